What follows belongs to an exercise in optimizing a design on an open flow for a short achievable clock period and low power; a production flow would make more cautious choices. RTL that was checked went through simulation tests only; none was proved equivalent to the original. Runs are listed by start time; runs that overlapped did not see each other's results, and the first one shown may already differ from the original design. Some runs may be left out. An edit can pass the tests and still lose a function that they never use. Function not checked in runs 4, 6, 12 to 14 and 16: the RTL went through the layout flow alone. No activity file was given, so power comes from the tool's default toggle rates.

[config.mk]
export PLATFORM = sky130hd
export DESIGN_NAME = bn_mac_unit
export DESIGN_NICKNAME = bn_mac_unit
export VERILOG_FILES = /design/flow/design.v
export SDC_FILE = /design/flow/constraint.sdc
export NUM_CORES = 4
export LEC_CHECK = 0
export CAP_MARGIN = 20
export CORE_MARGIN = 2
export CORE_UTILIZATION = 40
export SLEW_MARGIN = 20
[constraint.sdc]
create_clock -name core_clock -period 9.0 [get_ports {aclk}]
set_input_delay 1.8000 -clock core_clock [delete_from_list [all_inputs] [get_ports {aclk}]]
set_output_delay 1.8000 -clock core_clock [all_outputs]
set_load 0.01 [all_outputs]
[design.v]
`timescale 1ns / 1ps
module signed_mul #(
	parameter integer op_a_width = 16,  
	parameter integer op_b_width = 16,  
	parameter integer output_width = 32,  
	parameter en_in_reg = "false",  
	parameter en_out_reg = "false",  
	parameter real simulation_delay = 1  
)(
	input wire clk,
	input wire ce_in_reg,
	input wire ce_mul,
	input wire ce_out_reg,
	input wire signed[op_a_width-1:0] op_a,
	input wire signed[op_b_width-1:0] op_b,
	output wire signed[output_width-1:0] res
);
	reg signed[op_a_width-1:0] op_a_r;
	reg signed[op_b_width-1:0] op_b_r;
	always @(posedge clk)
	begin
		if(ce_in_reg)
		begin
			op_a_r <= op_a;
			op_b_r <= op_b;
		end
	end
	wire signed[op_a_width-1:0] mul_in1;
	wire signed[op_b_width-1:0] mul_in2;
	reg signed[(op_a_width+op_b_width)-1:0] mul_res;
	assign mul_in1 = (en_in_reg == "false") ? op_a:op_a_r;
	assign mul_in2 = (en_in_reg == "false") ? op_b:op_b_r;
	always @(posedge clk)
	begin
		if(ce_mul)
			mul_res <= mul_in1 * mul_in2;
	end
	reg signed[(op_a_width+op_b_width)-1:0] res_r;
	assign res = (en_out_reg == "false") ? mul_res:res_r;
	always @(posedge clk)
	begin
		if(ce_out_reg)
			res_r <= mul_res;
	end
endmodule
`timescale 1ns / 1ps
module batch_nml_mac_cell #(
	parameter INT16_SUPPORTED = 1'b0,  
	parameter INT32_SUPPORTED = 1'b1,  
	parameter FP32_SUPPORTED = 1'b1,  
	parameter integer INFO_ALONG_WIDTH = 1,  
	parameter real SIM_DELAY = 1  
)(
	input wire aclk,
	input wire aresetn,
	input wire aclken,
	input wire bypass,  
	input wire[1:0] bn_calfmt,  
	input wire[4:0] fixed_point_quat_accrc,  
	input wire[31:0] mac_cell_i_op_a,  
	input wire[31:0] mac_cell_i_op_x,  
	input wire[31:0] mac_cell_i_op_b,  
	input wire mac_cell_i_is_a_eq_1,  
	input wire mac_cell_i_is_b_eq_0,  
	input wire[INFO_ALONG_WIDTH-1:0] mac_cell_i_info_along,  
	input wire mac_cell_i_vld,
	output wire[31:0] mac_cell_o_res,  
	output wire[INFO_ALONG_WIDTH-1:0] mac_cell_o_info_along,  
	output wire mac_cell_o_vld,
	output wire mul_clk,
	output wire[(INT16_SUPPORTED ? 4*18:(INT32_SUPPORTED ? 32:25))-1:0] mul_op_a,  
	output wire[(INT16_SUPPORTED ? 4*18:(INT32_SUPPORTED ? 32:25))-1:0] mul_op_b,  
	output wire[(INT16_SUPPORTED ? 4:3)-1:0] mul_ce,  
	input wire[(INT16_SUPPORTED ? 4*36:(INT32_SUPPORTED ? 64:50))-1:0] mul_res  
);
	localparam BN_CAL_FMT_INT16 = 2'b00;
	localparam BN_CAL_FMT_INT32 = 2'b01;
	localparam BN_CAL_FMT_FP32 = 2'b10;
	localparam BN_CAL_FMT_NONE = 2'b11;
	wire[1:0] bn_calfmt_inner;
	assign bn_calfmt_inner = 
		(INT16_SUPPORTED & (bn_calfmt == BN_CAL_FMT_INT16)) ? BN_CAL_FMT_INT16:
		(INT32_SUPPORTED & (bn_calfmt == BN_CAL_FMT_INT32)) ? BN_CAL_FMT_INT32:
		(FP32_SUPPORTED & (bn_calfmt == BN_CAL_FMT_FP32))   ? BN_CAL_FMT_FP32:
		                                                      BN_CAL_FMT_NONE;
	wire[17:0] int_mac_mul_op_a[3:0];
	wire[17:0] int_mac_mul_op_b[3:0];
	wire[3:0] int_mac_mul_ce;
	wire[17:0] fp_mac_mul_op_a[3:0];
	wire[17:0] fp_mac_mul_op_b[3:0];
	wire[3:0] fp_mac_mul_ce;
	reg[17:0] mul_op_a_r[3:0];
	reg[17:0] mul_op_b_r[3:0];
	reg[3:0] mul_in_vld_r;
	assign mul_clk = aclk;
	assign mul_op_a = 
		INT16_SUPPORTED ? 
			{mul_op_a_r[3], mul_op_a_r[2], mul_op_a_r[1], mul_op_a_r[0]}:
			{mul_op_a_r[2][(INT32_SUPPORTED ? 16:9)-1:0], mul_op_a_r[0][15:0]};
	assign mul_op_b = 
		INT16_SUPPORTED ? 
			{mul_op_b_r[3], mul_op_b_r[2], mul_op_b_r[1], mul_op_b_r[0]}:
			{mul_op_b_r[1][(INT32_SUPPORTED ? 16:9)-1:0], mul_op_b_r[0][15:0]};
	genvar mul_in_i;
	generate
		for(mul_in_i = 0;mul_in_i < 4;mul_in_i = mul_in_i + 1)
		begin:mul_in_blk
			always @(posedge aclk)
			begin
				if(
					aclken & 
					(
						(bn_calfmt_inner == BN_CAL_FMT_FP32) ? 
							fp_mac_mul_ce[mul_in_i]:
							int_mac_mul_ce[mul_in_i]
					)
				)
				begin
					mul_op_a_r[mul_in_i] <= 
						(bn_calfmt_inner == BN_CAL_FMT_FP32) ? 
							fp_mac_mul_op_a[mul_in_i]:
							int_mac_mul_op_a[mul_in_i];
					mul_op_b_r[mul_in_i] <= 
						(bn_calfmt_inner == BN_CAL_FMT_FP32) ? 
							fp_mac_mul_op_b[mul_in_i]:
							int_mac_mul_op_b[mul_in_i];
				end
			end
			always @(posedge aclk or negedge aresetn)
			begin
				if(~aresetn)
					mul_in_vld_r[mul_in_i] <= 1'b0;
				else if(aclken)
					mul_in_vld_r[mul_in_i] <= 
						(bn_calfmt_inner == BN_CAL_FMT_FP32) ? 
							fp_mac_mul_ce[mul_in_i]:
							int_mac_mul_ce[mul_in_i];
			end
		end
	endgenerate
	wire signed[31:0] int_mac_add_op_a;
	wire signed[31:0] int_mac_add_op_b;
	wire signed[31:0] fp_mac_add_op_a;
	wire signed[31:0] fp_mac_add_op_b;
	wire signed[31:0] shared_adder0_op_a;
	wire signed[31:0] shared_adder0_op_b;
	wire signed[32:0] shared_adder0_res;
	assign shared_adder0_op_a = 
		(bn_calfmt_inner == BN_CAL_FMT_FP32) ? 
			fp_mac_add_op_a:
			int_mac_add_op_a;
	assign shared_adder0_op_b = 
		(bn_calfmt_inner == BN_CAL_FMT_FP32) ? 
			fp_mac_add_op_b:
			int_mac_add_op_b;
	assign shared_adder0_res = 
		{shared_adder0_op_a[31], shared_adder0_op_a} + 
		{shared_adder0_op_b[31], shared_adder0_op_b};
	wire signed[31:0] shared_sh0_op_a;
	wire[4:0] shared_sh0_op_b;
	wire signed[31:0] shared_sh0_res;
	assign shared_sh0_res = $signed(shared_sh0_op_a) >>> shared_sh0_op_b;
	reg[8:1] mac_cell_i_vld_delayed;  
	always @(posedge aclk or negedge aresetn)
	begin
		if(~aresetn)
			mac_cell_i_vld_delayed <= 8'b00000000;
		else if(aclken)
			mac_cell_i_vld_delayed <= {mac_cell_i_vld_delayed[7:1], mac_cell_i_vld};
	end
	reg[6:1] mac_cell_i_is_a_eq_1_delayed;  
	reg[6:1] mac_cell_i_is_b_eq_0_delayed;  
	always @(posedge aclk)
	begin
		if(aclken & mac_cell_i_vld)
			mac_cell_i_is_a_eq_1_delayed[1] <= mac_cell_i_is_a_eq_1;
	end
	always @(posedge aclk)
	begin
		if(aclken & mac_cell_i_vld_delayed[1])
			mac_cell_i_is_a_eq_1_delayed[2] <= mac_cell_i_is_a_eq_1_delayed[1];
	end
	always @(posedge aclk)
	begin
		if(aclken & mac_cell_i_vld_delayed[2])
			mac_cell_i_is_a_eq_1_delayed[3] <= mac_cell_i_is_a_eq_1_delayed[2];
	end
	always @(posedge aclk)
	begin
		if(aclken & mac_cell_i_vld_delayed[3])
			mac_cell_i_is_a_eq_1_delayed[4] <= mac_cell_i_is_a_eq_1_delayed[3];
	end
	always @(posedge aclk)
	begin
		if(aclken & mac_cell_i_vld_delayed[4])
			mac_cell_i_is_a_eq_1_delayed[5] <= mac_cell_i_is_a_eq_1_delayed[4];
	end
	always @(posedge aclk)
	begin
		if(aclken & mac_cell_i_vld_delayed[5])
			mac_cell_i_is_a_eq_1_delayed[6] <= mac_cell_i_is_a_eq_1_delayed[5];
	end
	always @(posedge aclk)
	begin
		if(aclken & mac_cell_i_vld)
			mac_cell_i_is_b_eq_0_delayed[1] <= mac_cell_i_is_b_eq_0;
	end
	always @(posedge aclk)
	begin
		if(aclken & mac_cell_i_vld_delayed[1])
			mac_cell_i_is_b_eq_0_delayed[2] <= mac_cell_i_is_b_eq_0_delayed[1];
	end
	always @(posedge aclk)
	begin
		if(aclken & mac_cell_i_vld_delayed[2])
			mac_cell_i_is_b_eq_0_delayed[3] <= mac_cell_i_is_b_eq_0_delayed[2];
	end
	always @(posedge aclk)
	begin
		if(aclken & mac_cell_i_vld_delayed[3])
			mac_cell_i_is_b_eq_0_delayed[4] <= mac_cell_i_is_b_eq_0_delayed[3];
	end
	always @(posedge aclk)
	begin
		if(aclken & mac_cell_i_vld_delayed[4])
			mac_cell_i_is_b_eq_0_delayed[5] <= mac_cell_i_is_b_eq_0_delayed[4];
	end
	always @(posedge aclk)
	begin
		if(aclken & mac_cell_i_vld_delayed[5])
			mac_cell_i_is_b_eq_0_delayed[6] <= mac_cell_i_is_b_eq_0_delayed[5];
	end
	reg signed[31:0] mac_cell_i_op_x_delayed[1:4];  
	reg signed[31:0] mac_cell_i_op_b_delayed[1:6];  
	always @(posedge aclk)
	begin
		if(aclken & mac_cell_i_vld)
			mac_cell_i_op_x_delayed[1] <= mac_cell_i_op_x;
	end
	always @(posedge aclk)
	begin
		if(aclken & mac_cell_i_vld_delayed[1])
			mac_cell_i_op_x_delayed[2] <= mac_cell_i_op_x_delayed[1];
	end
	always @(posedge aclk)
	begin
		if(aclken & mac_cell_i_vld_delayed[2])
			mac_cell_i_op_x_delayed[3] <= mac_cell_i_op_x_delayed[2];
	end
	always @(posedge aclk)
	begin
		if(aclken & mac_cell_i_vld_delayed[3])
			mac_cell_i_op_x_delayed[4] <= mac_cell_i_op_x_delayed[3];
	end
	always @(posedge aclk)
	begin
		if(aclken & mac_cell_i_vld & (~mac_cell_i_is_b_eq_0))
			mac_cell_i_op_b_delayed[1] <= mac_cell_i_op_b;
	end
	always @(posedge aclk)
	begin
		if(aclken & mac_cell_i_vld_delayed[1] & (~mac_cell_i_is_b_eq_0_delayed[1]))
			mac_cell_i_op_b_delayed[2] <= mac_cell_i_op_b_delayed[1];
	end
	always @(posedge aclk)
	begin
		if(aclken & mac_cell_i_vld_delayed[2] & (~mac_cell_i_is_b_eq_0_delayed[2]))
			mac_cell_i_op_b_delayed[3] <= mac_cell_i_op_b_delayed[2];
	end
	always @(posedge aclk)
	begin
		if(aclken & mac_cell_i_vld_delayed[3] & (~mac_cell_i_is_b_eq_0_delayed[3]))
			mac_cell_i_op_b_delayed[4] <= mac_cell_i_op_b_delayed[3];
	end
	always @(posedge aclk)
	begin
		if(aclken & mac_cell_i_vld_delayed[4] & (~mac_cell_i_is_b_eq_0_delayed[4]))
			mac_cell_i_op_b_delayed[5] <= mac_cell_i_op_b_delayed[4];
	end
	always @(posedge aclk)
	begin
		if(aclken & mac_cell_i_vld_delayed[5] & (~mac_cell_i_is_b_eq_0_delayed[5]))
			mac_cell_i_op_b_delayed[6] <= mac_cell_i_op_b_delayed[5];
	end
	reg[INFO_ALONG_WIDTH-1:0] mac_cell_i_info_along_delayed[1:8];
	always @(posedge aclk)
	begin
		if(aclken & mac_cell_i_vld)
			mac_cell_i_info_along_delayed[1] <= mac_cell_i_info_along;
	end
	always @(posedge aclk)
	begin
		if(aclken & mac_cell_i_vld_delayed[1])
			mac_cell_i_info_along_delayed[2] <= mac_cell_i_info_along_delayed[1];
	end
	always @(posedge aclk)
	begin
		if(aclken & mac_cell_i_vld_delayed[2])
			mac_cell_i_info_along_delayed[3] <= mac_cell_i_info_along_delayed[2];
	end
	always @(posedge aclk)
	begin
		if(aclken & mac_cell_i_vld_delayed[3])
			mac_cell_i_info_along_delayed[4] <= mac_cell_i_info_along_delayed[3];
	end
	always @(posedge aclk)
	begin
		if(aclken & mac_cell_i_vld_delayed[4])
			mac_cell_i_info_along_delayed[5] <= mac_cell_i_info_along_delayed[4];
	end
	always @(posedge aclk)
	begin
		if(aclken & mac_cell_i_vld_delayed[5])
			mac_cell_i_info_along_delayed[6] <= mac_cell_i_info_along_delayed[5];
	end
	always @(posedge aclk)
	begin
		if(aclken & mac_cell_i_vld_delayed[6])
			mac_cell_i_info_along_delayed[7] <= mac_cell_i_info_along_delayed[6];
	end
	always @(posedge aclk)
	begin
		if(aclken & mac_cell_i_vld_delayed[7])
			mac_cell_i_info_along_delayed[8] <= mac_cell_i_info_along_delayed[7];
	end
	wire partial_product_adder_in_vld;
	wire partial_product_adder_in_vld_d1;
	wire partial_product_adder_out_vld;
	wire partial_product_adder_in_mask;
	wire partial_product_adder_in_mask_d1;
	wire[31:0] partial_product_arr[3:0];  
	reg[31:0] partial_product_d1[3:0];  
	reg[31:0] partial_product_d2[3:0];  
	reg[47:0] partial_product_add_0;  
	reg[47:0] partial_product_add_1;  
	wire signed[63:0] partial_product_add_res;  
	assign mul_ce = 
		INT16_SUPPORTED ? 
			({4{aclken}} & mul_in_vld_r):
			(
				{3{aclken}} & 
				{
					partial_product_adder_in_vld_d1 & (~partial_product_adder_in_mask_d1),
					partial_product_adder_in_vld & (~partial_product_adder_in_mask),
					mul_in_vld_r[0]
				}
			);
	assign partial_product_adder_in_vld = mac_cell_i_vld_delayed[2];
	assign partial_product_adder_in_vld_d1 = mac_cell_i_vld_delayed[3];
	assign partial_product_adder_out_vld = mac_cell_i_vld_delayed[4];
	assign partial_product_adder_in_mask = (bn_calfmt_inner == BN_CAL_FMT_INT16) | mac_cell_i_is_a_eq_1_delayed[2];
	assign partial_product_adder_in_mask_d1 = (bn_calfmt_inner == BN_CAL_FMT_INT16) | mac_cell_i_is_a_eq_1_delayed[3];
	assign partial_product_arr[0] = INT16_SUPPORTED ? mul_res[0*36+31:0*36]:32'dx;
	assign partial_product_arr[1] = INT16_SUPPORTED ? mul_res[1*36+31:1*36]:32'dx;
	assign partial_product_arr[2] = INT16_SUPPORTED ? mul_res[2*36+31:2*36]:32'dx;
	assign partial_product_arr[3] = INT16_SUPPORTED ? mul_res[3*36+31:3*36]:32'dx;
	assign partial_product_add_res = 
		INT16_SUPPORTED ? 
			(
				(bn_calfmt_inner == BN_CAL_FMT_INT16) ? 
					{{32{partial_product_d2[0][31]}}, partial_product_d2[0][31:0]}:
					{partial_product_add_1[47:0], partial_product_d2[0][15:0]}
			):
			{
				INT32_SUPPORTED ? 
					mul_res[63:50]:
					{14{mul_res[49]}},
				mul_res[49:0]
			};
	always @(posedge aclk)
	begin
		if(aclken & partial_product_adder_in_vld & (~partial_product_adder_in_mask))
		begin
			partial_product_d1[0] <= partial_product_arr[0];
			partial_product_d1[1] <= partial_product_arr[1];
			partial_product_d1[2] <= partial_product_arr[2];
			partial_product_d1[3] <= partial_product_arr[3];
		end
	end
	always @(posedge aclk)
	begin
		if(aclken & partial_product_adder_in_vld_d1 & (~partial_product_adder_in_mask_d1))
		begin
			partial_product_d2[0] <= partial_product_d1[0];
			partial_product_d2[1] <= partial_product_d1[1];
			partial_product_d2[2] <= partial_product_d1[2];
			partial_product_d2[3] <= partial_product_d1[3];
		end
	end
	always @(posedge aclk)
	begin
		if(aclken & partial_product_adder_in_vld & (~partial_product_adder_in_mask))
			partial_product_add_0 <= 
				{partial_product_arr[3][31:0], partial_product_arr[0][31:16]} + 
				{{16{partial_product_arr[1][31]}}, partial_product_arr[1][31:0]};
	end
	always @(posedge aclk)
	begin
		if(aclken & partial_product_adder_in_vld_d1 & (~partial_product_adder_in_mask_d1))
			partial_product_add_1 <= 
				partial_product_add_0[47:0] + 
				{{16{partial_product_d1[2][31]}}, partial_product_d1[2][31:0]};
	end
	wire int_mac_dec_pt_align_in_vld;
	wire int_mac_dec_pt_align_in_is_a_eq_1;
	wire signed[31:0] int_mac_dec_pt_align_in_op_x;
	wire signed[63:0] int_mac_dec_pt_align_in_mul_res;
	wire signed[63:0] int_mac_dec_pt_align_in_mul_res_shifted;
	reg signed[63:0] int_mac_amx;
	wire int_mac_amx_lmt_in_vld;
	wire signed[63:0] int_mac_amx_lmt_in_amx;
	wire int_mac_amx_lmt_amx_up_ovf;
	wire int_mac_amx_lmt_amx_down_ovf;
	reg signed[31:0] int_mac_amx_lmt_res;
	wire int_mac_final_in_vld;
	wire int_mac_final_in_is_b_eq_0;
	wire int_mac_final_out_vld;
	wire[INFO_ALONG_WIDTH-1:0] int_mac_final_out_info_along;
	wire int_mac_final_add_res_up_ovf;
	wire int_mac_final_add_res_down_ovf;
	reg signed[31:0] int_mac_final_res;
	assign int_mac_mul_op_a[0] = {{2{(bn_calfmt_inner == BN_CAL_FMT_INT16) & mac_cell_i_op_a[15]}}, mac_cell_i_op_a[15:0]};
	assign int_mac_mul_op_b[0] = {{2{(bn_calfmt_inner == BN_CAL_FMT_INT16) & mac_cell_i_op_x[15]}}, mac_cell_i_op_x[15:0]};
	assign int_mac_mul_op_a[1] = {2'b00, mac_cell_i_op_a[15:0]};
	assign int_mac_mul_op_b[1] = {{2{mac_cell_i_op_x[31]}}, mac_cell_i_op_x[31:16]};
	assign int_mac_mul_op_a[2] = {{2{mac_cell_i_op_a[31]}}, mac_cell_i_op_a[31:16]};
	assign int_mac_mul_op_b[2] = {2'b00, mac_cell_i_op_x[15:0]};
	assign int_mac_mul_op_a[3] = {{2{mac_cell_i_op_a[31]}}, mac_cell_i_op_a[31:16]};
	assign int_mac_mul_op_b[3] = {{2{mac_cell_i_op_x[31]}}, mac_cell_i_op_x[31:16]};
	assign int_mac_mul_ce = {4{mac_cell_i_vld & (~mac_cell_i_is_a_eq_1)}} & {{3{bn_calfmt_inner != BN_CAL_FMT_INT16}}, 1'b1};
	assign int_mac_add_op_a = 
		int_mac_final_in_vld ? 
			int_mac_amx_lmt_res:
			32'h0000_0000;
	assign int_mac_add_op_b = 
		(int_mac_final_in_vld & (~int_mac_final_in_is_b_eq_0)) ? 
			mac_cell_i_op_b_delayed[6]:
			32'h0000_0000;
	assign int_mac_dec_pt_align_in_vld = mac_cell_i_vld_delayed[4];
	assign int_mac_dec_pt_align_in_is_a_eq_1 = mac_cell_i_is_a_eq_1_delayed[4];
	assign int_mac_dec_pt_align_in_op_x = mac_cell_i_op_x_delayed[4];
	assign int_mac_dec_pt_align_in_mul_res = partial_product_add_res;
	assign int_mac_dec_pt_align_in_mul_res_shifted = $signed(int_mac_dec_pt_align_in_mul_res) >>> fixed_point_quat_accrc;
	assign int_mac_amx_lmt_in_vld = mac_cell_i_vld_delayed[5];
	assign int_mac_amx_lmt_in_amx = int_mac_amx;
	assign int_mac_amx_lmt_amx_up_ovf = (~int_mac_amx_lmt_in_amx[63]) & (|int_mac_amx_lmt_in_amx[63:31]);
	assign int_mac_amx_lmt_amx_down_ovf = int_mac_amx_lmt_in_amx[63] & (~(&int_mac_amx_lmt_in_amx[63:31]));
	assign int_mac_final_in_vld = mac_cell_i_vld_delayed[6];
	assign int_mac_final_in_is_b_eq_0 = mac_cell_i_is_b_eq_0_delayed[6];
	assign int_mac_final_out_vld = mac_cell_i_vld_delayed[7];
	assign int_mac_final_out_info_along = mac_cell_i_info_along_delayed[7];
	assign int_mac_final_add_res_up_ovf = 
		(bn_calfmt_inner == BN_CAL_FMT_INT16) ? 
			((~shared_adder0_res[32]) & (|shared_adder0_res[32:15])):
			((~shared_adder0_res[32]) & shared_adder0_res[31]);
	assign int_mac_final_add_res_down_ovf = 
		(bn_calfmt_inner == BN_CAL_FMT_INT16) ? 
			(shared_adder0_res[32] & (~(&shared_adder0_res[32:15]))):
			(shared_adder0_res[32] & (~shared_adder0_res[31]));
	always @(posedge aclk)
	begin
		if(aclken & int_mac_dec_pt_align_in_vld)
			int_mac_amx <= 
				int_mac_dec_pt_align_in_is_a_eq_1 ? 
					{{32{int_mac_dec_pt_align_in_op_x[31]}}, int_mac_dec_pt_align_in_op_x}:
					int_mac_dec_pt_align_in_mul_res_shifted;
	end
	always @(posedge aclk)
	begin
		if(aclken & int_mac_amx_lmt_in_vld)
			int_mac_amx_lmt_res <= 
				{
					int_mac_amx_lmt_in_amx[63],
					{31{~int_mac_amx_lmt_amx_down_ovf}} & ({31{int_mac_amx_lmt_amx_up_ovf}} | int_mac_amx_lmt_in_amx[30:0])
				};
	end
	always @(posedge aclk)
	begin
		if(aclken & int_mac_final_in_vld)
			int_mac_final_res <= 
				{
					shared_adder0_res[32],
					{31{~int_mac_final_add_res_down_ovf}} & ({31{int_mac_final_add_res_up_ovf}} | shared_adder0_res[30:0])
				};
	end
	wire fp_mac_i_op_a_s;  
	wire[7:0] fp_mac_i_op_a_ec;  
	wire signed[7:0] fp_mac_i_op_a_exp;  
	wire[22:0] fp_mac_i_op_a_m;  
	wire signed[24:0] fp_mac_i_op_a_f;  
	wire fp_mac_i_op_x_s;  
	wire[7:0] fp_mac_i_op_x_ec;  
	wire signed[7:0] fp_mac_i_op_x_exp;  
	wire[22:0] fp_mac_i_op_x_m;  
	wire signed[24:0] fp_mac_i_op_x_f;  
	reg signed[24:0] fp_mac_i_op_x_f_delayed[1:4];  
	wire fp_mac_i_op_b_s;  
	wire[4:1] fp_mac_i_op_b_s_delayed;  
	wire[7:0] fp_mac_i_op_b_ec;  
	wire[7:0] fp_mac_i_op_b_ec_delayed[1:4];  
	wire signed[7:0] fp_mac_i_op_b_exp;  
	wire signed[7:0] fp_mac_i_op_b_exp_delayed[1:4];  
	wire[22:0] fp_mac_i_op_b_m;  
	wire[22:0] fp_mac_i_op_b_m_delayed[1:4];  
	wire signed[24:0] fp_mac_i_op_b_f;  
	wire signed[24:0] fp_mac_i_op_b_f_delayed[1:4];  
	wire fp_mac_exp_alignment_in_vld;
	wire fp_mac_exp_alignment_in_is_b_eq_0;
	wire[5:1] fp_mac_exp_alignment_in_vld_delayed;
	wire fp_mac_is_exp_of_ax_gth_b;  
	reg[4:2] fp_mac_is_exp_of_ax_gth_b_delayed;  
	wire signed[8:0] fp_mac_exp_aligned;  
	reg signed[8:0] fp_mac_exp_aligned_delayed[2:7];  
	wire[8:0] fp_mac_exp_abs_diff;  
	reg[8:0] fp_mac_exp_abs_diff_delayed[2:4];  
	wire fp_mac_exp_algm_rsh_in_vld;
	wire fp_mac_exp_algm_rsh_in_is_b_eq_0;
	reg signed[31:0] fp_mac_ax_f_after_exp_algm;  
	reg signed[31:0] fp_mac_b_f_after_exp_algm;  
	wire fp_mac_ax_exp_in_vld;
	wire[3:1] fp_mac_ax_exp_in_vld_delayed;
	wire fp_mac_ax_exp_in_is_a_eq_1;
	wire[4:1] fp_mac_ax_exp_in_is_a_eq_1_delayed;
	reg signed[8:0] fp_mac_ax_exp_res;  
	wire signed[48:0] fp_mac_ax_f;  
	wire fp_mac_f_add_in_vld;
	wire fp_mac_f_add_in_is_b_eq_0;
	reg signed[32:0] fp_mac_f_added;  
	wire signed[32:0] fp_mac_f_added_rvs;
	wire fp_mac_nml_in_vld;
	wire fp_mac_nml_in_is_a_eq_1;
	wire fp_mac_nml_in_is_b_eq_0;
	wire[31:0] fp_mac_nml_shift_n_onehot;
	reg signed[32:0] fp_mac_nml_res;  
	reg signed[5:0] fp_mac_nml_exp_var;  
	wire fp_mac_pack_in_vld;
	wire fp_mac_pack_out_vld;
	wire[INFO_ALONG_WIDTH-1:0] fp_mac_pack_out_info_along;
	wire signed[9:0] fp_mac_pack_exp;  
	wire fp_mac_pack_underflow;  
	reg[31:0] fp_mac_fp32_packed;  
	assign fp_mac_mul_op_a[0] = {2'b00, fp_mac_i_op_a_f[15:0]};
	assign fp_mac_mul_op_b[0] = {2'b00, fp_mac_i_op_x_f[15:0]};
	assign fp_mac_mul_op_a[1] = {2'b00, fp_mac_i_op_a_f[15:0]};
	assign fp_mac_mul_op_b[1] = {{9{fp_mac_i_op_x_f[24]}}, fp_mac_i_op_x_f[24:16]};
	assign fp_mac_mul_op_a[2] = {{9{fp_mac_i_op_a_f[24]}}, fp_mac_i_op_a_f[24:16]};
	assign fp_mac_mul_op_b[2] = {2'b00, fp_mac_i_op_x_f[15:0]};
	assign fp_mac_mul_op_a[3] = {{9{fp_mac_i_op_a_f[24]}}, fp_mac_i_op_a_f[24:16]};
	assign fp_mac_mul_op_b[3] = {{9{fp_mac_i_op_x_f[24]}}, fp_mac_i_op_x_f[24:16]};
	assign fp_mac_mul_ce = {4{mac_cell_i_vld & (~mac_cell_i_is_a_eq_1)}};
	assign fp_mac_add_op_a = 
		fp_mac_f_add_in_vld ? 
			fp_mac_ax_f_after_exp_algm:
			32'h0000_0000;
	assign fp_mac_add_op_b = 
		(fp_mac_f_add_in_vld & (~fp_mac_f_add_in_is_b_eq_0)) ? 
			fp_mac_b_f_after_exp_algm:
			32'h0000_0000;
	assign shared_sh0_op_a = 
		fp_mac_exp_algm_rsh_in_vld ? 
			(
				fp_mac_is_exp_of_ax_gth_b_delayed[4] ? 
					{fp_mac_i_op_b_f_delayed[4][24], fp_mac_i_op_b_f_delayed[4][24:0], 6'd0}:
					fp_mac_ax_f[48:17]
			):
			32'h0000_0000;
	assign shared_sh0_op_b = 
		fp_mac_exp_algm_rsh_in_vld ? 
			fp_mac_exp_abs_diff_delayed[4][4:0]:
			5'd0;
	assign {fp_mac_i_op_a_s, fp_mac_i_op_a_ec, fp_mac_i_op_a_m} = mac_cell_i_op_a;
	assign {fp_mac_i_op_x_s, fp_mac_i_op_x_ec, fp_mac_i_op_x_m} = mac_cell_i_op_x;
	assign {fp_mac_i_op_b_s, fp_mac_i_op_b_ec, fp_mac_i_op_b_m} = mac_cell_i_op_b;
	assign fp_mac_i_op_a_exp = fp_mac_i_op_a_ec + {6'b100000, fp_mac_i_op_a_ec == 8'd0, fp_mac_i_op_a_ec != 8'd0};
	assign fp_mac_i_op_x_exp = fp_mac_i_op_x_ec + {6'b100000, fp_mac_i_op_x_ec == 8'd0, fp_mac_i_op_x_ec != 8'd0};
	assign fp_mac_i_op_b_exp = fp_mac_i_op_b_ec + {6'b100000, fp_mac_i_op_b_ec == 8'd0, fp_mac_i_op_b_ec != 8'd0};
	assign fp_mac_i_op_a_f = 
		({25{fp_mac_i_op_a_s}} ^ {1'b0, fp_mac_i_op_a_ec != 8'd0, fp_mac_i_op_a_m}) + fp_mac_i_op_a_s;
	assign fp_mac_i_op_x_f = 
		({25{fp_mac_i_op_x_s}} ^ {1'b0, fp_mac_i_op_x_ec != 8'd0, fp_mac_i_op_x_m}) + fp_mac_i_op_x_s;
	assign fp_mac_i_op_b_f = 
		({25{fp_mac_i_op_b_s}} ^ {1'b0, fp_mac_i_op_b_ec != 8'd0, fp_mac_i_op_b_m}) + fp_mac_i_op_b_s;
	genvar fp_mac_i_op_b_delay_i;
	generate
		for(fp_mac_i_op_b_delay_i = 1;fp_mac_i_op_b_delay_i <= 4;fp_mac_i_op_b_delay_i = fp_mac_i_op_b_delay_i + 1)
		begin:fp_mac_i_op_b_delay_blk
			assign {
				fp_mac_i_op_b_s_delayed[fp_mac_i_op_b_delay_i],
				fp_mac_i_op_b_ec_delayed[fp_mac_i_op_b_delay_i],
				fp_mac_i_op_b_m_delayed[fp_mac_i_op_b_delay_i]
			} = mac_cell_i_op_b_delayed[fp_mac_i_op_b_delay_i];
			assign fp_mac_i_op_b_exp_delayed[fp_mac_i_op_b_delay_i] = 
				fp_mac_i_op_b_ec_delayed[fp_mac_i_op_b_delay_i] + 
				{
					6'b100000,
					fp_mac_i_op_b_ec_delayed[fp_mac_i_op_b_delay_i] == 8'd0,
					fp_mac_i_op_b_ec_delayed[fp_mac_i_op_b_delay_i] != 8'd0
				};
			assign fp_mac_i_op_b_f_delayed[fp_mac_i_op_b_delay_i] = 
				(
					{25{fp_mac_i_op_b_s_delayed[fp_mac_i_op_b_delay_i]}} ^ 
					{1'b0, fp_mac_i_op_b_ec_delayed[fp_mac_i_op_b_delay_i] != 8'd0, fp_mac_i_op_b_m_delayed[fp_mac_i_op_b_delay_i]}
				) + fp_mac_i_op_b_s_delayed[fp_mac_i_op_b_delay_i];
		end
	endgenerate
	assign fp_mac_exp_alignment_in_vld = mac_cell_i_vld_delayed[1];
	assign fp_mac_exp_alignment_in_is_b_eq_0 = mac_cell_i_is_b_eq_0_delayed[1];
	assign fp_mac_exp_alignment_in_vld_delayed = 
		{
			mac_cell_i_vld_delayed[6],
			mac_cell_i_vld_delayed[5],
			mac_cell_i_vld_delayed[4],
			mac_cell_i_vld_delayed[3],
			mac_cell_i_vld_delayed[2]
		};
	assign fp_mac_is_exp_of_ax_gth_b = 
		fp_mac_exp_alignment_in_is_b_eq_0 | (fp_mac_ax_exp_res > fp_mac_i_op_b_exp_delayed[1]);
	assign fp_mac_exp_aligned = 
		fp_mac_is_exp_of_ax_gth_b ? 
			fp_mac_ax_exp_res:
			{fp_mac_i_op_b_exp_delayed[1][7], fp_mac_i_op_b_exp_delayed[1][7:0]};
	assign fp_mac_exp_abs_diff = 
		fp_mac_is_exp_of_ax_gth_b ? 
			(fp_mac_ax_exp_res - {fp_mac_i_op_b_exp_delayed[1][7], fp_mac_i_op_b_exp_delayed[1][7:0]}):
			({fp_mac_i_op_b_exp_delayed[1][7], fp_mac_i_op_b_exp_delayed[1][7:0]} - fp_mac_ax_exp_res);
	assign fp_mac_exp_algm_rsh_in_vld = mac_cell_i_vld_delayed[4];
	assign fp_mac_exp_algm_rsh_in_is_b_eq_0 = mac_cell_i_is_b_eq_0_delayed[4];
	assign fp_mac_ax_exp_in_vld = mac_cell_i_vld;
	assign fp_mac_ax_exp_in_vld_delayed = 
		{
			mac_cell_i_vld_delayed[3],
			mac_cell_i_vld_delayed[2],
			mac_cell_i_vld_delayed[1]
		};
	assign fp_mac_ax_exp_in_is_a_eq_1 = mac_cell_i_is_a_eq_1;
	assign fp_mac_ax_exp_in_is_a_eq_1_delayed = 
		{
			mac_cell_i_is_a_eq_1_delayed[4],
			mac_cell_i_is_a_eq_1_delayed[3],
			mac_cell_i_is_a_eq_1_delayed[2],
			mac_cell_i_is_a_eq_1_delayed[1]
		};
	assign fp_mac_ax_f = 
		fp_mac_ax_exp_in_is_a_eq_1_delayed[4] ? 
			{fp_mac_i_op_x_f_delayed[4][24], fp_mac_i_op_x_f_delayed[4][24:0], 23'd0}:
			partial_product_add_res[48:0];
	assign fp_mac_f_add_in_vld = mac_cell_i_vld_delayed[5];
	assign fp_mac_f_add_in_is_b_eq_0 = mac_cell_i_is_b_eq_0_delayed[5];
	assign fp_mac_f_added_rvs = 
		{
			fp_mac_f_added[0], fp_mac_f_added[1], fp_mac_f_added[2], fp_mac_f_added[3],
			fp_mac_f_added[4], fp_mac_f_added[5], fp_mac_f_added[6], fp_mac_f_added[7],
			fp_mac_f_added[8], fp_mac_f_added[9], fp_mac_f_added[10], fp_mac_f_added[11],
			fp_mac_f_added[12], fp_mac_f_added[13], fp_mac_f_added[14], fp_mac_f_added[15],
			fp_mac_f_added[16], fp_mac_f_added[17], fp_mac_f_added[18], fp_mac_f_added[19],
			fp_mac_f_added[20], fp_mac_f_added[21], fp_mac_f_added[22], fp_mac_f_added[23],
			fp_mac_f_added[24], fp_mac_f_added[25], fp_mac_f_added[26], fp_mac_f_added[27],
			fp_mac_f_added[28], fp_mac_f_added[29], fp_mac_f_added[30], fp_mac_f_added[31],
			fp_mac_f_added[32]
		};
	assign fp_mac_nml_in_vld = mac_cell_i_vld_delayed[6];
	assign fp_mac_nml_in_is_a_eq_1 = mac_cell_i_is_a_eq_1_delayed[6];
	assign fp_mac_nml_in_is_b_eq_0 = mac_cell_i_is_b_eq_0_delayed[6];
	assign fp_mac_nml_shift_n_onehot = 
		({32{fp_mac_f_added_rvs[0]}} ^ fp_mac_f_added_rvs[32:1]) & 
		((~({32{fp_mac_f_added_rvs[0]}} ^ fp_mac_f_added_rvs[32:1])) + 1'b1);
	assign fp_mac_pack_in_vld = mac_cell_i_vld_delayed[7];
	assign fp_mac_pack_out_vld = mac_cell_i_vld_delayed[8];
	assign fp_mac_pack_out_info_along = mac_cell_i_info_along_delayed[8];
	assign fp_mac_pack_exp = 
		{fp_mac_exp_aligned_delayed[7][8], fp_mac_exp_aligned_delayed[7][8:0]} + {{4{fp_mac_nml_exp_var[5]}}, fp_mac_nml_exp_var[5:0]};
	assign fp_mac_pack_underflow = 
		(fp_mac_pack_exp < -10'sd126) | 
		(fp_mac_nml_res[30:29] == 2'b00) | ((fp_mac_nml_res[30:29] == 2'b11) & (|fp_mac_nml_res[28:6]));  
	always @(posedge aclk)
	begin
		if(aclken & mac_cell_i_vld)
			fp_mac_i_op_x_f_delayed[1] <= fp_mac_i_op_x_f;
	end
	always @(posedge aclk)
	begin
		if(aclken & mac_cell_i_vld_delayed[1])
			fp_mac_i_op_x_f_delayed[2] <= fp_mac_i_op_x_f_delayed[1];
	end
	always @(posedge aclk)
	begin
		if(aclken & mac_cell_i_vld_delayed[2])
			fp_mac_i_op_x_f_delayed[3] <= fp_mac_i_op_x_f_delayed[2];
	end
	always @(posedge aclk)
	begin
		if(aclken & mac_cell_i_vld_delayed[3])
			fp_mac_i_op_x_f_delayed[4] <= fp_mac_i_op_x_f_delayed[3];
	end
	always @(posedge aclk)
	begin
		if(aclken & fp_mac_exp_alignment_in_vld)
		begin
			fp_mac_is_exp_of_ax_gth_b_delayed[2] <= fp_mac_is_exp_of_ax_gth_b;
			fp_mac_exp_aligned_delayed[2] <= fp_mac_exp_aligned;
			fp_mac_exp_abs_diff_delayed[2] <= fp_mac_exp_abs_diff;
		end
	end
	always @(posedge aclk)
	begin
		if(aclken & fp_mac_exp_alignment_in_vld_delayed[1])
		begin
			fp_mac_is_exp_of_ax_gth_b_delayed[3] <= fp_mac_is_exp_of_ax_gth_b_delayed[2];
			fp_mac_exp_aligned_delayed[3] <= fp_mac_exp_aligned_delayed[2];
			fp_mac_exp_abs_diff_delayed[3] <= fp_mac_exp_abs_diff_delayed[2];
		end
	end
	always @(posedge aclk)
	begin
		if(aclken & fp_mac_exp_alignment_in_vld_delayed[2])
		begin
			fp_mac_is_exp_of_ax_gth_b_delayed[4] <= fp_mac_is_exp_of_ax_gth_b_delayed[3];
			fp_mac_exp_aligned_delayed[4] <= fp_mac_exp_aligned_delayed[3];
			fp_mac_exp_abs_diff_delayed[4] <= fp_mac_exp_abs_diff_delayed[3];
		end
	end
	always @(posedge aclk)
	begin
		if(aclken & fp_mac_exp_alignment_in_vld_delayed[3])
		begin
			fp_mac_exp_aligned_delayed[5] <= fp_mac_exp_aligned_delayed[4];
		end
	end
	always @(posedge aclk)
	begin
		if(aclken & fp_mac_exp_alignment_in_vld_delayed[4])
		begin
			fp_mac_exp_aligned_delayed[6] <= fp_mac_exp_aligned_delayed[5];
		end
	end
	always @(posedge aclk)
	begin
		if(aclken & fp_mac_exp_alignment_in_vld_delayed[5])
		begin
			fp_mac_exp_aligned_delayed[7] <= fp_mac_exp_aligned_delayed[6];
		end
	end
	always @(posedge aclk)
	begin
		if(aclken & fp_mac_exp_algm_rsh_in_vld)
			fp_mac_ax_f_after_exp_algm <= 
				fp_mac_is_exp_of_ax_gth_b_delayed[4] ? 
					fp_mac_ax_f[48:17]:
					(
						(fp_mac_exp_abs_diff_delayed[4] >= 9'd32) ? 
							32'd0:
							shared_sh0_res[31:0]
					);
	end
	always @(posedge aclk)
	begin
		if(aclken & fp_mac_exp_algm_rsh_in_vld & (~fp_mac_exp_algm_rsh_in_is_b_eq_0))
			fp_mac_b_f_after_exp_algm <= 
				fp_mac_is_exp_of_ax_gth_b_delayed[4] ? 
					(
						(fp_mac_exp_abs_diff_delayed[4] >= 9'd32) ? 
							32'd0:
							shared_sh0_res[31:0]
					):
					{fp_mac_i_op_b_f_delayed[4][24], fp_mac_i_op_b_f_delayed[4][24:0], 6'd0};
	end
	always @(posedge aclk)
	begin
		if(aclken & fp_mac_ax_exp_in_vld)
			fp_mac_ax_exp_res <= 
				fp_mac_ax_exp_in_is_a_eq_1 ? 
					{fp_mac_i_op_x_exp[7], fp_mac_i_op_x_exp[7:0]}:
					(
						({9{~fp_mac_ax_exp_in_is_a_eq_1}} & {fp_mac_i_op_a_exp[7], fp_mac_i_op_a_exp[7:0]}) + 
						({9{~fp_mac_ax_exp_in_is_a_eq_1}} & {fp_mac_i_op_x_exp[7], fp_mac_i_op_x_exp[7:0]})
					);
	end
	always @(posedge aclk)
	begin
		if(aclken & fp_mac_f_add_in_vld)
			fp_mac_f_added <= shared_adder0_res;
	end
	always @(posedge aclk)
	begin
		if(aclken & fp_mac_nml_in_vld)
		begin
			fp_mac_nml_res <= 
				(fp_mac_nml_in_is_a_eq_1 & fp_mac_nml_in_is_b_eq_0) ? 
					fp_mac_f_added:
					(
						({33{fp_mac_nml_shift_n_onehot[0]}} & {{2{fp_mac_f_added[32]}}, fp_mac_f_added[32:2]}) |  
						({33{fp_mac_nml_shift_n_onehot[1]}} & {fp_mac_f_added[32], fp_mac_f_added[32:1]}) |  
						({33{fp_mac_nml_shift_n_onehot[2]}} & fp_mac_f_added) | 
						({33{fp_mac_nml_shift_n_onehot[3]}} & (fp_mac_f_added << 1)) | 
						({33{fp_mac_nml_shift_n_onehot[4]}} & (fp_mac_f_added << 2)) | 
						({33{fp_mac_nml_shift_n_onehot[5]}} & (fp_mac_f_added << 3)) | 
						({33{fp_mac_nml_shift_n_onehot[6]}} & (fp_mac_f_added << 4)) | 
						({33{fp_mac_nml_shift_n_onehot[7]}} & (fp_mac_f_added << 5)) | 
						({33{fp_mac_nml_shift_n_onehot[8]}} & (fp_mac_f_added << 6)) | 
						({33{fp_mac_nml_shift_n_onehot[9]}} & (fp_mac_f_added << 7)) | 
						({33{fp_mac_nml_shift_n_onehot[10]}} & (fp_mac_f_added << 8)) | 
						({33{fp_mac_nml_shift_n_onehot[11]}} & (fp_mac_f_added << 9)) | 
						({33{fp_mac_nml_shift_n_onehot[12]}} & (fp_mac_f_added << 10)) | 
						({33{fp_mac_nml_shift_n_onehot[13]}} & (fp_mac_f_added << 11)) | 
						({33{fp_mac_nml_shift_n_onehot[14]}} & (fp_mac_f_added << 12)) | 
						({33{fp_mac_nml_shift_n_onehot[15]}} & (fp_mac_f_added << 13)) | 
						({33{fp_mac_nml_shift_n_onehot[16]}} & (fp_mac_f_added << 14)) | 
						({33{fp_mac_nml_shift_n_onehot[17]}} & (fp_mac_f_added << 15)) | 
						({33{fp_mac_nml_shift_n_onehot[18]}} & (fp_mac_f_added << 16)) | 
						({33{fp_mac_nml_shift_n_onehot[19]}} & (fp_mac_f_added << 17)) | 
						({33{fp_mac_nml_shift_n_onehot[20]}} & (fp_mac_f_added << 18)) | 
						({33{fp_mac_nml_shift_n_onehot[21]}} & (fp_mac_f_added << 19)) | 
						({33{fp_mac_nml_shift_n_onehot[22]}} & (fp_mac_f_added << 20)) | 
						({33{fp_mac_nml_shift_n_onehot[23]}} & (fp_mac_f_added << 21)) | 
						({33{fp_mac_nml_shift_n_onehot[24]}} & (fp_mac_f_added << 22)) | 
						({33{fp_mac_nml_shift_n_onehot[25]}} & (fp_mac_f_added << 23)) | 
						({33{fp_mac_nml_shift_n_onehot[26]}} & (fp_mac_f_added << 24)) | 
						({33{fp_mac_nml_shift_n_onehot[27]}} & (fp_mac_f_added << 25)) | 
						({33{fp_mac_nml_shift_n_onehot[28]}} & (fp_mac_f_added << 26)) | 
						({33{fp_mac_nml_shift_n_onehot[29]}} & (fp_mac_f_added << 27)) | 
						({33{fp_mac_nml_shift_n_onehot[30]}} & (fp_mac_f_added << 28)) | 
						({33{fp_mac_nml_shift_n_onehot[31] | (~(|fp_mac_nml_shift_n_onehot))}} & (fp_mac_f_added << 29))
					);
			fp_mac_nml_exp_var <= 
				(fp_mac_nml_in_is_a_eq_1 & fp_mac_nml_in_is_b_eq_0) ? 
					6'b000000:
					(
						({6{fp_mac_nml_shift_n_onehot[0]}} & 6'b000010) |  
						({6{fp_mac_nml_shift_n_onehot[1]}} & 6'b000001) |  
						({6{fp_mac_nml_shift_n_onehot[2]}} & 6'b000000) |  
						({6{fp_mac_nml_shift_n_onehot[3]}} & 6'b111111) |  
						({6{fp_mac_nml_shift_n_onehot[4]}} & 6'b111110) |  
						({6{fp_mac_nml_shift_n_onehot[5]}} & 6'b111101) |  
						({6{fp_mac_nml_shift_n_onehot[6]}} & 6'b111100) |  
						({6{fp_mac_nml_shift_n_onehot[7]}} & 6'b111011) |  
						({6{fp_mac_nml_shift_n_onehot[8]}} & 6'b111010) |  
						({6{fp_mac_nml_shift_n_onehot[9]}} & 6'b111001) |  
						({6{fp_mac_nml_shift_n_onehot[10]}} & 6'b111000) |  
						({6{fp_mac_nml_shift_n_onehot[11]}} & 6'b110111) |  
						({6{fp_mac_nml_shift_n_onehot[12]}} & 6'b110110) |  
						({6{fp_mac_nml_shift_n_onehot[13]}} & 6'b110101) |  
						({6{fp_mac_nml_shift_n_onehot[14]}} & 6'b110100) |  
						({6{fp_mac_nml_shift_n_onehot[15]}} & 6'b110011) |  
						({6{fp_mac_nml_shift_n_onehot[16]}} & 6'b110010) |  
						({6{fp_mac_nml_shift_n_onehot[17]}} & 6'b110001) |  
						({6{fp_mac_nml_shift_n_onehot[18]}} & 6'b110000) |  
						({6{fp_mac_nml_shift_n_onehot[19]}} & 6'b101111) |  
						({6{fp_mac_nml_shift_n_onehot[20]}} & 6'b101110) |  
						({6{fp_mac_nml_shift_n_onehot[21]}} & 6'b101101) |  
						({6{fp_mac_nml_shift_n_onehot[22]}} & 6'b101100) |  
						({6{fp_mac_nml_shift_n_onehot[23]}} & 6'b101011) |  
						({6{fp_mac_nml_shift_n_onehot[24]}} & 6'b101010) |  
						({6{fp_mac_nml_shift_n_onehot[25]}} & 6'b101001) |  
						({6{fp_mac_nml_shift_n_onehot[26]}} & 6'b101000) |  
						({6{fp_mac_nml_shift_n_onehot[27]}} & 6'b100111) |  
						({6{fp_mac_nml_shift_n_onehot[28]}} & 6'b100110) |  
						({6{fp_mac_nml_shift_n_onehot[29]}} & 6'b100101) |  
						({6{fp_mac_nml_shift_n_onehot[30]}} & 6'b100100) |  
						({6{fp_mac_nml_shift_n_onehot[31] | (~(|fp_mac_nml_shift_n_onehot))}} & 6'b100011)  
					);
		end
	end
	always @(posedge aclk)
	begin
		if(aclken & fp_mac_pack_in_vld)
		begin
			fp_mac_fp32_packed[31] <= 
				fp_mac_nml_res[32];
			fp_mac_fp32_packed[30:23] <= 
				fp_mac_pack_underflow ? 
					8'h00:
					(
						fp_mac_pack_exp[7:0] + 
						(
							(fp_mac_nml_res[30:6] == {2'b10, 23'd0}) ?  
								8'd128:
								8'd127
						)
					);
			fp_mac_fp32_packed[22:0] <= 
				(
					{23{fp_mac_nml_res[32]}} ^ 
					(
						(fp_mac_pack_underflow | (fp_mac_nml_res[30:6] == {2'b10, 23'd0})) ? 
							23'd0:
							fp_mac_nml_res[28:6]
					)
				) + fp_mac_nml_res[32];
		end
	end
	reg[31:0] mac_cell_o_res_r;  
	reg[INFO_ALONG_WIDTH-1:0] mac_cell_o_info_along_r;  
	reg mac_cell_o_vld_r;
	assign mac_cell_o_res = mac_cell_o_res_r;
	assign mac_cell_o_info_along = mac_cell_o_info_along_r;
	assign mac_cell_o_vld = mac_cell_o_vld_r;
	always @(posedge aclk or negedge aresetn)
	begin
		if(~aresetn)
			mac_cell_o_vld_r <= 1'b0;
		else if(aclken)
			mac_cell_o_vld_r <= 
				bypass ? 
					mac_cell_i_vld:
					(
						(bn_calfmt_inner == BN_CAL_FMT_FP32) ? 
							fp_mac_pack_out_vld:
							int_mac_final_out_vld
					);
	end
	always @(posedge aclk)
	begin
		if(
			aclken & 
			(
				bypass ? 
					mac_cell_i_vld:
					(
						(bn_calfmt_inner == BN_CAL_FMT_FP32) ? 
							fp_mac_pack_out_vld:
							int_mac_final_out_vld
					)
			)
		)
		begin
			mac_cell_o_res_r <= 
				bypass ? 
					mac_cell_i_op_x:
					(
						(bn_calfmt_inner == BN_CAL_FMT_FP32) ? 
							fp_mac_fp32_packed:
							int_mac_final_res
					);
			mac_cell_o_info_along_r <= 
				bypass ? 
					mac_cell_i_info_along:
					(
						(bn_calfmt_inner == BN_CAL_FMT_FP32) ? 
							fp_mac_pack_out_info_along:
							int_mac_final_out_info_along
					);
		end
	end
endmodule
`timescale 1ns / 1ps
module bn_mac_unit (
	input wire aclk,
	input wire aresetn,
	input wire aclken,
	input wire bypass,
	input wire[1:0] bn_calfmt,
	input wire[4:0] fixed_point_quat_accrc,
	input wire[31:0] mac_cell_i_op_a,
	input wire[31:0] mac_cell_i_op_x,
	input wire[31:0] mac_cell_i_op_b,
	input wire mac_cell_i_is_a_eq_1,
	input wire mac_cell_i_is_b_eq_0,
	input wire[1:0] mac_cell_i_info_along,
	input wire mac_cell_i_vld,
	output wire[31:0] mac_cell_o_res,
	output wire[1:0] mac_cell_o_info_along,
	output wire mac_cell_o_vld
);
	wire mul_clk;
	wire[31:0] mul_op_a;
	wire[31:0] mul_op_b;
	wire[2:0] mul_ce;
	wire[63:0] mul_res;
	batch_nml_mac_cell #(
		.INT16_SUPPORTED(1'b0),
		.INT32_SUPPORTED(1'b1),
		.FP32_SUPPORTED(1'b1),
		.INFO_ALONG_WIDTH(2),
		.SIM_DELAY(0)
	)mac_cell_u(
		.aclk(aclk),
		.aresetn(aresetn),
		.aclken(aclken),
		.bypass(bypass),
		.bn_calfmt(bn_calfmt),
		.fixed_point_quat_accrc(fixed_point_quat_accrc),
		.mac_cell_i_op_a(mac_cell_i_op_a),
		.mac_cell_i_op_x(mac_cell_i_op_x),
		.mac_cell_i_op_b(mac_cell_i_op_b),
		.mac_cell_i_is_a_eq_1(mac_cell_i_is_a_eq_1),
		.mac_cell_i_is_b_eq_0(mac_cell_i_is_b_eq_0),
		.mac_cell_i_info_along(mac_cell_i_info_along),
		.mac_cell_i_vld(mac_cell_i_vld),
		.mac_cell_o_res(mac_cell_o_res),
		.mac_cell_o_info_along(mac_cell_o_info_along),
		.mac_cell_o_vld(mac_cell_o_vld),
		.mul_clk(mul_clk),
		.mul_op_a(mul_op_a),
		.mul_op_b(mul_op_b),
		.mul_ce(mul_ce),
		.mul_res(mul_res)
	);
	signed_mul #(
		.op_a_width(32),
		.op_b_width(32),
		.output_width(64),
		.en_in_reg("true"),
		.en_out_reg("true"),
		.simulation_delay(0)
	)mul_u(
		.clk(aclk),
		.ce_in_reg(mul_ce[0]),
		.ce_mul(mul_ce[1]),
		.ce_out_reg(mul_ce[2]),
		.op_a(mul_op_a),
		.op_b(mul_op_b),
		.res(mul_res)
	);
endmodule
[run.sh]
#!/bin/bash
# synth_recipe.tcl (not shown) runs the flow's synth.tcl, then flattens the netlist and writes it again
# the make line also repeats each setting of config.mk as NAME=value (left out here)
make -C /OpenROAD-flow-scripts/flow DESIGN_CONFIG=/design/flow/config.mk WORK_HOME=/design/flow/orfs CLKGATE_MAP_FILE= SYNTH_SCRIPT=/design/flow/synth_recipe.tcl finish
==> results of run 1 <==
==> flip-flops by register name (all words and copies together) (netlist names), 26 cells and up <==
signal	cells
mac_cell_u.mac_cell_i_op_b_delayed	192
mac_cell_u.mac_cell_i_op_x_delayed	128
mac_cell_u.fp_mac_i_op_x_f_delayed	100
mac_cell_u.int_mac_amx	64
mul_u.mul_res	64
mul_u.res_r	64
mac_cell_u.fp_mac_exp_aligned_delayed	54
mac_cell_u.fp_mac_f_added	33
mac_cell_u.fp_mac_ax_f_after_exp_algm	32
mac_cell_u.fp_mac_b_f_after_exp_algm	32
mac_cell_u.fp_mac_fp32_packed	32
mac_cell_u.int_mac_amx_lmt_res	32
mac_cell_u.int_mac_final_res	32
mac_cell_u.mac_cell_o_res_r	32
mac_cell_u.mul_op_a_r	32
mac_cell_u.mul_op_b_r	32
mul_u.op_a_r	32
mul_u.op_b_r	32
mac_cell_u.fp_mac_exp_abs_diff_delayed	27
mac_cell_u.fp_mac_nml_res	26
==> synthesized netlist by cell type, drive strengths merged (89+ instances only) <==
master / instances
a21o: 94
a21oi: 289
a22oi: 89
and2: 542
clkbuf: 503
edfxtp: 1120
fa: 1088
ha: 273
inv: 1035
mux2i: 124
nand2: 1114
nand3: 102
nor2: 407
o21ai: 265
xnor2: 180
xor2: 112
==> path summary, 6_finish.rpt <==
kind | endpoint | from | depth (start not counted) | slack [ps]
worst max register to register | mul_u.mul_res[57]$_DFFE_PP_ | mul_u.op_b_r[3]$_DFFE_PP_ | 21 | 400
worst min-delay path | mac_cell_u.fp_mac_i_op_x_f_delayed[2][4]$_DFFE_PP_ | mac_cell_u.fp_mac_i_op_x_f_delayed[1][4]$_DFFE_PP_ | 0 | 380
worst max-delay path | mul_u.mul_res[57]$_DFFE_PP_ | mul_u.op_b_r[3]$_DFFE_PP_ | 21 | 400
max in group asynchronous | mac_cell_u.mac_cell_i_vld_delayed[1]$_DFFE_PN0P_ | aresetn | 1 | 7090
worst min register to register | mac_cell_u.fp_mac_i_op_x_f_delayed[2][4]$_DFFE_PP_ | mac_cell_u.fp_mac_i_op_x_f_delayed[1][4]$_DFFE_PP_ | 0 | 380
min in group asynchronous | mac_cell_u.mac_cell_o_vld_r$_DFFE_PN0P_ | aresetn | 1 | 1420
==> cells in the final DEF (no fill, tap or decap), types with 112 or more instances in the layout <==
cell / count
sky130_fd_sc_hd__buf_4: 262
sky130_fd_sc_hd__xor2_1: 112
sky130_fd_sc_hd__ha_1: 273
sky130_fd_sc_hd__nand2_1: 1113
sky130_fd_sc_hd__fa_1: 1088
sky130_fd_sc_hd__xnor2_1: 179
sky130_fd_sc_hd__clkbuf_16: 119
sky130_fd_sc_hd__o21ai_0: 253
sky130_fd_sc_hd__nor2_1: 390
sky130_fd_sc_hd__mux2i_1: 124
sky130_fd_sc_hd__clkdlybuf4s50_1: 139
sky130_fd_sc_hd__inv_1: 1026
sky130_fd_sc_hd__edfxtp_1: 1120
sky130_fd_sc_hd__a21oi_1: 289
sky130_fd_sc_hd__and2_1: 539
==> metrics by stage <==
step | area [µm²] | hold WS [ps] | cells | worst slack (ps)
final | 102000 | 377 | 11700 | 396
after global routing | 102000 | 392 | 11700 | 144
after CTS | 102000 | 382 | 11700 | 393
after detailed placement | 98100 | 405 | 11500 | 405
after global placement | 98100 | 401 | 11500 | 487
after floorplan | 92900 | 400 | 8600 | 1010
==> layer usage <==
metal  track usage  vias to the layer above
met5             0                        -
met4        0.0856                        0
met3        0.0368                      485
met2         0.410                     2833
met1         0.332                    34000
li1              -                    29100
==> cell type report <==
class	instances	share of cell area
Clock inverter	69	0.00854
Tap cell	3026	0.0370
Antenna cell	9	0.000220
Inverter	1040	0.0382
Sequential cell	1130	0.331
Timing Repair Buffer	415	0.0349
Clock buffer	152	0.0307
Multi-Input combinational cell	5863	0.519
==> critical path: stages (launching register included) <==
cell and delay [ps]:
sky130_fd_sc_hd__edfxtp_1 810, sky130_fd_sc_hd__buf_4 270, sky130_fd_sc_hd__nand2_1 80, sky130_fd_sc_hd__fa_1 550, sky130_fd_sc_hd__fa_1 430, sky130_fd_sc_hd__fa_1 530, sky130_fd_sc_hd__fa_1 560, sky130_fd_sc_hd__inv_1 60
sky130_fd_sc_hd__fa_1 500, sky130_fd_sc_hd__fa_1 590, sky130_fd_sc_hd__fa_1 440, sky130_fd_sc_hd__fa_1 440, sky130_fd_sc_hd__ha_1 390, sky130_fd_sc_hd__and3_1 230, sky130_fd_sc_hd__a221o_1 330, sky130_fd_sc_hd__a311o_1 350
sky130_fd_sc_hd__a21oi_1 510, sky130_fd_sc_hd__o31a_1 370, sky130_fd_sc_hd__o211ai_1 210, sky130_fd_sc_hd__a31oi_1 350, sky130_fd_sc_hd__o21ai_0 170, sky130_fd_sc_hd__xor2_1 170
==> what timing repair did <==
| item | 4_1_cts | 5_1_grt |
|---|---|---|
| setup buffers | 0 | 1 |
| endpoints found under the hold margin | 0 | 0 |
| endpoints found under the setup margin | 0 | 1 |
==> cell families after synthesis <==
group	Yosys count
adder cells (fa/ha/maj)	1392
XOR/XNOR	292
buffers and inverters	1607
multiplexers	222
AO/OA/AOI/OAI	1377
flip-flops	1130
AND/OR/NAND/NOR	2580
==> flow_metrics.py, run 1 <==
metrics = {
    "yosys": {
        "largest_family_of_logic_cells_by_synthesized_area": "adder cells",
        "post_synth_mux_area_share": 0.0322,
        "synth_compound_area_frac": 0.102,
        "synth_largest_type_area_fraction": 0.362,
        "postSynthAreaPerCell_um2": 10.8,
        "library_cell_with_the_largest_summed_area_after_synthesis": "sky130_fd_sc_hd__edfxtp_1",
        "net_count_of_the_mapped_netlist": 10100,
        "post_synth_xor_area_fraction": 0.0275,
        "syn-cell-area_um2": 92900,
        "netlist-cell-type-count": 103,
        "post_synth_and_or_nand_nor_area_fraction": 0.133,
        "synth_warnings": 12,
        "synth-seq-cells": 1130,
        "synth-edff-count": 1120,
        "synth-main-ff-cell": "sky130_fd_sc_hd__edfxtp_1",
        "synthTopCellsByArea": "sky130_fd_sc_hd__edfxtp_1 (36%), sky130_fd_sc_hd__fa_1 (23%), sky130_fd_sc_hd__nand2_1 (4.5%), sky130_fd_sc_hd__inv_1 (4.2%), sky130_fd_sc_hd__ha_1 (3.7%)",
        "asyncSetResetFlopFracSynth": 0.00885,
        "postSynthCellCount": 8600,
        "seq_area_frac_synth": 0.365,
        "post_synth_fa_ha_maj_area_fraction": 0.275,
    },
    "drt": {
        "highest-signal-layer": "met4",
        "met3RoutedLength_um": 20800,
        "drt-met1-wl_um": 122000,
        "drt_pre_antenna_iters": 8,
        "route.vias.total": 66400,
        "met2RoutedLength_um": 141000,
        "drcViolationCount": 0,
        "drt-wirelength-per-cell_um": 25.1,
        "viasPerCell": 5.67,
        "drt-total-wl_um": 294000,
        "detail_route.iter0.violations": 7046,
        "route.antenna.remaining_nets": 0,
    },
    "timing": {
        "drv_slew": 0,
        "hold_viol_final": 0,
        "setup-violations-final": 0,
        "final.min_clock_period_ps": 8600,
        "timing.final.crit_share": 0.956,
        "tightest_slew_ps": 1130,
        "max_fclk_mhz": 116,
        "rsz_0062_raised_after_global_routing": "false",
        "setup-tns-final_ps": 0,
        "worst_clock_skew_ps": 53.2,
        "max_slew_margin": 0.242,
    },
    "status": {
        "run_status": "no timing/DRC/antenna violations",
    },
    "floorplan": {
        "std_cell_rows": 176,
        "start_util": 0.403,
        "core_area_um2": 230000,
        "dieHeight_um": 486,
        "design.die.area_um2": 236000,
        "dieWidth_um": 486,
        "num_io_pins": 147,
    },
    "global_routing": {
        "antenna_found_initial": 13,
        "first_global_vias": 67700,
        "largest_net_degree_at_the_start_of_global_routing": 77,
        "grt_first_pass_wirelength_um": 442000,
        "global_route.overflow_total": 0,
        "grt_util_all_layers": 0.248,
    },
    "cells_and_area": {
        "final-seq-area_um2": 33900,
        "final_core_utilization": 0.444,
        "fillCellCount": 21400,
        "area_growth_pct": 10.1,
        "num-nets-final": 10000,
        "multiInputGateArea_um2": 53100,
        "drive_above_1_share": 0.0738,
    },
    "setup_path": {
        "crit_arrival_ps": 9100,
        "cp-start-kind": "flip-flop",
        "critical_path_required_ps": 9490,
        "crit_path_max_fanout": 13,
        "crit_path_end_kind": "flip-flop",
        "critical_setup_path_kind": "flip-flop to flip-flop",
    },
    "cts": {
        "cts_hold_buffers": 0,
        "clk-insertion-delay-late_ps": 800,
        "tritoncts": "yes",
        "cts-buffers-inserted": 119,
        "htreeDepth": 3,
        "numClockSinks": 1130,
        "cts_max_path_buffers": 3,
        "post_cts_resize_count": 0,
        "clk_transition_reported_paths_ps": 60,
        "clk_root_buf": "sky130_fd_sc_hd__clkbuf_16",
    },
    "worst_hold_path": {
        "hold_path_class": "flip-flop to flip-flop",
    },
    "job": {
        "cap_violations": 0,
    },
    "place": {
        "dp_hpwl_um": 227000,
        "buffer_ports.inserted": 146,
        "place_congestion": 0.944,
    },
}
Power of run 1 is not shown: default switching activity piles up to over one toggle a cycle in this logic, so the estimate is an artifact.
--- run 2: outline of the changes from run 1 ---
design.v: 1014 -> 4086 lines; modules unchanged: 0
  bn_mul_tree: new, 3836 lines, shown in part
  bn_mac_unit: edited, 69 -> 248 lines
  removed: signed_mul, batch_nml_mac_cell
  code outside the modules changed too, not shown
==> module bn_mul_tree as of run 2, first 142 of 3836 lines <==
module bn_mul_tree (
	input wire clk,
	input wire en,
	input wire[31:0] a,
	input wire[31:0] b,
	input wire flip,
	output wire[63:0] s,
	output wire[63:0] c
);
	wire one1;
	wire two2;
	wire neg3;
	wire pp4;
	wire pp5;
	wire pp6;
	wire pp7;
	wire pp8;
	wire pp9;
	wire pp10;
	wire pp11;
	wire pp12;
	wire pp13;
	wire pp14;
	wire pp15;
	wire pp16;
	wire pp17;
	wire pp18;
	wire pp19;
	wire pp20;
	wire pp21;
	wire pp22;
	wire pp23;
	wire pp24;
	wire pp25;
	wire pp26;
	wire pp27;
	wire pp28;
	wire pp29;
	wire pp30;
	wire pp31;
	wire pp32;
	wire pp33;
	wire pp34;
	wire pp35;
	wire pp36;
	wire pp37;
	wire one38;
	wire two39;
	wire neg40;
	wire pp41;
	wire pp42;
	wire pp43;
	wire pp44;
	wire pp45;
	wire pp46;
	wire pp47;
	wire pp48;
	wire pp49;
	wire pp50;
	wire pp51;
	wire pp52;
	wire pp53;
	wire pp54;
	wire pp55;
	wire pp56;
	wire pp57;
	wire pp58;
	wire pp59;
	wire pp60;
	wire pp61;
	wire pp62;
	wire pp63;
	wire pp64;
	wire pp65;
	wire pp66;
	wire pp67;
	wire pp68;
	wire pp69;
	wire pp70;
	wire pp71;
	wire pp72;
	wire pp73;
	wire pp74;
	wire one75;
	wire two76;
	wire neg77;
	wire pp78;
	wire pp79;
	wire pp80;
	wire pp81;
	wire pp82;
	wire pp83;
	wire pp84;
	wire pp85;
	wire pp86;
	wire pp87;
	wire pp88;
	wire pp89;
	wire pp90;
	wire pp91;
	wire pp92;
	wire pp93;
	wire pp94;
	wire pp95;
	wire pp96;
	wire pp97;
	wire pp98;
	wire pp99;
	wire pp100;
	wire pp101;
	wire pp102;
	wire pp103;
	wire pp104;
	wire pp105;
	wire pp106;
	wire pp107;
	wire pp108;
	wire pp109;
	wire pp110;
	wire pp111;
	wire one112;
	wire two113;
	wire neg114;
	wire pp115;
	wire pp116;
	wire pp117;
	wire pp118;
	wire pp119;
	wire pp120;
	wire pp121;
	wire pp122;
	wire pp123;
	wire pp124;
	wire pp125;
	wire pp126;
	wire pp127;
	wire pp128;
	wire pp129;
	wire pp130;
	wire pp131;
	wire pp132;
	wire pp133;
==> module bn_mac_unit as of run 2 <==
module bn_mac_unit (
	input wire aclk,
	input wire aresetn,
	input wire aclken,
	input wire bypass,
	input wire[1:0] bn_calfmt,
	input wire[4:0] fixed_point_quat_accrc,
	input wire[31:0] mac_cell_i_op_a,
	input wire[31:0] mac_cell_i_op_x,
	input wire[31:0] mac_cell_i_op_b,
	input wire mac_cell_i_is_a_eq_1,
	input wire mac_cell_i_is_b_eq_0,
	input wire[1:0] mac_cell_i_info_along,
	input wire mac_cell_i_vld,
	output wire[31:0] mac_cell_o_res,
	output wire[1:0] mac_cell_o_info_along,
	output wire mac_cell_o_vld
);
	reg fp_m;
	reg[4:0] q_m;
	always @(posedge aclk)
	begin
		fp_m <= (bn_calfmt == 2'b10) & (~bypass);
		q_m <= fixed_point_quat_accrc;
	end
	reg[6:0] v;
	always @(posedge aclk or negedge aresetn)
	begin
		if(~aresetn)
			v <= 7'd0;
		else if(aclken)
			v <= {v[5:0], mac_cell_i_vld};
	end
	wire[6:0] en = {7{aclken}} & v;
	wire en_in = aclken & mac_cell_i_vld;
	wire fp_in = (bn_calfmt == 2'b10) & (~bypass);
	wire a1_in = mac_cell_i_is_a_eq_1 | bypass;
	wire b0_in = mac_cell_i_is_b_eq_0 | bypass;
	wire[31:0] ia = mac_cell_i_op_a;
	wire[31:0] ix = mac_cell_i_op_x;
	reg[31:0] A0;  
	reg[31:0] X0;
	reg[31:0] B0;
	reg F0;  
	reg a1_0, b0_0;
	reg[1:0] I0;
	always @(posedge aclk)
	begin
		if(en_in)
		begin
			A0 <=
				fp_in ?
					(a1_in ? {8'd127, 1'b1, 23'd0}:{ia[30:23], |ia[30:23], ia[22:0]}):
					(a1_in ? 32'd1:ia);
			X0 <= fp_in ? {ix[30:23], |ix[30:23], ix[22:0]}:ix;
			B0 <= b0_in ? 32'd0:mac_cell_i_op_b;
			F0 <= fp_in & (a1_in ? ix[31]:(ia[31] ^ ix[31]));
			a1_0 <= a1_in;
			b0_0 <= b0_in;
			I0 <= mac_cell_i_info_along;
		end
	end
	wire[31:0] mA = {A0[31:24] & {8{~fp_m}}, A0[23:0]};
	wire[31:0] mX = {X0[31:24] & {8{~fp_m}}, X0[23:0]};
	wire[63:0] tree_s;
	wire[63:0] tree_c;
	bn_mul_tree tree_u(
		.clk(aclk),
		.en(en[0]),
		.a(mA),
		.b(mX),
		.flip(F0),
		.s(tree_s),
		.c(tree_c)
	);
	wire[7:0] a_exp0 = A0[31:24] + {6'b100000, A0[31:24] == 8'd0, A0[31:24] != 8'd0};
	wire[7:0] x_exp0 = X0[31:24] + {6'b100000, X0[31:24] == 8'd0, X0[31:24] != 8'd0};
	wire[7:0] b_exp0 = B0[30:23] + {6'b100000, B0[30:23] == 8'd0, B0[30:23] != 8'd0};
	wire[24:0] b_f0 = ({25{B0[31]}} ^ {1'b0, B0[30:23] != 8'd0, B0[22:0]}) + B0[31];
	reg[8:0] AXE1;  
	reg[32:0] B1;  
	reg a1_1, b0_1;
	reg[1:0] I1;
	always @(posedge aclk)
	begin
		if(en[0])
		begin
			AXE1 <= {a_exp0[7], a_exp0} + {x_exp0[7], x_exp0};
			B1 <= fp_m ? {b_exp0, b_f0}:{1'b0, B0};
			a1_1 <= a1_0;
			b0_1 <= b0_0;
			I1 <= I0;
		end
	end
	reg[63:0] RS2;
	reg[63:0] RC2;
	reg[31:0] B2;  
	reg gth2;  
	reg[4:0] diff2;
	reg big2;  
	reg[8:0] E2;  
	reg a1_2, nn2;  
	reg[1:0] I2;
	wire signed[9:0] ed1 = {AXE1[8], AXE1} - {{2{B1[32]}}, B1[32:25]};
	wire gth1 = b0_1 | (~ed1[9] & (|ed1[8:0]));
	wire[9:0] adiff1 = gth1 ? ed1:(-ed1);
	always @(posedge aclk)
	begin
		if(en[1])
		begin
			RS2 <= tree_s;
			RC2 <= tree_c;
			B2 <= fp_m ? {{7{B1[24]}}, B1[24:0]}:B1[31:0];
			gth2 <= gth1;
			diff2 <= adiff1[4:0];
			big2 <= |adiff1[8:5];
			E2 <= gth1 ? AXE1:{B1[32], B1[32:25]};
			a1_2 <= a1_1;
			nn2 <= a1_1 & b0_1;
			I2 <= I1;
		end
	end
	reg[63:0] P3;
	reg[31:0] B3;  
	reg[5:0] sh3;  
	reg z3;  
	reg[8:0] E3;
	reg nn3;
	reg[1:0] I3;
	wire[31:0] b_q29 = {B2[24], B2[24:0], 6'd0};
	wire[31:0] b_sh2 = $signed(b_q29) >>> diff2;
	wire[31:0] b_al2 =
		gth2 ?
			(big2 ? 32'd0:b_sh2):
			b_q29;
	always @(posedge aclk)
	begin
		if(en[2])
		begin
			P3 <= RS2 + RC2;
			B3 <= fp_m ? b_al2:B2;
			sh3 <=
				fp_m ?
					(gth2 ? 6'd17:(6'd17 + {1'b0, diff2})):
					(a1_2 ? 6'd0:{1'b0, q_m});
			z3 <= fp_m & (~gth2) & big2;
			E3 <= E2;
			nn3 <= nn2;
			I3 <= I2;
		end
	end
	reg[31:0] AX4;
	reg[31:0] B4;
	reg[8:0] E4;
	reg nn4;
	reg[1:0] I4;
	wire[63:0] p_sh3 = $signed(P3) >>> sh3;
	wire[31:0] p_ne3 = P3[62:31] ^ {32{P3[63]}};
	wire[31:0] p_keep3 = {32{1'b1}} << sh3[4:0];
	wire ovf3 = |(p_ne3 & p_keep3);
	wire[31:0] amx3 = ovf3 ? {P3[63], {31{~P3[63]}}}:p_sh3[31:0];
	always @(posedge aclk)
	begin
		if(en[3])
		begin
			AX4 <= fp_m ? (z3 ? 32'd0:p_sh3[31:0]):amx3;
			B4 <= B3;
			E4 <= E3;
			nn4 <= nn3;
			I4 <= I3;
		end
	end
	reg[32:0] SUM5;
	reg[8:0] E5;
	reg nn5;
	reg[1:0] I5;
	always @(posedge aclk)
	begin
		if(en[4])
		begin
			SUM5 <= {AX4[31], AX4} + {B4[31], B4};
			E5 <= E4;
			nn5 <= nn4;
			I5 <= I4;
		end
	end
	wire[31:0] int_res5 =
		{
			SUM5[32],
			{31{~(SUM5[32] & (~SUM5[31]))}} & ({31{(~SUM5[32]) & SUM5[31]}} | SUM5[30:0])
		};
	wire[31:0] lsd5 = SUM5[31:0] ^ {32{SUM5[32]}};
	reg[4:0] j5;
	integer k;
	always @(*)
	begin
		j5 = 5'd31;
		for(k = 31;k >= 0;k = k - 1)
			if(lsd5[31 - k])
				j5 = k;
		if(nn5)
			j5 = 5'd2;
	end
	wire[34:0] nml_ext5 = {SUM5[32], SUM5[32], SUM5} << j5;
	wire[32:0] nml5 = nml_ext5[34:2];
	reg NS6;  
	reg[24:0] NM6;  
	reg[9:0] PE6;  
	reg[1:0] I6;
	always @(posedge aclk)
	begin
		if(en[5] & fp_m)
		begin
			NS6 <= nml5[32];
			NM6 <= nml5[30:6];
			PE6 <= {E5[8], E5} + 10'd2 - {5'd0, j5};
			I6 <= I5;
		end
	end
	wire uf6 =
		($signed(PE6) < -10'sd126) |
		(NM6[24:23] == 2'b00) | ((NM6[24:23] == 2'b11) & (|NM6[22:0]));
	wire neg2_6 = NM6 == {2'b10, 23'd0};
	wire[7:0] fe6 = uf6 ? 8'h00:(PE6[7:0] + (neg2_6 ? 8'd128:8'd127));
	wire[22:0] fm6 = ({23{NS6}} ^ ((uf6 | neg2_6) ? 23'd0:NM6[22:0])) + NS6;
	reg[31:0] res_r;
	reg[1:0] info_r;
	reg vld_r;
	wire out_vld = fp_m ? v[6]:v[5];
	assign mac_cell_o_res = res_r;
	assign mac_cell_o_info_along = info_r;
	assign mac_cell_o_vld = vld_r;
	always @(posedge aclk or negedge aresetn)
	begin
		if(~aresetn)
			vld_r <= 1'b0;
		else if(aclken)
			vld_r <= out_vld;
	end
	always @(posedge aclk)
	begin
		if(aclken & out_vld)
		begin
			res_r <= fp_m ? {NS6, fe6, fm6}:int_res5;
			info_r <= fp_m ? I6:I5;
		end
	end
endmodule
==> flow_metrics.py, run 2 <==
metrics = {
    "floorplan": {
        "core_area_um2": 176000,
        "dieWidth_um": 424,
        "num_io_pins": 147,
        "dieHeight_um": 424,
        "std_cell_rows": 154,
        "design.die.area_um2": 180000,
        "start_util": 0.402,
    },
    "cts": {
        "cts_hold_buffers": 0,
        "clk_transition_reported_paths_ps": 60,
        "post_cts_resize_count": 0,
        "numClockSinks": 977,
        "cts_setup_buffers": 0,
        "htreeDepth": 3,
        "clk_root_buf": "sky130_fd_sc_hd__clkbuf_16",
        "clk-insertion-delay-late_ps": 800,
        "cts-buffers-inserted": 111,
        "cts_max_path_buffers": 3,
        "tritoncts": "yes",
    },
    "cells_and_area": {
        "final_core_utilization": 0.446,
        "num-nets-final": 7152,
        "final-seq-area_um2": 29200,
        "multiInputGateArea_um2": 37200,
        "area_growth_pct": 11.1,
        "drive_above_1_share": 0.0808,
        "most_used_cells_in_the_layout_excluding_fill_and_tap_cells": "sky130_fd_sc_hd__edfxtp_1 (963), sky130_fd_sc_hd__inv_1 (703), sky130_fd_sc_hd__xnor2_1 (510), sky130_fd_sc_hd__fa_1 (435)",
        "fillCellCount": 16300,
        "top_regs": "P3 x64, RS2 x64, RC2 x63",
        "design_area_um2": 78400,
        "final_common_cell": "sky130_fd_sc_hd__edfxtp_1",
    },
    "setup_path": {
        "reg2reg_to": "res_r[22]$_DFFE_PP_",
        "cp-start-kind": "flip-flop",
        "critical_path_required_ps": 9520,
        "crit_arrival_ps": 5620,
        "r2r_cells": 16,
        "timing.critical_path.mode_cell": "sky130_fd_sc_hd__nand2_1",
        "crit_path_end_kind": "flip-flop",
        "critical_setup_path_kind": "flip-flop to flip-flop",
        "critical_path.max_stage_delay_ps": 660,
        "regToRegStartpoint": "NM6[17]$_DFFE_PP_",
        "crit_path_max_fanout": 19,
        "slowest_stage": "sky130_fd_sc_hd__nor2_1",
        "ff2ff_setup_slack_ps": 3900,
        "crit_path_cell_trace": "nor3_1, nand4_1, o31a_1, xnor2_4, nor2_1, buf_4, nand2_1, xnor2_1, ha_1, nand2_1, o2bb2ai_2, nand2b_4, or2_1, a22o_1, a21oi_1, o21ai_1",
    },
    "drt": {
        "drt-total-wl_um": 210000,
        "drcViolationCount": 0,
        "route.antenna.remaining_nets": 0,
        "route.vias.total": 50300,
        "viasPerCell": 5.69,
        "drt_pre_antenna_iters": 6,
        "drt-wirelength-per-cell_um": 23.7,
        "detail_route.iter0.violations": 5096,
    },
    "timing": {
        "rsz_0062_raised_after_global_routing": "false",
        "setup-violations-final": 0,
        "drv_slew": 0,
        "max_fclk_mhz": 196,
        "max_slew_margin": 0.195,
        "timing.final.crit_share": 0.567,
        "setup-tns-final_ps": 0,
        "worst_clock_skew_ps": 85.3,
        "hold_viol_final": 0,
        "tightest_slew_ps": 1200,
        "final.min_clock_period_ps": 5100,
    },
    "job": {
        "cap_violations": 0,
    },
    "place": {
        "place_congestion": 0.924,
        "placed_area_um2": 74500,
        "dp_hpwl_um": 147000,
        "buffer_ports.inserted": 146,
    },
    "yosys": {
        "asyncSetResetFlopFracSynth": 0.00819,
        "net_count_of_the_mapped_netlist": 7248,
        "synth-seq-cells": 977,
        "yosysMostFrequentCell": "sky130_fd_sc_hd__edfxtp_1",
        "syn-cell-area_um2": 70600,
        "synth_warnings": 2,
        "synthTopCellsByArea": "sky130_fd_sc_hd__edfxtp_1 (41%), sky130_fd_sc_hd__fa_1 (12%), sky130_fd_sc_hd__xnor2_1 (6.5%), sky130_fd_sc_hd__a22oi_1 (4.5%), sky130_fd_sc_hd__inv_1 (3.7%)",
        "netlist-cell-type-count": 103,
        "seq_area_frac_synth": 0.414,
        "library_cell_with_the_largest_summed_area_after_synthesis": "sky130_fd_sc_hd__edfxtp_1",
        "synth-main-ff-cell": "sky130_fd_sc_hd__edfxtp_1",
        "synth-edff-count": 963,
        "synth_largest_type_area_fraction": 0.409,
        "ys_top_cells_by_count": "sky130_fd_sc_hd__edfxtp_1 (963), sky130_fd_sc_hd__inv_1 (705), sky130_fd_sc_hd__xnor2_1 (522)",
        "postSynthCellCount": 6499,
        "postSynthAreaPerCell_um2": 10.9,
    },
    "worst_hold_path": {
        "hold_path_class": "flip-flop to flip-flop",
        "hold_start": "B1[22]$_DFFE_PP_",
        "whs_path_depth": 0,
        "worst_hold_path.endpoint": "B2[22]$_DFFE_PP_",
    },
    "global_routing": {
        "first_global_vias": 50300,
        "grt_util_all_layers": 0.231,
        "grt_first_pass_wirelength_um": 316000,
        "antenna_found_initial": 2,
        "global_route.overflow_total": 0,
        "largest_net_degree_at_the_start_of_global_routing": 182,
    },
    "power_and_ir_drop": {
        "cellLeakagePower_uw": 0.0298,
        "pwr_density_cell_nw_per_um2": 299,
        "max-vdd-ir-drop_mv": 0.182,
    },
    "status": {
        "run_status": "no timing/DRC/antenna violations",
    },
}
-- run 2: stage by stage --
step                      worst slack, ps  hold slack (ps)  std cells  power [µW]
after floorplan                      1610              400       6499       14800
after global placement               3980              401       8626       18400
after detailed placement             3930              405       8626       18600
after CTS                            3960              403       8836       23500
after global routing                 3570              412       8842       25100
final                                3900              394       8843       23500
-- run 2: worst max-delay path by stage --
stage	start	to	slack (ps)	cells after the start
global placement	NM6[20]$_DFFE_PP_	res_r[22]$_DFFE_PP_	3980	16
detailed placement	NM6[20]$_DFFE_PP_	res_r[14]$_DFFE_PP_	3930	16
floorplan	aclken	AXE1[0]$_DFFE_PP_	1610	3
finish	NM6[17]$_DFFE_PP_	res_r[22]$_DFFE_PP_	3900	16
CTS	NM6[20]$_DFFE_PP_	res_r[22]$_DFFE_PP_	3960	16
global route	NM6[3]$_SDFFCE_PP0P_	res_r[22]$_DFFE_PP_	3570	16
-- run 2: cells by family after synthesis --
group | after synthesis | share of synthesized area
flip-flops | 977 | 0.414
buffers and inverters | 1196 | 0.0644
multiplexers | 240 | 0.0457
AND/OR/NAND/NOR | 1146 | 0.0766
AO/OA/AOI/OAI | 1527 | 0.143
adder cells (fa/ha/maj) | 639 | 0.159
XOR/XNOR | 774 | 0.0965
-- run 2: layout make-up --
type,count,area share
Clock buffer,124,0.0360
Multi-Input combinational cell,4326,0.475
Antenna cell,3,0.0000957
Inverter,719,0.0344
Timing Repair Buffer,268,0.0315
Sequential cell,977,0.373
Clock inverter,86,0.0132
Tap cell,2340,0.0373
-- run 2: where the power goes --
group | leakage, µW | internal (µW) | switching, µW | total [µW]
clock | 0.00187 | 2750 | 2020 | 4780
sequential | 0.00909 | 7030 | 665 | 7690
combinational | 0.0189 | 4380 | 6630 | 11000
-- run 2: critical path: cells and delay by family, from the launching register on --
family                   cells  cell delay [ps]
buffers and inverters        1              360
AO/OA/AOI/OAI                5             1270
flip-flops                   1              500
XOR/XNOR                     2              400
AND/OR/NAND/NOR              7             1990
adder cells (fa/ha/maj)      1              310
-- run 2: per-layer routing --
| layer | part of all wire | wire (µm) | global-route usage | vias up |
|---|---|---|---|---|
| met2 | 0.48 | 101000 | 0.384 | 2186 |
| met1 | 0.40 | 83900 | 0.295 | 24900 |
| met3 | 0.073 | 15200 | 0.0371 | 518 |
| met5 | 0.000062 | 13 | 0 | - |
| met4 | 0.048 | 10100 | 0.107 | 2 |
| li1 | - | - | - | 22700 |
==> inputs of run 3 (changes only) <==
--- a/config.mk
+++ b/config.mk
@@ -5,7 +5,9 @@
 export SDC_FILE = /design/flow/constraint.sdc
 export NUM_CORES = 4
 export LEC_CHECK = 0
+export ABC_CLOCK_PERIOD_IN_PS = 2500
 export CAP_MARGIN = 20
 export CORE_MARGIN = 2
 export CORE_UTILIZATION = 40
+export SETUP_SLACK_MARGIN = 5
 export SLEW_MARGIN = 20
==> flow_metrics.py, run 3 <==
metrics = {
    "global_routing": {
        "grt_first_pass_wirelength_um": 323000,
        "antenna_found_initial": 4,
        "largest_net_degree_at_the_start_of_global_routing": 171,
        "global_route.overflow_total": 0,
        "grt_util_all_layers": 0.236,
        "first_global_vias": 51200,
    },
    "cts": {
        "htreeDepth": 3,
        "clk_transition_reported_paths_ps": 60,
        "cts_hold_buffers": 0,
        "cts_max_path_buffers": 3,
        "numClockSinks": 977,
        "tritoncts": "yes",
        "cts-buffers-inserted": 110,
        "clk-insertion-delay-late_ps": 800,
        "clk_root_buf": "sky130_fd_sc_hd__clkbuf_16",
    },
    "cells_and_area": {
        "multiInputGateArea_um2": 37700,
        "fillCellCount": 16100,
        "final_common_cell": "sky130_fd_sc_hd__edfxtp_1",
        "drive_above_1_share": 0.101,
        "final_core_utilization": 0.453,
        "num-nets-final": 7233,
        "final-seq-area_um2": 29200,
        "area_growth_pct": 12.8,
        "top_regs": "P3 x64, RS2 x64, RC2 x63",
        "final-instance-count-excl-fill": 8920,
        "most_used_cells_in_the_layout_excluding_fill_and_tap_cells": "sky130_fd_sc_hd__edfxtp_1 (963), sky130_fd_sc_hd__inv_1 (702), sky130_fd_sc_hd__xnor2_1 (508), sky130_fd_sc_hd__fa_1 (435), sky130_fd_sc_hd__a22oi_1 (428)",
    },
    "worst_hold_path": {
        "hold_start": "B3[0]$_DFFE_PP_",
        "whs_path_depth": 0,
        "hold_path_class": "flip-flop to flip-flop",
        "worst_hold_path.endpoint": "B4[0]$_DFFE_PP_",
    },
    "timing": {
        "max_fclk_mhz": 256,
        "setup-violations-final": 0,
        "rsz_0062_raised_after_global_routing": "true",
        "max_slew_margin": 0.194,
        "drv_slew": 0,
        "whs_ps": 378,
        "final.min_clock_period_ps": 3910,
        "tightest_slew_ps": 1210,
        "timing.final.crit_share": 0.435,
        "hold_viol_final": 0,
        "worst_clock_skew_ps": 78.5,
        "setup-tns-final_ps": 0,
    },
    "yosys": {
        "post_synth_xor_area_fraction": 0.0965,
        "post_synth_and_or_nand_nor_area_fraction": 0.0766,
        "synth_largest_type_area_fraction": 0.409,
        "ys_top_cells_by_count": "sky130_fd_sc_hd__edfxtp_1 (963), sky130_fd_sc_hd__inv_1 (705), sky130_fd_sc_hd__xnor2_1 (522)",
        "post_synth_fa_ha_maj_area_fraction": 0.159,
        "seq_area_frac_synth": 0.414,
        "asyncSetResetFlopFracSynth": 0.00819,
        "synth-main-ff-cell": "sky130_fd_sc_hd__edfxtp_1",
        "netlist-cell-type-count": 103,
        "postSynthCellCount": 6499,
        "yosysMostFrequentCell": "sky130_fd_sc_hd__edfxtp_1",
        "synth-seq-cells": 977,
        "syn-cell-area_um2": 70600,
        "largest_family_of_logic_cells_by_synthesized_area": "adder cells",
        "net_count_of_the_mapped_netlist": 7248,
        "post_synth_mux_area_share": 0.0457,
        "library_cell_with_the_largest_summed_area_after_synthesis": "sky130_fd_sc_hd__edfxtp_1",
        "postSynthAreaPerCell_um2": 10.9,
        "synth-edff-count": 963,
        "synth_compound_area_frac": 0.143,
        "synthTopCellsByArea": "sky130_fd_sc_hd__edfxtp_1 (41%), sky130_fd_sc_hd__fa_1 (12%), sky130_fd_sc_hd__xnor2_1 (6.5%), sky130_fd_sc_hd__a22oi_1 (4.5%), sky130_fd_sc_hd__inv_1 (3.7%)",
        "synth_warnings": 2,
    },
    "setup_path": {
        "crit_path_end_kind": "flip-flop",
        "reg2reg_to": "tree_u.r3_s1033$_DFFE_PP_",
        "r2r_cells": 9,
        "critical_path_required_ps": 9470,
        "crit_arrival_ps": 4380,
        "cp-start-kind": "flip-flop",
        "regToRegStartpoint": "F0$_DFFE_PP_",
        "ff2ff_setup_slack_ps": 5090,
        "crit_path_max_fanout": 20,
        "critical_setup_path_kind": "flip-flop to flip-flop",
    },
    "drt": {
        "route.antenna.remaining_nets": 0,
        "route.vias.total": 51000,
        "drt-total-wl_um": 218000,
        "detail_route.iter0.violations": 5124,
        "drt_pre_antenna_iters": 6,
        "drt-wirelength-per-cell_um": 24.4,
        "drcViolationCount": 0,
        "viasPerCell": 5.71,
    },
    "place": {
        "post-place-cells": 8635,
        "dp_hpwl_um": 151000,
        "place_congestion": 0.912,
        "buffer_ports.inserted": 146,
    },
    "power_and_ir_drop": {
        "switching_share": 0.399,
        "p_int_uw": 14300,
        "sequential_share_of_power": 0.321,
        "pwr_density_cell_nw_per_um2": 300,
        "power_dissipated_by_switching_net_loads_uw": 9520,
        "combPwrFrac": 0.476,
        "cellLeakagePower_uw": 0.0304,
        "max-vdd-ir-drop_mv": 0.189,
        "clock_power_share": 0.203,
        "totalPowerFinal_uw": 23900,
    },
    "floorplan": {
        "std_cell_rows": 154,
        "start_util": 0.402,
        "core_area_um2": 176000,
        "dieHeight_um": 424,
        "design.die.area_um2": 180000,
        "dieWidth_um": 424,
        "num_io_pins": 147,
    },
    "job": {
        "cap_violations": 0,
    },
    "status": {
        "run_status": "no timing/DRC/antenna violations",
    },
}
## run 3: cell counts after synthesis
No cell type changed its count.
## run 3: routing by layer
| layer | routed length (µm) | up-vias | global-route usage |
|---|---|---|---|
| met3 | 16800 | 561 | 0.0423 |
| met1 | 86600 | 25200 | 0.301 |
| met5 | 12 | - | 0 |
| met2 | 105000 | 2358 | 0.398 |
| li1 | - | 22800 | - |
| met4 | 9250 | 2 | 0.0929 |
## run 3: worst max-delay path, cell delays in order (launching register included)
cell	delay [ps]
sky130_fd_sc_hd__edfxtp_1	400
sky130_fd_sc_hd__buf_8	250
sky130_fd_sc_hd__xnor2_4	650
sky130_fd_sc_hd__buf_4	550
sky130_fd_sc_hd__xor2_1	180
sky130_fd_sc_hd__fa_1	460
sky130_fd_sc_hd__inv_1	110
sky130_fd_sc_hd__fa_1	430
sky130_fd_sc_hd__inv_1	100
sky130_fd_sc_hd__fa_1	420
## run 3: layout make-up
class,instances,area share
Antenna cell,1,0.0000314
Clock buffer,120,0.0350
Clock inverter,87,0.0141
Inverter,719,0.0343
Multi-Input combinational cell,4330,0.473
Sequential cell,977,0.367
Tap cell,2340,0.0368
Timing Repair Buffer,346,0.0396
## run 3: worst max-delay path by stage
stage                        from                        end  slack [ps]  depth (start not counted)
4_1_cts              F0$_DFFE_PP_  tree_u.r3_s1033$_DFFE_PP_        4990                          9
3_5_place_dp   SUM5[32]$_DFFE_PP_           PE6[9]$_DFFE_PP_        4140                         18
6_report             F0$_DFFE_PP_  tree_u.r3_s1033$_DFFE_PP_        5090                          9
3_3_place_gp   SUM5[32]$_DFFE_PP_           PE6[8]$_DFFE_PP_        4100                         17
2_1_floorplan              aclken          AXE1[0]$_DFFE_PP_        3890                          3
5_1_grt        SUM5[32]$_DFFE_PP_           PE6[9]$_DFFE_PP_        4930                         18
## run 3: what timing repair did
action                     4_1_cts  5_1_grt
cloned                           2        4
buffers inserted                18       52
setup endpoints to repair      119      459
pin swaps                        6       20
gates resized for setup         47       64
## run 3: logic make-up (layout without fill, tap and decap cells)
kind of cell | Yosys count | in the layout
flip-flops | 977 | 977
AND/OR/NAND/NOR | 1146 | 1148
other | 0 | 1
adder cells (fa/ha/maj) | 639 | 639
AO/OA/AOI/OAI | 1527 | 1529
XOR/XNOR | 774 | 774
buffers and inverters | 1196 | 1272
multiplexers | 240 | 240
## run 3: power groups by stage
| stage | Combinational, µW | Clock, µW | Sequential (µW) |
|---|---|---|---|
| 2_1_floorplan | 7380 | 0 | 7450 |
| 3_3_place_gp | 10800 | 0 | 7750 |
| 3_5_place_dp | 11100 | 0 | 7770 |
| 4_1_cts | 11200 | 4930 | 7680 |
| 5_1_grt | 12700 | 5110 | 7770 |
| 6_report | 11400 | 4840 | 7670 |
## run 3: metrics by stage
step | cell area (µm²) | worst slack [ps]
after floorplan | 70800 | 3890
after global placement | 74600 | 4100
after detailed placement | 74600 | 4140
after CTS | 78900 | 4990
after global routing | 79600 | 4930
final | 79600 | 5090
==> run 4: too many edits to list; what changed since run 3 <==
design.v: 4086 -> 3320 lines; modules unchanged: 0
  bn_mul_tree: edited, 3836 -> 3079 lines, shown in part
  bn_mac_unit: edited, 248 -> 239 lines
==> module bn_mul_tree, changes in run 4, first 120 of 4140 lines <==
@@ -1,15 +1,14 @@
 module bn_mul_tree (
-	input wire clk,
-	input wire en,
 	input wire[31:0] a,
-	input wire[31:0] b,
-	input wire flip,
+	input wire[15:0] one,
+	input wire[15:0] two,
+	input wire[15:0] neg,
 	output wire[63:0] s,
 	output wire[63:0] c
 );
-	wire one1;
-	wire two2;
-	wire neg3;
+	wire pp1;
+	wire pp2;
+	wire pp3;
 	wire pp4;
 	wire pp5;
 	wire pp6;
@@ -44,9 +43,9 @@
 	wire pp35;
 	wire pp36;
 	wire pp37;
-	wire one38;
-	wire two39;
-	wire neg40;
+	wire pp38;
+	wire pp39;
+	wire pp40;
 	wire pp41;
 	wire pp42;
 	wire pp43;
@@ -81,9 +80,9 @@
 	wire pp72;
 	wire pp73;
 	wire pp74;
-	wire one75;
-	wire two76;
-	wire neg77;
+	wire pp75;
+	wire pp76;
+	wire pp77;
 	wire pp78;
 	wire pp79;
 	wire pp80;
@@ -118,9 +117,9 @@
 	wire pp109;
 	wire pp110;
 	wire pp111;
-	wire one112;
-	wire two113;
-	wire neg114;
+	wire pp112;
+	wire pp113;
+	wire pp114;
 	wire pp115;
 	wire pp116;
 	wire pp117;
@@ -155,9 +154,9 @@
 	wire pp146;
 	wire pp147;
 	wire pp148;
-	wire one149;
-	wire two150;
-	wire neg151;
+	wire pp149;
+	wire pp150;
+	wire pp151;
 	wire pp152;
 	wire pp153;
 	wire pp154;
@@ -192,9 +191,9 @@
 	wire pp183;
 	wire pp184;
 	wire pp185;
-	wire one186;
-	wire two187;
-	wire neg188;
+	wire pp186;
+	wire pp187;
+	wire pp188;
 	wire pp189;
 	wire pp190;
 	wire pp191;
@@ -229,9 +228,9 @@
 	wire pp220;
 	wire pp221;
 	wire pp222;
-	wire one223;
-	wire two224;
-	wire neg225;
+	wire pp223;
+	wire pp224;
+	wire pp225;
 	wire pp226;
 	wire pp227;
 	wire pp228;
@@ -266,9 +265,9 @@
 	wire pp257;
 	wire pp258;
 	wire pp259;
-	wire one260;
-	wire two261;
-	wire neg262;
+	wire pp260;
+	wire pp261;
+	wire pp262;
 	wire pp263;
 	wire pp264;
 	wire pp265;
@@ -303,9 +302,9 @@
 	wire pp294;
 	wire pp295;
 	wire pp296;
-	wire one297;
-	wire two298;
-	wire neg299;
==> module bn_mac_unit as of run 4 <==
module bn_mac_unit (
	input wire aclk,
	input wire aresetn,
	input wire aclken,
	input wire bypass,
	input wire[1:0] bn_calfmt,
	input wire[4:0] fixed_point_quat_accrc,
	input wire[31:0] mac_cell_i_op_a,
	input wire[31:0] mac_cell_i_op_x,
	input wire[31:0] mac_cell_i_op_b,
	input wire mac_cell_i_is_a_eq_1,
	input wire mac_cell_i_is_b_eq_0,
	input wire[1:0] mac_cell_i_info_along,
	input wire mac_cell_i_vld,
	output wire[31:0] mac_cell_o_res,
	output wire[1:0] mac_cell_o_info_along,
	output wire mac_cell_o_vld
);
	reg fp_m;
	reg[4:0] q_m;
	always @(posedge aclk)
	begin
		fp_m <= (bn_calfmt == 2'b10) & (~bypass);
		q_m <= fixed_point_quat_accrc;
	end
	reg[4:0] v;
	always @(posedge aclk or negedge aresetn)
	begin
		if(~aresetn)
			v <= 5'd0;
		else if(aclken)
			v <= {v[3:0], mac_cell_i_vld};
	end
	wire[4:0] en = {5{aclken}} & v;
	wire en_in = aclken & mac_cell_i_vld;
	wire fp_in = (bn_calfmt == 2'b10) & (~bypass);
	wire a1_in = mac_cell_i_is_a_eq_1 | bypass;
	wire b0_in = mac_cell_i_is_b_eq_0 | bypass;
	wire[31:0] ia = mac_cell_i_op_a;
	wire[31:0] ix = mac_cell_i_op_x;
	wire[31:0] op_a =
		fp_in ?
			(a1_in ? {8'd0, 1'b1, 23'd0}:{8'd0, |ia[30:23], ia[22:0]}):
			(a1_in ? 32'd1:ia);
	wire[31:0] op_x = fp_in ? {8'd0, |ix[30:23], ix[22:0]}:ix;
	wire flip = fp_in & (a1_in ? ix[31]:(ia[31] ^ ix[31]));
	wire[32:0] op_x_ext = {op_x, 1'b0};
	reg[15:0] bd_one, bd_two, bd_neg;
	integer d;
	always @(*)
	begin
		for(d = 0;d < 16;d = d + 1)
		begin
			bd_one[d] = op_x_ext[2 * d + 1] ^ op_x_ext[2 * d];
			bd_two[d] =
				(op_x_ext[2 * d + 2] & (~op_x_ext[2 * d + 1]) & (~op_x_ext[2 * d])) |
				((~op_x_ext[2 * d + 2]) & op_x_ext[2 * d + 1] & op_x_ext[2 * d]);
			bd_neg[d] = op_x_ext[2 * d + 2] ^ flip;
		end
	end
	wire[7:0] a_exp_in = a1_in ? 8'd0:(ia[30:23] + {6'b100000, ia[30:23] == 8'd0, ia[30:23] != 8'd0});
	wire[7:0] x_exp_in = ix[30:23] + {6'b100000, ix[30:23] == 8'd0, ix[30:23] != 8'd0};
	reg[31:0] A0;
	reg[15:0] ONE0, TWO0, NEG0;
	reg[8:0] AXE0;  
	reg[31:0] B0;
	reg a1_0, b0_0;
	reg[1:0] I0;
	always @(posedge aclk)
	begin
		if(en_in)
		begin
			A0 <= op_a;
			ONE0 <= bd_one;
			TWO0 <= bd_two;
			NEG0 <= bd_neg;
			AXE0 <= {a_exp_in[7], a_exp_in} + {x_exp_in[7], x_exp_in};
			B0 <= b0_in ? 32'd0:mac_cell_i_op_b;
			a1_0 <= a1_in;
			b0_0 <= b0_in;
			I0 <= mac_cell_i_info_along;
		end
	end
	wire[63:0] tree_s;
	wire[63:0] tree_c;
	bn_mul_tree tree_u(
		.a(A0),
		.one(ONE0),
		.two(TWO0),
		.neg(NEG0),
		.s(tree_s),
		.c(tree_c)
	);
	wire[7:0] b_exp0 = B0[30:23] + {6'b100000, B0[30:23] == 8'd0, B0[30:23] != 8'd0};
	wire[24:0] b_f0 = ({25{B0[31]}} ^ {1'b0, B0[30:23] != 8'd0, B0[22:0]}) + B0[31];
	wire[9:0] ed0 = {AXE0[8], AXE0} - {{2{b_exp0[7]}}, b_exp0};
	wire gth0 = b0_0 | ((~ed0[9]) & (|ed0[8:0]));
	wire[9:0] adiff0 = gth0 ? ed0:(-ed0);
	reg[63:0] RS1;
	reg[63:0] RC1;
	reg[31:0] B1;  
	reg gth1;  
	reg[4:0] diff1;
	reg big1;  
	reg[8:0] E1;  
	reg a1_1, nn1;  
	reg[1:0] I1;
	always @(posedge aclk)
	begin
		if(en[0])
		begin
			RS1 <= tree_s;
			RC1 <= tree_c;
			B1 <= fp_m ? {{7{b_f0[24]}}, b_f0}:B0;
			gth1 <= gth0;
			diff1 <= adiff0[4:0];
			big1 <= |adiff0[8:5];
			E1 <= gth0 ? AXE0:{b_exp0[7], b_exp0};
			a1_1 <= a1_0;
			nn1 <= a1_0 & b0_0;
			I1 <= I0;
		end
	end
	wire[5:0] sh1 =
		fp_m ?
			(gth1 ? 6'd17:(6'd17 + {1'b0, diff1})):
			(a1_1 ? 6'd0:{1'b0, q_m});
	wire[63:0] p1 = RS1 + RC1;
	wire[63:0] p_hi1 = $signed(p1) >>> {sh1[5:3], 3'b000};
	wire[31:0] b_q29 = {B1[24], B1[24:0], 6'd0};
	wire[31:0] b_sh1 = $signed(b_q29) >>> diff1;
	wire[31:0] b_al1 =
		gth1 ?
			(big1 ? 32'd0:b_sh1):
			b_q29;
	reg[63:0] P2;
	reg[2:0] sh2;
	reg z2;  
	reg[31:0] B2;  
	reg[8:0] E2;
	reg nn2;
	reg[1:0] I2;
	always @(posedge aclk)
	begin
		if(en[1])
		begin
			P2 <= p_hi1;
			sh2 <= sh1[2:0];
			z2 <= fp_m & (~gth1) & big1;
			B2 <= fp_m ? b_al1:B1;
			E2 <= E1;
			nn2 <= nn1;
			I2 <= I1;
		end
	end
	wire[63:0] p_sh2 = $signed(P2) >>> sh2;
	wire[31:0] p_ne2 = P2[62:31] ^ {32{P2[63]}};
	wire[31:0] p_keep2 = {32{1'b1}} << sh2;
	wire ovf2 = |(p_ne2 & p_keep2);
	wire[31:0] ax2 =
		fp_m ?
			(z2 ? 32'd0:p_sh2[31:0]):
			(ovf2 ? {P2[63], {31{~P2[63]}}}:p_sh2[31:0]);
	reg[32:0] SUM3;
	reg[8:0] E3;
	reg nn3;
	reg[1:0] I3;
	always @(posedge aclk)
	begin
		if(en[2])
		begin
			SUM3 <= {ax2[31], ax2} + {B2[31], B2};
			E3 <= E2;
			nn3 <= nn2;
			I3 <= I2;
		end
	end
	wire[31:0] int_res3 =
		{
			SUM3[32],
			{31{~(SUM3[32] & (~SUM3[31]))}} & ({31{(~SUM3[32]) & SUM3[31]}} | SUM3[30:0])
		};
	wire[31:0] lsd3 = SUM3[31:0] ^ {32{SUM3[32]}};
	reg[4:0] j3;
	integer k;
	always @(*)
	begin
		j3 = 5'd31;
		for(k = 31;k >= 0;k = k - 1)
			if(lsd3[31 - k])
				j3 = k;
		if(nn3)
			j3 = 5'd2;
	end
	wire[34:0] nml_ext3 = {SUM3[32], SUM3[32], SUM3} << j3;
	wire[32:0] nml3 = nml_ext3[34:2];
	reg NS4;  
	reg[24:0] NM4;  
	reg[9:0] PE4;  
	reg[1:0] I4;
	always @(posedge aclk)
	begin
		if(en[3] & fp_m)
		begin
			NS4 <= nml3[32];
			NM4 <= nml3[30:6];
			PE4 <= {E3[8], E3} + 10'd2 - {5'd0, j3};
			I4 <= I3;
		end
	end
	wire uf4 =
		($signed(PE4) < -10'sd126) |
		(NM4[24:23] == 2'b00) | ((NM4[24:23] == 2'b11) & (|NM4[22:0]));
	wire neg2_4 = NM4 == {2'b10, 23'd0};
	wire[7:0] fe4 = uf4 ? 8'h00:(PE4[7:0] + (neg2_4 ? 8'd128:8'd127));
	wire[22:0] fm4 = ({23{NS4}} ^ ((uf4 | neg2_4) ? 23'd0:NM4[22:0])) + NS4;
	reg[31:0] res_r;
	reg[1:0] info_r;
	reg vld_r;
	wire out_vld = fp_m ? v[4]:v[3];
	assign mac_cell_o_res = res_r;
	assign mac_cell_o_info_along = info_r;
	assign mac_cell_o_vld = vld_r;
	always @(posedge aclk or negedge aresetn)
	begin
		if(~aresetn)
			vld_r <= 1'b0;
		else if(aclken)
			vld_r <= out_vld;
	end
	always @(posedge aclk)
	begin
		if(aclken & out_vld)
		begin
			res_r <= fp_m ? {NS4, fe4, fm4}:int_res3;
			info_r <= fp_m ? I4:I3;
		end
	end
endmodule
==> flow_metrics.py, run 4 <==
metrics = {
    "yosys": {
        "synth-main-ff-cell": "sky130_fd_sc_hd__edfxtp_1",
        "seq_area_frac_synth": 0.285,
        "asyncSetResetFlopFracSynth": 0.0110,
        "synth-seq-cells": 544,
        "net_count_of_the_mapped_netlist": 6712,
        "syn-cell-area_um2": 57000,
        "postSynthAreaPerCell_um2": 9.56,
        "postSynthCellCount": 5966,
        "yosysMostFrequentCell": "sky130_fd_sc_hd__inv_1",
        "synth_warnings": 1,
        "ys_top_cells_by_count": "sky130_fd_sc_hd__inv_1 (548), sky130_fd_sc_hd__edfxtp_1 (532), sky130_fd_sc_hd__a22oi_1 (508)",
        "netlist-cell-type-count": 106,
        "synth_largest_type_area_fraction": 0.280,
        "synthTopCellsByArea": "sky130_fd_sc_hd__edfxtp_1 (28%), sky130_fd_sc_hd__fa_1 (15%), sky130_fd_sc_hd__a22oi_1 (6.7%), sky130_fd_sc_hd__xnor2_1 (6.4%), sky130_fd_sc_hd__xor2_1 (5.1%)",
        "library_cell_with_the_largest_summed_area_after_synthesis": "sky130_fd_sc_hd__edfxtp_1",
        "synth-edff-count": 532,
    },
    "power_and_ir_drop": {
        "cellLeakagePower_uw": 0.0265,
        "max-vdd-ir-drop_mv": 0.343,
        "totalPowerFinal_uw": 24600,
        "pwr_density_cell_nw_per_um2": 361,
    },
    "cts": {
        "cts-buffers-inserted": 67,
        "cts_max_path_buffers": 3,
        "tritoncts": "yes",
        "clk-insertion-delay-late_ps": 700,
        "clk_root_buf": "sky130_fd_sc_hd__clkbuf_16",
        "htreeDepth": 3,
        "cts_hold_buffers": 0,
        "numClockSinks": 544,
        "clk_transition_reported_paths_ps": 60,
    },
    "drt": {
        "route.antenna.remaining_nets": 0,
        "drt-met1-wl_um": 78200,
        "viasPerCell": 6.07,
        "met3RoutedLength_um": 17100,
        "met2RoutedLength_um": 93600,
        "drcViolationCount": 0,
        "drt-wirelength-per-cell_um": 25.2,
        "drt_pre_antenna_iters": 7,
        "drt-total-wl_um": 202000,
        "detail_route.iter0.violations": 5260,
        "highest-signal-layer": "met5",
        "route.vias.total": 48600,
    },
    "setup_path": {
        "crit_arrival_ps": 4960,
        "cp-start-kind": "flip-flop",
        "slowest_stage": "sky130_fd_sc_hd__a2111oi_4",
        "timing.critical_path.buf_inv": 4,
        "path_delay_family": "compound AO/OA/AOI/OAI gates",
        "critical_path.max_stage_delay_ps": 420,
        "critical_path_required_ps": 9430,
        "crit_path_end_kind": "flip-flop",
        "ff2ff_setup_slack_ps": 4470,
        "critical_setup_path_kind": "flip-flop to flip-flop",
        "crit_path_max_fanout": 7,
        "timing.critical_path.mode_cell": "sky130_fd_sc_hd__o21ai_2",
    },
    "timing": {
        "setup-violations-final": 0,
        "final.min_clock_period_ps": 4530,
        "max_slew_margin": 0.306,
        "timing.final.crit_share": 0.503,
        "worst_clock_skew_ps": 48.4,
        "hold_viol_final": 0,
        "drv_slew": 0,
        "tightest_slew_ps": 1040,
        "rsz_0062_raised_after_global_routing": "true",
        "max_fclk_mhz": 221,
        "setup-tns-final_ps": 0,
    },
    "floorplan": {
        "dieWidth_um": 382,
        "std_cell_rows": 138,
        "design.die.area_um2": 146000,
        "start_util": 0.403,
        "dieHeight_um": 382,
        "core_area_um2": 142000,
        "num_io_pins": 147,
    },
    "global_routing": {
        "antenna_found_initial": 4,
        "first_global_vias": 48100,
        "grt_first_pass_wirelength_um": 299000,
        "global_route.overflow_total": 0,
        "grt_util_all_layers": 0.267,
        "largest_net_degree_at_the_start_of_global_routing": 134,
    },
    "cells_and_area": {
        "top_regs": "P2 x64, RC1 x63, RS1 x63",
        "fillCellCount": 13000,
        "most_used_cells_in_the_layout_excluding_fill_and_tap_cells": "sky130_fd_sc_hd__edfxtp_1 (532), sky130_fd_sc_hd__inv_1 (468), sky130_fd_sc_hd__a22oi_1 (397), sky130_fd_sc_hd__nand2_1 (392), sky130_fd_sc_hd__xnor2_1 (380)",
        "drive_above_1_share": 0.198,
        "final_antenna_diode_count": 0,
        "top_register": "P2",
        "num-nets-final": 6806,
        "multiInputGateArea_um2": 39300,
        "final-seq-area_um2": 16200,
        "largest_register_ff_count": 64,
        "final_common_cell": "sky130_fd_sc_hd__edfxtp_1",
        "area_growth_pct": 19.5,
    },
    "place": {
        "buffer_ports.inserted": 146,
        "dp_hpwl_um": 132000,
        "place_congestion": 0.959,
    },
    "job": {
        "cap_violations": 0,
    },
    "status": {
        "run_status": "no timing/DRC/antenna violations",
    },
    "worst_hold_path": {
        "hold_path_class": "flip-flop to flip-flop",
    },
}
-- run 4: logic make-up (layout without fill, tap and decap cells) --
logic type | Yosys count | after routing | share of synthesized area
mux | 219 | 219 | 0.0475
fa+ha+maj | 634 | 634 | 0.196
flops | 544 | 544 | 0.285
xor+xnor | 746 | 746 | 0.115
buf+inv | 1063 | 1207 | 0.0710
simple gates | 1168 | 1170 | 0.0976
compound gates | 1592 | 1595 | 0.189
-- run 4: final timing paths --
path,start,endpoint,cells after the start
setup reg to reg,sh2[1]$_DFFE_PP_,SUM3[30]$_DFFE_PP_,25
setup / recovery,sh2[1]$_DFFE_PP_,SUM3[30]$_DFFE_PP_,25
hold / removal,E2[5]$_DFFE_PP_,E3[5]$_DFFE_PP_,0
max in group asynchronous,aresetn,vld_r$_DFFE_PN0P_,1
min in group asynchronous,aresetn,v[2]$_DFFE_PN0P_,1
hold reg to reg,E2[5]$_DFFE_PP_,E3[5]$_DFFE_PP_,0
-- run 4: metal layers --
layer / track usage / up-vias
met5: 0 / -
met4: 0.138 / 4
met3: 0.0505 / 732
met2: 0.436 / 2684
met1: 0.336 / 23900
li1: - / 21300
-- run 4: final cells by class --
| cell class | instances | area share |
|---|---|---|
| Inverter | 557 | 0.0319 |
| Multi-Input combinational cell | 4364 | 0.577 |
| Timing Repair Buffer | 526 | 0.0833 |
| Clock buffer | 80 | 0.0259 |
| Sequential cell | 544 | 0.238 |
| Tap cell | 1890 | 0.0347 |
| Clock inverter | 44 | 0.00885 |
-- run 4: worst register-to-register path: stages, from the launching register on --
cell and delay [ps]:
sky130_fd_sc_hd__edfxtp_1 400, sky130_fd_sc_hd__buf_12 150, sky130_fd_sc_hd__clkinv_8 70, sky130_fd_sc_hd__a21oi_4 120
sky130_fd_sc_hd__nor2_2 60, sky130_fd_sc_hd__nor2_2 120, sky130_fd_sc_hd__o21ai_2 100, sky130_fd_sc_hd__nor4_2 210
sky130_fd_sc_hd__a21oi_2 80, sky130_fd_sc_hd__a2111oi_4 420, sky130_fd_sc_hd__or3_4 280, sky130_fd_sc_hd__buf_6 110
sky130_fd_sc_hd__o21ai_2 40, sky130_fd_sc_hd__ha_2 200, sky130_fd_sc_hd__fa_2 340, sky130_fd_sc_hd__a21o_1 200
sky130_fd_sc_hd__a21oi_4 170, sky130_fd_sc_hd__o21ai_2 90, sky130_fd_sc_hd__nand3_2 140, sky130_fd_sc_hd__a31oi_4 130
sky130_fd_sc_hd__o22ai_4 140, sky130_fd_sc_hd__o211ai_1 170, sky130_fd_sc_hd__buf_4 190, sky130_fd_sc_hd__a21oi_4 180
sky130_fd_sc_hd__o21ai_2 70, sky130_fd_sc_hd__xnor2_1 120
-- run 4: power by group --
group          internal, µW  total, µW  leakage [µW]  switching, µW
Sequential             4380       4770       0.00502            385
Combinational          6860      16900        0.0204          10000
Clock                  1700       2900       0.00113           1200
-- run 4: metrics by stage --
step / utilization / cell area, µm² / instances / hold WS (ps) / worst slack, ps
after floorplan: - / 58100 / 5966 / 400 / 4330
after global placement: 0.426 / 60300 / 7619 / 402 / 3390
after detailed placement: 0.426 / 60300 / 7619 / 406 / 3260
after CTS: 0.465 / 65800 / 7881 / 417 / 4510
after global routing: 0.481 / 68100 / 8005 / 422 / 4290
final: 0.481 / 68100 / 8005 / 416 / 4470
-- run 4: what timing repair did --
item / in CTS / in global routing
buffers inserted: 112 / 116
endpoints found under the setup margin: 197 / 178
cloned: 26 / 8
resized for setup: 455 / 375
pin swaps: 159 / 249
==> inputs of run 5 (changes only) <==
==> design.v: back to that of run 2 <==
--- a/config.mk
+++ b/config.mk
@@ -8,6 +8,7 @@
 export ABC_CLOCK_PERIOD_IN_PS = 2500
 export CAP_MARGIN = 20
 export CORE_MARGIN = 2
-export CORE_UTILIZATION = 40
+export CORE_UTILIZATION = 65
+export PLACE_DENSITY = 0.75
 export SETUP_SLACK_MARGIN = 5
 export SLEW_MARGIN = 20
==> flow_metrics.py, run 5 <==
metrics = {
    "global_routing": {
        "antenna_found_initial": 17,
        "global_route.overflow_total": 0,
        "first_global_vias": 51900,
        "largest_net_degree_at_the_start_of_global_routing": 165,
        "grt_first_pass_wirelength_um": 319000,
        "grt_util_all_layers": 0.382,
    },
    "setup_path": {
        "r2r_cells": 11,
        "path_delay_family": "adder cells",
        "timing.critical_path.buf_inv": 6,
        "reg2reg_to": "tree_u.r3_s1015$_DFFE_PP_",
        "crit_path_cell_trace": "buf_4, buf_6, xnor2_1, buf_4, inv_4, xnor2_1, fa_1, inv_1, fa_1, inv_1, fa_1",
        "crit_arrival_ps": 4450,
        "crit_path_end_kind": "flip-flop",
        "ff2ff_setup_slack_ps": 5000,
        "slowest_stage": "sky130_fd_sc_hd__fa_1",
        "critical_path_required_ps": 9450,
        "worst_setup_path_startpoint": "F0$_DFFE_PP_",
        "cp-start-kind": "flip-flop",
        "crit_path_max_fanout": 28,
        "timing.critical_path.mode_cell": "sky130_fd_sc_hd__fa_1",
        "critical_setup_path_kind": "flip-flop to flip-flop",
        "critical_path.max_stage_delay_ps": 550,
        "regToRegStartpoint": "F0$_DFFE_PP_",
    },
    "yosys": {
        "synth-main-ff-cell": "sky130_fd_sc_hd__edfxtp_1",
        "synth-edff-count": 963,
        "postSynthCellCount": 6499,
        "net_count_of_the_mapped_netlist": 7248,
        "synth_warnings": 2,
        "synthTopCellsByArea": "sky130_fd_sc_hd__edfxtp_1 (41%), sky130_fd_sc_hd__fa_1 (12%), sky130_fd_sc_hd__xnor2_1 (6.5%), sky130_fd_sc_hd__a22oi_1 (4.5%), sky130_fd_sc_hd__inv_1 (3.7%)",
        "asyncSetResetFlopFracSynth": 0.00819,
        "yosysMostFrequentCell": "sky130_fd_sc_hd__edfxtp_1",
        "library_cell_with_the_largest_summed_area_after_synthesis": "sky130_fd_sc_hd__edfxtp_1",
        "netlist-cell-type-count": 103,
        "postSynthAreaPerCell_um2": 10.9,
        "seq_area_frac_synth": 0.414,
        "synth-seq-cells": 977,
        "synth_largest_type_area_fraction": 0.409,
        "ys_top_cells_by_count": "sky130_fd_sc_hd__edfxtp_1 (963), sky130_fd_sc_hd__inv_1 (705), sky130_fd_sc_hd__xnor2_1 (522)",
        "syn-cell-area_um2": 70600,
    },
    "timing": {
        "whs_ps": 390,
        "rsz_0062_raised_after_global_routing": "true",
        "final.min_clock_period_ps": 4000,
        "timing.final.crit_share": 0.445,
        "max_slew_margin": 0.190,
        "max_fclk_mhz": 250,
        "drv_slew": 0,
        "worst_clock_skew_ps": 45.2,
        "setup-violations-final": 0,
        "setup-tns-final_ps": 0,
        "tightest_slew_ps": 1210,
        "hold_viol_final": 0,
    },
    "floorplan": {
        "dieHeight_um": 334,
        "dieWidth_um": 334,
        "core_area_um2": 107000,
        "num_io_pins": 147,
        "start_util": 0.658,
        "design.die.area_um2": 111000,
        "std_cell_rows": 120,
    },
    "power_and_ir_drop": {
        "pwr_density_cell_nw_per_um2": 314,
        "max-vdd-ir-drop_mv": 0.311,
        "cellLeakagePower_uw": 0.0304,
    },
    "cts": {
        "cts-buffers-inserted": 105,
        "cts_max_path_buffers": 3,
        "clk_root_buf": "sky130_fd_sc_hd__clkbuf_16",
        "tritoncts": "yes",
        "cts_hold_buffers": 0,
        "clk_transition_reported_paths_ps": 70,
        "clk-insertion-delay-late_ps": 730,
        "numClockSinks": 977,
        "htreeDepth": 3,
    },
    "job": {
        "cap_violations": 0,
    },
    "status": {
        "run_status": "no timing/DRC/antenna violations",
    },
    "drt": {
        "detail_route.iter0.violations": 7694,
        "viasPerCell": 6.69,
        "route.antenna.remaining_nets": 0,
        "drt-total-wl_um": 217000,
        "route.vias.total": 53400,
        "drcViolationCount": 0,
        "drt_pre_antenna_iters": 9,
        "drt-wirelength-per-cell_um": 27.2,
    },
    "cells_and_area": {
        "most_used_cells_in_the_layout_excluding_fill_and_tap_cells": "sky130_fd_sc_hd__edfxtp_1 (963), sky130_fd_sc_hd__inv_1 (703), sky130_fd_sc_hd__xnor2_1 (510), sky130_fd_sc_hd__fa_1 (435), sky130_fd_sc_hd__a22oi_1 (428)",
        "top_regs": "P3 x64, RS2 x64, RC2 x63",
        "drive_above_1_share": 0.0995,
        "num-nets-final": 7235,
        "final_core_utilization": 0.730,
        "area_growth_pct": 10.9,
        "final_common_cell": "sky130_fd_sc_hd__edfxtp_1",
    },
    "worst_hold_path": {
        "hold_start": "tree_u.r3_neg3$_DFFE_PP_",
        "whs_path_depth": 0,
        "worst_hold_path.endpoint": "RC2[0]$_DFFE_PP_",
        "hold_path_class": "flip-flop to flip-flop",
    },
    "place": {
        "buffer_ports.inserted": 146,
        "dp_hpwl_um": 146000,
        "place_congestion": 0.977,
    },
}
## run 5: worst max path at each step
| stage | end | slack, ps | depth (start not counted) |
|---|---|---|---|
| floorplan | AXE1[0]$_DFFE_PP_ | 3890 | 3 |
| global placement | PE6[9]$_DFFE_PP_ | 4310 | 18 |
| detailed placement | PE6[9]$_DFFE_PP_ | 4200 | 18 |
| CTS | PE6[9]$_DFFE_PP_ | 4980 | 17 |
| global route | PE6[9]$_DFFE_PP_ | 4870 | 17 |
| finish | tree_u.r3_s1015$_DFFE_PP_ | 5000 | 11 |
## run 5: report_power, final
part           total, µW  switching [µW]  internal (µW)
logic              12300            7530           4720
clock network       4700            1960           2730
registers           7690             661           7030
total              24600           10200          14500
## run 5: per-layer routing
layer | track usage | share of wire | up-vias | wire length, µm
met5 | 0 | 0.00045 | - | 97
met4 | 0.160 | 0.048 | 14 | 10500
met3 | 0.119 | 0.14 | 821 | 30500
met2 | 0.557 | 0.43 | 3848 | 93000
met1 | 0.532 | 0.38 | 25800 | 82700
li1 | - | - | 22900 | -
## run 5: kinds of logic (layout without fill, tap and decap cells)
family,after synthesis,in the layout,share of synthesized area
buffers and inverters,1196,1267,0.0644
flip-flops,977,977,0.414
XOR/XNOR,774,776,0.0965
adder cells (fa/ha/maj),639,639,0.159
AO/OA/AOI/OAI,1527,1529,0.143
AND/OR/NAND/NOR,1146,1148,0.0766
other,0,3,0
multiplexers,240,240,0.0457
## run 5: layout make-up
type / count / area (µm²)
clock buffers: 112 / 2700
inverters: 719 / 2720
well taps: 1403 / 1760
flip-flops and latches: 977 / 29200
multi-input cells: 4332 / 37700
fillers: 7414 / 29000
repair buffers: 351 / 3230
diodes: 3 / 7.51
clock inverters: 85 / 1030
## run 5: repair_timing
action	CTS	global route
gates resized for setup	44	44
pin swaps	5	26
endpoints found under the setup margin	121	429
cloned	4	5
setup buffers	22	56
## run 5: metrics by stage
stage          area (µm²)  instances  setup WS, ps  power [µW]
3_5_place_dp        73500       7695          4200       19300
3_3_place_gp        73500       7695          4310       18900
2_1_floorplan       70800       6499          3890       14800
6_report            78400       7982          5000       24600
4_1_cts             77600       7918          4980       24100
5_1_grt             78300       7979          4870       25900
--- run 6: outline of the changes from run 5 ---
design.v: 4086 -> 4015 lines; modules unchanged: 0
  bn_mul_tree: edited, 3836 -> 3741 lines, shown in part
  bn_mac_unit: edited, 248 -> 272 lines
==> module bn_mul_tree, changes in run 6, first 121 of 4071 lines <==
@@ -2,14 +2,15 @@
 	input wire clk,
 	input wire en,
 	input wire[31:0] a,
-	input wire[31:0] b,
-	input wire flip,
+	input wire[15:0] one,
+	input wire[15:0] two,
+	input wire[15:0] neg,
 	output wire[63:0] s,
 	output wire[63:0] c
 );
-	wire one1;
-	wire two2;
-	wire neg3;
+	wire pp1;
+	wire pp2;
+	wire pp3;
 	wire pp4;
 	wire pp5;
 	wire pp6;
@@ -44,9 +45,9 @@
 	wire pp35;
 	wire pp36;
 	wire pp37;
-	wire one38;
-	wire two39;
-	wire neg40;
+	wire pp38;
+	wire pp39;
+	wire pp40;
 	wire pp41;
 	wire pp42;
 	wire pp43;
@@ -81,9 +82,9 @@
 	wire pp72;
 	wire pp73;
 	wire pp74;
-	wire one75;
-	wire two76;
-	wire neg77;
+	wire pp75;
+	wire pp76;
+	wire pp77;
 	wire pp78;
 	wire pp79;
 	wire pp80;
@@ -118,9 +119,9 @@
 	wire pp109;
 	wire pp110;
 	wire pp111;
-	wire one112;
-	wire two113;
-	wire neg114;
+	wire pp112;
+	wire pp113;
+	wire pp114;
 	wire pp115;
 	wire pp116;
 	wire pp117;
@@ -155,9 +156,9 @@
 	wire pp146;
 	wire pp147;
 	wire pp148;
-	wire one149;
-	wire two150;
-	wire neg151;
+	wire pp149;
+	wire pp150;
+	wire pp151;
 	wire pp152;
 	wire pp153;
 	wire pp154;
@@ -192,9 +193,9 @@
 	wire pp183;
 	wire pp184;
 	wire pp185;
-	wire one186;
-	wire two187;
-	wire neg188;
+	wire pp186;
+	wire pp187;
+	wire pp188;
 	wire pp189;
 	wire pp190;
 	wire pp191;
@@ -229,9 +230,9 @@
 	wire pp220;
 	wire pp221;
 	wire pp222;
-	wire one223;
-	wire two224;
-	wire neg225;
+	wire pp223;
+	wire pp224;
+	wire pp225;
 	wire pp226;
 	wire pp227;
 	wire pp228;
@@ -266,9 +267,9 @@
 	wire pp257;
 	wire pp258;
 	wire pp259;
-	wire one260;
-	wire two261;
-	wire neg262;
+	wire pp260;
+	wire pp261;
+	wire pp262;
 	wire pp263;
 	wire pp264;
 	wire pp265;
@@ -303,9 +304,9 @@
 	wire pp294;
 	wire pp295;
 	wire pp296;
-	wire one297;
-	wire two298;
-	wire neg299;
+	wire pp297;
+	wire pp298;
==> module bn_mac_unit as of run 6 <==
module bn_mac_unit (
	input wire aclk,
	input wire aresetn,
	input wire aclken,
	input wire bypass,
	input wire[1:0] bn_calfmt,
	input wire[4:0] fixed_point_quat_accrc,
	input wire[31:0] mac_cell_i_op_a,
	input wire[31:0] mac_cell_i_op_x,
	input wire[31:0] mac_cell_i_op_b,
	input wire mac_cell_i_is_a_eq_1,
	input wire mac_cell_i_is_b_eq_0,
	input wire[1:0] mac_cell_i_info_along,
	input wire mac_cell_i_vld,
	output wire[31:0] mac_cell_o_res,
	output wire[1:0] mac_cell_o_info_along,
	output wire mac_cell_o_vld
);
	reg fp_m;
	reg[4:0] q_m;
	always @(posedge aclk)
	begin
		fp_m <= (bn_calfmt == 2'b10) & (~bypass);
		q_m <= fixed_point_quat_accrc;
	end
	reg[5:0] v;
	always @(posedge aclk or negedge aresetn)
	begin
		if(~aresetn)
			v <= 6'd0;
		else if(aclken)
			v <= {v[4:0], mac_cell_i_vld};
	end
	wire[5:0] en = {6{aclken}} & v;
	wire en_in = aclken & mac_cell_i_vld;
	wire fp_in = (bn_calfmt == 2'b10) & (~bypass);
	wire a1_in = mac_cell_i_is_a_eq_1 | bypass;
	wire b0_in = mac_cell_i_is_b_eq_0 | bypass;
	wire[31:0] ia = mac_cell_i_op_a;
	wire[31:0] ix = mac_cell_i_op_x;
	wire[31:0] op_a =
		fp_in ?
			(a1_in ? {8'd0, 1'b1, 23'd0}:{8'd0, |ia[30:23], ia[22:0]}):
			(a1_in ? 32'd1:ia);
	wire[31:0] op_x = fp_in ? {8'd0, |ix[30:23], ix[22:0]}:ix;
	wire flip = fp_in & (a1_in ? ix[31]:(ia[31] ^ ix[31]));
	wire[32:0] op_x_ext = {op_x, 1'b0};
	reg[15:0] bd_one, bd_two, bd_neg;
	integer d;
	always @(*)
	begin
		for(d = 0;d < 16;d = d + 1)
		begin
			bd_one[d] = op_x_ext[2 * d + 1] ^ op_x_ext[2 * d];
			bd_two[d] =
				(op_x_ext[2 * d + 2] & (~op_x_ext[2 * d + 1]) & (~op_x_ext[2 * d])) |
				((~op_x_ext[2 * d + 2]) & op_x_ext[2 * d + 1] & op_x_ext[2 * d]);
			bd_neg[d] = op_x_ext[2 * d + 2] ^ flip;
		end
	end
	wire[7:0] a_exp_in = a1_in ? 8'd0:(ia[30:23] + {6'b100000, ia[30:23] == 8'd0, ia[30:23] != 8'd0});
	wire[7:0] x_exp_in = ix[30:23] + {6'b100000, ix[30:23] == 8'd0, ix[30:23] != 8'd0};
	reg[31:0] A0;
	reg[15:0] ONE0, TWO0, NEG0;
	reg[8:0] AXE0;  
	reg[31:0] B0;
	reg a1_0, b0_0;
	reg[1:0] I0;
	always @(posedge aclk)
	begin
		if(en_in)
		begin
			A0 <= op_a;
			ONE0 <= bd_one;
			TWO0 <= bd_two;
			NEG0 <= bd_neg;
			AXE0 <= {a_exp_in[7], a_exp_in} + {x_exp_in[7], x_exp_in};
			B0 <= b0_in ? 32'd0:mac_cell_i_op_b;
			a1_0 <= a1_in;
			b0_0 <= b0_in;
			I0 <= mac_cell_i_info_along;
		end
	end
	wire[63:0] tree_s;
	wire[63:0] tree_c;
	bn_mul_tree tree_u(
		.clk(aclk),
		.en(en[0]),
		.a(A0),
		.one(ONE0),
		.two(TWO0),
		.neg(NEG0),
		.s(tree_s),
		.c(tree_c)
	);
	wire[7:0] b_exp0 = B0[30:23] + {6'b100000, B0[30:23] == 8'd0, B0[30:23] != 8'd0};
	wire[24:0] b_f0 = ({25{B0[31]}} ^ {1'b0, B0[30:23] != 8'd0, B0[22:0]}) + B0[31];
	wire bz0 = B0[30:23] == 8'd0;
	wire b255 = &B0[30:23];
	wire[9:0] ed0 =
		b255 ?
			({AXE0[8], AXE0} + 10'd128):
			({AXE0[8], AXE0} - {2'b00, B0[30:23]} + 10'd127 - {9'd0, bz0});
	wire[9:0] edn0 =
		b255 ?
			(-10'd128 - {AXE0[8], AXE0}):
			({2'b00, B0[30:23]} - {AXE0[8], AXE0} - 10'd127 + {9'd0, bz0});
	wire gth0 = b0_0 | ((~ed0[9]) & (|ed0[8:0]));
	wire[9:0] adiff0 = gth0 ? ed0:edn0;
	reg[31:0] B1;  
	reg gth1;  
	reg[4:0] diff1;
	reg big1;  
	reg[8:0] E1;  
	reg a1_1, nn1;  
	reg[1:0] I1;
	always @(posedge aclk)
	begin
		if(en[0])
		begin
			B1 <= fp_m ? {{7{b_f0[24]}}, b_f0}:B0;
			gth1 <= gth0;
			diff1 <= adiff0[4:0];
			big1 <= |adiff0[8:5];
			E1 <= gth0 ? AXE0:{b_exp0[7], b_exp0};
			a1_1 <= a1_0;
			nn1 <= a1_0 & b0_0;
			I1 <= I0;
		end
	end
	wire[31:0] b_q29 = {B1[24], B1[24:0], 6'd0};
	wire[31:0] b_sh1 = $signed(b_q29) >>> diff1;
	wire[31:0] b_al1 =
		gth1 ?
			(big1 ? 32'd0:b_sh1):
			b_q29;
	wire[32:0] p_lo1 = {1'b0, tree_s[31:0]} + {1'b0, tree_c[31:0]};
	reg[31:0] RS2;
	reg[31:0] RC2;
	reg[32:0] PL2;  
	reg[31:0] B2;  
	reg[5:0] sh2;  
	reg z2;  
	reg[8:0] E2;
	reg nn2;
	reg[1:0] I2;
	always @(posedge aclk)
	begin
		if(en[1])
		begin
			RS2 <= tree_s[63:32];
			RC2 <= tree_c[63:32];
			PL2 <= p_lo1;
			B2 <= fp_m ? b_al1:B1;
			sh2 <=
				fp_m ?
					(gth1 ? 6'd17:(6'd17 + {1'b0, diff1})):
					(a1_1 ? 6'd0:{1'b0, q_m});
			z2 <= fp_m & (~gth1) & big1;
			E2 <= E1;
			nn2 <= nn1;
			I2 <= I1;
		end
	end
	wire[31:0] p_hi2 = RS2 + RC2 + {31'd0, PL2[32]};
	wire[63:0] p2 = {p_hi2, PL2[31:0]};
	wire[63:0] p_sh2 = $signed(p2) >>> sh2;
	wire[31:0] p_ne2 = p2[62:31] ^ {32{p2[63]}};
	wire[31:0] p_keep2 = {32{1'b1}} << sh2[4:0];
	wire ovf2 = (~fp_m) & (|(p_ne2 & p_keep2));
	reg[31:0] AX3;
	reg ovf3;
	reg ps3;  
	reg[31:0] B3;
	reg[8:0] E3;
	reg nn3;
	reg[1:0] I3;
	always @(posedge aclk)
	begin
		if(en[2])
		begin
			AX3 <= z2 ? 32'd0:p_sh2[31:0];
			ovf3 <= ovf2;
			ps3 <= p2[63];
			B3 <= B2;
			E3 <= E2;
			nn3 <= nn2;
			I3 <= I2;
		end
	end
	wire[32:0] sum3 = {AX3[31], AX3} + {B3[31], B3};
	wire[32:0] bx3 = {1'b0, ~B3[31], B3[30:0]};
	wire[32:0] sat_lo3 = {1'b1, ~B3[31], B3[30:0]};
	wire[32:0] sat_hi3 = bx3 - 33'd1;
	reg[32:0] SUM4;
	reg[8:0] E4;
	reg nn4;
	reg[1:0] I4;
	always @(posedge aclk)
	begin
		if(en[3])
		begin
			SUM4 <= ovf3 ? (ps3 ? sat_lo3:sat_hi3):sum3;
			E4 <= E3;
			nn4 <= nn3;
			I4 <= I3;
		end
	end
	wire[31:0] int_res4 =
		{
			SUM4[32],
			{31{~(SUM4[32] & (~SUM4[31]))}} & ({31{(~SUM4[32]) & SUM4[31]}} | SUM4[30:0])
		};
	wire[31:0] lsd4 = SUM4[31:0] ^ {32{SUM4[32]}};
	reg[4:0] j4;
	integer k;
	always @(*)
	begin
		j4 = 5'd31;
		for(k = 31;k >= 0;k = k - 1)
			if(lsd4[31 - k])
				j4 = k;
		if(nn4)
			j4 = 5'd2;
	end
	wire[34:0] nml_ext4 = {SUM4[32], SUM4[32], SUM4} << j4;
	wire[32:0] nml4 = nml_ext4[34:2];
	reg NS5;  
	reg[24:0] NM5;  
	reg[9:0] PE5;  
	reg[1:0] I5;
	always @(posedge aclk)
	begin
		if(en[4] & fp_m)
		begin
			NS5 <= nml4[32];
			NM5 <= nml4[30:6];
			PE5 <= {E4[8], E4} + 10'd2 - {5'd0, j4};
			I5 <= I4;
		end
	end
	wire uf5 =
		($signed(PE5) < -10'sd126) |
		(NM5[24:23] == 2'b00) | ((NM5[24:23] == 2'b11) & (|NM5[22:0]));
	wire neg2_5 = NM5 == {2'b10, 23'd0};
	wire[7:0] fe_raw5 = PE5[7:0] + (neg2_5 ? 8'd128:8'd127);
	wire[22:0] fm_raw5 = ({23{NS5}} ^ NM5[22:0]) + NS5;
	wire[7:0] fe5 = uf5 ? 8'h00:fe_raw5;
	wire[22:0] fm5 = (uf5 | neg2_5) ? 23'd0:fm_raw5;
	reg[31:0] res_r;
	reg[1:0] info_r;
	reg vld_r;
	wire out_vld = fp_m ? v[5]:v[4];
	assign mac_cell_o_res = res_r;
	assign mac_cell_o_info_along = info_r;
	assign mac_cell_o_vld = vld_r;
	always @(posedge aclk or negedge aresetn)
	begin
		if(~aresetn)
			vld_r <= 1'b0;
		else if(aclken)
			vld_r <= out_vld;
	end
	always @(posedge aclk)
	begin
		if(aclken & out_vld)
		begin
			res_r <= fp_m ? {NS5, fe5, fm5}:int_res4;
			info_r <= fp_m ? I5:I4;
		end
	end
endmodule
removed: run.sh
==> flow/run.sh (new file) <==
#!/bin/bash
set -euo pipefail
bash standard.sh SETUP_SLACK_MARGIN=5.6 finish > standard_flow.log 2>&1
==> standard.sh (new file) <==
#!/bin/bash
# synth_recipe.tcl (not shown) runs the flow's synth.tcl, then flattens the netlist and writes it again
# the make line also repeats each setting of config.mk as NAME=value (left out here)
make -C /OpenROAD-flow-scripts/flow DESIGN_CONFIG=/design/flow/config.mk WORK_HOME=/design/flow/orfs CLKGATE_MAP_FILE= SYNTH_SCRIPT=/design/flow/synth_recipe.tcl "${@:-finish}"
--- a/config.mk
+++ b/config.mk
@@ -8,7 +8,5 @@
 export ABC_CLOCK_PERIOD_IN_PS = 2500
 export CAP_MARGIN = 20
 export CORE_MARGIN = 2
-export CORE_UTILIZATION = 65
-export PLACE_DENSITY = 0.75
-export SETUP_SLACK_MARGIN = 5
+export CORE_UTILIZATION = 40
 export SLEW_MARGIN = 20
==> flow_metrics.py, run 6 <==
metrics = {
    "yosys": {
        "yosysMostFrequentCell": "sky130_fd_sc_hd__edfxtp_1",
        "ys_top_cells_by_count": "sky130_fd_sc_hd__edfxtp_1 (849), sky130_fd_sc_hd__inv_1 (758), sky130_fd_sc_hd__a22oi_1 (506), sky130_fd_sc_hd__xnor2_1 (506), sky130_fd_sc_hd__fa_1 (440)",
        "postSynthAreaPerCell_um2": 10.4,
        "netlist-cell-type-count": 102,
        "net_count_of_the_mapped_netlist": 7323,
        "synth-main-ff-cell": "sky130_fd_sc_hd__edfxtp_1",
        "synth_warnings": 2,
        "synth_largest_type_area_fraction": 0.373,
        "syn-cell-area_um2": 68400,
        "synthTopCellsByArea": "sky130_fd_sc_hd__edfxtp_1 (37%), sky130_fd_sc_hd__fa_1 (13%), sky130_fd_sc_hd__xnor2_1 (6.5%), sky130_fd_sc_hd__a22oi_1 (5.6%), sky130_fd_sc_hd__inv_1 (4.2%)",
        "synth-seq-cells": 862,
        "library_cell_with_the_largest_summed_area_after_synthesis": "sky130_fd_sc_hd__edfxtp_1",
        "synth-edff-count": 849,
        "seq_area_frac_synth": 0.377,
        "postSynthCellCount": 6546,
        "asyncSetResetFlopFracSynth": 0.00812,
    },
    "global_routing": {
        "grt_util_all_layers": 0.255,
        "largest_net_degree_at_the_start_of_global_routing": 126,
        "global_route.overflow_total": 0,
        "antenna_found_initial": 9,
        "first_global_vias": 54000,
        "grt_first_pass_wirelength_um": 340000,
    },
    "power_and_ir_drop": {
        "max-vdd-ir-drop_mv": 0.399,
        "p_int_uw": 15500,
        "clock_power_share": 0.162,
        "cellLeakagePower_uw": 0.0319,
        "switching_share": 0.423,
        "sequential_share_of_power": 0.231,
        "combPwrFrac": 0.607,
        "pwr_density_cell_nw_per_um2": 329,
        "power_dissipated_by_switching_net_loads_uw": 11400,
    },
    "setup_path": {
        "crit_path_cell_trace": "inv_2, fa_1, inv_1, fa_1, inv_1, fa_1, inv_1, ha_2, or3_4, a211oi_4, nand2_2, nor3_4, a31oi_4, o2111ai_2, a21boi_2, o41ai_2, o21ai_1, nor2_2, a21oi_2",
        "slowest_stage": "sky130_fd_sc_hd__fa_1",
        "critical_path_required_ps": 9520,
        "ff2ff_setup_slack_ps": 4380,
        "critical_path.max_stage_delay_ps": 520,
        "cp-start-kind": "flip-flop",
        "crit_path_end_kind": "flip-flop",
        "regToRegStartpoint": "tree_u.r3_c884$_DFFE_PP_",
        "critical_setup_path_kind": "flip-flop to flip-flop",
        "reg2reg_to": "PL2[32]$_DFFE_PP_",
        "r2r_cells": 19,
        "crit_path_max_fanout": 3,
        "crit_arrival_ps": 5140,
    },
    "cells_and_area": {
        "num-nets-final": 7517,
        "most_used_cells_in_the_layout_excluding_fill_and_tap_cells": "sky130_fd_sc_hd__edfxtp_1 (849), sky130_fd_sc_hd__inv_1 (730), sky130_fd_sc_hd__a22oi_1 (501), sky130_fd_sc_hd__xnor2_1 (495), sky130_fd_sc_hd__fa_1 (429)",
        "final-instance-count-excl-fill": 9043,
        "drive_above_1_share": 0.188,
        "top_regs": "PL2 x33, SUM4 x33",
        "design_area_um2": 81600,
        "area_growth_pct": 19.4,
        "final_common_cell": "sky130_fd_sc_hd__edfxtp_1",
    },
    "cts": {
        "clk_root_buf": "sky130_fd_sc_hd__clkbuf_16",
        "tritoncts": "yes",
        "clk-insertion-delay-late_ps": 770,
        "cts_hold_buffers": 0,
        "clk_transition_reported_paths_ps": 70,
        "htreeDepth": 3,
        "cts-buffers-inserted": 100,
        "cts_max_path_buffers": 3,
        "numClockSinks": 862,
    },
    "timing": {
        "max_fclk_mhz": 216,
        "hold_viol_final": 0,
        "drv_slew": 0,
        "worst_clock_skew_ps": 41.8,
        "rsz_0062_raised_after_global_routing": "true",
        "tightest_slew_ps": 1070,
        "timing.final.crit_share": 0.513,
        "max_slew_margin": 0.289,
        "setup-violations-final": 0,
        "setup-tns-final_ps": 0,
        "final.min_clock_period_ps": 4620,
    },
    "place": {
        "buffer_ports.inserted": 146,
        "place_congestion": 0.902,
        "placed_area_um2": 72000,
        "post-place-cells": 8554,
        "dp_hpwl_um": 144000,
    },
    "worst_hold_path": {
        "hold_path_class": "flip-flop to flip-flop",
        "hold_start": "B2[21]$_DFFE_PP_",
        "whs_path_depth": 0,
        "worst_hold_path.endpoint": "B3[21]$_DFFE_PP_",
    },
    "drt": {
        "detail_route.iter0.violations": 5577,
        "drt_pre_antenna_iters": 9,
        "drt-wirelength-per-cell_um": 25.0,
        "viasPerCell": 5.88,
        "route.vias.total": 53200,
        "drt-total-wl_um": 226000,
        "drcViolationCount": 0,
        "route.antenna.remaining_nets": 0,
    },
    "floorplan": {
        "start_util": 0.403,
        "num_io_pins": 147,
        "dieWidth_um": 417,
        "design.die.area_um2": 174000,
        "core_area_um2": 170000,
        "std_cell_rows": 151,
        "dieHeight_um": 417,
    },
    "job": {
        "cap_violations": 0,
    },
    "status": {
        "run_status": "no timing/DRC/antenna violations",
    },
}
==> run 6: cell types whose count changed after synthesis, sizes merged, moves of 30 or more <==
cell,change
a22oi,+78
nand2,-66
edfxtp,-114
o21ai,-58
nor3,+30
inv,+50
nor2,+57
a21oi,-47
mux2i,+32
==> run 6: how the worst max path moves through the flow <==
stage                             start           endpoint  slack (ps)
6_report       tree_u.r3_c884$_DFFE_PP_  PL2[32]$_DFFE_PP_        4380
5_1_grt        tree_u.r3_c878$_DFFE_PP_  PL2[30]$_DFFE_PP_        4230
4_1_cts        tree_u.r3_c866$_DFFE_PP_  PL2[30]$_DFFE_PP_        4510
3_5_place_dp         SUM4[32]$_DFFE_PP_   PE5[8]$_DFFE_PP_        3900
3_3_place_gp        mac_cell_i_op_a[24]  AXE0[8]$_DFFE_PP_        3950
2_1_floorplan                    aclken    B1[0]$_DFFE_PP_        3840
==> run 6: cells by family (layout without fill, tap and decap cells) <==
family,Yosys count,after routing,share of synthesized area
XOR/XNOR,771,771,0.0991
buffers and inverters,1255,1529,0.0695
adder cells (fa/ha/maj),667,667,0.170
AO/OA/AOI/OAI,1540,1540,0.155
AND/OR/NAND/NOR,1198,1202,0.0828
other,0,1,0
multiplexers,253,253,0.0459
flip-flops,862,862,0.377
==> run 6: power by group through the flow <==
stage	logic, µW	registers (µW)	clock network, µW
floorplan	8680	6160	0
global placement	12200	6290	0
detailed placement	12400	6310	0
CTS	14700	6220	4420
global route	17700	6280	4550
finish	16300	6220	4340
==> run 6: repair_timing <==
action	4_1_cts	5_1_grt
gates cloned	11	0
buffers inserted	203	88
setup endpoints to repair	676	197
pin swaps	208	177
gates resized for setup	675	248
==> run 6: layer usage <==
layer  share of wire  up-vias  track usage  wire, µm
li1                -    23400            -         -
met1            0.39    26400        0.323     89400
met2            0.48     2626        0.423    108000
met3           0.077      736       0.0464     17400
met4           0.052        8        0.119     11800
met5         0.00027        -            0        62
==> run 6: critical path, delay by kind of cell, from the launching register on <==
| kind | cells | cell delay, ps |
|---|---|---|
| simple gates | 4 | 880 |
| compound gates | 7 | 1250 |
| buf+inv | 4 | 200 |
| fa+ha+maj | 4 | 1700 |
| flops | 1 | 340 |
==> run 6: final cells by class <==
| class | count | area (µm²) |
|---|---|---|
| tap | 2218 | 2780 |
| clock inverter | 75 | 926 |
| sequential | 862 | 25800 |
| clock buffer | 111 | 2550 |
| inverter | 770 | 2960 |
| antenna | 1 | 2.50 |
| timing repair buffer | 573 | 5220 |
| fill | 15300 | 88000 |
| multi-input combinational | 4433 | 41400 |
==> run 6: metrics by stage <==
step	utilization	total power, µW	setup WS (ps)	hold WS (ps)
after floorplan	-	14800	3840	400
after global placement	0.424	18500	3950	401
after detailed placement	0.424	18700	3900	405
after CTS	0.470	25300	4510	414
after global routing	0.481	28500	4230	423
final	0.481	26900	4380	413
==> inputs of run 7 (changes only) <==
==> design.v: back to that of run 2 <==
==> run.sh (new file) <==
#!/bin/bash
# synth_recipe.tcl (not shown) runs the flow's synth.tcl, then flattens the netlist and writes it again
# the make line also repeats each setting of config.mk as NAME=value (left out here)
make -C /OpenROAD-flow-scripts/flow DESIGN_CONFIG=/design/flow/config.mk WORK_HOME=/design/flow/orfs CLKGATE_MAP_FILE= SYNTH_SCRIPT=/design/flow/synth_recipe.tcl finish
--- a/config.mk
+++ b/config.mk
@@ -9,4 +9,7 @@
 export CAP_MARGIN = 20
 export CORE_MARGIN = 2
 export CORE_UTILIZATION = 40
+export CTS_BUF_LIST = sky130_fd_sc_hd__clkbuf_4 sky130_fd_sc_hd__clkbuf_8
+export CTS_CLUSTER_SIZE = 20
+export SETUP_SLACK_MARGIN = 5
 export SLEW_MARGIN = 20
removed: flow/run.sh
removed: standard.sh
==> flow_metrics.py, run 7 <==
metrics = {
    "status": {
        "run_status": "no timing/DRC/antenna violations",
    },
    "cells_and_area": {
        "drive_above_1_share": 0.116,
        "final-seq-area_um2": 29200,
        "num-nets-final": 7307,
        "area_growth_pct": 12.7,
        "fillCellCount": 16200,
        "most_used_cells_in_the_layout_excluding_fill_and_tap_cells": "sky130_fd_sc_hd__edfxtp_1 (963), sky130_fd_sc_hd__inv_1 (702), sky130_fd_sc_hd__xnor2_1 (508), sky130_fd_sc_hd__fa_1 (435), sky130_fd_sc_hd__a22oi_1 (428)",
        "top_regs": "P3 x64, RS2 x64, RC2 x63",
        "multiInputGateArea_um2": 37700,
        "final-instance-count-excl-fill": 9031,
        "final_common_cell": "sky130_fd_sc_hd__edfxtp_1",
    },
    "setup_path": {
        "crit_arrival_ps": 4570,
        "critical_path_required_ps": 9660,
        "slowest_stage": "sky130_fd_sc_hd__edfxtp_1",
        "critical_path.max_stage_delay_ps": 750,
        "cp-start-kind": "flip-flop",
        "crit_path_end_kind": "flip-flop",
        "timing.critical_path.mode_cell": "sky130_fd_sc_hd__fa_1",
        "critical_setup_path_kind": "flip-flop to flip-flop",
        "crit_path_cell_trace": "nand2_1, o22ai_1, xnor2_1, fa_1, inv_1, fa_1, inv_1, fa_1",
        "crit_path_max_fanout": 9,
    },
    "cts": {
        "htreeDepth": 4,
        "clk_root_buf": "sky130_fd_sc_hd__clkbuf_8",
        "cts_max_path_buffers": 3,
        "cts_hold_buffers": 0,
        "tritoncts": "yes",
        "clk-insertion-delay-late_ps": 970,
        "clk_transition_reported_paths_ps": 60,
        "numClockSinks": 977,
        "cts-buffers-inserted": 170,
    },
    "floorplan": {
        "design.die.area_um2": 180000,
        "std_cell_rows": 154,
        "core_area_um2": 176000,
        "num_io_pins": 147,
        "dieWidth_um": 424,
        "dieHeight_um": 424,
        "start_util": 0.402,
    },
    "timing": {
        "max_slew_margin": 0.174,
        "hold_viol_final": 0,
        "rsz_0062_raised_after_global_routing": "false",
        "worst_clock_skew_ps": 66.3,
        "setup-violations-final": 0,
        "setup-tns-final_ps": 0,
        "max_fclk_mhz": 256,
        "timing.final.crit_share": 0.434,
        "tightest_slew_ps": 1240,
        "drv_slew": 0,
        "final.min_clock_period_ps": 3910,
        "whs_ps": 405,
        "setup_slack_ps": 5090,
    },
    "place": {
        "buffer_ports.inserted": 146,
        "place_congestion": 0.912,
        "dp_slack_ps": 4140,
        "post-place-cells": 8635,
        "dp_hpwl_um": 151000,
    },
    "power_and_ir_drop": {
        "pwr_density_cell_nw_per_um2": 297,
        "cellLeakagePower_uw": 0.0305,
        "max-vdd-ir-drop_mv": 0.168,
        "totalPowerFinal_uw": 23600,
    },
    "yosys": {
        "postSynthAreaPerCell_um2": 10.9,
        "largest_family_of_logic_cells_by_synthesized_area": "adder cells",
        "syn-cell-area_um2": 70600,
        "post_synth_fa_ha_maj_area_fraction": 0.159,
        "seq_area_frac_synth": 0.414,
        "ys_top_cells_by_count": "sky130_fd_sc_hd__edfxtp_1 (963), sky130_fd_sc_hd__inv_1 (705), sky130_fd_sc_hd__xnor2_1 (522)",
        "netlist-cell-type-count": 103,
        "post_synth_mux_area_share": 0.0457,
        "post_synth_and_or_nand_nor_area_fraction": 0.0766,
        "synth_warnings": 2,
        "synth-main-ff-cell": "sky130_fd_sc_hd__edfxtp_1",
        "postSynthCellCount": 6499,
        "library_cell_with_the_largest_summed_area_after_synthesis": "sky130_fd_sc_hd__edfxtp_1",
        "synth_largest_type_area_fraction": 0.409,
        "synth-seq-cells": 977,
        "synth_compound_area_frac": 0.143,
        "net_count_of_the_mapped_netlist": 7248,
        "asyncSetResetFlopFracSynth": 0.00819,
        "synth-edff-count": 963,
        "post_synth_xor_area_fraction": 0.0965,
        "synthTopCellsByArea": "sky130_fd_sc_hd__edfxtp_1 (41%), sky130_fd_sc_hd__fa_1 (12%), sky130_fd_sc_hd__xnor2_1 (6.5%), sky130_fd_sc_hd__a22oi_1 (4.5%), sky130_fd_sc_hd__inv_1 (3.7%)",
        "yosysMostFrequentCell": "sky130_fd_sc_hd__edfxtp_1",
    },
    "global_routing": {
        "grt_util_all_layers": 0.238,
        "grt_first_pass_wirelength_um": 325000,
        "largest_net_degree_at_the_start_of_global_routing": 171,
        "global_route.overflow_total": 0,
        "first_global_vias": 51700,
        "antenna_found_initial": 4,
    },
    "drt": {
        "viasPerCell": 5.68,
        "drt-wirelength-per-cell_um": 24.3,
        "drcViolationCount": 0,
        "route.vias.total": 51300,
        "route.antenna.remaining_nets": 0,
        "drt-total-wl_um": 219000,
        "drt_pre_antenna_iters": 6,
        "detail_route.iter0.violations": 5225,
    },
    "worst_hold_path": {
        "hold_path_class": "flip-flop to flip-flop",
    },
    "job": {
        "cap_violations": 0,
    },
}
## run 7: final timing paths
check	startpoint	end	slack, ps	cells after the start
min reg2reg	E4[1]$_DFFE_PP_	E5[1]$_DFFE_PP_	410	0
min in group asynchronous	aresetn	v[0]$_DFFE_PN0P_	1140	1
min	E4[1]$_DFFE_PP_	E5[1]$_DFFE_PP_	410	0
max reg2reg	A0[25]$_DFFE_PP_	tree_u.r3_s1021$_DFFE_PP_	5090	8
max	A0[25]$_DFFE_PP_	tree_u.r3_s1021$_DFFE_PP_	5090	8
max in group asynchronous	aresetn	v[1]$_DFFE_PN0P_	7570	1
## run 7: cell families (layout without fill, tap and decap cells)
logic type	after synthesis	count (layout)
xor+xnor	774	774
compound gates	1527	1530
other cells	0	1
flops	977	977
mux	240	240
buf+inv	1196	1383
fa+ha+maj	639	639
simple gates	1146	1147
## run 7: layout make-up
class                   instances  area share
flip-flops and latches        977       0.368
clock buffers                 213      0.0337
multi-input cells            4330       0.473
clock inverters                91      0.0134
repair buffers                359      0.0407
inverters                     719      0.0344
diodes                          1   0.0000314
well taps                    2340      0.0368
repair inverters                1   0.0000629
## run 7: what timing repair did
item                                    in CTS  in global routing
endpoints found under the setup margin     123                107
buffers inserted                            16                 67
gates resized for setup                     49                 59
cloned                                       3                  4
pin swaps                                    6                 20
## run 7: worst max-delay path: cells and delay by family, from the launching register on
kind	cells	cell delay (ps)
AO/OA/AOI/OAI	1	400
flip-flops	1	750
XOR/XNOR	1	140
adder cells (fa/ha/maj)	3	1470
AND/OR/NAND/NOR	1	750
buffers and inverters	2	100
## run 7: metrics by stage
stage | instance area (µm²) | util
2_1_floorplan | 70800 | -
3_3_place_gp | 74600 | 0.424
3_5_place_dp | 74600 | 0.424
4_1_cts | 78700 | 0.448
5_1_grt | 79600 | 0.453
6_report | 79600 | 0.453
## run 7: per-layer routing
| layer | global-route usage | vias up | part of all wire |
|---|---|---|---|
| met2 | 0.400 | 2351 | 0.48 |
| li1 | - | 23000 | - |
| met4 | 0.0949 | 2 | 0.044 |
| met3 | 0.0473 | 562 | 0.078 |
| met1 | 0.302 | 25400 | 0.40 |
| met5 | 0 | - | 0.000055 |
## run 7: where the power goes
group / leakage (µW) / total (µW) / internal [µW] / switching [µW]
clock network: 0.00194 / 4560 / 2500 / 2050
logic: 0.0195 / 11400 / 4510 / 6870
registers: 0.00909 / 7670 / 7030 / 641
==> inputs of run 8 (changes only) <==
--- a/config.mk
+++ b/config.mk
@@ -5,7 +5,7 @@
 export SDC_FILE = /design/flow/constraint.sdc
 export NUM_CORES = 4
 export LEC_CHECK = 0
-export ABC_CLOCK_PERIOD_IN_PS = 2500
+export ABC_AREA = 1
 export CAP_MARGIN = 20
 export CORE_MARGIN = 2
 export CORE_UTILIZATION = 40
==> flow_metrics.py, run 8 <==
metrics = {
    "setup_path": {
        "critical_setup_path_kind": "flip-flop to flip-flop",
        "critical_path.max_stage_delay_ps": 430,
        "critical_path_required_ps": 9810,
        "timing.critical_path.mode_cell": "sky130_fd_sc_hd__nor2_1",
        "slowest_stage": "sky130_fd_sc_hd__edfxtp_1",
        "cp-start-kind": "flip-flop",
        "path_delay_family": "compound AO/OA/AOI/OAI gates",
        "crit_arrival_ps": 5060,
        "crit_path_max_fanout": 19,
        "timing.critical_path.buf_inv": 7,
        "crit_path_end_kind": "flip-flop",
    },
    "yosys": {
        "yosysMostFrequentCell": "sky130_fd_sc_hd__inv_1",
        "postSynthCellCount": 7041,
        "ys_top_cells_by_count": "sky130_fd_sc_hd__inv_1 (1050), sky130_fd_sc_hd__edfxtp_1 (963), sky130_fd_sc_hd__nand2_1 (962)",
        "postSynthAreaPerCell_um2": 9.76,
        "synth_warnings": 2,
        "seq_area_frac_synth": 0.426,
        "netlist-cell-type-count": 65,
        "synth-main-ff-cell": "sky130_fd_sc_hd__edfxtp_1",
        "synth-seq-cells": 977,
        "synthTopCellsByArea": "sky130_fd_sc_hd__edfxtp_1 (42%), sky130_fd_sc_hd__fa_1 (13%), sky130_fd_sc_hd__xor2_1 (8.7%), sky130_fd_sc_hd__inv_1 (5.7%), sky130_fd_sc_hd__nand2_1 (5.3%)",
        "syn-cell-area_um2": 68700,
        "asyncSetResetFlopFracSynth": 0.00819,
        "synth_largest_type_area_fraction": 0.421,
        "synth-edff-count": 963,
        "library_cell_with_the_largest_summed_area_after_synthesis": "sky130_fd_sc_hd__edfxtp_1",
        "net_count_of_the_mapped_netlist": 7790,
    },
    "place": {
        "place_congestion": 0.935,
        "dp_hpwl_um": 145000,
        "buffer_ports.inserted": 146,
    },
    "drt": {
        "route.antenna.remaining_nets": 0,
        "drt_pre_antenna_iters": 6,
        "drt-wirelength-per-cell_um": 22.3,
        "drcViolationCount": 0,
        "route.vias.total": 52600,
        "drt-total-wl_um": 212000,
        "detail_route.iter0.violations": 5022,
        "viasPerCell": 5.53,
    },
    "cells_and_area": {
        "final-seq-area_um2": 29200,
        "multiInputGateArea_um2": 35000,
        "final_common_cell": "sky130_fd_sc_hd__inv_1",
        "drive_above_1_share": 0.104,
        "most_used_cells_in_the_layout_excluding_fill_and_tap_cells": "sky130_fd_sc_hd__inv_1 (1020), sky130_fd_sc_hd__edfxtp_1 (963), sky130_fd_sc_hd__nand2_1 (900), sky130_fd_sc_hd__xor2_1 (679), sky130_fd_sc_hd__o22ai_1 (524)",
        "top_regs": "P3 x64, RS2 x64, RC2 x63",
        "num-nets-final": 7877,
        "area_growth_pct": 13.3,
        "final_core_utilization": 0.455,
        "fillCellCount": 16100,
    },
    "floorplan": {
        "dieHeight_um": 418,
        "dieWidth_um": 418,
        "num_io_pins": 147,
        "start_util": 0.401,
        "std_cell_rows": 152,
        "design.die.area_um2": 175000,
        "core_area_um2": 171000,
    },
    "timing": {
        "tightest_slew_ps": 1310,
        "setup-violations-final": 0,
        "hold_viol_final": 0,
        "max_fclk_mhz": 235,
        "worst_clock_skew_ps": 76.8,
        "rsz_0062_raised_after_global_routing": "true",
        "drv_slew": 0,
        "setup-tns-final_ps": 0,
        "timing.final.crit_share": 0.472,
        "max_slew_margin": 0.124,
        "final.min_clock_period_ps": 4250,
    },
    "power_and_ir_drop": {
        "max-vdd-ir-drop_mv": 0.234,
        "pwr_density_cell_nw_per_um2": 263,
        "cellLeakagePower_uw": 0.0323,
    },
    "cts": {
        "numClockSinks": 977,
        "cts_hold_buffers": 0,
        "clk_root_buf": "sky130_fd_sc_hd__clkbuf_8",
        "clk_transition_reported_paths_ps": 60,
        "cts_max_path_buffers": 3,
        "clk-insertion-delay-late_ps": 980,
        "htreeDepth": 4,
        "cts-buffers-inserted": 172,
        "tritoncts": "yes",
    },
    "job": {
        "cap_violations": 0,
    },
    "status": {
        "run_status": "no timing/DRC/antenna violations",
    },
    "global_routing": {
        "grt_first_pass_wirelength_um": 321000,
        "antenna_found_initial": 5,
        "first_global_vias": 53500,
        "global_route.overflow_total": 0,
        "grt_util_all_layers": 0.240,
        "largest_net_degree_at_the_start_of_global_routing": 186,
    },
    "worst_hold_path": {
        "hold_path_class": "flip-flop to flip-flop",
    },
}
[run 8: changes by cell type in the layout (fill, tap and decap cells not counted), moves of 318 or more]
cell	before	now
sky130_fd_sc_hd__nand2_1	417	900
sky130_fd_sc_hd__o22ai_1	78	524
sky130_fd_sc_hd__xor2_1	237	679
sky130_fd_sc_hd__xnor2_1	508	79
sky130_fd_sc_hd__a22oi_1	428	6
sky130_fd_sc_hd__inv_1	702	1020
[run 8: final timing paths]
| kind | slack (ps) | cells past startpoint | from | end |
|---|---|---|---|---|
| worst max-delay path | 4750 | 28 | SUM5[32]$_DFFE_PP_ | PE6[9]$_DFFE_PP_ |
| worst min-delay path | 400 | 0 | E4[0]$_DFFE_PP_ | E5[0]$_DFFE_PP_ |
| worst max register to register | 4750 | 28 | SUM5[32]$_DFFE_PP_ | PE6[9]$_DFFE_PP_ |
| worst min register to register | 400 | 0 | E4[0]$_DFFE_PP_ | E5[0]$_DFFE_PP_ |
| max in group asynchronous | 7480 | 1 | aresetn | v[6]$_DFFE_PN0P_ |
| min in group asynchronous | 1180 | 1 | aresetn | v[1]$_DFFE_PN0P_ |
[run 8: area by class of cell]
| cell class | count | share of cell area |
|---|---|---|
| multi-input combinational | 4577 | 0.450 |
| sequential | 977 | 0.376 |
| inverter | 1073 | 0.0522 |
| timing repair buffer | 326 | 0.0403 |
| tap | 2233 | 0.0359 |
| clock buffer | 215 | 0.0346 |
| clock inverter | 105 | 0.0111 |
| antenna | 5 | 0.000161 |
| timing repair inverter | 1 | 0.0000643 |
[run 8: where the power goes]
| part | total (µW) | switching [µW] | leakage (µW) | internal, µW |
|---|---|---|---|---|
| sequential | 6970 | 353 | 0.00902 | 6620 |
| combinational | 9230 | 5810 | 0.0214 | 3420 |
| clock | 4290 | 2040 | 0.00184 | 2250 |
[run 8: kinds of logic (layout without fill, tap and decap cells)]
logic type	Yosys count	after routing	share of synthesized area
AOI/OAI and AO/OA	1347	1348	0.114
and+or+nand+nor	1753	1754	0.107
other	0	5	0
buffers and inverters	1489	1720	0.0819
muxes	63	63	0.00918
adders and majority gates	637	637	0.164
xor gates and xnor gates	775	775	0.0989
DFF	977	977	0.426
[run 8: through the flow]
step / setup WS [ps] / cell area (µm²) / hold WS, ps / power [µW] / std cells
after floorplan: 1140 / 68800 / 400 / 12700 / 7041
after global placement: 3070 / 72500 / 401 / 15700 / 9116
after detailed placement: 3050 / 72500 / 405 / 15900 / 9116
after CTS: 4770 / 76600 / 405 / 20300 / 9466
after global routing: 4430 / 77800 / 403 / 21900 / 9509
final: 4750 / 77800 / 404 / 20500 / 9512
[run 8: timing repair]
action	4_1_cts	5_1_grt
pin swaps	13	63
buffers inserted	23	36
endpoints found under the setup margin	80	184
resized for setup	58	204
gates cloned	7	4
[run 8: metal layers]
layer,up-vias,routed length (µm),GRT usage
li1,23900,-,-
met2,2526,99500,0.391
met5,-,0,0
met1,25500,84800,0.298
met3,687,17200,0.0559
met4,0,10800,0.120
==> run 9: too many edits to list; what changed since run 8 <==
design.v: 4086 -> 4009 lines; modules unchanged: 0
  bn_mul_tree: edited, 3836 -> 3741 lines, shown in part
  bn_mac_unit: edited, 248 -> 266 lines
==> module bn_mul_tree, changes in run 9, first 121 of 4071 lines <==
@@ -2,14 +2,15 @@
 	input wire clk,
 	input wire en,
 	input wire[31:0] a,
-	input wire[31:0] b,
-	input wire flip,
+	input wire[15:0] one,
+	input wire[15:0] two,
+	input wire[15:0] neg,
 	output wire[63:0] s,
 	output wire[63:0] c
 );
-	wire one1;
-	wire two2;
-	wire neg3;
+	wire pp1;
+	wire pp2;
+	wire pp3;
 	wire pp4;
 	wire pp5;
 	wire pp6;
@@ -44,9 +45,9 @@
 	wire pp35;
 	wire pp36;
 	wire pp37;
-	wire one38;
-	wire two39;
-	wire neg40;
+	wire pp38;
+	wire pp39;
+	wire pp40;
 	wire pp41;
 	wire pp42;
 	wire pp43;
@@ -81,9 +82,9 @@
 	wire pp72;
 	wire pp73;
 	wire pp74;
-	wire one75;
-	wire two76;
-	wire neg77;
+	wire pp75;
+	wire pp76;
+	wire pp77;
 	wire pp78;
 	wire pp79;
 	wire pp80;
@@ -118,9 +119,9 @@
 	wire pp109;
 	wire pp110;
 	wire pp111;
-	wire one112;
-	wire two113;
-	wire neg114;
+	wire pp112;
+	wire pp113;
+	wire pp114;
 	wire pp115;
 	wire pp116;
 	wire pp117;
@@ -155,9 +156,9 @@
 	wire pp146;
 	wire pp147;
 	wire pp148;
-	wire one149;
-	wire two150;
-	wire neg151;
+	wire pp149;
+	wire pp150;
+	wire pp151;
 	wire pp152;
 	wire pp153;
 	wire pp154;
@@ -192,9 +193,9 @@
 	wire pp183;
 	wire pp184;
 	wire pp185;
-	wire one186;
-	wire two187;
-	wire neg188;
+	wire pp186;
+	wire pp187;
+	wire pp188;
 	wire pp189;
 	wire pp190;
 	wire pp191;
@@ -229,9 +230,9 @@
 	wire pp220;
 	wire pp221;
 	wire pp222;
-	wire one223;
-	wire two224;
-	wire neg225;
+	wire pp223;
+	wire pp224;
+	wire pp225;
 	wire pp226;
 	wire pp227;
 	wire pp228;
@@ -266,9 +267,9 @@
 	wire pp257;
 	wire pp258;
 	wire pp259;
-	wire one260;
-	wire two261;
-	wire neg262;
+	wire pp260;
+	wire pp261;
+	wire pp262;
 	wire pp263;
 	wire pp264;
 	wire pp265;
@@ -303,9 +304,9 @@
 	wire pp294;
 	wire pp295;
 	wire pp296;
-	wire one297;
-	wire two298;
-	wire neg299;
+	wire pp297;
+	wire pp298;
==> module bn_mac_unit, changes in run 9 <==
@@ -38,43 +38,61 @@
 	wire b0_in = mac_cell_i_is_b_eq_0 | bypass;
 	wire[31:0] ia = mac_cell_i_op_a;
 	wire[31:0] ix = mac_cell_i_op_x;
-	reg[31:0] A0;  
-	reg[31:0] X0;
+	wire[31:0] op_a =
+		fp_in ?
+			(a1_in ? {8'd0, 1'b1, 23'd0}:{8'd0, |ia[30:23], ia[22:0]}):
+			(a1_in ? 32'd1:ia);
+	wire[31:0] op_x = fp_in ? {8'd0, |ix[30:23], ix[22:0]}:ix;
+	wire flip = fp_in & (a1_in ? ix[31]:(ia[31] ^ ix[31]));
+	wire[32:0] op_x_ext = {op_x, 1'b0};
+	reg[15:0] bd_one, bd_two, bd_neg;
+	integer d;
+	always @(*)
+	begin
+		for(d = 0;d < 16;d = d + 1)
+		begin
+			bd_one[d] = op_x_ext[2 * d + 1] ^ op_x_ext[2 * d];
+			bd_two[d] =
+				(op_x_ext[2 * d + 2] & (~op_x_ext[2 * d + 1]) & (~op_x_ext[2 * d])) |
+				((~op_x_ext[2 * d + 2]) & op_x_ext[2 * d + 1] & op_x_ext[2 * d]);
+			bd_neg[d] = op_x_ext[2 * d + 2] ^ flip;
+		end
+	end
+	wire[7:0] a_exp_in = a1_in ? 8'd0:(ia[30:23] + {6'b100000, ia[30:23] == 8'd0, ia[30:23] != 8'd0});
+	wire[7:0] x_exp_in = ix[30:23] + {6'b100000, ix[30:23] == 8'd0, ix[30:23] != 8'd0};
+	reg[31:0] A0;
+	reg[15:0] ONE0, TWO0, NEG0;
+	reg[8:0] AXE0;  
 	reg[31:0] B0;
-	reg F0;  
 	reg a1_0, b0_0;
 	reg[1:0] I0;
 	always @(posedge aclk)
 	begin
 		if(en_in)
 		begin
-			A0 <=
-				fp_in ?
-					(a1_in ? {8'd127, 1'b1, 23'd0}:{ia[30:23], |ia[30:23], ia[22:0]}):
-					(a1_in ? 32'd1:ia);
-			X0 <= fp_in ? {ix[30:23], |ix[30:23], ix[22:0]}:ix;
+			A0 <= op_a;
+			ONE0 <= bd_one;
+			TWO0 <= bd_two;
+			NEG0 <= bd_neg;
+			AXE0 <= {a_exp_in[7], a_exp_in} + {x_exp_in[7], x_exp_in};
 			B0 <= b0_in ? 32'd0:mac_cell_i_op_b;
-			F0 <= fp_in & (a1_in ? ix[31]:(ia[31] ^ ix[31]));
 			a1_0 <= a1_in;
 			b0_0 <= b0_in;
 			I0 <= mac_cell_i_info_along;
 		end
 	end
-	wire[31:0] mA = {A0[31:24] & {8{~fp_m}}, A0[23:0]};
-	wire[31:0] mX = {X0[31:24] & {8{~fp_m}}, X0[23:0]};
 	wire[63:0] tree_s;
 	wire[63:0] tree_c;
 	bn_mul_tree tree_u(
 		.clk(aclk),
 		.en(en[0]),
-		.a(mA),
-		.b(mX),
-		.flip(F0),
+		.a(A0),
+		.one(ONE0),
+		.two(TWO0),
+		.neg(NEG0),
 		.s(tree_s),
 		.c(tree_c)
 	);
-	wire[7:0] a_exp0 = A0[31:24] + {6'b100000, A0[31:24] == 8'd0, A0[31:24] != 8'd0};
-	wire[7:0] x_exp0 = X0[31:24] + {6'b100000, X0[31:24] == 8'd0, X0[31:24] != 8'd0};
 	wire[7:0] b_exp0 = B0[30:23] + {6'b100000, B0[30:23] == 8'd0, B0[30:23] != 8'd0};
 	wire[24:0] b_f0 = ({25{B0[31]}} ^ {1'b0, B0[30:23] != 8'd0, B0[22:0]}) + B0[31];
 	reg[8:0] AXE1;  
@@ -85,7 +103,7 @@
 	begin
 		if(en[0])
 		begin
-			AXE1 <= {a_exp0[7], a_exp0} + {x_exp0[7], x_exp0};
+			AXE1 <= AXE0;
 			B1 <= fp_m ? {b_exp0, b_f0}:{1'b0, B0};
 			a1_1 <= a1_0;
 			b0_1 <= b0_0;
--- a/config.mk
+++ b/config.mk
@@ -5,7 +5,7 @@
 export SDC_FILE = /design/flow/constraint.sdc
 export NUM_CORES = 4
 export LEC_CHECK = 0
-export ABC_AREA = 1
+export ABC_CLOCK_PERIOD_IN_PS = 2500
 export CAP_MARGIN = 20
 export CORE_MARGIN = 2
 export CORE_UTILIZATION = 40
==> flow_metrics.py, run 9 <==
metrics = {
    "status": {
        "run_status": "no timing/DRC/antenna violations",
    },
    "place": {
        "dp_hpwl_um": 143000,
        "place_congestion": 0.889,
        "placed_area_um2": 74700,
        "buffer_ports.inserted": 146,
        "post-place-cells": 8670,
    },
    "cells_and_area": {
        "most_used_cells_in_the_layout_excluding_fill_and_tap_cells": "sky130_fd_sc_hd__edfxtp_1 (987), sky130_fd_sc_hd__inv_1 (680), sky130_fd_sc_hd__a22oi_1 (508), sky130_fd_sc_hd__xnor2_1 (496), sky130_fd_sc_hd__fa_1 (433)",
        "design_area_um2": 80300,
        "fillCellCount": 16500,
        "final_common_cell": "sky130_fd_sc_hd__edfxtp_1",
        "area_growth_pct": 12.9,
        "final-instance-count-excl-fill": 9105,
        "drive_above_1_share": 0.117,
        "num-nets-final": 7371,
        "top_regs": "P3 x64, RS2 x64, RC2 x63",
    },
    "power_and_ir_drop": {
        "cellLeakagePower_uw": 0.0311,
        "sequential_share_of_power": 0.353,
        "max-vdd-ir-drop_mv": 0.158,
        "totalPowerFinal_uw": 20700,
        "pwr_density_cell_nw_per_um2": 257,
        "combPwrFrac": 0.435,
        "power_dissipated_by_switching_net_loads_uw": 7970,
        "clock_power_share": 0.213,
        "p_int_uw": 12700,
        "switching_share": 0.386,
    },
    "worst_hold_path": {
        "whs_path_depth": 0,
        "hold_path_class": "flip-flop to flip-flop",
        "hold_start": "E4[1]$_DFFE_PP_",
    },
    "global_routing": {
        "largest_net_degree_at_the_start_of_global_routing": 183,
        "grt_first_pass_wirelength_um": 329000,
        "global_route.overflow_total": 0,
        "grt_util_all_layers": 0.238,
        "first_global_vias": 52300,
        "antenna_found_initial": 3,
    },
    "yosys": {
        "yosysMostFrequentCell": "sky130_fd_sc_hd__edfxtp_1",
        "synthTopCellsByArea": "sky130_fd_sc_hd__edfxtp_1 (42%), sky130_fd_sc_hd__fa_1 (12%), sky130_fd_sc_hd__xnor2_1 (6.2%), sky130_fd_sc_hd__a22oi_1 (5.4%), sky130_fd_sc_hd__inv_1 (3.6%)",
        "postSynthCellCount": 6550,
        "synth-edff-count": 987,
        "netlist-cell-type-count": 97,
        "seq_area_frac_synth": 0.421,
        "synth_warnings": 2,
        "syn-cell-area_um2": 71100,
        "synth-main-ff-cell": "sky130_fd_sc_hd__edfxtp_1",
        "synth_largest_type_area_fraction": 0.417,
        "net_count_of_the_mapped_netlist": 7300,
        "library_cell_with_the_largest_summed_area_after_synthesis": "sky130_fd_sc_hd__edfxtp_1",
        "ys_top_cells_by_count": "sky130_fd_sc_hd__edfxtp_1 (987), sky130_fd_sc_hd__inv_1 (687), sky130_fd_sc_hd__a22oi_1 (509)",
        "postSynthAreaPerCell_um2": 10.9,
        "synth-seq-cells": 1001,
        "asyncSetResetFlopFracSynth": 0.00799,
    },
    "drt": {
        "drcViolationCount": 0,
        "drt-total-wl_um": 220000,
        "viasPerCell": 5.75,
        "drt_pre_antenna_iters": 7,
        "route.vias.total": 52400,
        "detail_route.iter0.violations": 5787,
        "route.antenna.remaining_nets": 0,
        "drt-wirelength-per-cell_um": 24.2,
    },
    "timing": {
        "max_fclk_mhz": 242,
        "hold_viol_final": 0,
        "worst_clock_skew_ps": 83.1,
        "tightest_slew_ps": 1280,
        "setup-violations-final": 0,
        "timing.final.crit_share": 0.459,
        "final.min_clock_period_ps": 4140,
        "whs_ps": 381,
        "drv_slew": 0,
        "max_slew_margin": 0.145,
        "setup-tns-final_ps": 0,
        "rsz_0062_raised_after_global_routing": "true",
    },
    "floorplan": {
        "dieWidth_um": 426,
        "design.die.area_um2": 181000,
        "dieHeight_um": 426,
        "core_area_um2": 176000,
        "std_cell_rows": 154,
        "num_io_pins": 147,
        "start_util": 0.403,
    },
    "setup_path": {
        "regToRegStartpoint": "SUM5[32]$_DFFE_PP_",
        "r2r_cells": 18,
        "crit_path_max_fanout": 9,
        "critical_path_required_ps": 9610,
        "crit_arrival_ps": 4750,
        "critical_setup_path_kind": "flip-flop to flip-flop",
        "cp-start-kind": "flip-flop",
        "crit_path_end_kind": "flip-flop",
        "worst_setup_path_startpoint": "SUM5[32]$_DFFE_PP_",
    },
    "cts": {
        "cts_hold_buffers": 0,
        "numClockSinks": 1001,
        "clk_root_buf": "sky130_fd_sc_hd__clkbuf_8",
        "htreeDepth": 4,
        "cts-buffers-inserted": 180,
        "tritoncts": "yes",
        "cts_max_path_buffers": 3,
        "clk-insertion-delay-late_ps": 930,
        "clk_transition_reported_paths_ps": 60,
    },
    "job": {
        "cap_violations": 0,
    },
}
==> run 9: changes by cell type after synthesis, moves of 49 or more <==
| cell | delta |
|---|---|
| sky130_fd_sc_hd__nand2_1 | -577 |
| sky130_fd_sc_hd__a22oi_1 | +503 |
| sky130_fd_sc_hd__o22ai_1 | -492 |
| sky130_fd_sc_hd__xor2_1 | -431 |
| sky130_fd_sc_hd__xnor2_1 | +408 |
| sky130_fd_sc_hd__inv_1 | -363 |
| sky130_fd_sc_hd__nand3_1 | -301 |
| sky130_fd_sc_hd__and2_1 | +83 |
| sky130_fd_sc_hd__o21ai_0 | -75 |
| sky130_fd_sc_hd__mux2_2 | +62 |
| sky130_fd_sc_hd__a21oi_1 | +60 |
| sky130_fd_sc_hd__a21o_1 | +59 |
| sky130_fd_sc_hd__clkbuf_1 | +49 |
==> run 9: repair_timing <==
action                                  4_1_cts  5_1_grt
gates resized for setup                     111      130
cloned                                        8        6
setup buffers                                43       52
endpoints found under the setup margin      117      259
pin swaps                                    26       49
==> run 9: power groups by stage <==
stage	Combinational (µW)	Sequential (µW)	Clock, µW
after floorplan	5810	7140	0
after global placement	8370	7370	0
after detailed placement	8530	7380	0
after CTS	8750	7290	4510
after global routing	10000	7380	4710
final	8990	7290	4390
==> run 9: per-stage QoR <==
stage,setup slack (ps),util
after floorplan,3890,-
after global placement,3670,0.423
after detailed placement,3650,0.423
after CTS,4730,0.449
after global routing,4710,0.455
final,4860,0.455
==> run 9: worst paths after layout <==
| kind | to | slack [ps] |
|---|---|---|
| worst max-delay path | PE6[8]$_DFFE_PP_ | 4860 |
| worst min-delay path | E5[1]$_DFFE_PP_ | 380 |
| worst max register to register | PE6[8]$_DFFE_PP_ | 4860 |
| worst min register to register | E5[1]$_DFFE_PP_ | 380 |
| max in group asynchronous | v[4]$_DFFE_PN0P_ | 7510 |
| min in group asynchronous | v[0]$_DFFE_PN0P_ | 1190 |
==> run 9: kinds of logic after synthesis <==
logic type | share of synthesized area
DFF | 0.421
muxes | 0.0365
buffers and inverters | 0.0636
and+or+nand+nor | 0.0754
AOI/OAI and AO/OA | 0.152
adders and majority gates | 0.158
xor gates and xnor gates | 0.0928
==> run 9: worst max-delay path: stages (launching register included) <==
cell and delay, ps:
sky130_fd_sc_hd__edfxtp_1 470, sky130_fd_sc_hd__buf_6 170, sky130_fd_sc_hd__clkbuf_16 150, sky130_fd_sc_hd__nor3_1 310, sky130_fd_sc_hd__nand3_1 160, sky130_fd_sc_hd__o21ai_2 140
sky130_fd_sc_hd__nand2_1 180, sky130_fd_sc_hd__a21boi_2 280, sky130_fd_sc_hd__o21ba_4 240, sky130_fd_sc_hd__clkinv_1 100, sky130_fd_sc_hd__ha_1 330, sky130_fd_sc_hd__ha_1 300
sky130_fd_sc_hd__a21o_1 190, sky130_fd_sc_hd__a21oi_2 190, sky130_fd_sc_hd__o21bai_1 90, sky130_fd_sc_hd__a21oi_1 220, sky130_fd_sc_hd__o21bai_1 90, sky130_fd_sc_hd__a21oi_1 170
sky130_fd_sc_hd__xnor2_1 80
==> run 9: area by class of cell <==
type	instances	area [µm²]	area share
Clock inverter	107	862	0.0107
Clock buffer	217	2770	0.0345
Timing Repair Buffer	379	3500	0.0436
Multi-Input combinational cell	4361	37600	0.468
Tap cell	2340	2930	0.0365
Inverter	697	2650	0.0329
Timing Repair inverter	1	5.00	0.0000623
Sequential cell	1001	30000	0.373
Antenna cell	2	5.00	0.0000623
==> run 9: per-layer routing <==
metal  GRT usage  part of all wire  vias up
li1            -                 -    23300
met3      0.0435             0.078      651
met2       0.389              0.47     2565
met4       0.102             0.047        2
met1       0.310              0.41    25800
met5           0          0.000059        -
==> inputs of run 10 (changes only) <==
==> config.mk (replaced) <==
export PLATFORM = sky130hd
export DESIGN_NAME = bn_mac_unit
export DESIGN_NICKNAME = bn_mac_unit
export VERILOG_FILES = /design/flow/design.v
export SDC_FILE = /design/flow/constraint.sdc
export NUM_CORES = 4
export LEC_CHECK = 0
export ABC_AREA = 1
export CAP_MARGIN = 20
export CORE_MARGIN = 2
export CORE_UTILIZATION = 40
export CTS_BUF_LIST = sky130_fd_sc_hd__clkbuf_8
export CTS_CLUSTER_DIAMETER = 80
export CTS_CLUSTER_SIZE = 16
export SETUP_SLACK_MARGIN = 5
export SLEW_MARGIN = 20
==> flow_metrics.py, run 10 <==
metrics = {
    "status": {
        "run_status": "no timing/DRC/antenna violations",
    },
    "place": {
        "place_congestion": 0.893,
        "buffer_ports.inserted": 146,
        "dp_hpwl_um": 146000,
        "dp_slack_ps": 3850,
    },
    "floorplan": {
        "design.die.area_um2": 176000,
        "dieHeight_um": 420,
        "core_area_um2": 172000,
        "start_util": 0.403,
        "num_io_pins": 147,
        "std_cell_rows": 152,
        "dieWidth_um": 420,
    },
    "cts": {
        "htreeDepth": 3,
        "clk-insertion-delay-late_ps": 880,
        "cts_max_path_buffers": 3,
        "clk_transition_reported_paths_ps": 100,
        "cts-buffers-inserted": 81,
        "numClockSinks": 1001,
        "tritoncts": "yes",
        "clk_root_buf": "sky130_fd_sc_hd__clkbuf_8",
        "cts_hold_buffers": 0,
    },
    "cells_and_area": {
        "multiInputGateArea_um2": 34500,
        "fillCellCount": 16300,
        "area_growth_pct": 10.2,
        "num-nets-final": 7768,
        "most_used_cells_in_the_layout_excluding_fill_and_tap_cells": "sky130_fd_sc_hd__inv_1 (1021), sky130_fd_sc_hd__edfxtp_1 (987), sky130_fd_sc_hd__nand2_1 (892), sky130_fd_sc_hd__xor2_1 (669), sky130_fd_sc_hd__o22ai_1 (518)",
        "final-seq-area_um2": 30000,
        "top_regs": "P3 x64, RS2 x64, RC2 x63",
        "final_common_cell": "sky130_fd_sc_hd__inv_1",
        "drive_above_1_share": 0.0740,
    },
    "yosys": {
        "net_count_of_the_mapped_netlist": 7777,
        "syn-cell-area_um2": 69300,
        "synth-seq-cells": 1001,
        "synth-main-ff-cell": "sky130_fd_sc_hd__edfxtp_1",
        "yosysMostFrequentCell": "sky130_fd_sc_hd__inv_1",
        "synth_warnings": 2,
        "seq_area_frac_synth": 0.433,
        "synth-edff-count": 987,
        "postSynthCellCount": 7027,
        "synth_largest_type_area_fraction": 0.428,
        "asyncSetResetFlopFracSynth": 0.00799,
        "postSynthAreaPerCell_um2": 9.86,
        "ys_top_cells_by_count": "sky130_fd_sc_hd__inv_1 (1058), sky130_fd_sc_hd__edfxtp_1 (987), sky130_fd_sc_hd__nand2_1 (917)",
        "library_cell_with_the_largest_summed_area_after_synthesis": "sky130_fd_sc_hd__edfxtp_1",
        "synthTopCellsByArea": "sky130_fd_sc_hd__edfxtp_1 (43%), sky130_fd_sc_hd__fa_1 (13%), sky130_fd_sc_hd__xor2_1 (8.5%), sky130_fd_sc_hd__inv_1 (5.7%), sky130_fd_sc_hd__nand2_1 (5.0%)",
        "netlist-cell-type-count": 65,
    },
    "global_routing": {
        "largest_net_degree_at_the_start_of_global_routing": 168,
        "antenna_found_initial": 7,
        "global_route.overflow_total": 0,
        "grt_util_all_layers": 0.239,
        "grt_first_pass_wirelength_um": 320000,
        "first_global_vias": 52000,
    },
    "timing": {
        "setup_slack_ps": 4940,
        "final.min_clock_period_ps": 4060,
        "worst_clock_skew_ps": 70.6,
        "max_fclk_mhz": 246,
        "setup-tns-final_ps": 0,
        "setup-violations-final": 0,
        "tightest_slew_ps": 1260,
        "rsz_0062_raised_after_global_routing": "true",
        "max_slew_margin": 0.154,
        "hold_viol_final": 0,
        "timing.final.crit_share": 0.451,
        "drv_slew": 0,
    },
    "drt": {
        "drt-wirelength-per-cell_um": 22.7,
        "drt_pre_antenna_iters": 6,
        "route.antenna.remaining_nets": 0,
        "drcViolationCount": 0,
        "drt-total-wl_um": 213000,
        "detail_route.iter0.violations": 5381,
        "viasPerCell": 5.49,
        "route.vias.total": 51500,
    },
    "setup_path": {
        "critical_path.max_stage_delay_ps": 410,
        "cp-start-kind": "flip-flop",
        "r2r_cells": 21,
        "crit_path_max_fanout": 13,
        "crit_path_end_kind": "flip-flop",
        "critical_setup_path_kind": "flip-flop to flip-flop",
        "timing.critical_path.buf_inv": 8,
        "crit_path_cell_trace": "buf_4, buf_4, bufbuf_16, xnor2_2, inv_1, nor2_1, nand3_2, inv_1, nand2_1, nor2_2, buf_6, clkinvlp_4, ha_1, ha_1, a21oi_2, inv_1, a21oi_2, nor2_1, o21ai_1, nand2_1, xor2_1",
        "timing.critical_path.mode_cell": "sky130_fd_sc_hd__inv_1",
        "slowest_stage": "sky130_fd_sc_hd__edfxtp_1",
        "critical_path_required_ps": 9640,
        "path_delay_family": "buffers and inverters",
        "cell_count_along_the_critical_path": 21,
        "crit_arrival_ps": 4700,
    },
    "power_and_ir_drop": {
        "max-vdd-ir-drop_mv": 0.154,
        "cellLeakagePower_uw": 0.0313,
        "pwr_density_cell_nw_per_um2": 215,
    },
    "worst_hold_path": {
        "hold_path_class": "flip-flop to flip-flop",
        "whs_path_depth": 0,
    },
    "job": {
        "cap_violations": 0,
    },
}
[run 10: changes by cell type after synthesis, sizes merged, moves of 51 or more]
cell    change
nand3     +289
clkbuf     -51
and2       -82
xnor2     -405
xor2      +422
o22ai     +486
a21o       -58
a22oi     -504
o21ai      +98
inv       +383
nand2     +541
mux2       -61
[run 10: worst paths after layout]
check                              startpoint          endpoint  slack [ps]
hold reg to reg                 nn2$_DFFE_PP_     nn3$_DFFE_PP_         410
min in group asynchronous             aresetn  v[0]$_DFFE_PN0P_        1180
setup / recovery           SUM5[32]$_DFFE_PP_  PE6[8]$_DFFE_PP_        4940
max in group asynchronous             aresetn  v[5]$_DFFE_PN0P_        7580
hold / removal                  nn2$_DFFE_PP_     nn3$_DFFE_PP_         410
setup reg to reg           SUM5[32]$_DFFE_PP_  PE6[8]$_DFFE_PP_        4940
[run 10: final cells by class]
type                    count  share of cell area
diodes                      3           0.0000984
clock buffers              81              0.0146
clock inverters            51             0.00669
inverters                1081              0.0540
multi-input cells        4529               0.452
flip-flops and latches   1001               0.393
well taps                2310              0.0379
repair buffers            322              0.0420
repair inverters            2            0.000164
[run 10: kinds of logic (layout without fill, tap and decap cells)]
logic type      count (synthesis)  count (layout)  share of synthesized area
mux                            69              69                    0.00999
fa+ha+maj                     638             638                      0.162
buf+inv                      1500            1537                     0.0819
other cells                     0               3                          0
simple gates                 1692            1694                      0.102
flops                        1001            1001                      0.433
compound gates               1358            1359                      0.113
xor+xnor                      769             769                     0.0974
[run 10: repair_timing]
action | 4_1_cts | 5_1_grt
setup buffers | 34 | 23
endpoints found under the setup margin | 223 | 212
hold endpoints to repair | 0 | 0
resized for setup | 77 | 148
pin swaps | 34 | 57
cloned | 10 | 3
[run 10: worst reg2reg max path: stages (launching register included)]
cell	delay (ps)
sky130_fd_sc_hd__edfxtp_1	410
sky130_fd_sc_hd__buf_4	170
sky130_fd_sc_hd__buf_4	130
sky130_fd_sc_hd__bufbuf_16	280
sky130_fd_sc_hd__xnor2_2	190
sky130_fd_sc_hd__inv_1	80
sky130_fd_sc_hd__nor2_1	160
sky130_fd_sc_hd__nand3_2	190
sky130_fd_sc_hd__inv_1	110
sky130_fd_sc_hd__nand2_1	130
sky130_fd_sc_hd__nor2_2	150
sky130_fd_sc_hd__buf_6	200
sky130_fd_sc_hd__clkinvlp_4	190
sky130_fd_sc_hd__ha_1	320
sky130_fd_sc_hd__ha_1	390
sky130_fd_sc_hd__a21oi_2	180
sky130_fd_sc_hd__inv_1	60
sky130_fd_sc_hd__a21oi_2	140
sky130_fd_sc_hd__nor2_1	50
sky130_fd_sc_hd__o21ai_1	110
sky130_fd_sc_hd__nand2_1	80
sky130_fd_sc_hd__xor2_1	140
[run 10: routing by layer]
metal	wire, µm	global-route usage
met1	84800	0.299
met2	101000	0.397
met3	15800	0.0406
met4	11300	0.122
met5	46	0
[run 10: through the flow]
step	power [µW]	cells	util	hold slack, ps	cell area [µm²]
floorplan	11100	7027	-	400	69500
global placement	13400	9171	0.425	401	73000
detailed placement	13500	9174	0.426	405	73100
CTS	16300	9350	0.440	415	75600
global route	17500	9378	0.444	424	76300
finish	16400	9380	0.444	411	76300
[run 10: power breakdown]
part | internal (µW) | switching [µW]
logic | 2600 | 4420
registers | 6380 | 302
clock network | 1060 | 1660
==> inputs of run 11 (changes only) <==
--- a/config.mk
+++ b/config.mk
@@ -9,8 +9,8 @@
 export CAP_MARGIN = 20
 export CORE_MARGIN = 2
 export CORE_UTILIZATION = 40
-export CTS_BUF_LIST = sky130_fd_sc_hd__clkbuf_8
-export CTS_CLUSTER_DIAMETER = 80
-export CTS_CLUSTER_SIZE = 16
+export CTS_BUF_LIST = sky130_fd_sc_hd__clkbuf_8 sky130_fd_sc_hd__clkbuf_16
+export CTS_CLUSTER_DIAMETER = 100
+export CTS_CLUSTER_SIZE = 25
 export SETUP_SLACK_MARGIN = 5
 export SLEW_MARGIN = 20
==> flow_metrics.py, run 11 <==
metrics = {
    "yosys": {
        "synth-main-ff-cell": "sky130_fd_sc_hd__edfxtp_1",
        "ys_top_cells_by_count": "sky130_fd_sc_hd__inv_1 (1058), sky130_fd_sc_hd__edfxtp_1 (987), sky130_fd_sc_hd__nand2_1 (917)",
        "asyncSetResetFlopFracSynth": 0.00799,
        "yosysMostFrequentCell": "sky130_fd_sc_hd__inv_1",
        "synth_largest_type_area_fraction": 0.428,
        "seq_area_frac_synth": 0.433,
        "library_cell_with_the_largest_summed_area_after_synthesis": "sky130_fd_sc_hd__edfxtp_1",
        "postSynthCellCount": 7027,
        "synth-edff-count": 987,
        "synthTopCellsByArea": "sky130_fd_sc_hd__edfxtp_1 (43%), sky130_fd_sc_hd__fa_1 (13%), sky130_fd_sc_hd__xor2_1 (8.5%), sky130_fd_sc_hd__inv_1 (5.7%), sky130_fd_sc_hd__nand2_1 (5.0%)",
        "net_count_of_the_mapped_netlist": 7777,
        "netlist-cell-type-count": 65,
        "postSynthAreaPerCell_um2": 9.86,
        "synth_warnings": 2,
        "synth-seq-cells": 1001,
        "syn-cell-area_um2": 69300,
    },
    "worst_hold_path": {
        "hold_path_class": "flip-flop to flip-flop",
        "whs_path_depth": 0,
        "hold_start": "tree_u.r3_neg_0$_DFFE_PP_",
        "worst_hold_path.endpoint": "RC2[0]$_DFFE_PP_",
    },
    "place": {
        "buffer_ports.inserted": 146,
        "dp_hpwl_um": 146000,
        "place_congestion": 0.893,
    },
    "job": {
        "cap_violations": 0,
    },
    "timing": {
        "max_fclk_mhz": 246,
        "tightest_slew_ps": 1290,
        "whs_ps": 418,
        "worst_clock_skew_ps": 87.3,
        "setup-tns-final_ps": 0,
        "final.min_clock_period_ps": 4060,
        "setup-violations-final": 0,
        "timing.final.crit_share": 0.451,
        "rsz_0062_raised_after_global_routing": "true",
        "drv_slew": 0,
        "hold_viol_final": 0,
        "max_slew_margin": 0.132,
    },
    "setup_path": {
        "cp-start-kind": "flip-flop",
        "critical_path.max_stage_delay_ps": 540,
        "r2r_cells": 20,
        "crit_path_end_kind": "flip-flop",
        "slowest_stage": "sky130_fd_sc_hd__edfxtp_1",
        "ff2ff_setup_slack_ps": 4940,
        "timing.critical_path.mode_cell": "sky130_fd_sc_hd__inv_1",
        "path_delay_family": "buffers and inverters",
        "critical_path_required_ps": 9450,
        "critical_setup_path_kind": "flip-flop to flip-flop",
        "cell_count_along_the_critical_path": 20,
        "crit_path_cell_trace": "buf_4, bufbuf_16, xnor2_1, inv_1, nor2_1, nand3_2, inv_1, nand2_1, nor2_2, buf_6, clkinvlp_4, ha_1, ha_1, a21oi_2, inv_1, a21oi_2, nor2_1, o21ai_1, nand2_1, xor2_1",
        "reg2reg_to": "PE6[8]$_DFFE_PP_",
        "crit_arrival_ps": 4510,
        "timing.critical_path.buf_inv": 7,
        "regToRegStartpoint": "SUM5[32]$_DFFE_PP_",
        "crit_path_max_fanout": 13,
    },
    "drt": {
        "drt_pre_antenna_iters": 6,
        "drcViolationCount": 0,
        "drt-wirelength-per-cell_um": 22.7,
        "detail_route.iter0.violations": 5164,
        "drt-total-wl_um": 212000,
        "route.vias.total": 51400,
        "route.antenna.remaining_nets": 0,
        "viasPerCell": 5.52,
    },
    "global_routing": {
        "globalRouteMet2Util": 0.397,
        "met1_usage": 0.299,
        "antenna_found_initial": 9,
        "largest_net_degree_at_the_start_of_global_routing": 168,
        "global_route_met3_utilization": 0.0385,
        "grt_first_pass_wirelength_um": 318000,
        "first_global_vias": 51600,
        "grt_util_all_layers": 0.236,
        "global_route.overflow_total": 0,
        "top_usage_layer": "met2",
    },
    "floorplan": {
        "dieHeight_um": 420,
        "num_io_pins": 147,
        "core_area_um2": 172000,
        "design.die.area_um2": 176000,
        "std_cell_rows": 152,
        "start_util": 0.403,
        "dieWidth_um": 420,
    },
    "cts": {
        "htreeDepth": 2,
        "cts_hold_buffers": 0,
        "clk_root_buf": "sky130_fd_sc_hd__clkbuf_16",
        "numClockSinks": 1001,
        "cts_max_path_buffers": 3,
        "clk-insertion-delay-late_ps": 720,
        "clk_transition_reported_paths_ps": 100,
        "tritoncts": "yes",
        "cts-buffers-inserted": 51,
    },
    "power_and_ir_drop": {
        "max-vdd-ir-drop_mv": 0.179,
        "pwr_density_cell_nw_per_um2": 216,
        "cellLeakagePower_uw": 0.0310,
    },
    "cells_and_area": {
        "final_antenna_diode_count": 0,
        "multiInputGateArea_um2": 34500,
        "fillCellCount": 16300,
        "area_growth_pct": 9.86,
        "most_used_cells_in_the_layout_excluding_fill_and_tap_cells": "sky130_fd_sc_hd__inv_1 (1008), sky130_fd_sc_hd__edfxtp_1 (987), sky130_fd_sc_hd__nand2_1 (897), sky130_fd_sc_hd__xor2_1 (669), sky130_fd_sc_hd__o22ai_1 (518)",
        "drive_above_1_share": 0.0674,
        "final_core_utilization": 0.443,
        "final-seq-area_um2": 30000,
        "final_common_cell": "sky130_fd_sc_hd__inv_1",
        "top_regs": "P3 x64, RS2 x64, RC2 x63",
        "num-nets-final": 7733,
    },
    "status": {
        "run_status": "no timing/DRC/antenna violations",
    },
}
## run 11: cell counts after synthesis
No cell type changed its count.
## run 11: area by class of cell
cell class                 instances  share of cell area
sequential                      1001               0.394
multi-input combinational       4529               0.453
timing repair inverter             2            0.000164
clock inverter                    27             0.00398
inverter                        1081              0.0541
timing repair buffer             317              0.0404
clock buffer                      51              0.0168
tap                             2310              0.0380
## run 11: worst max-delay path by stage
stage | start | endpoint | slack, ps
after global placement | SUM5[32]$_DFFE_PP_ | PE6[9]$_DFFE_PP_ | 3440
after global routing | SUM5[32]$_DFFE_PP_ | PE6[8]$_DFFE_PP_ | 4670
final | SUM5[32]$_DFFE_PP_ | PE6[8]$_DFFE_PP_ | 4940
after CTS | SUM5[32]$_DFFE_PP_ | PE6[7]$_DFFE_PP_ | 4970
after floorplan | aclken | AXE1[0]$_DFFE_PP_ | 1140
after detailed placement | aclken | tree_u.r3_c1064$_DFFE_PP_ | 3850
## run 11: metal layers
metal | routed length, µm | vias up
met2 | 101000 | 2333
met3 | 15500 | 633
met1 | 84600 | 25000
met4 | 10600 | 10
met5 | 63 | -
li1 | - | 23400
## run 11: through the flow
step                cells  total power [µW]  area (µm²)  setup WS [ps]
CTS                  9295             16300       75400           4970
finish               9318             16400       76100           4940
detailed placement   9174             13500       73100           3850
global placement     9171             13400       73000           3440
floorplan            7027             11100       69500           1140
global route         9318             17500       76100           4670
## run 11: timing repair
item | in CTS | in global routing
buffers inserted | 34 | 20
pin swaps | 34 | 54
endpoints found under the setup margin | 232 | 97
gates cloned | 9 | 2
resized for setup | 87 | 144
## run 11: report_power, final
part           internal [µW]  switching [µW]  leakage (µW)
Combinational           2600            4440        0.0210
Clock                   1110            1580      0.000798
Sequential              6380             302       0.00924
Total                  10100            6320        0.0310
## run 11: logic make-up (layout without fill, tap and decap cells)
kind of cell               Yosys count  count (layout)  share of synthesized area
buffers and inverters             1500            1478                     0.0819
DFF                               1001            1001                      0.433
and+or+nand+nor                   1692            1694                      0.102
xor gates and xnor gates           769             769                     0.0974
AOI/OAI and AO/OA                 1358            1359                      0.113
adders and majority gates          638             638                      0.162
muxes                               69              69                    0.00999
==> inputs of run 12 (changes only) <==
--- a/design.v
+++ b/design.v
@@ -3805,7 +3805,7 @@
 	wire[7:0] x_exp_in = ix[30:23] + {6'b100000, ix[30:23] == 8'd0, ix[30:23] != 8'd0};
 	reg[31:0] A0;
 	reg[15:0] ONE0, TWO0, NEG0;
-	reg[8:0] AXE0;  
+	reg[7:0] AE0, XE0;  
 	reg[31:0] B0;
 	reg a1_0, b0_0;
 	reg[1:0] I0;
@@ -3817,7 +3817,8 @@
 			ONE0 <= bd_one;
 			TWO0 <= bd_two;
 			NEG0 <= bd_neg;
-			AXE0 <= {a_exp_in[7], a_exp_in} + {x_exp_in[7], x_exp_in};
+			AE0 <= a_exp_in;
+			XE0 <= x_exp_in;
 			B0 <= b0_in ? 32'd0:mac_cell_i_op_b;
 			a1_0 <= a1_in;
 			b0_0 <= b0_in;
@@ -3846,7 +3847,7 @@
 	begin
 		if(en[0])
 		begin
-			AXE1 <= AXE0;
+			AXE1 <= {AE0[7], AE0} + {XE0[7], XE0};
 			B1 <= fp_m ? {b_exp0, b_f0}:{1'b0, B0};
 			a1_1 <= a1_0;
 			b0_1 <= b0_0;
@@ -3932,7 +3933,7 @@
 		end
 	end
 	reg[32:0] SUM5;
-	reg[8:0] E5;
+	reg[9:0] E5;  
 	reg nn5;
 	reg[1:0] I5;
 	always @(posedge aclk)
@@ -3940,7 +3941,7 @@
 		if(en[4])
 		begin
 			SUM5 <= {AX4[31], AX4} + {B4[31], B4};
-			E5 <= E4;
+			E5 <= {E4[8], E4} + 10'd2;
 			nn5 <= nn4;
 			I5 <= I4;
 		end
@@ -3964,6 +3965,9 @@
 	end
 	wire[34:0] nml_ext5 = {SUM5[32], SUM5[32], SUM5} << j5;
 	wire[32:0] nml5 = nml_ext5[34:2];
+	wire[9:0] e_ext5 = E5;
+	wire[5:0] pe_lo5 = {1'b0, e_ext5[4:0]} - {1'b0, j5};
+	wire[4:0] pe_hi5 = pe_lo5[5] ? (e_ext5[9:5] - 5'd1):e_ext5[9:5];
 	reg NS6;  
 	reg[24:0] NM6;  
 	reg[9:0] PE6;  
@@ -3974,7 +3978,7 @@
 		begin
 			NS6 <= nml5[32];
 			NM6 <= nml5[30:6];
-			PE6 <= {E5[8], E5} + 10'd2 - {5'd0, j5};
+			PE6 <= {pe_hi5, pe_lo5[4:0]};
 			I6 <= I5;
 		end
 	end
@@ -3982,8 +3986,10 @@
 		($signed(PE6) < -10'sd126) |
 		(NM6[24:23] == 2'b00) | ((NM6[24:23] == 2'b11) & (|NM6[22:0]));
 	wire neg2_6 = NM6 == {2'b10, 23'd0};
-	wire[7:0] fe6 = uf6 ? 8'h00:(PE6[7:0] + (neg2_6 ? 8'd128:8'd127));
-	wire[22:0] fm6 = ({23{NS6}} ^ ((uf6 | neg2_6) ? 23'd0:NM6[22:0])) + NS6;
+	wire[7:0] fe_raw6 = PE6[7:0] + (neg2_6 ? 8'd128:8'd127);
+	wire[22:0] fm_raw6 = ({23{NS6}} ^ NM6[22:0]) + NS6;
+	wire[7:0] fe6 = uf6 ? 8'h00:fe_raw6;
+	wire[22:0] fm6 = (uf6 | neg2_6) ? 23'd0:fm_raw6;
 	reg[31:0] res_r;
 	reg[1:0] info_r;
 	reg vld_r;
==> flow_metrics.py, run 12 <==
metrics = {
    "status": {
        "run_status": "no timing/DRC/antenna violations",
    },
    "cts": {
        "cts_hold_buffers": 0,
        "cts-buffers-inserted": 54,
        "cts_max_path_buffers": 3,
        "tritoncts": "yes",
        "clk_root_buf": "sky130_fd_sc_hd__clkbuf_16",
        "clk_transition_reported_paths_ps": 100,
        "htreeDepth": 2,
        "numClockSinks": 1009,
        "clk-insertion-delay-late_ps": 740,
    },
    "timing": {
        "max_fclk_mhz": 251,
        "setup-violations-final": 0,
        "timing.final.crit_share": 0.442,
        "final.min_clock_period_ps": 3980,
        "whs_ps": 423,
        "hold_viol_final": 0,
        "max_slew_margin": 0.206,
        "drv_slew": 0,
        "setup-tns-final_ps": 0,
        "setup_slack_ps": 5020,
        "rsz_0062_raised_after_global_routing": "true",
        "worst_clock_skew_ps": 76.2,
        "tightest_slew_ps": 1190,
    },
    "setup_path": {
        "reg2reg_to": "PE6[8]$_DFFE_PP_",
        "r2r_cells": 13,
        "crit_path_end_kind": "flip-flop",
        "regToRegStartpoint": "SUM5[32]$_DFFE_PP_",
        "crit_path_max_fanout": 11,
        "critical_setup_path_kind": "flip-flop to flip-flop",
        "crit_arrival_ps": 4460,
        "critical_path_required_ps": 9480,
        "cp-start-kind": "flip-flop",
        "ff2ff_setup_slack_ps": 5020,
    },
    "yosys": {
        "synth-seq-cells": 1009,
        "postSynthAreaPerCell_um2": 9.93,
        "netlist-cell-type-count": 69,
        "synthTopCellsByArea": "sky130_fd_sc_hd__edfxtp_1 (43%), sky130_fd_sc_hd__fa_1 (13%), sky130_fd_sc_hd__xor2_1 (8.4%), sky130_fd_sc_hd__inv_1 (5.8%), sky130_fd_sc_hd__nand2_1 (4.9%)",
        "postSynthCellCount": 6989,
        "synth-main-ff-cell": "sky130_fd_sc_hd__edfxtp_1",
        "yosysMostFrequentCell": "sky130_fd_sc_hd__inv_1",
        "synth_largest_type_area_fraction": 0.430,
        "asyncSetResetFlopFracSynth": 0.00793,
        "synth_warnings": 2,
        "seq_area_frac_synth": 0.435,
        "syn-cell-area_um2": 69400,
        "net_count_of_the_mapped_netlist": 7733,
        "synth-edff-count": 995,
        "ys_top_cells_by_count": "sky130_fd_sc_hd__inv_1 (1065), sky130_fd_sc_hd__edfxtp_1 (995), sky130_fd_sc_hd__nand2_1 (897)",
        "library_cell_with_the_largest_summed_area_after_synthesis": "sky130_fd_sc_hd__edfxtp_1",
    },
    "floorplan": {
        "start_util": 0.404,
        "dieWidth_um": 421,
        "std_cell_rows": 152,
        "dieHeight_um": 421,
        "design.die.area_um2": 177000,
        "num_io_pins": 147,
        "core_area_um2": 172000,
    },
    "cells_and_area": {
        "num-nets-final": 7692,
        "fillCellCount": 16300,
        "area_growth_pct": 9.40,
        "top_regs": "P3 x64, RS2 x64, RC2 x63",
        "final_common_cell": "sky130_fd_sc_hd__inv_1",
        "most_used_cells_in_the_layout_excluding_fill_and_tap_cells": "sky130_fd_sc_hd__inv_1 (1043), sky130_fd_sc_hd__edfxtp_1 (995), sky130_fd_sc_hd__nand2_1 (871), sky130_fd_sc_hd__xor2_1 (664), sky130_fd_sc_hd__o22ai_1 (519)",
        "final_antenna_diode_count": 0,
        "drive_above_1_share": 0.0563,
    },
    "drt": {
        "detail_route.iter0.violations": 5019,
        "route.antenna.remaining_nets": 0,
        "drt-wirelength-per-cell_um": 22.8,
        "drt_pre_antenna_iters": 6,
        "viasPerCell": 5.54,
        "drcViolationCount": 0,
        "route.vias.total": 51400,
        "drt-total-wl_um": 212000,
    },
    "power_and_ir_drop": {
        "pwr_density_cell_nw_per_um2": 221,
        "max-vdd-ir-drop_mv": 0.159,
        "cellLeakagePower_uw": 0.0309,
        "totalPowerFinal_uw": 16800,
    },
    "place": {
        "buffer_ports.inserted": 146,
        "dp_hpwl_um": 148000,
        "place_congestion": 0.905,
        "dp_slack_ps": 3770,
    },
    "global_routing": {
        "global_route_met3_utilization": 0.0432,
        "top_usage_layer": "met2",
        "antenna_found_initial": 4,
        "grt_first_pass_wirelength_um": 318000,
        "largest_net_degree_at_the_start_of_global_routing": 183,
        "first_global_vias": 52300,
        "globalRouteMet2Util": 0.390,
        "grt_util_all_layers": 0.235,
        "met1_usage": 0.295,
        "global_route.overflow_total": 0,
    },
    "worst_hold_path": {
        "hold_path_class": "flip-flop to flip-flop",
        "worst_hold_path.endpoint": "B2[8]$_DFFE_PP_",
        "whs_path_depth": 0,
        "hold_start": "B1[8]$_DFFE_PP_",
    },
    "job": {
        "cap_violations": 0,
    },
}
-- run 12: per-layer routing --
metal | routed length [µm] | part of all wire
met4 | 12500 | 0.059
met5 | 39 | 0.00018
met3 | 17100 | 0.081
met2 | 99000 | 0.47
met1 | 83200 | 0.39
-- run 12: where the power goes --
group	switching [µW]	internal, µW
sequential	290	6420
clock	1690	1160
combinational	4590	2660
-- run 12: stage by stage --
stage          cells   util  cell area (µm²)
5_1_grt         9287  0.442            75900
3_3_place_gp    9149  0.425            73200
4_1_cts         9241  0.436            75000
6_report        9287  0.442            75900
2_1_floorplan   6989      -            69500
3_5_place_dp    9150  0.426            73200
-- run 12: timing repair --
item                                    4_1_cts  5_1_grt
setup buffers                                 4       40
gates cloned                                  2        5
resized for setup                            32      108
pin swaps                                     3       40
endpoints found under the setup margin      439      378
-- run 12: critical path, stage by stage, from the launching register on --
cell,delay [ps]
sky130_fd_sc_hd__edfxtp_1,440
sky130_fd_sc_hd__buf_12,180
sky130_fd_sc_hd__buf_4,180
sky130_fd_sc_hd__xnor2_4,420
sky130_fd_sc_hd__nand2_1,140
sky130_fd_sc_hd__nor4_1,430
sky130_fd_sc_hd__nand2_2,320
sky130_fd_sc_hd__nor2_4,350
sky130_fd_sc_hd__inv_1,340
sky130_fd_sc_hd__ha_1,430
sky130_fd_sc_hd__a21oi_2,200
sky130_fd_sc_hd__buf_4,140
sky130_fd_sc_hd__nand4_1,80
sky130_fd_sc_hd__xnor2_1,140
-- run 12: kinds of logic after synthesis --
kind of cell | Yosys count | share of synthesized area
multiplexers | 83 | 0.0120
adder cells (fa/ha/maj) | 632 | 0.161
flip-flops | 1009 | 0.435
XOR/XNOR | 770 | 0.0972
AND/OR/NAND/NOR | 1666 | 0.101
buffers and inverters | 1491 | 0.0816
AO/OA/AOI/OAI | 1338 | 0.112
-- run 12: layout make-up --
class                           count  area, µm²  area share
Clock buffer                       54       1350      0.0178
Sequential cell                  1009      30200       0.398
Timing Repair Buffer              306       2880      0.0380
Clock inverter                     31        344     0.00453
Multi-Input combinational cell   4492      34100       0.450
Inverter                         1084       4110      0.0542
Timing Repair inverter              1       5.00   0.0000659
Tap cell                         2310       2890      0.0381
-- run 12: how the worst max path moves through the flow --
stage          slack, ps          startpoint  cells past startpoint                        end
6_report            5020  SUM5[32]$_DFFE_PP_                     13           PE6[8]$_DFFE_PP_
4_1_cts             4860  SUM5[32]$_DFFE_PP_                     12           PE6[9]$_DFFE_PP_
3_3_place_gp        3640  SUM5[32]$_DFFE_PP_                     42           PE6[9]$_DFFE_PP_
3_5_place_dp        3770              aclken                      5  tree_u.r3_s1043$_DFFE_PP_
2_1_floorplan       1140              aclken                      2          AXE1[0]$_DFFE_PP_
5_1_grt             4710  SUM5[32]$_DFFE_PP_                     42           PE6[9]$_DFFE_PP_
--- run 13: outline of the changes from run 12 ---
design.v: 4015 -> 3829 lines; modules unchanged: 1
  bn_mul_tree: edited, 3741 -> 3555 lines, shown in part
==> module bn_mul_tree, changes in run 13, first 118 of 2026 lines <==
@@ -1542,335 +1542,242 @@
 	wire c1532;
 	wire s1533;
 	wire c1534;
-	reg r3_pp1;
-	reg r3_neg_0;
-	reg r3_pp2;
-	reg r3_pp3;
-	reg r3_pp35;
-	reg r3_neg_1;
-	reg r3_pp4;
-	reg r3_pp36;
-	reg r3_pp5;
-	reg r3_pp37;
-	reg r3_pp69;
-	reg r3_neg_2;
-	reg r3_pp6;
-	reg r3_pp38;
-	reg r3_pp70;
-	reg r3_pp7;
-	reg r3_pp39;
-	reg r3_pp71;
-	reg r3_pp103;
-	reg r3_neg_3;
-	reg r3_pp8;
-	reg r3_pp40;
-	reg r3_pp72;
-	reg r3_pp104;
-	reg r3_pp9;
-	reg r3_pp41;
-	reg r3_pp73;
-	reg r3_pp105;
-	reg r3_pp137;
-	reg r3_neg_4;
-	reg r3_pp10;
-	reg r3_pp42;
-	reg r3_pp74;
-	reg r3_pp106;
-	reg r3_pp138;
-	reg r3_pp75;
-	reg r3_pp107;
-	reg r3_pp139;
-	reg r3_pp171;
-	reg r3_neg_5;
-	reg r3_s849;
-	reg r3_pp76;
-	reg r3_pp108;
-	reg r3_pp140;
-	reg r3_pp172;
-	reg r3_c850;
-	reg r3_s851;
-	reg r3_pp173;
-	reg r3_pp205;
-	reg r3_neg_6;
-	reg r3_c852;
-	reg r3_s853;
-	reg r3_s855;
-	reg r3_pp174;
-	reg r3_pp206;
-	reg r3_c854;
-	reg r3_c856;
-	reg r3_s857;
-	reg r3_s859;
-	reg r3_neg_7;
-	reg r3_c858;
-	reg r3_c860;
-	reg r3_s861;
-	reg r3_s863;
-	reg r3_s865;
-	reg r3_c862;
-	reg r3_c864;
-	reg r3_c866;
-	reg r3_s867;
-	reg r3_s869;
-	reg r3_s871;
-	reg r3_c868;
-	reg r3_c870;
-	reg r3_c872;
-	reg r3_s873;
-	reg r3_s875;
-	reg r3_s877;
-	reg r3_c874;
-	reg r3_c876;
-	reg r3_c878;
-	reg r3_s879;
-	reg r3_s881;
-	reg r3_s883;
-	reg r3_c880;
-	reg r3_c882;
-	reg r3_c884;
-	reg r3_s885;
-	reg r3_s887;
-	reg r3_s889;
-	reg r3_c886;
-	reg r3_c888;
-	reg r3_c890;
-	reg r3_s891;
-	reg r3_s893;
-	reg r3_s895;
-	reg r3_c892;
-	reg r3_c894;
-	reg r3_c896;
-	reg r3_s897;
-	reg r3_s899;
-	reg r3_s901;
-	reg r3_c898;
-	reg r3_c900;
-	reg r3_c902;
-	reg r3_s903;
-	reg r3_s905;
-	reg r3_s907;
-	reg r3_c904;
-	reg r3_c906;
-	reg r3_c908;
-	reg r3_s909;
-	reg r3_s911;
-	reg r3_s913;
-	reg r3_c910;
==> flow_metrics.py, run 13 <==
metrics = {
    "status": {
        "run_status": "no timing/DRC/antenna violations",
    },
    "timing": {
        "max_slew_margin": 0.250,
        "worst_clock_skew_ps": 56.7,
        "setup-violations-final": 0,
        "max_fclk_mhz": 245,
        "whs_ps": 409,
        "timing.final.crit_share": 0.454,
        "drv_slew": 0,
        "hold_viol_final": 0,
        "setup-tns-final_ps": 0,
        "final.min_clock_period_ps": 4080,
        "tightest_slew_ps": 1120,
        "rsz_0062_raised_after_global_routing": "true",
    },
    "yosys": {
        "netlist-cell-type-count": 65,
        "postSynthAreaPerCell_um2": 9.89,
        "synth_compound_area_frac": 0.118,
        "largest_family_of_logic_cells_by_synthesized_area": "adder cells",
        "asyncSetResetFlopFracSynth": 0.00873,
        "yosysMostFrequentCell": "sky130_fd_sc_hd__edfxtp_1",
        "net_count_of_the_mapped_netlist": 7376,
        "post_synth_and_or_nand_nor_area_fraction": 0.106,
        "synth_warnings": 2,
        "synth_largest_type_area_fraction": 0.413,
        "synth-seq-cells": 916,
        "postSynthCellCount": 6634,
        "seq_area_frac_synth": 0.418,
        "post_synth_fa_ha_maj_area_fraction": 0.170,
        "synth-edff-count": 902,
        "synthTopCellsByArea": "sky130_fd_sc_hd__edfxtp_1 (41%), sky130_fd_sc_hd__fa_1 (13%), sky130_fd_sc_hd__xor2_1 (8.8%), sky130_fd_sc_hd__o22ai_1 (5.1%), sky130_fd_sc_hd__nand2_1 (4.9%)",
        "library_cell_with_the_largest_summed_area_after_synthesis": "sky130_fd_sc_hd__edfxtp_1",
        "post_synth_xor_area_fraction": 0.104,
        "post_synth_mux_area_share": 0.0124,
        "synth-main-ff-cell": "sky130_fd_sc_hd__edfxtp_1",
        "syn-cell-area_um2": 65600,
        "ys_top_cells_by_count": "sky130_fd_sc_hd__edfxtp_1 (902), sky130_fd_sc_hd__nand2_1 (857), sky130_fd_sc_hd__inv_1 (808)",
    },
    "floorplan": {
        "dieHeight_um": 409,
        "design.die.area_um2": 167000,
        "start_util": 0.403,
        "dieWidth_um": 409,
        "core_area_um2": 163000,
        "num_io_pins": 147,
        "std_cell_rows": 148,
    },
    "power_and_ir_drop": {
        "clock_power_share": 0.153,
        "combPwrFrac": 0.461,
        "pwr_density_cell_nw_per_um2": 228,
        "p_int_uw": 10100,
        "power_dissipated_by_switching_net_loads_uw": 6480,
        "max-vdd-ir-drop_mv": 0.161,
        "sequential_share_of_power": 0.386,
        "switching_share": 0.391,
        "cellLeakagePower_uw": 0.0288,
    },
    "cts": {
        "clk_root_buf": "sky130_fd_sc_hd__clkbuf_16",
        "clk_transition_reported_paths_ps": 100,
        "htreeDepth": 2,
        "cts-buffers-inserted": 48,
        "cts_max_path_buffers": 3,
        "clk-insertion-delay-late_ps": 700,
        "numClockSinks": 916,
        "tritoncts": "yes",
    },
    "setup_path": {
        "critical_path_required_ps": 9460,
        "crit_path_end_kind": "flip-flop",
        "crit_path_cell_trace": "buf_12, buf_4, xnor2_1, nand2_1, nor2_1, a21boi_0, o31ai_1, a21oi_2, buf_12, clkinv_8, ha_4, nand2_1, nor2_4, a211oi_2, o21bai_1, a21oi_2, buf_4, nand4_1, xnor2_1",
        "crit_path_max_fanout": 37,
        "cp-start-kind": "flip-flop",
        "timing.critical_path.buf_inv": 5,
        "critical_path.max_stage_delay_ps": 520,
        "crit_arrival_ps": 4540,
        "path_delay_family": "compound AO/OA/AOI/OAI gates",
        "slowest_stage": "sky130_fd_sc_hd__edfxtp_1",
        "critical_setup_path_kind": "flip-flop to flip-flop",
    },
    "global_routing": {
        "grt_first_pass_wirelength_um": 296000,
        "largest_net_degree_at_the_start_of_global_routing": 167,
        "first_global_vias": 48900,
        "global_route.overflow_total": 0,
        "grt_util_all_layers": 0.229,
        "antenna_found_initial": 1,
    },
    "place": {
        "dp_hpwl_um": 139000,
        "post-place-cells": 8664,
        "place_congestion": 0.922,
        "buffer_ports.inserted": 146,
    },
    "drt": {
        "drcViolationCount": 0,
        "route.antenna.remaining_nets": 0,
        "route.vias.total": 49500,
        "drt-wirelength-per-cell_um": 22.5,
        "detail_route.iter0.violations": 5394,
        "viasPerCell": 5.62,
        "drt_pre_antenna_iters": 6,
        "drt-total-wl_um": 198000,
    },
    "cells_and_area": {
        "drive_above_1_share": 0.0788,
        "top_regs": "P3 x64, RS2 x64, RC2 x63",
        "area_growth_pct": 10.6,
        "final_antenna_diode_count": 0,
        "final-instance-count-excl-fill": 8809,
        "most_used_cells_in_the_layout_excluding_fill_and_tap_cells": "sky130_fd_sc_hd__edfxtp_1 (902), sky130_fd_sc_hd__nand2_1 (812), sky130_fd_sc_hd__inv_1 (800), sky130_fd_sc_hd__xor2_1 (658), sky130_fd_sc_hd__o22ai_1 (540)",
        "fillCellCount": 15300,
        "num-nets-final": 7343,
        "final_common_cell": "sky130_fd_sc_hd__edfxtp_1",
    },
    "job": {
        "cap_violations": 0,
    },
    "worst_hold_path": {
        "hold_path_class": "flip-flop to flip-flop",
    },
}
-- run 13: cell count changes in the layout (fill, tap and decap cells not counted), sizes merged, moves of 4 or more --
cell    change
nor2       +45
nand2      -38
buf        +15
o21ai      -32
a22oi       +4
clkbuf      -5
nor4        -9
inv       -247
xnor2      +11
nand3       -7
edfxtp     -93
o22ai      +21
a31oi       +5
-- run 13: per-stage QoR --
step	instance area (µm²)	setup slack (ps)	util	power, µW
2_1_floorplan	65700	2550	-	11100
3_3_place_gp	69200	3670	0.425	13700
3_5_place_dp	69200	3770	0.425	13800
4_1_cts	71100	4900	0.437	16400
5_1_grt	72600	4640	0.446	17800
6_report	72600	4920	0.446	16600
-- run 13: metal layers --
layer  vias up  GRT usage  routed length (µm)
li1      22500          -                   -
met3       701     0.0384               15400
met1     24000      0.296               80100
met5         -          0                   0
met4         0      0.105               10800
met2      2338      0.374               91900
-- run 13: layout make-up --
cell class | count | area (µm²) | share of cell area
Multi-Input combinational cell | 4479 | 34600 | 0.477
Timing Repair Buffer | 323 | 3050 | 0.0421
Tap cell | 2175 | 2720 | 0.0375
Clock inverter | 35 | 345 | 0.00476
Sequential cell | 916 | 27400 | 0.378
Inverter | 833 | 3190 | 0.0439
Clock buffer | 48 | 1200 | 0.0166
-- run 13: what timing repair did --
action / CTS / global route
hold buffers: 0 / 0
pin swaps: 8 / 44
hold endpoints to repair: 0 / 0
resized for setup: 43 / 231
setup buffers: 12 / 38
cloned: 3 / 8
setup endpoints to repair: 244 / 176
-- run 13: worst paths after layout --
kind,from,end,slack [ps],depth (start not counted)
worst min register to register,B3[27]$_DFFE_PP_,B4[27]$_DFFE_PP_,410,0
min in group asynchronous,aresetn,v[3]$_DFFE_PN0P_,1420,1
worst max-delay path,SUM5[32]$_DFFE_PP_,PE6[8]$_DFFE_PP_,4920,19
worst min-delay path,B3[27]$_DFFE_PP_,B4[27]$_DFFE_PP_,410,0
worst max register to register,SUM5[32]$_DFFE_PP_,PE6[8]$_DFFE_PP_,4920,19
max in group asynchronous,aresetn,v[0]$_DFFE_PN0P_,7240,1
-- run 13: kinds of logic (layout without fill, tap and decap cells) --
kind of cell | after synthesis | count (layout)
AO/OA/AOI/OAI | 1331 | 1331
XOR/XNOR | 778 | 778
adder cells (fa/ha/maj) | 630 | 630
buffers and inverters | 1244 | 1239
flip-flops | 916 | 916
multiplexers | 81 | 81
AND/OR/NAND/NOR | 1654 | 1659
-- run 13: power groups by stage --
stage,clock (µW),sequential (µW),combinational [µW]
after floorplan,0,6380,4770
after global placement,0,6480,7170
after detailed placement,0,6500,7310
after CTS,2600,6400,7380
after global routing,2740,6470,8570
final,2530,6400,7630
==> inputs of run 14 (changes only) <==
==> design.v: back to that of run 12 <==
--- a/config.mk
+++ b/config.mk
@@ -10,7 +10,7 @@
 export CORE_MARGIN = 2
 export CORE_UTILIZATION = 40
 export CTS_BUF_LIST = sky130_fd_sc_hd__clkbuf_8 sky130_fd_sc_hd__clkbuf_16
-export CTS_CLUSTER_DIAMETER = 100
-export CTS_CLUSTER_SIZE = 25
+export CTS_CLUSTER_DIAMETER = 90
+export CTS_CLUSTER_SIZE = 30
 export SETUP_SLACK_MARGIN = 5
 export SLEW_MARGIN = 20
==> flow_metrics.py, run 14 <==
metrics = {
    "status": {
        "run_status": "no timing/DRC/antenna violations",
    },
    "cts": {
        "cts_max_path_buffers": 3,
        "clk_transition_reported_paths_ps": 110,
        "cts-buffers-inserted": 58,
        "clk-insertion-delay-late_ps": 760,
        "numClockSinks": 1009,
        "clk_root_buf": "sky130_fd_sc_hd__clkbuf_16",
        "htreeDepth": 2,
        "cts_hold_buffers": 0,
        "tritoncts": "yes",
    },
    "power_and_ir_drop": {
        "power_dissipated_by_switching_net_loads_uw": 6800,
        "switching_share": 0.394,
        "cellLeakagePower_uw": 0.0312,
        "max-vdd-ir-drop_mv": 0.208,
        "combPwrFrac": 0.421,
        "sequential_share_of_power": 0.388,
        "pwr_density_cell_nw_per_um2": 225,
        "clock_power_share": 0.191,
        "p_int_uw": 10500,
    },
    "yosys": {
        "postSynthCellCount": 6989,
        "library_cell_with_the_largest_summed_area_after_synthesis": "sky130_fd_sc_hd__edfxtp_1",
        "netlist-cell-type-count": 69,
        "net_count_of_the_mapped_netlist": 7733,
        "ys_top_cells_by_count": "sky130_fd_sc_hd__inv_1 (1065), sky130_fd_sc_hd__edfxtp_1 (995), sky130_fd_sc_hd__nand2_1 (897)",
        "yosysMostFrequentCell": "sky130_fd_sc_hd__inv_1",
        "asyncSetResetFlopFracSynth": 0.00793,
        "synthTopCellsByArea": "sky130_fd_sc_hd__edfxtp_1 (43%), sky130_fd_sc_hd__fa_1 (13%), sky130_fd_sc_hd__xor2_1 (8.4%), sky130_fd_sc_hd__inv_1 (5.8%), sky130_fd_sc_hd__nand2_1 (4.9%)",
        "synth-edff-count": 995,
        "postSynthAreaPerCell_um2": 9.93,
        "synth_largest_type_area_fraction": 0.430,
        "synth-main-ff-cell": "sky130_fd_sc_hd__edfxtp_1",
        "syn-cell-area_um2": 69400,
        "synth-seq-cells": 1009,
        "synth_warnings": 2,
        "seq_area_frac_synth": 0.435,
    },
    "drt": {
        "drcViolationCount": 0,
        "drt-wirelength-per-cell_um": 22.8,
        "drt_pre_antenna_iters": 8,
        "route.vias.total": 51700,
        "detail_route.iter0.violations": 5030,
        "route.antenna.remaining_nets": 0,
        "viasPerCell": 5.56,
        "drt-total-wl_um": 212000,
    },
    "global_routing": {
        "global_route.overflow_total": 0,
        "first_global_vias": 52400,
        "antenna_found_initial": 3,
        "grt_util_all_layers": 0.236,
        "largest_net_degree_at_the_start_of_global_routing": 183,
        "grt_first_pass_wirelength_um": 318000,
    },
    "cells_and_area": {
        "final_antenna_diode_count": 0,
        "most_used_cells_in_the_layout_excluding_fill_and_tap_cells": "sky130_fd_sc_hd__inv_1 (1038), sky130_fd_sc_hd__edfxtp_1 (995), sky130_fd_sc_hd__nand2_1 (866), sky130_fd_sc_hd__xor2_1 (663), sky130_fd_sc_hd__o22ai_1 (519)",
        "top_regs": "P3 x64, RS2 x64, RC2 x63",
        "num-nets-final": 7698,
        "final_core_utilization": 0.447,
        "area_growth_pct": 10.7,
        "final_common_cell": "sky130_fd_sc_hd__inv_1",
        "drive_above_1_share": 0.0681,
    },
    "floorplan": {
        "start_util": 0.404,
        "dieHeight_um": 421,
        "design.die.area_um2": 177000,
        "std_cell_rows": 152,
        "num_io_pins": 147,
        "dieWidth_um": 421,
        "core_area_um2": 172000,
    },
    "timing": {
        "timing.final.crit_share": 0.442,
        "drv_slew": 0,
        "max_fclk_mhz": 252,
        "rsz_0062_raised_after_global_routing": "true",
        "setup-tns-final_ps": 0,
        "worst_clock_skew_ps": 86.5,
        "setup-violations-final": 0,
        "final.min_clock_period_ps": 3970,
        "tightest_slew_ps": 1080,
        "max_slew_margin": 0.276,
        "hold_viol_final": 0,
    },
    "setup_path": {
        "critical_path_required_ps": 9510,
        "crit_arrival_ps": 4490,
        "crit_path_max_fanout": 11,
        "cp-start-kind": "flip-flop",
        "critical_setup_path_kind": "flip-flop to flip-flop",
        "crit_path_end_kind": "flip-flop",
    },
    "place": {
        "buffer_ports.inserted": 146,
        "place_congestion": 0.905,
        "dp_hpwl_um": 148000,
    },
    "job": {
        "cap_violations": 0,
    },
    "worst_hold_path": {
        "hold_path_class": "flip-flop to flip-flop",
    },
}
-- run 14: logic make-up after synthesis --
| group | share of synthesized area |
|---|---|
| fa+ha+maj | 0.161 |
| flops | 0.435 |
| xor+xnor | 0.0972 |
| buf+inv | 0.0816 |
| compound gates | 0.112 |
| mux | 0.0120 |
| simple gates | 0.101 |
-- run 14: final timing paths --
| kind | start | to | slack [ps] | cells after the start |
|---|---|---|---|---|
| min in group asynchronous | aresetn | vld_r$_DFFE_PN0P_ | 1320 | 1 |
| worst max-delay path | SUM5[32]$_DFFE_PP_ | PE6[9]$_DFFE_PP_ | 5030 | 13 |
| max in group asynchronous | aresetn | v[5]$_DFFE_PN0P_ | 7410 | 1 |
| worst max register to register | SUM5[32]$_DFFE_PP_ | PE6[9]$_DFFE_PP_ | 5030 | 13 |
| worst min register to register | B3[22]$_DFFE_PP_ | B4[22]$_DFFE_PP_ | 420 | 0 |
| worst min-delay path | B3[22]$_DFFE_PP_ | B4[22]$_DFFE_PP_ | 420 | 0 |
-- run 14: area by class of cell --
type	count	area [µm²]
timing repair inverter	1	5.00
fill	16200	95100
timing repair buffer	305	2940
inverter	1084	4110
multi-input combinational	4495	34400
sequential	1009	30200
clock inverter	49	810
tap	2310	2890
clock buffer	58	1450
-- run 14: per-layer routing --
layer  up-vias  global-route usage  wire (µm)
met4         6               0.114      12100
met2      2526               0.393      99600
met5         -                   0         47
li1      23400                   -          -
met3       682              0.0441      17600
met1     25100               0.294      83000
-- run 14: power by group through the flow --
stage	Clock [µW]	Combinational, µW	Sequential (µW)
floorplan	0	4440	6730
global placement	0	6790	6810
detailed placement	0	6910	6830
CTS	3390	6970	6720
global route	3540	8060	6780
finish	3300	7270	6710
-- run 14: worst max-delay path, stage by stage, from the launching register on --
cell	delay, ps
sky130_fd_sc_hd__edfxtp_1	520
sky130_fd_sc_hd__buf_12	200
sky130_fd_sc_hd__buf_4	180
sky130_fd_sc_hd__xnor2_4	450
sky130_fd_sc_hd__nand2_1	170
sky130_fd_sc_hd__nor4_2	290
sky130_fd_sc_hd__nand2_2	280
sky130_fd_sc_hd__nor2_4	360
sky130_fd_sc_hd__inv_1	350
sky130_fd_sc_hd__ha_1	430
sky130_fd_sc_hd__a21oi_2	200
sky130_fd_sc_hd__nand2_2	90
sky130_fd_sc_hd__nor3_2	190
sky130_fd_sc_hd__xor2_1	80
-- run 14: repair_timing --
action,in CTS,in global routing
pin swaps,3,46
resized for setup,30,158
gates cloned,4,9
setup buffers,7,33
endpoints found under the setup margin,421,382
-- run 14: metrics by stage --
stage               hold slack [ps]  worst slack, ps  power, µW  std cells  instance area [µm²]
finish                          418             5030      17300       9311                76800
floorplan                       400             1140      11200       6989                69500
global placement                400             3640      13600       9149                73200
detailed placement              405             3770      13700       9150                73200
global route                    428             4750      18400       9311                76800
CTS                             419             4870      17100       9268                75700
==> inputs of run 15 (changes only) <==
--- a/design.v
+++ b/design.v
@@ -3805,7 +3805,7 @@
 	wire[7:0] x_exp_in = ix[30:23] + {6'b100000, ix[30:23] == 8'd0, ix[30:23] != 8'd0};
 	reg[31:0] A0;
 	reg[15:0] ONE0, TWO0, NEG0;
-	reg[7:0] AE0, XE0;  
+	reg[8:0] AXE0;  
 	reg[31:0] B0;
 	reg a1_0, b0_0;
 	reg[1:0] I0;
@@ -3817,8 +3817,7 @@
 			ONE0 <= bd_one;
 			TWO0 <= bd_two;
 			NEG0 <= bd_neg;
-			AE0 <= a_exp_in;
-			XE0 <= x_exp_in;
+			AXE0 <= {a_exp_in[7], a_exp_in} + {x_exp_in[7], x_exp_in};
 			B0 <= b0_in ? 32'd0:mac_cell_i_op_b;
 			a1_0 <= a1_in;
 			b0_0 <= b0_in;
@@ -3847,7 +3846,7 @@
 	begin
 		if(en[0])
 		begin
-			AXE1 <= {AE0[7], AE0} + {XE0[7], XE0};
+			AXE1 <= AXE0;
 			B1 <= fp_m ? {b_exp0, b_f0}:{1'b0, B0};
 			a1_1 <= a1_0;
 			b0_1 <= b0_0;
@@ -3933,7 +3932,7 @@
 		end
 	end
 	reg[32:0] SUM5;
-	reg[9:0] E5;  
+	reg[8:0] E5;
 	reg nn5;
 	reg[1:0] I5;
 	always @(posedge aclk)
@@ -3941,7 +3940,7 @@
 		if(en[4])
 		begin
 			SUM5 <= {AX4[31], AX4} + {B4[31], B4};
-			E5 <= {E4[8], E4} + 10'd2;
+			E5 <= E4;
 			nn5 <= nn4;
 			I5 <= I4;
 		end
@@ -3965,9 +3964,6 @@
 	end
 	wire[34:0] nml_ext5 = {SUM5[32], SUM5[32], SUM5} << j5;
 	wire[32:0] nml5 = nml_ext5[34:2];
-	wire[9:0] e_ext5 = E5;
-	wire[5:0] pe_lo5 = {1'b0, e_ext5[4:0]} - {1'b0, j5};
-	wire[4:0] pe_hi5 = pe_lo5[5] ? (e_ext5[9:5] - 5'd1):e_ext5[9:5];
 	reg NS6;  
 	reg[24:0] NM6;  
 	reg[9:0] PE6;  
@@ -3978,7 +3974,7 @@
 		begin
 			NS6 <= nml5[32];
 			NM6 <= nml5[30:6];
-			PE6 <= {pe_hi5, pe_lo5[4:0]};
+			PE6 <= {E5[8], E5} + 10'd2 - {5'd0, j5};
 			I6 <= I5;
 		end
 	end
@@ -3986,10 +3982,8 @@
 		($signed(PE6) < -10'sd126) |
 		(NM6[24:23] == 2'b00) | ((NM6[24:23] == 2'b11) & (|NM6[22:0]));
 	wire neg2_6 = NM6 == {2'b10, 23'd0};
-	wire[7:0] fe_raw6 = PE6[7:0] + (neg2_6 ? 8'd128:8'd127);
-	wire[22:0] fm_raw6 = ({23{NS6}} ^ NM6[22:0]) + NS6;
-	wire[7:0] fe6 = uf6 ? 8'h00:fe_raw6;
-	wire[22:0] fm6 = (uf6 | neg2_6) ? 23'd0:fm_raw6;
+	wire[7:0] fe6 = uf6 ? 8'h00:(PE6[7:0] + (neg2_6 ? 8'd128:8'd127));
+	wire[22:0] fm6 = ({23{NS6}} ^ ((uf6 | neg2_6) ? 23'd0:NM6[22:0])) + NS6;
 	reg[31:0] res_r;
 	reg[1:0] info_r;
 	reg vld_r;
--- a/config.mk
+++ b/config.mk
@@ -8,9 +8,9 @@
 export ABC_AREA = 1
 export CAP_MARGIN = 20
 export CORE_MARGIN = 2
-export CORE_UTILIZATION = 40
+export CORE_UTILIZATION = 50
 export CTS_BUF_LIST = sky130_fd_sc_hd__clkbuf_8 sky130_fd_sc_hd__clkbuf_16
-export CTS_CLUSTER_DIAMETER = 90
-export CTS_CLUSTER_SIZE = 30
+export CTS_CLUSTER_DIAMETER = 100
+export CTS_CLUSTER_SIZE = 25
 export SETUP_SLACK_MARGIN = 5
 export SLEW_MARGIN = 20
==> flow_metrics.py, run 15 <==
metrics = {
    "status": {
        "run_status": "no timing/DRC/antenna violations",
    },
    "global_routing": {
        "grt_first_pass_wirelength_um": 316000,
        "global_route.overflow_total": 0,
        "first_global_vias": 51100,
        "grt_util_all_layers": 0.295,
        "largest_net_degree_at_the_start_of_global_routing": 165,
        "antenna_found_initial": 10,
    },
    "yosys": {
        "postSynthCellCount": 7027,
        "synth_compound_area_frac": 0.113,
        "seq_area_frac_synth": 0.433,
        "post_synth_xor_area_fraction": 0.0974,
        "synth-main-ff-cell": "sky130_fd_sc_hd__edfxtp_1",
        "netlist-cell-type-count": 65,
        "yosysMostFrequentCell": "sky130_fd_sc_hd__inv_1",
        "post_synth_mux_area_share": 0.00999,
        "synthTopCellsByArea": "sky130_fd_sc_hd__edfxtp_1 (43%), sky130_fd_sc_hd__fa_1 (13%), sky130_fd_sc_hd__xor2_1 (8.5%), sky130_fd_sc_hd__inv_1 (5.7%), sky130_fd_sc_hd__nand2_1 (5.0%)",
        "synth_largest_type_area_fraction": 0.428,
        "net_count_of_the_mapped_netlist": 7777,
        "synth-edff-count": 987,
        "asyncSetResetFlopFracSynth": 0.00799,
        "postSynthAreaPerCell_um2": 9.86,
        "post_synth_fa_ha_maj_area_fraction": 0.162,
        "ys_top_cells_by_count": "sky130_fd_sc_hd__inv_1 (1058), sky130_fd_sc_hd__edfxtp_1 (987), sky130_fd_sc_hd__nand2_1 (917)",
        "largest_family_of_logic_cells_by_synthesized_area": "adder cells",
        "synth-seq-cells": 1001,
        "synth_warnings": 2,
        "syn-cell-area_um2": 69300,
        "post_synth_and_or_nand_nor_area_fraction": 0.102,
        "library_cell_with_the_largest_summed_area_after_synthesis": "sky130_fd_sc_hd__edfxtp_1",
    },
    "setup_path": {
        "crit_arrival_ps": 4650,
        "critical_setup_path_kind": "flip-flop to flip-flop",
        "ff2ff_setup_slack_ps": 4900,
        "crit_path_end_kind": "flip-flop",
        "reg2reg_to": "PE6[9]$_DFFE_PP_",
        "crit_path_max_fanout": 6,
        "cp-start-kind": "flip-flop",
        "critical_path.max_stage_delay_ps": 390,
        "slowest_stage": "sky130_fd_sc_hd__edfxtp_1",
        "regToRegStartpoint": "SUM5[32]$_DFFE_PP_",
        "critical_path_required_ps": 9550,
        "timing.critical_path.mode_cell": "sky130_fd_sc_hd__nand2_1",
        "r2r_cells": 46,
    },
    "cells_and_area": {
        "final_core_utilization": 0.548,
        "top_regs": "P3 x64, RS2 x64, RC2 x63",
        "final_common_cell": "sky130_fd_sc_hd__inv_1",
        "most_used_cells_in_the_layout_excluding_fill_and_tap_cells": "sky130_fd_sc_hd__inv_1 (1020), sky130_fd_sc_hd__edfxtp_1 (987), sky130_fd_sc_hd__nand2_1 (892), sky130_fd_sc_hd__xor2_1 (670), sky130_fd_sc_hd__o22ai_1 (518)",
        "multiInputGateArea_um2": 34600,
        "drive_above_1_share": 0.0688,
        "final-seq-area_um2": 30000,
        "fillCellCount": 12100,
        "area_growth_pct": 8.72,
        "num-nets-final": 7708,
    },
    "power_and_ir_drop": {
        "pwr_density_cell_nw_per_um2": 221,
        "cellLeakagePower_uw": 0.0310,
        "max-vdd-ir-drop_mv": 0.223,
    },
    "drt": {
        "drt-total-wl_um": 211000,
        "route.antenna.remaining_nets": 0,
        "route.vias.total": 51800,
        "viasPerCell": 5.90,
        "drt-wirelength-per-cell_um": 24.1,
        "detail_route.iter0.violations": 5753,
        "drcViolationCount": 0,
        "drt_pre_antenna_iters": 8,
    },
    "worst_hold_path": {
        "worst_hold_path.endpoint": "B4[31]$_DFFE_PP_",
        "hold_path_class": "flip-flop to flip-flop",
        "whs_path_depth": 0,
        "hold_start": "B3[31]$_DFFE_PP_",
    },
    "cts": {
        "cts_max_path_buffers": 3,
        "tritoncts": "yes",
        "clk_root_buf": "sky130_fd_sc_hd__clkbuf_16",
        "clk-insertion-delay-late_ps": 710,
        "htreeDepth": 2,
        "numClockSinks": 1001,
        "cts-buffers-inserted": 49,
        "clk_transition_reported_paths_ps": 100,
        "cts_hold_buffers": 0,
    },
    "floorplan": {
        "core_area_um2": 137000,
        "dieWidth_um": 376,
        "dieHeight_um": 376,
        "num_io_pins": 147,
        "std_cell_rows": 136,
        "design.die.area_um2": 142000,
        "start_util": 0.504,
    },
    "timing": {
        "setup-tns-final_ps": 0,
        "final.min_clock_period_ps": 4100,
        "rsz_0062_raised_after_global_routing": "true",
        "timing.final.crit_share": 0.456,
        "worst_clock_skew_ps": 62.5,
        "max_fclk_mhz": 244,
        "tightest_slew_ps": 1180,
        "setup-violations-final": 0,
        "whs_ps": 403,
        "max_slew_margin": 0.211,
        "drv_slew": 0,
        "hold_viol_final": 0,
    },
    "job": {
        "cap_violations": 0,
    },
    "place": {
        "place_congestion": 0.965,
        "buffer_ports.inserted": 146,
        "dp_hpwl_um": 146000,
    },
}
==> run 15: worst max-delay path, delay by kind of cell (launching register included) <==
kind / cells / cell delay, ps
AOI/OAI and AO/OA: 3 / 380
adders and majority gates: 3 / 640
buffers and inverters: 6 / 630
DFF: 1 / 390
and+or+nand+nor: 34 / 1960
==> run 15: routing by layer <==
metal | up-vias | routed length, µm | track usage
met3 | 597 | 22200 | 0.0800
li1 | 23400 | - | -
met1 | 25100 | 88400 | 0.409
met5 | - | 48 | 0
met2 | 2719 | 92200 | 0.445
met4 | 8 | 8720 | 0.109
==> run 15: power breakdown <==
part / switching (µW) / internal (µW)
Combinational: 4700 / 2640
Sequential: 302 / 6380
Clock: 1530 / 1070
Total: 6530 / 10100
==> run 15: cell families after synthesis <==
kind of cell | after synthesis
AOI/OAI and AO/OA | 1358
xor gates and xnor gates | 769
adders and majority gates | 638
buffers and inverters | 1500
DFF | 1001
muxes | 69
and+or+nand+nor | 1692
==> run 15: worst max path at each step <==
stage	startpoint	end	slack, ps	cells after the start
after floorplan	aclken	AXE1[0]$_DFFE_PP_	1140	2
after global routing	SUM5[32]$_DFFE_PP_	PE6[9]$_DFFE_PP_	4450	46
final	SUM5[32]$_DFFE_PP_	PE6[9]$_DFFE_PP_	4900	46
after global placement	aclken	tree_u.r3_c914$_DFFE_PP_	3660	5
after CTS	SUM5[32]$_DFFE_PP_	PE6[9]$_DFFE_PP_	4920	47
after detailed placement	aclken	tree_u.r3_s899$_DFFE_PP_	3560	5
==> run 15: timing repair <==
| item | CTS | global route |
|---|---|---|
| buffers inserted | 18 | 18 |
| endpoints found under the setup margin | 565 | 155 |
| gates cloned | 8 | 4 |
| pin swaps | 21 | 52 |
| resized for setup | 88 | 180 |
==> run 15: stage by stage <==
step / worst slack (ps) / power, µW / instance area (µm²) / instances
2_1_floorplan: 1140 / 11100 / 69500 / 7027
3_3_place_gp: 3660 / 13600 / 72400 / 8651
3_5_place_dp: 3560 / 13800 / 72400 / 8651
4_1_cts: 4920 / 16400 / 74400 / 8757
5_1_grt: 4450 / 17700 / 75300 / 8781
6_report: 4900 / 16600 / 75300 / 8784
==> run 15: area by class of cell <==
class,instances,area share
Tap cell,1794,0.0298
Timing Repair Buffer,295,0.0383
Antenna cell,3,0.0000997
Multi-Input combinational cell,4528,0.459
Clock inverter,28,0.00281
Timing Repair inverter,2,0.000166
Clock buffer,52,0.0171
Inverter,1081,0.0548
Sequential cell,1001,0.398
==> inputs of run 16 (changes only) <==
--- a/design.v
+++ b/design.v
@@ -3805,7 +3805,7 @@
 	wire[7:0] x_exp_in = ix[30:23] + {6'b100000, ix[30:23] == 8'd0, ix[30:23] != 8'd0};
 	reg[31:0] A0;
 	reg[15:0] ONE0, TWO0, NEG0;
-	reg[8:0] AXE0;  
+	reg[7:0] AE0, XE0;  
 	reg[31:0] B0;
 	reg a1_0, b0_0;
 	reg[1:0] I0;
@@ -3817,7 +3817,8 @@
 			ONE0 <= bd_one;
 			TWO0 <= bd_two;
 			NEG0 <= bd_neg;
-			AXE0 <= {a_exp_in[7], a_exp_in} + {x_exp_in[7], x_exp_in};
+			AE0 <= a_exp_in;
+			XE0 <= x_exp_in;
 			B0 <= b0_in ? 32'd0:mac_cell_i_op_b;
 			a1_0 <= a1_in;
 			b0_0 <= b0_in;
@@ -3846,7 +3847,7 @@
 	begin
 		if(en[0])
 		begin
-			AXE1 <= AXE0;
+			AXE1 <= {AE0[7], AE0} + {XE0[7], XE0};
 			B1 <= fp_m ? {b_exp0, b_f0}:{1'b0, B0};
 			a1_1 <= a1_0;
 			b0_1 <= b0_0;
@@ -3932,7 +3933,7 @@
 		end
 	end
 	reg[32:0] SUM5;
-	reg[8:0] E5;
+	reg[9:0] E5;  
 	reg nn5;
 	reg[1:0] I5;
 	always @(posedge aclk)
@@ -3940,7 +3941,7 @@
 		if(en[4])
 		begin
 			SUM5 <= {AX4[31], AX4} + {B4[31], B4};
-			E5 <= E4;
+			E5 <= {E4[8], E4} + 10'd2;
 			nn5 <= nn4;
 			I5 <= I4;
 		end
@@ -3964,6 +3965,9 @@
 	end
 	wire[34:0] nml_ext5 = {SUM5[32], SUM5[32], SUM5} << j5;
 	wire[32:0] nml5 = nml_ext5[34:2];
+	wire[9:0] e_ext5 = E5;
+	wire[5:0] pe_lo5 = {1'b0, e_ext5[4:0]} - {1'b0, j5};
+	wire[4:0] pe_hi5 = pe_lo5[5] ? (e_ext5[9:5] - 5'd1):e_ext5[9:5];
 	reg NS6;  
 	reg[24:0] NM6;  
 	reg[9:0] PE6;  
@@ -3974,7 +3978,7 @@
 		begin
 			NS6 <= nml5[32];
 			NM6 <= nml5[30:6];
-			PE6 <= {E5[8], E5} + 10'd2 - {5'd0, j5};
+			PE6 <= {pe_hi5, pe_lo5[4:0]};
 			I6 <= I5;
 		end
 	end
@@ -3982,8 +3986,10 @@
 		($signed(PE6) < -10'sd126) |
 		(NM6[24:23] == 2'b00) | ((NM6[24:23] == 2'b11) & (|NM6[22:0]));
 	wire neg2_6 = NM6 == {2'b10, 23'd0};
-	wire[7:0] fe6 = uf6 ? 8'h00:(PE6[7:0] + (neg2_6 ? 8'd128:8'd127));
-	wire[22:0] fm6 = ({23{NS6}} ^ ((uf6 | neg2_6) ? 23'd0:NM6[22:0])) + NS6;
+	wire[7:0] fe_raw6 = PE6[7:0] + (neg2_6 ? 8'd128:8'd127);
+	wire[22:0] fm_raw6 = ({23{NS6}} ^ NM6[22:0]) + NS6;
+	wire[7:0] fe6 = uf6 ? 8'h00:fe_raw6;
+	wire[22:0] fm6 = (uf6 | neg2_6) ? 23'd0:fm_raw6;
 	reg[31:0] res_r;
 	reg[1:0] info_r;
 	reg vld_r;
--- a/config.mk
+++ b/config.mk
@@ -8,9 +8,9 @@
 export ABC_AREA = 1
 export CAP_MARGIN = 20
 export CORE_MARGIN = 2
-export CORE_UTILIZATION = 50
-export CTS_BUF_LIST = sky130_fd_sc_hd__clkbuf_8 sky130_fd_sc_hd__clkbuf_16
+export CORE_UTILIZATION = 40
+export CTS_BUF_LIST = sky130_fd_sc_hd__clkbuf_16
 export CTS_CLUSTER_DIAMETER = 100
-export CTS_CLUSTER_SIZE = 25
+export CTS_CLUSTER_SIZE = 24
 export SETUP_SLACK_MARGIN = 5
 export SLEW_MARGIN = 20
==> flow_metrics.py, run 16 <==
metrics = {
    "status": {
        "run_status": "no timing/DRC/antenna violations",
    },
    "cells_and_area": {
        "final-seq-area_um2": 30200,
        "num-nets-final": 7711,
        "top_regs": "P3 x64, RS2 x64, RC2 x63",
        "multiInputGateArea_um2": 34800,
        "fillCellCount": 16300,
        "final_common_cell": "sky130_fd_sc_hd__inv_1",
        "area_growth_pct": 10.7,
        "drive_above_1_share": 0.0761,
        "most_used_cells_in_the_layout_excluding_fill_and_tap_cells": "sky130_fd_sc_hd__inv_1 (1043), sky130_fd_sc_hd__edfxtp_1 (995), sky130_fd_sc_hd__nand2_1 (845), sky130_fd_sc_hd__xor2_1 (664), sky130_fd_sc_hd__o22ai_1 (519)",
    },
    "floorplan": {
        "start_util": 0.404,
        "num_io_pins": 147,
        "dieWidth_um": 421,
        "std_cell_rows": 152,
        "design.die.area_um2": 177000,
        "core_area_um2": 172000,
        "dieHeight_um": 421,
    },
    "setup_path": {
        "crit_path_cell_trace": "buf_4, clkinv_1, xor2_1, fa_1, fa_1, inv_1, fa_1",
        "crit_path_end_kind": "flip-flop",
        "crit_path_max_fanout": 21,
        "critical_path_required_ps": 9460,
        "critical_setup_path_kind": "flip-flop to flip-flop",
        "regToRegStartpoint": "NEG0[2]$_DFFE_PP_",
        "timing.critical_path.buf_inv": 3,
        "slowest_stage": "sky130_fd_sc_hd__clkinv_1",
        "critical_path.max_stage_delay_ps": 830,
        "crit_arrival_ps": 4480,
        "path_delay_family": "adder cells",
        "cp-start-kind": "flip-flop",
        "timing.critical_path.mode_cell": "sky130_fd_sc_hd__fa_1",
        "worst_setup_path_startpoint": "NEG0[2]$_DFFE_PP_",
    },
    "cts": {
        "htreeDepth": 2,
        "cts_hold_buffers": 0,
        "clk_transition_reported_paths_ps": 90,
        "tritoncts": "yes",
        "cts_max_path_buffers": 3,
        "numClockSinks": 1009,
        "clk-insertion-delay-late_ps": 750,
        "clk_root_buf": "sky130_fd_sc_hd__clkbuf_16",
        "cts-buffers-inserted": 55,
    },
    "timing": {
        "final.min_clock_period_ps": 4020,
        "timing.final.crit_share": 0.447,
        "setup-violations-final": 0,
        "max_fclk_mhz": 249,
        "setup_slack_ps": 4980,
        "drv_slew": 0,
        "max_slew_margin": 0.230,
        "hold_viol_final": 0,
        "whs_ps": 410,
        "setup-tns-final_ps": 0,
        "rsz_0062_raised_after_global_routing": "true",
        "tightest_slew_ps": 1150,
        "worst_clock_skew_ps": 91.3,
    },
    "yosys": {
        "asyncSetResetFlopFracSynth": 0.00793,
        "syn-cell-area_um2": 69400,
        "synth-edff-count": 995,
        "net_count_of_the_mapped_netlist": 7733,
        "synth_largest_type_area_fraction": 0.430,
        "yosysMostFrequentCell": "sky130_fd_sc_hd__inv_1",
        "synth-main-ff-cell": "sky130_fd_sc_hd__edfxtp_1",
        "library_cell_with_the_largest_summed_area_after_synthesis": "sky130_fd_sc_hd__edfxtp_1",
        "seq_area_frac_synth": 0.435,
        "synthTopCellsByArea": "sky130_fd_sc_hd__edfxtp_1 (43%), sky130_fd_sc_hd__fa_1 (13%), sky130_fd_sc_hd__xor2_1 (8.4%), sky130_fd_sc_hd__inv_1 (5.8%), sky130_fd_sc_hd__nand2_1 (4.9%)",
        "postSynthAreaPerCell_um2": 9.93,
        "netlist-cell-type-count": 69,
        "postSynthCellCount": 6989,
        "synth_warnings": 2,
        "ys_top_cells_by_count": "sky130_fd_sc_hd__inv_1 (1065), sky130_fd_sc_hd__edfxtp_1 (995), sky130_fd_sc_hd__nand2_1 (897)",
        "synth-seq-cells": 1009,
    },
    "drt": {
        "drcViolationCount": 0,
        "met2RoutedLength_um": 100000,
        "viasPerCell": 5.55,
        "highest-signal-layer": "met5",
        "met3RoutedLength_um": 16800,
        "drt-total-wl_um": 213000,
        "route.antenna.remaining_nets": 0,
        "route.vias.total": 51600,
        "drt-met1-wl_um": 83100,
        "drt_pre_antenna_iters": 8,
        "detail_route.iter0.violations": 4952,
        "drt-wirelength-per-cell_um": 22.8,
    },
    "global_routing": {
        "grt_first_pass_wirelength_um": 318000,
        "first_global_vias": 52500,
        "antenna_found_initial": 3,
        "global_route.overflow_total": 0,
        "largest_net_degree_at_the_start_of_global_routing": 183,
        "grt_util_all_layers": 0.236,
    },
    "place": {
        "dp_hpwl_um": 148000,
        "dp_slack_ps": 3770,
        "place_congestion": 0.905,
        "buffer_ports.inserted": 146,
    },
    "power_and_ir_drop": {
        "totalPowerFinal_uw": 16900,
        "pwr_density_cell_nw_per_um2": 220,
        "max-vdd-ir-drop_mv": 0.161,
        "cellLeakagePower_uw": 0.0312,
    },
    "worst_hold_path": {
        "hold_start": "B3[22]$_DFFE_PP_",
        "hold_path_class": "flip-flop to flip-flop",
    },
    "job": {
        "cap_violations": 0,
    },
}
==> run 16: changes by cell type after synthesis, moves of 10 or more <==
cell	change
sky130_fd_sc_hd__o21ai_0	-17
sky130_fd_sc_hd__nand3_1	-24
sky130_fd_sc_hd__xnor2_1	+10
sky130_fd_sc_hd__mux2i_1	+12
sky130_fd_sc_hd__nand3_2	+10
sky130_fd_sc_hd__nand2_1	-20
sky130_fd_sc_hd__clkbuf_1	-10
==> run 16: timing repair <==
action                                 in CTS  in global routing
pin swaps                                   5                 84
endpoints found under the hold margin       0                  0
resized for setup                          38                246
cloned                                      5                  7
buffers inserted                            9                 48
setup endpoints to repair                 440                377
==> run 16: kinds of logic (layout without fill, tap and decap cells) <==
family	Yosys count	count (layout)	synth area share
buffers and inverters	1491	1491	0.0816
adder cells (fa/ha/maj)	632	632	0.161
AND/OR/NAND/NOR	1666	1671	0.101
AO/OA/AOI/OAI	1338	1338	0.112
XOR/XNOR	770	770	0.0972
multiplexers	83	83	0.0120
flip-flops	1009	1009	0.435
other	0	1	0
==> run 16: routing by layer <==
metal,vias to the layer above,global-route usage
li1,23400,-
met1,25100,0.293
met2,2408,0.393
met3,712,0.0444
met4,4,0.118
met5,-,0
==> run 16: final cells by class <==
cell class              instances  area share
repair inverters                1   0.0000652
multi-input cells            4494       0.453
inverters                    1084      0.0535
flip-flops and latches       1009       0.393
clock buffers                  55      0.0179
well taps                    2310      0.0376
clock inverters                29     0.00427
repair buffers                322      0.0404
diodes                          1   0.0000326
==> run 16: through the flow <==
stage / cells / area, µm² / util
2_1_floorplan: 6989 / 69500 / -
3_3_place_gp: 9149 / 73200 / 0.425
3_5_place_dp: 9150 / 73200 / 0.426
4_1_cts: 9248 / 75200 / 0.437
5_1_grt: 9304 / 76800 / 0.447
6_report: 9305 / 76800 / 0.447
==> run 16: report_power, final <==
| group | leakage, µW | switching [µW] | internal [µW] |
|---|---|---|---|
| logic | 0.0210 | 4640 | 2710 |
| clock network | 0.000866 | 1680 | 1170 |
| registers | 0.00931 | 291 | 6420 |
==> run 16: final timing paths <==
check / to / slack, ps / cells past startpoint
max: tree_u.r3_s973$_DFFE_PP_ / 4980 / 7
min: B4[22]$_DFFE_PP_ / 410 / 0
max reg2reg: tree_u.r3_s973$_DFFE_PP_ / 4980 / 7
min reg2reg: B4[22]$_DFFE_PP_ / 410 / 0
max in group asynchronous: v[5]$_DFFE_PN0P_ / 7370 / 1
min in group asynchronous: v[0]$_DFFE_PN0P_ / 1360 / 1

-- re-timing with driven ports --
Ports are ideal in the flow. The routed layouts listed here were re-timed in OpenROAD. Step 1 (the two cells are an assumption about what drives the block):
set clk [get_ports {aclk}]
set_driving_cell -lib_cell sky130_fd_sc_hd__clkbuf_16 $clk
set_driving_cell -lib_cell sky130_fd_sc_hd__buf_2 [delete_from_list [all_inputs] $clk]
Step 2 also shifts input and output timing later by t, the mid clock arrival at the registers, as if the neighbouring blocks saw the same clock. Slacks: ideal / step 1 / step 2; pairs: ideal / step 1.
| run | t (ns) | setup WS [ns] | hold WS [ns] | worst data-port slew with drivers (ns) |
|---|---|---|---|---|
| run 1 | 0.860 | 0.396 / 0.396 / 0.396 | 0.377 / 0.377 / 0.377 | 0.13 |
| run 2 | 0.846 | 3.897 / 3.897 / 3.897 | 0.394 / 0.394 / 0.394 | 0.07 |
| run 3 | 0.847 | 5.087 / 5.087 / 4.401 | 0.378 / 0.378 / 0.378 | 0.06 |
| run 4 | 0.768 | 4.474 / 4.474 / 4.227 | 0.416 / 0.416 / 0.416 | 0.07 |
| run 5 | 0.788 | 4.999 / 4.999 / 4.397 | 0.390 / 0.390 / 0.390 | 0.06 |
| run 6 | 0.836 | 4.379 / 4.379 / 4.379 | 0.413 / 0.413 / 0.413 | 0.06 |
| run 7 | 1.018 | 5.093 / 5.093 / 4.175 | 0.405 / 0.405 / 0.405 | 0.06 |
| run 8 | 1.018 | 4.748 / 4.748 / 3.977 | 0.404 / 0.404 / 0.404 | 0.11 |
| run 9 | 0.973 | 4.865 / 4.865 / 4.072 | 0.381 / 0.381 / 0.381 | 0.09 |
| run 10 | 0.930 | 4.938 / 4.938 / 4.363 | 0.411 / 0.411 / 0.411 | 0.05 |
| run 11 | 0.761 | 4.940 / 4.940 / 4.430 | 0.418 / 0.418 / 0.418 | 0.05 |
| run 12 | 0.787 | 5.020 / 5.020 / 4.607 | 0.423 / 0.423 / 0.423 | 0.11 |
| run 13 | 0.760 | 4.916 / 4.916 / 4.545 | 0.409 / 0.409 / 0.409 | 0.07 |
| run 14 | 0.797 | 5.026 / 5.026 / 4.402 | 0.418 / 0.418 / 0.418 | 0.08 |
| run 15 | 0.762 | 4.896 / 4.896 / 4.418 | 0.403 / 0.403 / 0.403 | 0.10 |
| run 16 | 0.790 | 4.980 / 4.980 / 4.317 | 0.410 / 0.410 / 0.410 | 0.11 |
After both steps setup and hold are still met in every run listed. For run 7, which loses most, drivers alone change the setup slack by 0.000 ns; drivers and shift together by -0.918 ns.
